From an optimization exercise on the open Yosys and OpenROAD flow, aimed at small area and a short achievable clock period; shortcuts taken in it are not production practice. RTL that was checked went through simulation tests only; none was proved equivalent to the original. Order is by start time. A run may have started before the one above it ended, and the first run may already hold edits. The series may have gaps, and a smaller design here may also do less where the tests do not look. Only the layout flow was run in runs 3, 4, 6, 12 to 17 and 20; the RTL was not checked for function there. No driver is modelled on the clock port, so clock power and skew are understated where the tree is cut down; a real chip needs a root buffer or a tree.

$ cat design/flow/run.sh
#!/bin/bash
# synth_recipe.tcl (not shown) runs the flow's synth.tcl, then flattens the netlist and writes it again
# the make line also repeats each setting of config.mk as NAME=value (left out here)
make -C /OpenROAD-flow-scripts/flow DESIGN_CONFIG=/design/flow/config.mk WORK_HOME=/design/flow/orfs CLKGATE_MAP_FILE= SYNTH_SCRIPT=/design/flow/synth_recipe.tcl finish
$ cat design/flow/config.mk
export PLATFORM = sky130hd
export DESIGN_NAME = fifo_sync
export DESIGN_NICKNAME = fifo_sync
export VERILOG_FILES = /design/flow/design.v
export SDC_FILE = /design/flow/constraint.sdc
export NUM_CORES = 4
export LEC_CHECK = 0
export CAP_MARGIN = 20
export CORE_MARGIN = 2
export CORE_UTILIZATION = 40
export SLEW_MARGIN = 20
$ cat design/flow/constraint.sdc
create_clock -name core_clock -period 5.0 [get_ports {clk}]
set_input_delay 1.0000 -clock core_clock [delete_from_list [all_inputs] [get_ports {clk}]]
set_output_delay 1.0000 -clock core_clock [all_outputs]
set_load 0.01 [all_outputs]
$ cat design/flow/design.v
module fifo_sync #(
    parameter DATA_WIDTH = 8,
    parameter DEPTH = 32,
    localparam ADDR_WIDTH = $clog2(DEPTH)
)(
    input  wire                  clk,
    input  wire                  reset,
    input  wire                  write_en,
    input  wire                  read_en,
    input  wire [DATA_WIDTH-1:0] data_in,
    output wire [DATA_WIDTH-1:0] data_out,
    output wire                  empty,
    output wire                  full
);
    reg [DATA_WIDTH-1:0] mem [0:DEPTH-1];
    reg [ADDR_WIDTH-1:0] wr_ptr;
    reg [ADDR_WIDTH-1:0] rd_ptr;
    reg [DATA_WIDTH-1:0] data_out_reg;
    assign data_out = data_out_reg;
    wire [ADDR_WIDTH-1:0] next_wr_ptr;
    assign next_wr_ptr = (wr_ptr == DEPTH-1) ? 0 : wr_ptr + 1;
    assign empty = (wr_ptr == rd_ptr);
    assign full  = (next_wr_ptr == rd_ptr);
    always @(posedge clk or posedge reset) begin
        if (reset) begin
            wr_ptr <= 0;
            rd_ptr <= 0;
            data_out_reg <= 0;
        end
        else begin
            if (write_en && !full) begin
                mem[wr_ptr] <= data_in;
                wr_ptr <= next_wr_ptr;
            end
            if (read_en && !empty) begin
                data_out_reg <= mem[rd_ptr];
                rd_ptr <= (rd_ptr == DEPTH-1) ? 0 : rd_ptr + 1;
            end
        end
    end
endmodule
==> results of run 1 <==
## per-stage QoR
stage               setup WS [ps]  area (um^2)  utilization
floorplan                    1810        11400            -
global placement             1350        12100        0.434
detailed placement           1240        12100        0.434
CTS                           808        13100        0.467
global route                  571        13100        0.467
finish                        805        13100        0.467
## worst max-delay path, cell delays in order, from the launching register on
cell	delay [ps]
dfrtp_1	480
ha_1	300
and3_1	220
ha_1	320
nor2_1	110
xnor2_1	130
nor4b_1	370
and2_1	190
clkdlybuf4s50_1	530
## logic make-up (layout without fill, tap and decap cells)
kind of cell / Yosys count / after routing / synth area share
xor gates and xnor gates: 10 / 10 / 0.00766
DFF: 274 / 274 / 0.712
muxes: 51 / 51 / 0.0551
buffers and inverters: 64 / 125 / 0.0276
and+or+nand+nor: 216 / 216 / 0.0964
AOI/OAI and AO/OA: 131 / 131 / 0.0883
adders and majority gates: 12 / 12 / 0.0131
## layout make-up
| type | instances | area [um^2] | share of cell area |
|---|---|---|---|
| sequential | 274 | 8140 | 0.624 |
| multi-input combinational | 420 | 2980 | 0.228 |
| clock buffer | 33 | 741 | 0.0568 |
| tap | 378 | 473 | 0.0362 |
| timing repair buffer | 59 | 470 | 0.0360 |
| clock inverter | 21 | 199 | 0.0152 |
| inverter | 12 | 45.0 | 0.00345 |
## worst paths after layout
| check | start | end | slack [ps] |
|---|---|---|---|
| max in group asynchronous | reset | rd_ptr[4] | 3970 |
| max reg2reg | wr_ptr[0] | mem[23][2] | 1190 |
| max | wr_ptr[0] | full | 800 |
| min | data_out_reg[5] | data_out_reg[5] | 480 |
| min in group asynchronous | reset | data_out_reg[0] | 790 |
| min reg2reg | data_out_reg[5] | data_out_reg[5] | 480 |
## cell usage in the layout, fill, tap and decap left out, types with 8 or more instances in the layout
cell type / instances
a22o_1: 12
a22oi_1: 29
a32oi_1: 10
buf_4: 38
clkbuf_16: 29
clkdlybuf4s50_1: 16
dfrtp_1: 15
edfxtp_1: 256
ha_1: 12
inv_1: 11
mux2_2: 25
mux2i_1: 19
nand2_1: 50
nand3_1: 42
nand4_1: 18
nor2_1: 28
nor2b_1: 11
nor3_1: 27
o21ai_0: 17
o22ai_1: 9
o31ai_1: 8
## per-layer routing
layer,wire length (um),track usage,vias up
li1,-,-,3081
met1,14200,0.328,3712
met2,14700,0.334,519
met3,3640,0.0444,103
met4,1430,0.0699,0
met5,0,0,-
## cells in the mapped netlist, types with 4 or more instances
library cell / number / area, um^2
a22o_1: 12 / 105
buf_6: 5 / 56.3
mux4_2: 7 / 158
a21oi_1: 6 / 30.0
dfrtp_1: 18 / 450
nor2b_1: 12 / 75.1
nor3_1: 27 / 135
xnor2_1: 6 / 52.6
nor2_1: 28 / 105
nand2_1: 50 / 188
and2_1: 5 / 31.3
xor2_1: 4 / 35.0
nor4_1: 4 / 25.0
o2111ai_1: 4 / 35.0
ha_1: 12 / 150
buf_1: 4 / 15.0
o221ai_1: 4 / 35.0
mux2_2: 25 / 282
nand2b_1: 5 / 31.3
a22oi_1: 29 / 218
and3_1: 7 / 43.8
inv_1: 11 / 41.3
a32oi_1: 10 / 87.6
clkbuf_1: 19 / 71.3
o22ai_1: 9 / 56.3
nand4_1: 18 / 113
a221oi_1: 4 / 35.0
nand3_1: 42 / 210
buf_2: 21 / 105
o31ai_1: 8 / 60.1
edfxtp_1: 256 / 7690
o21ai_0: 17 / 85.1
mux2i_1: 19 / 190
==> reports/metrics.csv, run 1 <==
stage;metric;value;unit
setup_path;crit_fanout;9;
min_path;holdCritPathClass;reg2reg;
setup_path;crit_type;reg2out;
layout;antenna_cells;0;
floorplanning;core_area;27900;um^2
layout;area_delta_synth_final;14.2;%
outcome;outcome;finished clean;
route;drcViolationCount;0;
cts;cts.sinks;274;
global_route;gr-total-overflow;0;
timing;tightestPinTransition;1130;ps
global_route;grt_pass1_vias;6939;
cts;path_clk_slew;60;ps
route;ant_nets;0;
floorplanning;die_h;173;um
synth;yosys.cell_types.count;63;
timing;slew_headroom;0.248;
setup_path;required;4000;ps
timing;rsz0062_at_grt;false;
layout;fin_nets;820;
cts;cts_resized;0;
timing;slew_viol_final;0;
floorplanning;rows;61;
synth;syn-cell-area;11400;um^2
cts;postCtsSetupBuffers;0;
min_path;hold_depth;2;
route;firstDrtPassIters;8;
global_route;grt_max_degree;41;
timing;period_minus_slack;4200;ps
setup_path;worstSetupStartpointType;flip-flop;
synth;synth_edf_count;256;
timing;finalSetupViolCount;0;
setup_path;worstSetupEndpointType;output port;
timing;hold_ws;477;ps
synth;syn_avg_cell_area;15.1;um^2
timing;max_freq;238;MHz
synth;synthArstFlopShare;0.0657;
cts;cts_tree;done;
layout;largest_register_ffs;256;
placement;portBuffers;21;
setup_path;arrival;3200;ps
synth;synth_warnings;2;
placement;gp_congestion;0.979;
timing;tns;0;ps
placement;post-place-cells;1143;
floorplanning;die_x;173;um
layout;drive_above_1_share;0.165;
cts;clk_latency;550;ps
synth;synth_seq_area_share;0.712;
synth;syn_inst;758;
synth;ys_ff_latch;274;
timing;hold_viol;0;
global_route;grt_pass1_wl;48.7;mm
synth;ys.flop_type;edfxtp_1;
global_route;antenna_found_initial;0;
cts;htreeDepth;1;
layout;fin_cells;1197;
route;viasPerCell;6.19;
global_route;track_usage;0.223;
setup_path;worstRegToRegCells;10;
route;wl_per_cell;28.4;um
cts;cts-root-buf;clkbuf_16;
timing;min_period_over_period;0.839;
cts;clockBufferDepth;3;
placement;dp_hpwl;21.9;mm
route;via_count;7415;
route;drtIter0Drc;1298;
cts;ctsHoldBuffers;0;
floorplanning;dieArea;29900;um^2
timing;finClkSkew;9.81;ps
job;max_cap_violations;0;
cts;numCtsBuffers;29;
floorplanning;ios;22;
floorplanning;initial_core_util;0.409;
layout;fill_cells;2455;
route;routed_wl;34.0;mm
Power of run 1 is not shown: the default activity estimate is doubtful for this run.
==> run 2: changes to the inputs <==
==> design/flow/design.v (replaced) <==
module fifo_sync #(
    parameter DATA_WIDTH = 8,
    parameter DEPTH = 32,
    localparam ADDR_WIDTH = $clog2(DEPTH)
)(
    input  wire                  clk,
    input  wire                  reset,
    input  wire                  write_en,
    input  wire                  read_en,
    input  wire [DATA_WIDTH-1:0] data_in,
    output wire [DATA_WIDTH-1:0] data_out,
    output wire                  empty,
    output wire                  full
);
    localparam W = DATA_WIDTH;
    localparam N = DEPTH - 1;
    reg  [W*N-1:0]        sh;
    reg  [W-1:0]          din_q;
    reg                   wr_q;
    reg  [ADDR_WIDTH-1:0] rd_idx;       
    reg  [W-1:0]          data_out_reg;
    reg                   empty_reg;
    reg                   full_reg;
    assign data_out = data_out_reg;
    assign empty    = empty_reg;
    assign full     = full_reg;
    wire wr = write_en & ~full_reg;
    wire rd = read_en  & ~empty_reg;
    wire [W*DEPTH-1:0] rd_arr = {din_q, sh};
    wire [W-1:0]       rd_word = rd_arr[rd_idx*W +: W];
    wire [ADDR_WIDTH-1:0] idx_w  = rd_idx + {{(ADDR_WIDTH-1){1'b0}}, wr_q};
    wire [ADDR_WIDTH-1:0] idx_wr = idx_w - 1'b1;
    wire n_is_1  = wr_q ? (rd_idx == DEPTH-1) : (rd_idx == 0);
    wire n_is_30 = wr_q ? (rd_idx == DEPTH-4) : (rd_idx == DEPTH-3);
    always @(posedge clk) begin
        din_q <= data_in;
        if (wr_q)
            sh <= {sh[W*(N-1)-1:0], din_q};
    end
    always @(posedge clk or posedge reset) begin
        if (reset) begin
            wr_q         <= 1'b0;
            rd_idx       <= {ADDR_WIDTH{1'b1}};
            data_out_reg <= {W{1'b0}};
            empty_reg    <= 1'b1;
            full_reg     <= 1'b0;
        end else begin
            wr_q   <= wr;
            rd_idx <= rd ? idx_wr : idx_w;
            if (rd)
                data_out_reg <= rd_word;
            if (wr & ~rd) begin
                empty_reg <= 1'b0;
                full_reg  <= n_is_30;
            end else if (rd & ~wr) begin
                empty_reg <= n_is_1;
                full_reg  <= 1'b0;
            end
        end
    end
endmodule
==> run 2 against run 1 <==
Against the previous run: sequential share of layout area up 4.3 points; final cell count down 23%; register-to-register slack better by 780 ps.
==> reports/metrics.csv, run 2 <==
stage;metric;value;unit;change
outcome;outcome;finished clean;;
synth;ys.flop_type;edfxtp_1;;
synth;ys_top_cells_by_count;edfxtp_1, mux2i_1, o22ai_1;;
cts;ctsHoldBuffers;0;;unchanged
cts;numCtsBuffers;29;;unchanged
setup_path;worstSetupStartpointType;flip-flop;;
layout;drive_above_1_share;0.164;;-0.000733
floorplanning;die_h;166;um;-3.8%
global_route;grtUsageMet3;0.0204;;-0.0240
route;drcViolationCount;0;;unchanged
setup_path;arrival;3490;ps;+290 ps
synth;synth_top_area_share;0.706;;+0.0332
floorplanning;rows;59;;-3.3%
timing;tightestPinTransition;1260;ps;+130 ps
cts;cts.sinks;272;;-0.73%
cts;cts_tree;done;;
setup_path;required;5460;ps;+1460 ps
route;drtIter0Drc;522;;-60%
layout;multiInputGateArea;2340;um^2;-21%
layout;fill_cells;2217;;-9.7%
route;ant_nets;0;;unchanged
floorplanning;die_x;166;um;-3.8%
floorplanning;core_area;26000;um^2;-7.0%
cts;clockBufferDepth;3;;unchanged
route;routed_wl;20.2;mm;-40%
cts;htreeDepth;1;;unchanged
setup_path;setup.worst_path.start;rd_idx[0];;
placement;gp_congestion;0.759;;-22%
synth;yosys.cell_types.count;43;;-32%
cts;cts_resized;0;;unchanged
setup_path;slowest_delay;1240;ps;+710 ps
setup_path;path_buf_inv;1;;unchanged
setup_path;crit_chain;ha_1 -> ha_1 -> inv_1 -> ha_1 -> nand3b_1 -> mux2_2 -> a31oi_1 -> xnor2_1;;
placement;dp_hpwl;11.8;mm;-46%
synth;synth_seq_area_share;0.759;;+0.0476
global_route;antenna_found_initial;0;;unchanged
global_route;use_met1;0.210;;-0.118
setup_path;crit_fanout;63;;+54
timing;slew_headroom;0.163;;-0.0852
cts;postCtsSetupBuffers;0;;unchanged
route;firstDrtPassIters;5;;-3
min_path;holdCritPathClass;reg2reg;;
setup_path;path_delay_family;flip-flops;;
timing;hold_viol;0;;unchanged
timing;min_period_over_period;0.607;;-0.233
synth;yosys-top-cells-area;edfxtp_1, mux2i_1, mux4_2;;
floorplanning;dieArea;27700;um^2;-7.5%
timing;finalSetupViolCount;0;;unchanged
layout;final_common_cell;edfxtp_1;;
timing;finClkSkew;18.3;ps;+8.47 ps
route;via_count;5109;;-31%
synth;syn_avg_cell_area;19.9;um^2;+32%
setup_path;path_common_cell;ha_1;;
floorplanning;initial_core_util;0.406;;-0.00310
cts;path_clk_slew;60;ps;about the same
setup_path;r2r-start;rd_idx[0];;
timing;rsz0062_at_grt;false;;
layout;largest_register_ffs;248;;-3.1%
setup_path;crit_type;reg2reg;;
timing;tns;0;ps;unchanged
layout;fin_nets;579;;-29%
setup_path;critPathSlowestCell;dfstp_4;;
route;wl_per_cell;22.0;um;-22%
floorplanning;ios;22;;unchanged
global_route;grt_util_met2;0.225;;-0.109
timing;slew_viol_final;0;;unchanged
placement;portBuffers;21;;unchanged
cts;clk_latency;550;ps;about the same
synth;yosys.cell_count.top_type;edfxtp_1;;
layout;seqCellArea;8020;um^2;-1.5%
synth;synth_warnings;1;;-1
route;viasPerCell;5.55;;-10%
global_route;grt_pass1_vias;5304;;-24%
synth;syn-cell-area;10600;um^2;-7.7%
global_route;track_usage;0.145;;-0.0785
global_route;grt_max_degree;202;;+390%
global_route;grt_busiest_layer;met2;;
synth;synth_edf_count;248;;-3.1%
layout;antenna_cells;0;;unchanged
layout;final_cell_mix;edfxtp_1, mux2i_1, clkbuf_16;;
job;max_cap_violations;0;;unchanged
global_route;gr-total-overflow;0;;unchanged
timing;max_freq;330;MHz;+38%
synth;synth.largest_area_cell;edfxtp_1;;
setup_path;worstSetupEndpointType;flip-flop;;
timing;period_minus_slack;3030;ps;-1160 ps
layout;area_delta_synth_final;13.9;%;
synth;syn_inst;531;;-30%
min_path;min_from;din_q[5];;
synth;ys_ff_latch;272;;-0.73%
global_route;grt_pass1_wl;31.5;mm;-35%
cts;cts-root-buf;clkbuf_16;;
synth;synthArstFlopShare;0.0588;;-0.00687
run 2: worst register-to-register path, cell delays in order, from the launching register on:
cell,delay [ps]
dfstp_4,1240
ha_1,410
ha_1,260
inv_1,80
ha_1,150
nand3b_1,150
mux2_2,310
a31oi_1,200
xnor2_1,150
run 2: worst paths after layout:
check	endpoint	slack (ps)	depth (start not counted)
setup / recovery	rd_idx[4]	1970	8
hold reg to reg	sh[5]	430	0
hold / removal	sh[5]	430	0
max in group asynchronous	wr_q	3540	2
min in group asynchronous	data_out_reg[3]	900	2
setup reg to reg	rd_idx[4]	1970	8
run 2: area by class of cell:
type | instances | area share
Inverter | 6 | 0.00187
Clock inverter | 12 | 0.00884
Timing Repair Buffer | 27 | 0.0223
Tap cell | 335 | 0.0349
Multi-Input combinational cell | 227 | 0.195
Clock buffer | 41 | 0.0699
Sequential cell | 272 | 0.667
run 2: logic make-up (layout without fill, tap and decap cells):
group	count (synthesis)	count (layout)	share of synthesized area
AND/OR/NAND/NOR	59	59	0.0307
buffers and inverters	32	86	0.0184
AO/OA/AOI/OAI	59	59	0.0417
flip-flops	272	272	0.759
XOR/XNOR	6	6	0.00498
multiplexers	99	99	0.140
adder cells (fa/ha/maj)	4	4	0.00474
run 2: per-layer routing:
layer | share of wire | vias up
li1 | - | 2257
met1 | 0.46 | 2675
met2 | 0.47 | 137
met3 | 0.047 | 40
met4 | 0.027 | 0
met5 | 0 | -
run 2: through the flow:
| stage | instance area, um^2 | setup WS (ps) | hold WS [ps] | util | std cells |
|---|---|---|---|---|---|
| CTS | 12000 | 1960 | 429 | 0.463 | 920 |
| floorplan | 10600 | 196 | 400 | - | 531 |
| global placement | 11100 | 2100 | 420 | 0.426 | 867 |
| detailed placement | 11100 | 1970 | 415 | 0.426 | 867 |
| finish | 12000 | 1970 | 425 | 0.463 | 920 |
| global route | 12000 | 1760 | 450 | 0.463 | 920 |
Power of run 2 is not shown: the default activity estimate is doubtful for this run.
==> run 3: changes to the inputs <==
--- a/design/flow/design.v
+++ b/design/flow/design.v
@@ -30,4 +30,6 @@
     wire [W-1:0]       rd_word = rd_arr[rd_idx*W +: W];
-    wire [ADDR_WIDTH-1:0] idx_w  = rd_idx + {{(ADDR_WIDTH-1){1'b0}}, wr_q};
-    wire [ADDR_WIDTH-1:0] idx_wr = idx_w - 1'b1;
+    wire [ADDR_WIDTH-1:0] idx_inc = rd_idx + 1'b1;
+    wire [ADDR_WIDTH-1:0] idx_dec = rd_idx - 1'b1;
+    wire [ADDR_WIDTH-1:0] idx_nrd = wr_q ? idx_inc : rd_idx;
+    wire [ADDR_WIDTH-1:0] idx_rd  = wr_q ? rd_idx  : idx_dec;
     wire n_is_1  = wr_q ? (rd_idx == DEPTH-1) : (rd_idx == 0);
@@ -48,3 +50,3 @@
             wr_q   <= wr;
-            rd_idx <= rd ? idx_wr : idx_w;
+            rd_idx <= rd ? idx_rd : idx_nrd;
             if (rd)
--- a/design/flow/config.mk
+++ b/design/flow/config.mk
@@ -9,3 +9,4 @@
 export CORE_MARGIN = 2
-export CORE_UTILIZATION = 40
+export CORE_UTILIZATION = 60
+export SETUP_SLACK_MARGIN = 3.0
 export SLEW_MARGIN = 20
==> run 3 against run 2 <==
Against the previous run: first-iteration DRC count is 5.7% lower; via count is 1.9% higher; fmax is 38% higher; critical path depth is 3 lower; final cell count is 10% lower; synthesized cell count is 3.4% lower; sequential share of layout area is 1.8 points lower; register-to-register slack better by 830 ps; setup slack better by 830 ps; synthesized area is 1.1% lower; global-route usage is 7.9 points higher; clock skew is 7.8 ps lower; highest routed layer unchanged.
==> reports/metrics.csv, run 3 <==
stage;metric;value;unit;change
outcome;outcome;finished clean;;
synth;syn-cell-area;10400;um^2;-1.1%
setup_path;crit_fanout;4;;-94%
route;ant_nets;0;;unchanged
global_route;grt_pass1_wl;30.8;mm;-2.1%
setup_path;worstSetupEndpointType;flip-flop;;
layout;final_cell_mix;edfxtp_1, mux4_2, clkbuf_16;;
setup_path;arrival;2590;ps;-900 ps
synth;synth.largest_area_cell;edfxtp_1;;
timing;finalSetupViolCount;0;;unchanged
cts;cts.sinks;272;;unchanged
timing;slew_headroom;0.507;;+0.344
layout;largest_register_ffs;248;;unchanged
setup_path;path_delay_family;multiplexers;;
timing;period_minus_slack;2200;ps;-835 ps
route;via_count;5208;;+1.9%
route;viasPerCell;6.31;;+14%
timing;max_freq;455;MHz;+38%
synth;yosys.cell_count.top_type;edfxtp_1;;
floorplanning;ios;22;;unchanged
layout;antenna_cells;0;;unchanged
floorplanning;dieArea;18500;um^2;-33%
setup_path;crit_type;reg2reg;;
cts;ctsHoldBuffers;0;;unchanged
layout;fill_cells;1082;;-51%
layout;area_delta_synth_final;18.6;%;
timing;tns;0;ps;unchanged
job;max_cap_violations;0;;unchanged
cts;cts-root-buf;clkbuf_16;;
synth;ys.flop_type;edfxtp_1;;
synth;syn_avg_cell_area;20.3;um^2;+2.3%
floorplanning;die_x;136;um;-18%
setup_path;rrSetupSlack;2800;ps;+830 ps
route;firstDrtPassIters;5;;unchanged
cts;numCtsBuffers;27;;-6.9%
synth;yosys-top-cells-area;edfxtp_1, mux4_2, mux2_2;;
placement;portBuffers;21;;unchanged
global_route;gr-total-overflow;0;;unchanged
setup_path;crit_chain;buf_6 -> mux4_2 -> mux2_2 -> a2111oi_4 -> a211oi_1;;
timing;min_period_over_period;0.440;;-0.167
global_route;track_usage;0.224;;+0.0789
route;wl_per_cell;25.2;um;+15%
timing;hold_viol;0;;unchanged
cts;clockBufferDepth;3;;unchanged
floorplanning;die_h;136;um;-18%
setup_path;critPathSlowestCell;dfstp_4;;
cts;cts_tree;done;;
setup_path;worstSetupStartpointType;flip-flop;;
timing;rsz0062_at_grt;true;;
timing;slew_viol_final;0;;unchanged
min_path;holdCritPathClass;reg2reg;;
floorplanning;rows;48;;-19%
timing;tightestPinTransition;739;ps;-517 ps
synth;syn_inst;513;;-3.4%
layout;multiInputGateArea;2420;um^2;+3.2%
synth;ys_top_cells_by_count;edfxtp_1, mux4_2, mux2i_1;;
placement;gp_congestion;0.753;;-0.88%
setup_path;slowest_delay;680;ps;-560 ps
global_route;antenna_found_initial;0;;unchanged
placement;dp_hpwl;10.8;mm;-8.7%
route;drcViolationCount;0;;unchanged
synth;ys_ff_latch;272;;unchanged
synth;synth_warnings;1;;unchanged
floorplanning;core_area;17200;um^2;-34%
layout;fin_nets;595;;+2.8%
global_route;grt_pass1_vias;5241;;-1.2%
floorplanning;initial_core_util;0.607;;+0.201
setup_path;required;5390;ps;-70 ps
cts;htreeDepth;1;;unchanged
layout;final_common_cell;edfxtp_1;;
synth;synth_top_area_share;0.714;;+0.00821
layout;seqCellArea;8030;um^2;+0.14%
synth;synth_edf_count;248;;unchanged
synth;synth_seq_area_share;0.768;;+0.00884
synth;yosys.cell_types.count;43;;unchanged
timing;finClkSkew;10.5;ps;-7.77 ps
layout;drive_above_1_share;0.313;;+0.149
global_route;grt_max_degree;117;;-42%
synth;synthArstFlopShare;0.0588;;unchanged
route;routed_wl;20.8;mm;+2.8%
route;drtIter0Drc;492;;-5.7%
cts;clk_latency;520;ps;-30 ps
cts;path_clk_slew;60;ps;about the same
setup_path;path_buf_inv;1;;unchanged
-- run 3: changes by cell type after synthesis, sizes merged, moves of 6 or more --
cell / delta
a21oi: +6
mux2: +14
o22ai: -14
nand2: +11
mux2i: -24
mux4: +6
nor2b: -6
-- run 3: routing by layer --
| layer | vias up | routed length, um | GRT usage |
|---|---|---|---|
| met2 | 154 | 9790 | 0.333 |
| li1 | 2270 | - | - |
| met1 | 2766 | 9800 | 0.359 |
| met4 | 0 | 274 | 0.0498 |
| met5 | - | 0 | 0 |
| met3 | 18 | 941 | 0.0339 |
-- run 3: cell type report --
class	instances	share of cell area
inverters	4	0.00152
clock buffers	37	0.0593
repair buffers	66	0.0655
flip-flops and latches	272	0.649
clock inverters	11	0.00597
multi-input cells	211	0.196
well taps	225	0.0228
-- run 3: logic make-up after synthesis --
kind of cell,share of synthesized area
flops,0.768
buf+inv,0.0144
xor+xnor,0.00588
fa+ha+maj,0.00120
simple gates,0.0273
mux,0.142
compound gates,0.0405
-- run 3: worst paths after layout --
check,from,end,cells past startpoint
worst max-delay path,rd_idx[0],data_out_reg[6],5
worst min-delay path,sh[105],sh[113],0
worst max register to register,rd_idx[0],data_out_reg[6],5
worst min register to register,sh[105],sh[113],0
max in group asynchronous,reset,wr_q,2
min in group asynchronous,reset,data_out_reg[1],2
-- run 3: worst reg2reg max path, cell delays in order (launching register included) --
cell       delay [ps]
dfstp_4           680
buf_6             150
mux4_2            510
mux2_2            310
a2111oi_4         340
a211oi_1           80
-- run 3: repair_timing --
item	in CTS	in global routing
resized for setup	54	39
pin swaps	0	18
setup buffers	12	23
gates cloned	1	2
endpoints found under the setup margin	185	20
-- run 3: per-stage QoR --
step                      cells  setup WS (ps)  utilization  cell area (um^2)  hold slack (ps)
after floorplan             513           2070            -             10500              403
after global placement      740           2050        0.635             10900              422
after detailed placement    740           2020        0.635             10900              427
after CTS                   801           2750        0.694             11900              444
after global routing        826           2770        0.720             12400              453
final                       826           2800        0.720             12400              446
Power of run 3 is not shown: the default activity estimate is doubtful for this run.
==> run 4: changes to the inputs <==
--- a/design/flow/config.mk
+++ b/design/flow/config.mk
@@ -10,2 +10,3 @@
 export CORE_UTILIZATION = 60
+export CTS_BUF_LIST = sky130_fd_sc_hd__clkbuf_4 sky130_fd_sc_hd__clkbuf_8
 export SETUP_SLACK_MARGIN = 3.0
==> run 4 against run 3 <==
Against the previous run: fmax is 0.70% lower; synthesized area stayed put; clock-buffer cell count is 31 higher; sequential cell count stayed put; register-to-register slack worse by 20 ps; global-route usage is 1.8 points higher; hold slack worse by 1.1 ps; wire length is 2.3% higher; critical endpoint unchanged.
==> reports/metrics.csv, run 4 <==
stage;metric;value;unit;change
outcome;outcome;finished clean;;
setup_path;crit_chain;buf_12 -> mux4_2 -> mux2_2 -> a2111oi_2 -> a211oi_1;;
setup_path;critPathCapture;data_out_reg[6];;
layout;final_cell_mix;edfxtp_1, clkbuf_8, mux4_2;;
cts;numCtsBuffers;43;;+59%
cts;cts.sinks;272;;unchanged
setup_path;worstRegToRegCells;5;;unchanged
setup_path;r2r-end;data_out_reg[6];;
layout;seqCellArea;8030;um^2;unchanged
timing;finalSetupViolCount;0;;unchanged
timing;slew_viol_final;0;;unchanged
synth;ys_ff_latch;272;;unchanged
route;viasPerCell;6.27;;-0.64%
timing;slew_headroom;0.509;;+0.00253
timing;rsz0062_at_grt;true;;
layout;final_common_cell;edfxtp_1;;
global_route;gr-total-overflow;0;;unchanged
placement;post-place-cells;740;;unchanged
setup_path;crit_fanout;11;;+7
placement;gp_congestion;0.753;;unchanged
floorplanning;dieArea;18500;um^2;unchanged
job;max_cap_violations;0;;unchanged
synth;yosys.cell_count.top_type;edfxtp_1;;
layout;fin_nets;605;;+1.7%
floorplanning;core_area;17200;um^2;unchanged
floorplanning;initial_core_util;0.607;;unchanged
route;via_count;5319;;+2.1%
setup_path;critPathSlowestCell;dfstp_4;;
cts;cts_tree;done;;
synth;synthArstFlopShare;0.0588;;unchanged
placement;dp_hpwl;10.8;mm;unchanged
timing;tightestPinTransition;736;ps;-3.79 ps
setup_path;rrSetupSlack;2790;ps;-20 ps
synth;synth_edf_count;248;;unchanged
layout;multiInputGateArea;2410;um^2;-0.36%
floorplanning;rows;48;;unchanged
setup_path;crit_type;reg2reg;;
setup_path;setup.worst_path.start;rd_idx[0];;
route;firstDrtPassIters;5;;unchanged
layout;fin_cells;849;;+2.8%
cts;clk_latency;540;ps;+20 ps
setup_path;slowest_delay;690;ps;about the same
layout;drive_above_1_share;0.354;;+0.0414
synth;synth_top_area_share;0.714;;unchanged
cts;htreeDepth;2;;+1
synth;syn_avg_cell_area;20.3;um^2;unchanged
timing;period_minus_slack;2210;ps;+15.5 ps
layout;largest_register_ffs;248;;unchanged
floorplanning;ios;22;;unchanged
synth;synth_warnings;1;;unchanged
cts;cts-root-buf;clkbuf_8;;
route;routed_wl;21.3;mm;+2.3%
global_route;grt_pass1_vias;5514;;+5.2%
synth;synth.largest_area_cell;edfxtp_1;;
synth;ys.flop_type;edfxtp_1;;
setup_path;required;5420;ps;+30 ps
global_route;grt_pass1_wl;32.7;mm;+6.2%
floorplanning;die_x;136;um;unchanged
timing;hold_viol;0;;unchanged
layout;fill_cells;1090;;+0.74%
placement;portBuffers;21;;unchanged
route;drcViolationCount;0;;unchanged
route;drtIter0Drc;548;;+11%
layout;area_delta_synth_final;18.6;%;unchanged
setup_path;worstSetupStartpointType;flip-flop;;
timing;min_period_over_period;0.443;;+0.00309
route;ant_nets;0;;unchanged
timing;tns;0;ps;unchanged
global_route;track_usage;0.242;;+0.0181
synth;yosys.cell_types.count;43;;unchanged
floorplanning;die_h;136;um;unchanged
route;wl_per_cell;25.1;um;-0.44%
cts;path_clk_slew;60;ps;about the same
setup_path;r2r-start;rd_idx[0];;
global_route;grt_max_degree;117;;unchanged
synth;yosys-top-cells-area;edfxtp_1, mux4_2, mux2_2;;
synth;ys_top_cells_by_count;edfxtp_1, mux4_2, mux2i_1;;
cts;ctsHoldBuffers;0;;unchanged
placement;place_area;10900;um^2;unchanged
synth;synth_seq_area_share;0.768;;unchanged
setup_path;arrival;2640;ps;+50 ps
setup_path;worstSetupEndpointType;flip-flop;;
layout;design_area;12400;um^2;unchanged
synth;syn_inst;513;;unchanged
layout;antenna_cells;0;;unchanged
cts;clockBufferDepth;3;;unchanged
min_path;holdCritPathClass;reg2reg;;
timing;finClkSkew;19.9;ps;+9.40 ps
global_route;antenna_found_initial;0;;unchanged
timing;max_freq;452;MHz;-0.70%
synth;syn-cell-area;10400;um^2;unchanged
==> run 4: cell counts after synthesis <==
Identical to the previous run, type by type.
==> run 4: what timing repair did <==
item	4_1_cts	5_1_grt
buffers inserted	25	2
resized for setup	87	11
setup endpoints to repair	185	20
hold endpoints to repair	0	0
cloned	5	0
pin swaps	18	10
==> run 4: stage by stage <==
| stage | hold WS [ps] | worst slack, ps | utilization |
|---|---|---|---|
| after floorplan | 403 | 2070 | - |
| after global placement | 422 | 2050 | 0.635 |
| after detailed placement | 427 | 2020 | 0.635 |
| after CTS | 443 | 2760 | 0.718 |
| after global routing | 453 | 2720 | 0.720 |
| final | 445 | 2790 | 0.720 |
==> run 4: kinds of logic (layout without fill, tap and decap cells) <==
family / Yosys count / in the layout / share of synthesized area
flops: 272 / 272 / 0.768
mux: 95 / 95 / 0.142
compound gates: 54 / 54 / 0.0405
simple gates: 54 / 54 / 0.0273
buf+inv: 30 / 141 / 0.0144
xor+xnor: 7 / 7 / 0.00588
fa+ha+maj: 1 / 1 / 0.00120
==> run 4: worst min-delay path by stage <==
stage               startpoint  endpoint  slack, ps  cells past startpoint
global route            sh[86]    sh[94]        450                      0
global placement         sh[2]    sh[10]        420                      0
CTS                    sh[109]   sh[117]        440                      0
floorplan             din_q[1]     sh[1]        400                      0
detailed placement     sh[112]   sh[120]        430                      0
finish                 sh[197]   sh[205]        450                      0
==> run 4: cell type report <==
class | instances | share of cell area
clock buffer | 68 | 0.0650
multi-input combinational | 211 | 0.195
timing repair buffer | 60 | 0.0634
clock inverter | 9 | 0.00334
inverter | 4 | 0.00121
sequential | 272 | 0.649
tap | 225 | 0.0228
==> run 4: layer usage <==
layer / track usage / part of all wire
met5: 0 / 0
met4: 0.0712 / 0.018
met3: 0.0418 / 0.063
met2: 0.350 / 0.45
met1: 0.385 / 0.47
==> run 4: critical path, delay by kind of cell, from the launching register on <==
| kind | cells | cell delay, ps |
|---|---|---|
| buf+inv | 1 | 170 |
| flops | 1 | 690 |
| compound gates | 2 | 430 |
| mux | 2 | 800 |
Power of run 4 is not shown: the default activity estimate is doubtful for this run.
==> run 5: changes to the inputs <==
==> design/flow/design.v (replaced) <==
module fifo_sync #(
    parameter DATA_WIDTH = 8,
    parameter DEPTH = 32,
    localparam ADDR_WIDTH = $clog2(DEPTH)
)(
    input  wire                  clk,
    input  wire                  reset,
    input  wire                  write_en,
    input  wire                  read_en,
    input  wire [DATA_WIDTH-1:0] data_in,
    output wire [DATA_WIDTH-1:0] data_out,
    output wire                  empty,
    output wire                  full
);
    localparam W = DATA_WIDTH;
    localparam N = DEPTH - 1;
    reg  [W*N-1:0]        sh;
    reg  [ADDR_WIDTH-1:0] rd_sel;
    reg  [W-1:0]          data_out_reg;
    reg                   not_empty;
    reg                   full_reg;
    assign data_out = data_out_reg;
    assign empty    = ~not_empty;
    assign full     = full_reg;
    wire wr = write_en & ~full_reg;
    wire rd = read_en  & not_empty;
    wire [W*DEPTH-1:0] rd_arr;
    genvar j;
    generate
        for (j = 0; j < DEPTH; j = j + 1) begin : g_rd
            if (j == 0) begin : g_none
                assign rd_arr[W-1:0] = {W{1'b0}};
            end else begin : g_word
                assign rd_arr[W*j +: W] = sh[W*(DEPTH-1-j) +: W];
            end
        end
    endgenerate
    wire [W-1:0] rd_word = rd_arr[rd_sel*W +: W];
    wire n_is_1  = (rd_sel == DEPTH-1);
    wire n_is_30 = (rd_sel == 2);
    always @(posedge clk) begin
        if (wr)
            sh <= {sh[W*(N-1)-1:0], data_in};
    end
    always @(posedge clk or posedge reset) begin
        if (reset) begin
            rd_sel       <= {ADDR_WIDTH{1'b0}};
            data_out_reg <= {W{1'b0}};
            not_empty    <= 1'b0;
            full_reg     <= 1'b0;
        end else begin
            if (rd)
                data_out_reg <= rd_word;
            if (wr & ~rd) begin
                rd_sel    <= rd_sel - 1'b1;
                not_empty <= 1'b1;
                full_reg  <= n_is_30;
            end else if (rd & ~wr) begin
                rd_sel    <= rd_sel + 1'b1;
                not_empty <= ~n_is_1;
                full_reg  <= 1'b0;
            end
        end
    end
endmodule
--- a/design/flow/config.mk
+++ b/design/flow/config.mk
@@ -10,3 +10,4 @@
 export CORE_UTILIZATION = 60
-export CTS_BUF_LIST = sky130_fd_sc_hd__clkbuf_4 sky130_fd_sc_hd__clkbuf_8
+export CTS_CLUSTER_DIAMETER = 60
+export CTS_CLUSTER_SIZE = 30
 export SETUP_SLACK_MARGIN = 3.0
==> run 5 against run 4 <==
Against the previous run: wire length is 7.4% lower; still clean on timing, DRC and antenna; utilization is 2.0 points lower; critical path depth is 3 lower; hold slack worse by 5.9 ps; via count is 1.4% lower; sequential share of layout area is 0.15 points higher; fmax is 6.7% higher.
==> reports/metrics.csv, run 5 <==
stage;metric;value;unit;change
floorplanning;initial_core_util;0.608;;about the same
synth;syn_avg_cell_area;19.0;um^2;-6.5%
layout;fill_cells;1156;;+6.1%
synth;yosys.cell_count.top_type;edfxtp_1;;
global_route;grt_max_degree;92;;-21%
setup_path;r2r-end;data_out_reg[7];;
synth;syn_inst;549;;+7.0%
layout;final_common_cell;edfxtp_1;;
timing;slew_viol_final;0;;unchanged
route;wl_met1;9.01;mm;-9.1%
min_path;holdCritPathClass;reg2reg;;
synth;synth_compound_area_frac;0.0592;;+0.0187
synth;yosys-top-cells-area;edfxtp_1, mux2i_1, dfrtp_1;;
setup_path;crit_fanout;2;;-9
cts;htreeDepth;1;;-1
setup_path;worstSetupStartpointType;flip-flop;;
global_route;grt_pass1_wl;31.0;mm;-5.3%
synth;synth-xor-area-share;0.00587;;about the same
synth;synth.largest_area_cell;edfxtp_1;;
cts;cts-root-buf;clkbuf_16;;
min_path;min_from;sh[37];;
synth;synth-simple-area-share;0.0216;;-0.00576
job;max_cap_violations;0;;unchanged
global_route;grt_pass1_vias;5271;;-4.4%
timing;hold_viol;0;;unchanged
timing;max_freq;482;MHz;+6.7%
route;via_count;5245;;-1.4%
placement;portBuffers;21;;unchanged
synth;synth_warnings;1;;unchanged
synth;synth_seq_area_share;0.750;;-0.0187
setup_path;worstRegToRegCells;9;;+4
layout;area_delta_synth_final;15.2;%;
setup_path;arrival;1080;ps;-1560 ps
floorplanning;rows;48;;unchanged
route;drtIter0Drc;507;;-7.5%
setup_path;worstSetupEndpointType;output port;;
floorplanning;dieArea;18500;um^2;about the same
timing;slew_headroom;0.276;;-0.233
synth;ys_ff_latch;263;;-3.3%
timing;tightestPinTransition;1090;ps;+350 ps
route;routed.top_layer;met4;;
cts;path_clk_slew;90;ps;+30 ps
cts;cts.sinks;263;;-3.3%
timing;hold_ws;439;ps;-5.93 ps
outcome;outcome;finished clean;;
layout;fin_nets;624;;+3.1%
synth;synth_top_area_share;0.714;;about the same
synth;syn-cell-area;10400;um^2;about the same
cts;numCtsBuffers;17;;-60%
synth;ys.flop_type;edfxtp_1;;
layout;antenna_cells;0;;unchanged
setup_path;required;4000;ps;-1420 ps
setup_path;slowest_delay;410;ps;-280 ps
synth;synthAdderAreaFrac;0.00360;;+0.00240
setup_path;critPathSlowestCell;dfrtp_1;;
cts;cts_tree;done;;
timing;period_minus_slack;2080;ps;-138 ps
floorplanning;die_x;136;um;about the same
route;route.met3.wl;1.04;mm;-22%
floorplanning;core_area;17200;um^2;unchanged
synth;synth_mux_area_frac;0.133;;-0.00952
setup_path;crit_chain;inv_2 -> buf_6;;
layout;largest_register_ffs;248;;unchanged
synth;ys_top_cells_by_count;edfxtp_1, mux2i_1, a22oi_1;;
setup_path;rrSetupSlack;2930;ps;+140 ps
setup_path;setup.worst_path.start;not_empty;;
route;firstDrtPassIters;5;;unchanged
cts;ctsHoldBuffers;0;;unchanged
min_path;hold_depth;0;;unchanged
route;ant_nets;0;;unchanged
placement;dp_hpwl;9.76;mm;-9.5%
min_path;holdPathEnd;sh[45];;
global_route;gr-total-overflow;0;;unchanged
route;drcViolationCount;0;;unchanged
timing;finalSetupViolCount;0;;unchanged
route;wl_per_cell;23.4;um;-6.8%
setup_path;r2r-start;rd_sel[0];;
layout;utilization;0.700;;-0.0201
layout;final_cell_mix;edfxtp_1, mux2i_1, buf_4;;
synth;synth_edf_count;248;;unchanged
global_route;track_usage;0.221;;-0.0205
placement;gp_congestion;0.730;;-3.0%
layout;drive_above_1_share;0.229;;-0.125
timing;finClkSkew;16.1;ps;-3.79 ps
route;viasPerCell;6.21;;-0.81%
cts;clk_latency;500;ps;-40 ps
global_route;antenna_found_initial;0;;unchanged
synth;synth_top_family_by_area;multiplexers;;
floorplanning;ios;22;;unchanged
floorplanning;die_h;136;um;about the same
cts;clockBufferDepth;3;;unchanged
route;wl_met2;9.32;mm;-3.4%
timing;min_period_over_period;0.415;;-0.0277
synth;synthArstFlopShare;0.0570;;-0.00179
timing;tns;0;ps;unchanged
layout;multiInputGateArea;2460;um^2;+2.0%
setup_path;crit_type;reg2out;;
timing;rsz0062_at_grt;true;;
route;routed_wl;19.7;mm;-7.4%
layout;seqCellArea;7830;um^2;-2.6%
synth;yosys.cell_types.count;45;;+4.7%
==> run 5: routing by layer <==
metal  GRT usage  up-vias
li1            -     2362
met1       0.342     2725
met2       0.335      132
met3      0.0377       26
met4      0.0532        0
met5           0        -
==> run 5: cell type report <==
| type | instances | share of cell area |
|---|---|---|
| timing repair buffer | 75 | 0.0685 |
| clock buffer | 17 | 0.0354 |
| sequential | 263 | 0.651 |
| tap | 225 | 0.0234 |
| inverter | 5 | 0.00156 |
| multi-input combinational | 247 | 0.204 |
| clock inverter | 12 | 0.0159 |
==> run 5: kinds of logic (layout without fill, tap and decap cells) <==
logic type                 Yosys count  after routing
xor gates and xnor gates             7              7
AOI/OAI and AO/OA                   86             86
and+or+nand+nor                     44             44
adders and majority gates            3              3
DFF                                263            263
buffers and inverters               39            109
muxes                              107            107
==> run 5: metrics by stage <==
step                      area, um^2  setup WS, ps  std cells
after floorplan                10500         -1400        549
after global placement         10800          1440        772
after detailed placement       10800          1300        772
after CTS                      11800          2910        829
after global routing           12000          2870        844
final                          12000          2920        844
==> run 5: worst max-delay path by stage <==
stage	endpoint	slack, ps	depth (start not counted)
after floorplan	rd_sel[4]	-1400	10
after global placement	rd_sel[4]	1440	10
after detailed placement	rd_sel[4]	1300	10
after CTS	data_out[1]	2910	1
after global routing	rd_sel[4]	2870	10
final	empty	2920	2
==> run 5: critical path, delay by kind of cell (launching register included) <==
family	cells	cell delay, ps
flops	1	410
buf+inv	2	160
==> run 5: what timing repair did <==
action,in CTS,in global routing
buffers inserted,23,14
endpoints found under the setup margin,273,98
hold endpoints to repair,0,0
gates resized for setup,84,15
gates cloned,5,1
pin swaps,9,20
Power of run 5 is not shown: the default activity estimate is doubtful for this run.
==> run 6: changes to the inputs <==
--- a/design/flow/design.v
+++ b/design/flow/design.v
@@ -17,2 +17,4 @@
     reg  [W*N-1:0]        sh;
+    reg  [W-1:0]          din_q;
+    reg                   wr_q;
     reg  [ADDR_WIDTH-1:0] rd_sel;
@@ -30,4 +32,4 @@
         for (j = 0; j < DEPTH; j = j + 1) begin : g_rd
-            if (j == 0) begin : g_none
-                assign rd_arr[W-1:0] = {W{1'b0}};
+            if (j == 0) begin : g_pend
+                assign rd_arr[W-1:0] = din_q;
             end else begin : g_word
@@ -38,7 +40,12 @@
     wire [W-1:0] rd_word = rd_arr[rd_sel*W +: W];
-    wire n_is_1  = (rd_sel == DEPTH-1);
-    wire n_is_30 = (rd_sel == 2);
+    wire [ADDR_WIDTH-1:0] sel_inc = rd_sel + 1'b1;
+    wire [ADDR_WIDTH-1:0] sel_dec = rd_sel - 1'b1;
+    wire [ADDR_WIDTH-1:0] sel_nrd = wr_q ? sel_dec : rd_sel;
+    wire [ADDR_WIDTH-1:0] sel_rd  = wr_q ? rd_sel  : sel_inc;
+    wire n_is_1  = wr_q ? (rd_sel == 0) : (rd_sel == DEPTH-1);
+    wire n_is_30 = wr_q ? (rd_sel == 3) : (rd_sel == 2);
     always @(posedge clk) begin
-        if (wr)
-            sh <= {sh[W*(N-1)-1:0], data_in};
+        din_q <= data_in;
+        if (wr_q)
+            sh <= {sh[W*(N-1)-1:0], din_q};
     end
@@ -46,2 +53,3 @@
         if (reset) begin
+            wr_q         <= 1'b0;
             rd_sel       <= {ADDR_WIDTH{1'b0}};
@@ -51,2 +59,4 @@
         end else begin
+            wr_q   <= wr;
+            rd_sel <= rd ? sel_rd : sel_nrd;
             if (rd)
@@ -54,3 +64,2 @@
             if (wr & ~rd) begin
-                rd_sel    <= rd_sel - 1'b1;
                 not_empty <= 1'b1;
@@ -58,3 +67,2 @@
             end else if (rd & ~wr) begin
-                rd_sel    <= rd_sel + 1'b1;
                 not_empty <= ~n_is_1;
==> run 6 against run 5 <==
Against the previous run: still clean on timing, DRC and antenna; critical path depth up 5; non-clock buffer count increased by 1; hold slack better by 5.2 ps; cell area grew 2.3%.
==> reports/metrics.csv, run 6 <==
stage;metric;value;unit;change
global_route;grt_max_degree;113;;+23%
synth;synthArstFlopShare;0.0588;;+0.00179
cts;cts_tree;done;;
route;firstDrtPassIters;5;;unchanged
route;drtIter0Drc;600;;+18%
setup_path;rrSetupSlack;2880;ps;-50 ps
floorplanning;initial_core_util;0.608;;about the same
min_path;holdCritPathClass;reg2reg;;
timing;slew_viol_final;0;;unchanged
layout;antenna_cells;0;;unchanged
job;max_cap_violations;0;;unchanged
synth;synth.largest_area_cell;edfxtp_1;;
route;drcViolationCount;0;;unchanged
placement;place_area;10900;um^2;+0.91%
synth;syn-cell-area;10400;um^2;about the same
synth;ys.flop_type;edfxtp_1;;
floorplanning;ios;22;;unchanged
route;wl_per_cell;25.1;um;+7.2%
route;ant_nets;0;;unchanged
global_route;track_usage;0.229;;+0.00798
route;via_count;5197;;-0.92%
layout;fin_nets;597;;-4.3%
cts;numCtsBuffers;17;;unchanged
floorplanning;rows;48;;unchanged
layout;area_delta_synth_final;17.8;%;
floorplanning;core_area;17200;um^2;unchanged
setup_path;crit_fanout;5;;+3
timing;rsz0062_at_grt;true;;
global_route;antenna_found_initial;0;;unchanged
synth;yosys-top-cells-area;edfxtp_1, mux4_2, mux2i_1;;
route;routed_wl;20.4;mm;+3.6%
cts;path_clk_slew;100;ps;about the same
layout;drive_above_1_share;0.322;;+0.0926
synth;syn_inst;510;;-7.1%
placement;gp_congestion;0.757;;+3.7%
setup_path;required;5370;ps;+1370 ps
setup_path;crit_type;reg2reg;;
floorplanning;dieArea;18500;um^2;about the same
synth;ys_top_cells_by_count;edfxtp_1, mux2i_1, mux4_2;;
layout;largest_register_ffs;248;;unchanged
placement;dp_hpwl;10.4;mm;+6.6%
synth;syn_avg_cell_area;20.5;um^2;+7.7%
placement;place_ws;1470;ps;+175 ps
global_route;grt_pass1_vias;5234;;-0.70%
synth;synth_edf_count;248;;unchanged
floorplanning;die_h;136;um;about the same
global_route;grt_pass1_wl;31.1;mm;+0.27%
timing;worst_slack;2880;ps;-47.1 ps
cts;clockBufferDepth;3;;unchanged
layout;final_cell_mix;edfxtp_1, mux2i_1, mux4_2;;
timing;period_minus_slack;2120;ps;+47.1 ps
timing;finClkSkew;14.7;ps;-1.40 ps
synth;yosys.cell_types.count;37;;-18%
synth;ys_ff_latch;272;;+3.4%
timing;tightestPinTransition;886;ps;-200 ps
cts;htreeDepth;1;;unchanged
cts;clk_latency;500;ps;about the same
timing;finalSetupViolCount;0;;unchanged
outcome;outcome;finished clean;;
synth;yosys.cell_count.top_type;edfxtp_1;;
timing;min_period_over_period;0.424;;+0.00942
route;viasPerCell;6.38;;+2.6%
timing;slew_headroom;0.409;;+0.133
setup_path;worstSetupEndpointType;flip-flop;;
floorplanning;die_x;136;um;about the same
cts;cts.sinks;272;;+3.4%
timing;max_freq;471;MHz;-2.2%
setup_path;worstSetupStartpointType;flip-flop;;
timing;tns;0;ps;unchanged
timing;hold_viol;0;;unchanged
layout;design_area;12300;um^2;+2.3%
setup_path;arrival;2490;ps;+1410 ps
synth;synth_top_area_share;0.713;;about the same
global_route;gr-total-overflow;0;;unchanged
placement;portBuffers;21;;unchanged
synth;synth_seq_area_share;0.767;;+0.0172
cts;ctsHoldBuffers;0;;unchanged
cts;cts-root-buf;clkbuf_16;;
layout;final_common_cell;edfxtp_1;;
synth;synth_warnings;1;;unchanged
[run 6: path summary, 6_finish.rpt]
path | cells after the start | end | start
min in group asynchronous | 2 | data_out_reg[6] | reset
setup reg to reg | 7 | data_out_reg[5] | rd_sel[0]
setup / recovery | 7 | data_out_reg[5] | rd_sel[0]
hold / removal | 0 | sh[59] | sh[51]
hold reg to reg | 0 | sh[59] | sh[51]
max in group asynchronous | 2 | wr_q | reset
[run 6: cells by family after synthesis]
| family | count (synthesis) | synth area share |
|---|---|---|
| DFF | 272 | 0.767 |
| muxes | 106 | 0.152 |
| AOI/OAI and AO/OA | 56 | 0.0374 |
| and+or+nand+nor | 37 | 0.0174 |
| buffers and inverters | 28 | 0.0152 |
| xor gates and xnor gates | 6 | 0.00503 |
| adders and majority gates | 5 | 0.00671 |
[run 6: layout make-up]
class,instances,area [um^2]
clock buffers,17,425
flip-flops and latches,272,8020
clock inverters,12,129
multi-input cells,210,2570
well taps,225,282
repair buffers,76,862
fillers,1070,4870
inverters,3,15.0
[run 6: timing repair]
item                       CTS  global route
gates cloned                 5             0
gates resized for setup    119            20
pin swaps                   16            16
setup endpoints to repair  191            76
setup buffers               35             8
[run 6: critical path, stage by stage (launching register included)]
cell and delay [ps]:
dfrtp_4 500, buf_4 150, buf_6 120, buf_16 140, mux4_2 420, mux2_4 300
a2111oi_4 290, a211oi_2 80
[run 6: routing by layer]
metal,vias to the layer above,GRT usage,share of wire
met2,139,0.361,0.49
met4,0,0.0532,0.016
met3,25,0.0347,0.046
met1,2790,0.347,0.45
met5,-,0,0
li1,2243,-,-
[run 6: through the flow]
stage,instances,hold WS (ps),utilization
2_1_floorplan,510,404,-
3_3_place_gp,738,420,0.633
5_1_grt,815,463,0.716
3_5_place_dp,738,428,0.633
6_report,815,444,0.716
4_1_cts,807,448,0.709
Power of run 6 is not shown: the default activity estimate is doubtful for this run.
==> run 7: changes to the inputs <==
--- a/design/flow/design.v
+++ b/design/flow/design.v
@@ -17,4 +17,2 @@
     reg  [W*N-1:0]        sh;
-    reg  [W-1:0]          din_q;
-    reg                   wr_q;
     reg  [ADDR_WIDTH-1:0] rd_sel;
@@ -32,4 +30,4 @@
         for (j = 0; j < DEPTH; j = j + 1) begin : g_rd
-            if (j == 0) begin : g_pend
-                assign rd_arr[W-1:0] = din_q;
+            if (j == 0) begin : g_none
+                assign rd_arr[W-1:0] = {W{1'b0}};
             end else begin : g_word
@@ -40,12 +38,7 @@
     wire [W-1:0] rd_word = rd_arr[rd_sel*W +: W];
-    wire [ADDR_WIDTH-1:0] sel_inc = rd_sel + 1'b1;
-    wire [ADDR_WIDTH-1:0] sel_dec = rd_sel - 1'b1;
-    wire [ADDR_WIDTH-1:0] sel_nrd = wr_q ? sel_dec : rd_sel;
-    wire [ADDR_WIDTH-1:0] sel_rd  = wr_q ? rd_sel  : sel_inc;
-    wire n_is_1  = wr_q ? (rd_sel == 0) : (rd_sel == DEPTH-1);
-    wire n_is_30 = wr_q ? (rd_sel == 3) : (rd_sel == 2);
+    wire n_is_1  = (rd_sel == DEPTH-1);
+    wire n_is_30 = (rd_sel == 2);
     always @(posedge clk) begin
-        din_q <= data_in;
-        if (wr_q)
-            sh <= {sh[W*(N-1)-1:0], din_q};
+        if (wr)
+            sh <= {sh[W*(N-1)-1:0], data_in};
     end
@@ -53,3 +46,2 @@
         if (reset) begin
-            wr_q         <= 1'b0;
             rd_sel       <= {ADDR_WIDTH{1'b0}};
@@ -59,4 +51,2 @@
         end else begin
-            wr_q   <= wr;
-            rd_sel <= rd ? sel_rd : sel_nrd;
             if (rd)
@@ -64,2 +54,3 @@
             if (wr & ~rd) begin
+                rd_sel    <= rd_sel - 1'b1;
                 not_empty <= 1'b1;
@@ -67,2 +58,3 @@
             end else if (rd & ~wr) begin
+                rd_sel    <= rd_sel + 1'b1;
                 not_empty <= ~n_is_1;
==> design/flow/flow/run.sh (new file) <==
#!/bin/bash
# Standard layout, with the clock tree built without dummy loads.
bash standard.sh CTS_ARGS="-sink_clustering_enable -repair_clock_nets -dont_use_dummy_load -sink_clustering_size 18 -sink_clustering_max_diameter 50 -buf_list sky130_fd_sc_hd__clkbuf_8" finish > standard.log 2>&1
==> design/flow/standard.sh (new file) <==
#!/bin/bash
# synth_recipe.tcl (not shown) runs the flow's synth.tcl, then flattens the netlist and writes it again
# the make line also repeats each setting of config.mk as NAME=value (left out here)
make -C /OpenROAD-flow-scripts/flow DESIGN_CONFIG=/design/flow/config.mk WORK_HOME=/design/flow/orfs CLKGATE_MAP_FILE= SYNTH_SCRIPT=/design/flow/synth_recipe.tcl "${@:-finish}"
removed: design/flow/run.sh
==> run 7 against run 6 <==
Against the previous run: still clean on timing, DRC and antenna; register-to-register slack better by 50 ps; die area about the same; fmax down 0.48%; hold slack worse by 20 ps; synthesized area about the same; clock-buffer cell count up 8; final cell count up 5.3%; utilization down 1.0 points; global-route usage down 0.43 points; largest cell class unchanged.
==> reports/metrics.csv, run 7 <==
stage;metric;value;unit;change
min_path;holdCritPathClass;reg2reg;;
timing;period_minus_slack;2130;ps;+10.1 ps
layout;largest_register_ffs;248;;unchanged
route;ant_nets;0;;unchanged
cts;numCtsBuffers;25;;+8
layout;fill_cells;1130;;+5.6%
layout;final_common_cell;edfxtp_1;;
timing;finalSetupViolCount;0;;unchanged
cts;cts-root-buf;clkbuf_8;;
synth;ys.flop_type;edfxtp_1;;
setup_path;crit_type;reg2out;;
placement;gp_congestion;0.730;;-3.5%
setup_path;arrival;1130;ps;-1360 ps
setup_path;required;4000;ps;-1370 ps
setup_path;critPathSlowestCell;dfrtp_1;;
route;wl_per_cell;23.7;um;-5.4%
synth;synthArstFlopShare;0.0570;;-0.00179
route;drtIter0Drc;593;;-1.2%
cts;cts.sinks;263;;-3.3%
floorplanning;initial_core_util;0.608;;about the same
floorplanning;die_h;136;um;about the same
setup_path;worstSetupStartpointType;flip-flop;;
cts;path_clk_slew;110;ps;about the same
timing;hold_viol;0;;unchanged
min_path;hold_depth;0;;unchanged
cts;ctsHoldBuffers;0;;unchanged
timing;min_period_over_period;0.426;;+0.00203
synth;synth_warnings;1;;unchanged
placement;post-place-cells;772;;+4.6%
route;firstDrtPassIters;5;;unchanged
synth;syn-cell-area;10400;um^2;about the same
synth;synth_edf_count;248;;unchanged
global_route;grt_pass1_vias;5401;;+3.2%
setup_path;crit_cells;2;;-5
synth;synth_top_area_share;0.714;;about the same
job;max_cap_violations;0;;unchanged
layout;fin_nets;650;;+8.9%
route;via_count;5393;;+3.8%
placement;place_area;10800;um^2;-0.90%
floorplanning;die_x;136;um;about the same
layout;final_cell_mix;edfxtp_1, mux2i_1, buf_4;;
timing;slew_viol_final;0;;unchanged
synth;synth.largest_area_cell;edfxtp_1;;
setup_path;r2r-end;data_out_reg[0];;
timing;slew_headroom;0.239;;-0.170
layout;antenna_cells;0;;unchanged
setup_path;worstSetupEndpointType;output port;;
setup_path;path_delay_family;flip-flops;;
timing;hold_ws;425;ps;-19.6 ps
synth;ys_top_cells_by_count;edfxtp_1, mux2i_1, a22oi_1;;
synth;syn_avg_cell_area;19.0;um^2;-7.2%
cts;cts_tree;done;;
route;routed_wl;20.3;mm;-0.46%
synth;yosys.cell_types.count;45;;+22%
route;drcViolationCount;0;;unchanged
layout;drive_above_1_share;0.265;;-0.0566
timing;tightestPinTransition;1140;ps;+255 ps
min_path;holdPathEnd;sh[154];;
floorplanning;dieArea;18500;um^2;about the same
global_route;gr-total-overflow;0;;unchanged
placement;dp_hpwl;9.76;mm;-6.2%
route;viasPerCell;6.29;;-1.4%
synth;yosys.cell_count.top_type;edfxtp_1;;
floorplanning;rows;48;;unchanged
timing;rsz0062_at_grt;true;;
cts;htreeDepth;1;;unchanged
setup_path;worstRegToRegCells;7;;unchanged
setup_path;r2r-start;rd_sel[0];;
floorplanning;core_area;17200;um^2;unchanged
setup_path;rrSetupSlack;2930;ps;+50 ps
outcome;outcome;finished clean;;
min_path;min_from;sh[146];;
timing;finClkSkew;40.3;ps;+25.5 ps
cts;clockBufferDepth;3;;unchanged
timing;max_freq;469;MHz;-0.48%
cts;clk_latency;560;ps;+60 ps
synth;syn_inst;549;;+7.6%
setup_path;crit_fanout;2;;-3
setup_path;slowest_delay;410;ps;-90 ps
synth;synth_seq_area_share;0.750;;-0.0172
floorplanning;ios;22;;unchanged
synth;yosys-top-cells-area;edfxtp_1, mux2i_1, dfrtp_1;;
setup_path;crit_chain;inv_2 -> buf_6;;
layout;area_delta_synth_final;16.3;%;
global_route;grt_pass1_wl;31.3;mm;+0.58%
global_route;track_usage;0.225;;-0.00429
synth;ys_ff_latch;263;;-3.3%
placement;portBuffers;21;;unchanged
global_route;grt_max_degree;92;;-19%
setup_path;path_buf_inv;2;;-1
layout;design_area;12100;um^2;-1.4%
layout;fin_cells;858;;+5.3%
global_route;antenna_found_initial;0;;unchanged
==> run 7: stage by stage <==
stage	util	setup TNS [ps]	worst slack, ps
after detailed placement	0.628	0	1300
after floorplan	-	-49820	-1400
final	0.706	0	2870
after CTS	0.691	0	2850
after global routing	0.706	0	2820
after global placement	0.628	0	1440
==> run 7: worst max-delay path by stage <==
| stage | startpoint | end | slack (ps) |
|---|---|---|---|
| global placement | read_en | rd_sel[4] | 1440 |
| floorplan | write_en | rd_sel[4] | -1400 |
| finish | not_empty | empty | 2870 |
| global route | not_empty | empty | 2820 |
| detailed placement | read_en | rd_sel[4] | 1300 |
| CTS | not_empty | empty | 2850 |
==> run 7: final cells by class <==
cell class | instances | area (um^2) | area share
clock buffers | 25 | 344 | 0.0284
flip-flops and latches | 263 | 7830 | 0.645
repair buffers | 93 | 1160 | 0.0953
inverters | 5 | 18.8 | 0.00155
multi-input cells | 247 | 2500 | 0.206
well taps | 225 | 282 | 0.0232
==> run 7: kinds of logic after synthesis <==
logic type,after synthesis,share of synthesized area
AOI/OAI and AO/OA,86,0.0592
xor gates and xnor gates,7,0.00587
adders and majority gates,3,0.00360
buffers and inverters,39,0.0273
DFF,263,0.750
muxes,107,0.133
and+or+nand+nor,44,0.0216
==> run 7: layer usage <==
metal	vias up	track usage	wire length (um)
met2	151	0.347	9700
li1	2397	-	-
met3	24	0.0354	852
met1	2821	0.341	9440
met5	-	0	0
met4	0	0.0590	334
==> run 7: timing repair <==
action	in CTS	in global routing
pin swaps	18	31
endpoints found under the setup margin	273	127
cloned	7	2
buffers inserted	35	17
gates resized for setup	93	32
Power of run 7 is not shown: the default activity estimate is doubtful for this run.
==> run 8: changes to the inputs <==
==> design/flow/flow/run.sh (replaced) <==
#!/bin/bash
# Standard layout, with the clock tree built without dummy loads.
bash standard.sh CTS_ARGS="-sink_clustering_enable -repair_clock_nets -dont_use_dummy_load -sink_clustering_size 30 -sink_clustering_max_diameter 60" finish > standard.log 2>&1
==> run 8 against run 7 <==
Against the previous run: hold slack improved by 8.4 ps; synthesized cell count did not move; non-clock buffer count fell by 23; wire length fell by 2.1%; clock-buffer cell count fell by 8; cell area fell by 2.8%; critical endpoint is now data_out_reg[6]; largest cell class unchanged.
==> reports/metrics.csv, run 8 <==
stage;metric;value;unit;change
outcome;outcome;finished clean;;
layout;final_cell_mix;edfxtp_1, mux2i_1, a22oi_1;;
cts;cts_tree;done;;
layout;drive_above_1_share;0.213;;-0.0528
route;wl_met2;9.23;mm;-4.8%
cts;clockBufferDepth;3;;unchanged
synth;synth.largest_area_cell;edfxtp_1;;
route;route.met3.wl;1.17;mm;+37%
layout;seqCellArea;7830;um^2;unchanged
floorplanning;rows;48;;unchanged
synth;synth_top_area_share;0.714;;unchanged
placement;gp_congestion;0.730;;unchanged
route;wl_met1;9.18;mm;-2.8%
cts;cts-root-buf;clkbuf_16;;
layout;design_area;11800;um^2;-2.8%
layout;fin_nets;619;;-4.8%
cts;cts.sinks;263;;unchanged
route;drcViolationCount;0;;unchanged
synth;yosys-top-cells-area;edfxtp_1, mux2i_1, dfrtp_1;;
cts;numCtsBuffers;17;;-32%
setup_path;crit_fanout;4;;+2
synth;syn_avg_cell_area;19.0;um^2;unchanged
floorplanning;dieArea;18500;um^2;unchanged
route;drtIter0Drc;568;;-4.2%
layout;largest_register_ffs;248;;unchanged
layout;antenna_cells;0;;unchanged
floorplanning;core_area;17200;um^2;unchanged
setup_path;required;5430;ps;+1430 ps
timing;rsz0062_at_grt;true;;
timing;tightestPinTransition;1060;ps;-83.6 ps
timing;finalSetupViolCount;0;;unchanged
setup_path;setup.worst_path.start;rd_sel[0];;
layout;fin_cells;827;;-3.6%
synth;yosys.cell_types.count;45;;unchanged
synth;synth_seq_area_share;0.750;;unchanged
floorplanning;die_x;136;um;unchanged
route;routed.top_layer;met4;;
placement;post-place-cells;772;;unchanged
synth;syn-cell-area;10400;um^2;unchanged
global_route;track_usage;0.221;;-0.00343
synth;ys_ff_latch;263;;unchanged
layout;multiInputGateArea;2430;um^2;-2.8%
synth;synth_warnings;1;;unchanged
timing;finClkSkew;34.6;ps;-5.63 ps
floorplanning;die_h;136;um;unchanged
timing;max_freq;481;MHz;+2.7%
global_route;grt_max_degree;92;;unchanged
global_route;gr-total-overflow;0;;unchanged
route;wl_per_cell;24.1;um;+1.6%
setup_path;r2r-start;rd_sel[0];;
route;firstDrtPassIters;5;;unchanged
global_route;grt_pass1_wl;30.9;mm;-1.1%
synth;syn_inst;549;;unchanged
global_route;grt_pass1_vias;5299;;-1.9%
setup_path;arrival;2510;ps;+1380 ps
min_path;min_from;sh[37];;
cts;path_clk_slew;90;ps;-20 ps
global_route;antenna_found_initial;0;;unchanged
layout;fill_cells;1152;;+1.9%
route;via_count;5208;;-3.4%
min_path;holdCritPathClass;reg2reg;;
floorplanning;initial_core_util;0.608;;unchanged
synth;ys_top_cells_by_count;edfxtp_1, mux2i_1, a22oi_1;;
cts;clk_latency;500;ps;-60 ps
route;ant_nets;0;;unchanged
timing;min_period_over_period;0.415;;-0.0110
placement;place_area;10800;um^2;unchanged
setup_path;worstSetupEndpointType;flip-flop;;
synth;ys.flop_type;edfxtp_1;;
route;viasPerCell;6.30;;+0.19%
placement;place_ws;1300;ps;unchanged
synth;synth_edf_count;248;;unchanged
timing;hold_viol;0;;unchanged
floorplanning;ios;22;;unchanged
cts;ctsHoldBuffers;0;;unchanged
synth;yosys.cell_count.top_type;edfxtp_1;;
timing;period_minus_slack;2080;ps;-55.2 ps
route;routed_wl;19.9;mm;-2.1%
layout;utilization;0.687;;-0.0194
cts;htreeDepth;1;;unchanged
timing;slew_viol_final;0;;unchanged
layout;final_common_cell;edfxtp_1;;
setup_path;crit_type;reg2reg;;
setup_path;worstSetupStartpointType;flip-flop;;
synth;synthArstFlopShare;0.0570;;unchanged
timing;slew_headroom;0.295;;+0.0557
timing;worst_slack;2920;ps;+55.2 ps
layout;area_delta_synth_final;13.1;%;
placement;portBuffers;21;;unchanged
placement;dp_hpwl;9.76;mm;unchanged
job;max_cap_violations;0;;unchanged
[run 8: final cells by class]
type	count	area share
Timing Repair Buffer	70	0.0687
Tap cell	225	0.0239
Inverter	5	0.00159
Clock buffer	17	0.0361
Multi-Input combinational cell	247	0.206
Sequential cell	263	0.663
[run 8: final timing paths]
path / cells past startpoint / to / slack, ps
max: 7 / data_out_reg[6] / 2920
max reg2reg: 7 / data_out_reg[6] / 2920
min reg2reg: 0 / sh[45] / 430
max in group asynchronous: 2 / rd_sel[1] / 3620
min: 0 / sh[45] / 430
min in group asynchronous: 2 / data_out_reg[6] / 890
[run 8: timing repair]
item / 4_1_cts / 5_1_grt
pin swaps: 5 / 24
cloned: 5 / 2
resized for setup: 78 / 22
buffers inserted: 23 / 8
setup endpoints to repair: 273 / 21
[run 8: cell families after synthesis]
logic type,after synthesis,synth area share
buffers and inverters,39,0.0273
xor gates and xnor gates,7,0.00587
and+or+nand+nor,44,0.0216
DFF,263,0.750
adders and majority gates,3,0.00360
muxes,107,0.133
AOI/OAI and AO/OA,86,0.0592
[run 8: critical path, cell delays in order (launching register included)]
cell and delay, ps:
dfrtp_4 510, buf_12 150, buf_4 140, mux4_1 320, nor2b_1 50, or4_1 520
a41oi_2 220, a21o_1 110
[run 8: per-layer routing]
layer | vias up | GRT usage
li1 | 2324 | -
met2 | 146 | 0.341
met1 | 2710 | 0.338
met4 | 0 | 0.0480
met3 | 28 | 0.0391
met5 | - | 0
[run 8: through the flow]
stage | setup TNS (ps) | hold slack, ps
5_1_grt | 0 | 440
2_1_floorplan | -49820 | 417
6_report | 0 | 433
4_1_cts | 0 | 437
3_3_place_gp | 0 | 424
3_5_place_dp | 0 | 430
Power of run 8 is not shown: the default activity estimate is doubtful for this run.
==> run 9: changes to the inputs <==
--- a/design/flow/design.v
+++ b/design/flow/design.v
@@ -40,2 +40,6 @@
     wire n_is_30 = (rd_sel == 2);
+    wire [ADDR_WIDTH-1:0] sel_inc = rd_sel + 1'b1;
+    wire [ADDR_WIDTH-1:0] sel_dec = rd_sel - 1'b1;
+    wire grow   = wr & ~rd;
+    wire shrink = rd & ~wr;
     always @(posedge clk) begin
@@ -53,11 +57,5 @@
                 data_out_reg <= rd_word;
-            if (wr & ~rd) begin
-                rd_sel    <= rd_sel - 1'b1;
-                not_empty <= 1'b1;
-                full_reg  <= n_is_30;
-            end else if (rd & ~wr) begin
-                rd_sel    <= rd_sel + 1'b1;
-                not_empty <= ~n_is_1;
-                full_reg  <= 1'b0;
-            end
+            rd_sel    <= grow ? sel_dec : shrink ? sel_inc : rd_sel;
+            not_empty <= grow | (not_empty & ~(shrink & n_is_1));
+            full_reg  <= (grow & n_is_30) | (full_reg & ~shrink);
         end
==> run 9 against run 8 <==
Against the previous run: register-to-register slack better by 90 ps; sequential cell count unchanged; die area up 0.79%; clock-buffer cell count shrank 1; sequential share of layout area increased by 0.50 points; global-route usage decreased by 1.2 points; hold slack got worse by 14 ps; critical path depth fell by 5; via count fell by 1.2%; wire length down 4.5%; non-clock buffer count is 10 lower; synthesized cell count fell by 2.4%.
==> reports/metrics.csv, run 9 <==
stage;metric;value;unit;change
synth;synth_edf_count;248;;unchanged
cts;htreeDepth;1;;unchanged
timing;tns;0;ps;unchanged
layout;fin_nets;599;;-3.2%
route;drcViolationCount;0;;unchanged
layout;multiInputGateArea;2550;um^2;+4.7%
timing;min_period_over_period;0.418;;+0.00278
setup_path;worstSetupStartpointType;flip-flop;;
setup_path;arrival;1090;ps;-1420 ps
layout;area_delta_synth_final;11.4;%;
timing;finClkSkew;45.3;ps;+10.7 ps
setup_path;crit_type;reg2out;;
synth;yosys.cell_types.count;40;;-11%
synth;syn_inst;536;;-2.4%
outcome;outcome;finished clean;;
cts;path_clk_slew;100;ps;about the same
floorplanning;ios;22;;unchanged
synth;syn-cell-area;10500;um^2;+0.82%
synth;yosys.cell_count.top_type;edfxtp_1;;
placement;place_area;10900;um^2;+1.0%
cts;cts-root-buf;clkbuf_16;;
cts;numCtsBuffers;16;;-1
placement;gp_congestion;0.748;;+2.4%
route;routed_wl;19.0;mm;-4.5%
timing;tightestPinTransition;709;ps;-348 ps
layout;drive_above_1_share;0.231;;+0.0180
floorplanning;die_h;136;um;+0.39%
floorplanning;die_x;136;um;+0.39%
route;wl_per_cell;23.6;um;-2.1%
synth;syn_avg_cell_area;19.6;um^2;+3.3%
global_route;grt_max_degree;125;;+36%
timing;period_minus_slack;2090;ps;+13.9 ps
route;viasPerCell;6.38;;+1.3%
layout;utilization;0.680;;-0.00718
timing;slew_headroom;0.527;;+0.232
global_route;gr-total-overflow;0;;unchanged
setup_path;r2r-end;data_out_reg[2];;
global_route;track_usage;0.209;;-0.0120
synth;synth_seq_area_share;0.743;;-0.00606
layout;final_cell_mix;edfxtp_1, mux2i_1, buf_4;;
route;firstDrtPassIters;5;;unchanged
setup_path;worstRegToRegCells;7;;unchanged
setup_path;required;4000;ps;-1430 ps
timing;max_freq;478;MHz;-0.67%
layout;largest_register_ffs;248;;unchanged
timing;hold_viol;0;;unchanged
synth;synth.largest_area_cell;edfxtp_1;;
floorplanning;initial_core_util;0.610;;+0.00282
synth;ys_ff_latch;263;;unchanged
global_route;grt_pass1_vias;5062;;-4.5%
timing;slew_viol_final;0;;unchanged
layout;final_common_cell;edfxtp_1;;
timing;rsz0062_at_grt;true;;
setup_path;crit_fanout;2;;-2
floorplanning;dieArea;18600;um^2;+0.79%
layout;antenna_cells;0;;unchanged
setup_path;r2r-start;rd_sel[0];;
min_path;holdCritPathClass;reg2reg;;
placement;dp_hpwl;10.2;mm;+4.7%
synth;ys.flop_type;edfxtp_1;;
setup_path;setup.worst_path.start;not_empty;;
cts;clk_latency;490;ps;about the same
setup_path;worstSetupEndpointType;output port;;
cts;cts_tree;done;;
synth;synthArstFlopShare;0.0570;;unchanged
timing;hold_ws;419;ps;-14.0 ps
setup_path;critPathCapture;empty;;
global_route;grt_pass1_wl;29.2;mm;-5.7%
synth;yosys-top-cells-area;edfxtp_1, mux4_2, mux2i_1;;
floorplanning;core_area;17200;um^2;+0.35%
synth;ys_top_cells_by_count;edfxtp_1, mux2i_1, mux2_2;;
route;drtIter0Drc;461;;-19%
cts;cts.sinks;263;;unchanged
route;ant_nets;0;;unchanged
layout;design_area;11700;um^2;-0.70%
synth;synth_warnings;1;;unchanged
global_route;antenna_found_initial;0;;unchanged
job;max_cap_violations;0;;unchanged
cts;clockBufferDepth;3;;unchanged
setup_path;rrSetupSlack;3010;ps;+90 ps
route;via_count;5144;;-1.2%
placement;portBuffers;21;;unchanged
synth;synth_top_area_share;0.708;;-0.00577
layout;seqCellArea;7830;um^2;about the same
timing;finalSetupViolCount;0;;unchanged
layout;fill_cells;1099;;-4.6%
floorplanning;rows;48;;unchanged
cts;ctsHoldBuffers;0;;unchanged
==> run 9: changes by cell type after synthesis, moves of 5 or more <==
cell,previous run,this run
a221oi_1,13,8
mux4_2,10,19
mux4_1,11,16
mux2_2,9,22
nor2b_1,7,13
o21ai_1,7,0
a22oi_1,28,17
nor2_1,3,8
mux2i_1,77,42
nand2b_1,1,6
a32oi_1,1,11
==> run 9: metal layers <==
metal | routed length [um] | track usage
met1 | 8660 | 0.315
met2 | 9010 | 0.332
met3 | 911 | 0.0317
met4 | 419 | 0.0440
met5 | 0 | 0
==> run 9: cell families (layout without fill, tap and decap cells) <==
logic type	after synthesis	after routing	share of synthesized area
multiplexers	99	99	0.144
adder cells (fa/ha/maj)	4	4	0.00476
XOR/XNOR	7	7	0.00583
buffers and inverters	37	82	0.0231
flip-flops	263	263	0.743
AND/OR/NAND/NOR	58	58	0.0294
AO/OA/AOI/OAI	68	68	0.0494
==> run 9: per-stage QoR <==
step	setup slack (ps)	cells
after floorplan	-1230	536
after global placement	1760	759
after detailed placement	1650	759
after CTS	2870	795
after global routing	2880	806
final	2910	806
==> run 9: worst min path at each step <==
stage,to,start,slack (ps),cells past startpoint
after floorplan,sh[152],sh[144],420,0
after global placement,sh[219],sh[211],420,0
after detailed placement,sh[221],sh[213],430,0
after CTS,sh[217],sh[209],420,0
after global routing,sh[217],sh[209],440,0
final,sh[217],sh[209],420,0
==> run 9: final cells by class <==
class | instances | area share
Multi-Input combinational cell | 236 | 0.218
Tap cell | 225 | 0.0240
Timing Repair Buffer | 60 | 0.0535
Clock buffer | 16 | 0.0342
Inverter | 6 | 0.00224
Sequential cell | 263 | 0.668
==> run 9: repair_timing <==
action                     in CTS  in global routing
pin swaps                       6                  9
gates resized for setup        68                 19
gates cloned                    1                  1
setup endpoints to repair     273                 18
hold endpoints to repair        0                  0
setup buffers                  19                 10
==> run 9: worst max-delay path: stages, from the launching register on <==
cell	delay [ps]
dfrtp_2	450
inv_2	60
buf_6	90
Power of run 9 is not shown: the default activity estimate is doubtful for this run.
==> run 10: changes to the inputs <==
==> design/flow/flow/run.sh (replaced) <==
#!/bin/bash
# Standard layout, with the clock tree built without dummy loads.
bash standard.sh CTS_ARGS="-sink_clustering_enable -repair_clock_nets -dont_use_dummy_load -sink_clustering_size 30 -sink_clustering_max_diameter 100" finish > standard.log 2>&1
--- a/design/flow/config.mk
+++ b/design/flow/config.mk
@@ -12,3 +12,3 @@
 export CTS_CLUSTER_SIZE = 30
-export SETUP_SLACK_MARGIN = 3.0
+export SETUP_SLACK_MARGIN = 2.85
 export SLEW_MARGIN = 20
==> run 10 against run 9 <==
Against the previous run: still clean; critical path depth rose by 8; utilization is 1.6 points lower; clock-buffer cell count down 4; setup slack got worse by 63 ps; wire length shrank 2.5%; largest cell class unchanged.
==> reports/metrics.csv, run 10 <==
stage;metric;value;unit;change
placement;gp_congestion;0.820;;+9.6%
cts;clk_latency;490;ps;about the same
min_path;holdCritPathClass;reg2reg;;
layout;final_common_cell;edfxtp_1;;
setup_path;r2r-end;data_out_reg[3];;
global_route;grt_pass1_vias;4949;;-2.2%
global_route;antenna_found_initial;0;;unchanged
synth;synth.largest_area_cell;edfxtp_1;;
layout;largest_register_ffs;248;;unchanged
synth;syn-cell-area;10500;um^2;unchanged
timing;max_freq;464;MHz;-2.9%
synth;synth_seq_area_share;0.743;;unchanged
synth;synth-simple-area-share;0.0294;;unchanged
layout;area_delta_synth_final;8.74;%;
timing;period_minus_slack;2150;ps;+62.7 ps
synth;synth_warnings;1;;unchanged
route;wl_per_cell;23.5;um;-0.38%
cts;ctsHoldBuffers;0;;unchanged
layout;antenna_cells;0;;unchanged
cts;cts_tree;done;;
timing;min_period_over_period;0.431;;+0.0125
timing;hold_viol;0;;unchanged
synth;ys.flop_type;edfxtp_1;;
synth;syn_inst;536;;unchanged
synth;synth_top_area_share;0.708;;unchanged
placement;dp_hpwl;10.3;mm;+0.91%
timing;rsz0062_at_grt;true;;
floorplanning;rows;48;;unchanged
floorplanning;dieArea;18600;um^2;unchanged
floorplanning;initial_core_util;0.610;;unchanged
cts;numCtsBuffers;12;;-4
route;viasPerCell;6.50;;+1.9%
cts;htreeDepth;1;;unchanged
route;drcViolationCount;0;;unchanged
outcome;outcome;finished clean;;
timing;slew_headroom;0.477;;-0.0497
setup_path;arrival;2530;ps;+1440 ps
synth;synthAdderAreaFrac;0.00476;;unchanged
synth;synth_compound_area_frac;0.0494;;unchanged
global_route;track_usage;0.200;;-0.00968
synth;yosys.cell_types.count;40;;unchanged
synth;synth_mux_area_frac;0.144;;unchanged
timing;slew_viol_final;0;;unchanged
route;ant_nets;0;;unchanged
global_route;grt_max_degree;99;;-21%
setup_path;r2r-start;rd_sel[1];;
synth;synthArstFlopShare;0.0570;;unchanged
floorplanning;die_h;136;um;unchanged
setup_path;required;5380;ps;+1380 ps
synth;synth-xor-area-share;0.00583;;unchanged
layout;fin_nets;582;;-2.8%
route;via_count;5131;;-0.25%
route;firstDrtPassIters;5;;unchanged
synth;synth_edf_count;248;;unchanged
setup_path;rrSetupSlack;2920;ps;-90 ps
timing;finClkSkew;50.1;ps;+4.85 ps
job;max_cap_violations;0;;unchanged
setup_path;critPathCapture;rd_sel[4];;
route;routed_wl;18.5;mm;-2.5%
cts;clockBufferDepth;3;;unchanged
setup_path;worstSetupEndpointType;flip-flop;;
layout;drive_above_1_share;0.199;;-0.0321
cts;cts.sinks;263;;unchanged
timing;worst_slack;2850;ps;-62.7 ps
route;drtIter0Drc;477;;+3.5%
cts;cts-root-buf;clkbuf_16;;
floorplanning;core_area;17200;um^2;unchanged
layout;fill_cells;1109;;+0.91%
synth;synth_top_family_by_area;multiplexers;;
setup_path;setup.worst_path.start;write_en;;
floorplanning;ios;22;;unchanged
cts;path_clk_slew;110;ps;about the same
synth;syn_avg_cell_area;19.6;um^2;unchanged
layout;final_cell_mix;edfxtp_1, mux2i_1, mux2_2;;
timing;finalSetupViolCount;0;;unchanged
placement;portBuffers;21;;unchanged
global_route;gr-total-overflow;0;;unchanged
setup_path;worstRegToRegCells;5;;-2
synth;yosys-top-cells-area;edfxtp_1, mux4_2, mux2i_1;;
setup_path;crit_fanout;3;;+1
floorplanning;die_x;136;um;unchanged
setup_path;worstSetupStartpointType;primary input;;
global_route;grt_pass1_wl;28.2;mm;-3.2%
synth;ys_top_cells_by_count;edfxtp_1, mux2i_1, mux2_2;;
placement;place_ws;1410;ps;-232 ps
timing;tightestPinTransition;781;ps;+71.7 ps
synth;ys_ff_latch;263;;unchanged
synth;yosys.cell_count.top_type;edfxtp_1;;
setup_path;crit_type;in2reg;;
-- run 10: cell counts after synthesis --
Identical to the previous run, type by type.
-- run 10: critical path, stage by stage --
cell,delay (ps)
clkdlybuf4s15_2,210
nand2b_4,90
clkinvlp_4,140
ha_4,200
xor2_1,130
ha_2,220
inv_1,60
a32oi_1,220
a21oi_1,110
xor2_1,150
-- run 10: repair_timing --
item / CTS / global route
setup endpoints to repair: 223 / 12
setup buffers: 13 / 4
cloned: 2 / 1
resized for setup: 56 / 8
pin swaps: 5 / 3
-- run 10: cell type report --
| class | count | area (um^2) | share of cell area |
|---|---|---|---|
| multi-input cells | 236 | 2510 | 0.219 |
| repair buffers | 47 | 495 | 0.0433 |
| clock buffers | 12 | 300 | 0.0262 |
| inverters | 6 | 26.3 | 0.00230 |
| well taps | 225 | 282 | 0.0246 |
| flip-flops and latches | 263 | 7830 | 0.684 |
-- run 10: per-layer routing --
metal,share of wire,track usage,vias up
met1,0.46,0.315,2711
met5,0,0,-
met3,0.064,0.0373,21
met4,0.016,0.0463,0
met2,0.46,0.294,161
li1,-,-,2238
-- run 10: stage by stage --
| stage | TNS (ps) | area (um^2) | hold slack [ps] | cells | util |
|---|---|---|---|---|---|
| final | 0 | 11400 | 432 | 789 | 0.664 |
| after global routing | 0 | 11400 | 445 | 789 | 0.664 |
| after CTS | 0 | 11400 | 439 | 784 | 0.661 |
| after detailed placement | 0 | 10900 | 430 | 757 | 0.631 |
| after global placement | 0 | 10900 | 425 | 757 | 0.631 |
| after floorplan | -50520 | 10500 | 417 | 536 | - |
-- run 10: worst min path at each step --
| stage | from | to | depth (start not counted) |
|---|---|---|---|
| CTS | sh[199] | sh[207] | 0 |
| detailed placement | sh[211] | sh[219] | 0 |
| floorplan | sh[144] | sh[152] | 0 |
| global route | sh[199] | sh[207] | 0 |
| finish | sh[199] | sh[207] | 0 |
| global placement | sh[30] | sh[38] | 0 |
-- run 10: cells by family after synthesis --
logic type / after synthesis
and+or+nand+nor: 58
muxes: 99
xor gates and xnor gates: 7
AOI/OAI and AO/OA: 68
DFF: 263
buffers and inverters: 37
adders and majority gates: 4
Power of run 10 is not shown: the default activity estimate is doubtful for this run.
==> run 11: changes to the inputs <==
--- a/design/flow/config.mk
+++ b/design/flow/config.mk
@@ -12,3 +12,3 @@
 export CTS_CLUSTER_SIZE = 30
-export SETUP_SLACK_MARGIN = 2.85
+export SETUP_SLACK_MARGIN = 2.7
 export SLEW_MARGIN = 20
==> run 11 against run 10 <==
Against the previous run: sequential share of layout area increased by 0.22 points; critical path type unchanged; still clean; largest cell class unchanged; cell area down 0.32%; sequential cell count stayed put.
==> reports/metrics.csv, run 11 <==
stage;metric;value;unit;change
job;max_cap_violations;0;;unchanged
floorplanning;die_h;136;um;unchanged
global_route;track_usage;0.198;;-0.00132
setup_path;worstSetupEndpointType;flip-flop;;
timing;rsz0062_at_grt;true;;
placement;gp_congestion;0.820;;unchanged
global_route;grtUsageMet3;0.0377;;+0.000373
cts;cts.sinks;263;;unchanged
setup_path;required;5420;ps;+40 ps
synth;synth-xor-area-share;0.00583;;unchanged
timing;hold_ws;429;ps;-3.16 ps
synth;synthArstFlopShare;0.0570;;unchanged
synth;synth_warnings;1;;unchanged
setup_path;critPathSlowestCell;dlygate4sd2_1;;
layout;fin_cells;784;;-0.63%
setup_path;crit_fanout;10;;+7
global_route;use_met1;0.314;;-0.000797
synth;synth_compound_area_frac;0.0494;;unchanged
layout;final_common_cell;edfxtp_1;;
global_route;grt_pass1_vias;4934;;-0.30%
cts;clockBufferDepth;3;;unchanged
route;via_count;5087;;-0.86%
global_route;grt_util_met2;0.290;;-0.00447
setup_path;crit_chain;dlygate4sd2_1 -> nand2b_4 -> clkinvlp_4 -> ha_4 -> xor2_1 -> ha_2 -> and3b_1 -> o21ai_1 -> a21oi_1 -> xor2_1;;
setup_path;worstSetupStartpointType;primary input;;
placement;portBuffers;21;;unchanged
floorplanning;die_x;136;um;unchanged
cts;numCtsBuffers;12;;unchanged
cts;cts_tree;done;;
synth;synth_edf_count;248;;unchanged
global_route;grt_busiest_layer;met1;;
setup_path;path_common_cell;xor2_1;;
setup_path;arrival;2670;ps;+140 ps
layout;fin_nets;577;;-0.86%
synth;syn_avg_cell_area;19.6;um^2;unchanged
synth;synth_seq_area_share;0.743;;unchanged
layout;antenna_cells;0;;unchanged
synth;ys.flop_type;edfxtp_1;;
timing;period_minus_slack;2250;ps;+94.4 ps
floorplanning;core_area;17200;um^2;unchanged
timing;slew_viol_final;0;;unchanged
global_route;grt_pass1_wl;28.1;mm;-0.46%
route;wl_per_cell;23.4;um;-0.55%
synth;syn_inst;536;;unchanged
route;routed_wl;18.3;mm;-1.2%
layout;fill_cells;1105;;-0.36%
global_route;antenna_found_initial;0;;unchanged
floorplanning;dieArea;18600;um^2;unchanged
min_path;holdCritPathClass;reg2reg;;
timing;tightestPinTransition;761;ps;-20.5 ps
setup_path;path_delay_family;adder cells;;
floorplanning;initial_core_util;0.610;;unchanged
synth;yosys.cell_count.top_type;edfxtp_1;;
floorplanning;ios;22;;unchanged
cts;htreeDepth;1;;unchanged
synth;synth.largest_area_cell;edfxtp_1;;
synth;syn-cell-area;10500;um^2;unchanged
synth;yosys.cell_types.count;40;;unchanged
route;firstDrtPassIters;7;;+2
timing;finClkSkew;47.5;ps;-2.61 ps
layout;area_delta_synth_final;8.40;%;
global_route;grt_max_degree;99;;unchanged
route;ant_nets;0;;unchanged
setup_path;path_buf_inv;2;;-1
route;drtIter0Drc;485;;+1.7%
outcome;outcome;finished clean;;
synth;synth-simple-area-share;0.0294;;unchanged
layout;largest_register_ffs;248;;unchanged
timing;slew_headroom;0.491;;+0.0137
synth;synth_mux_area_frac;0.144;;unchanged
setup_path;slowest_delay;270;ps;+50 ps
cts;path_clk_slew;110;ps;about the same
layout;final_cell_mix;edfxtp_1, mux2i_1, mux2_2;;
synth;ys_ff_latch;263;;unchanged
placement;post-place-cells;757;;unchanged
synth;yosys-top-cells-area;edfxtp_1, mux4_2, mux2i_1;;
setup_path;crit_type;in2reg;;
timing;finalSetupViolCount;0;;unchanged
timing;max_freq;445;MHz;-4.2%
floorplanning;rows;48;;unchanged
synth;ys_top_cells_by_count;edfxtp_1, mux2i_1, mux2_2;;
cts;clk_latency;490;ps;about the same
layout;utilization;0.662;;-0.00211
cts;cts-root-buf;clkbuf_16;;
placement;dp_hpwl;10.3;mm;unchanged
setup_path;rrSetupSlack;2940;ps;+20 ps
synth;synthAdderAreaFrac;0.00476;;unchanged
route;drcViolationCount;0;;unchanged
layout;drive_above_1_share;0.168;;-0.0304
timing;hold_viol;0;;unchanged
cts;ctsHoldBuffers;0;;unchanged
synth;synth_top_family_by_area;multiplexers;;
route;viasPerCell;6.49;;-0.23%
global_route;gr-total-overflow;0;;unchanged
synth;synth_top_area_share;0.708;;unchanged
timing;min_period_over_period;0.450;;+0.0189
-- run 11: cell counts after synthesis --
No cell type changed its count.
-- run 11: worst paths after layout --
check,cells after the start,from,end
setup reg to reg,5,rd_sel[1],data_out_reg[1]
min in group asynchronous,2,reset,data_out_reg[0]
hold / removal,0,sh[199],sh[207]
setup / recovery,10,write_en,rd_sel[4]
hold reg to reg,0,sh[199],sh[207]
max in group asynchronous,2,reset,rd_sel[0]
-- run 11: metal layers --
metal,vias up,share of wire,routed length (um)
li1,2228,-,-
met1,2715,0.47,8610
met2,127,0.46,8470
met3,17,0.054,991
met4,0,0.013,235
met5,-,0,0
-- run 11: through the flow --
stage	setup WS, ps	TNS, ps	instance area, um^2
after floorplan	-1230	-50520	10500
after global placement	1530	0	10900
after detailed placement	1410	0	10900
after CTS	2700	0	11400
after global routing	2700	0	11400
final	2750	0	11400
-- run 11: worst reg2reg max path: stages, from the launching register on --
cell and delay, ps:
dfrtp_2 380, buf_6 420, and2b_2 380, a221oi_1 460
or3_1 180, a32oi_1 90
-- run 11: cell families after synthesis --
kind of cell | count (synthesis)
compound gates | 68
xor+xnor | 7
flops | 263
simple gates | 58
buf+inv | 37
mux | 99
fa+ha+maj | 4
-- run 11: layout make-up --
cell class | count | area (um^2) | share of cell area
Inverter | 6 | 26.3 | 0.00230
Timing Repair Buffer | 42 | 464 | 0.0407
Clock buffer | 12 | 300 | 0.0263
Multi-Input combinational cell | 236 | 2500 | 0.220
Tap cell | 225 | 282 | 0.0247
Sequential cell | 263 | 7830 | 0.686
-- run 11: repair_timing --
action                     CTS  global route
setup buffers                9             4
gates cloned                 2             0
pin swaps                    0             2
setup endpoints to repair  218            10
resized for setup           24             6
Power of run 11 is not shown: the default activity estimate is doubtful for this run.
==> run 12: changes to the inputs <==
--- a/design/flow/design.v
+++ b/design/flow/design.v
@@ -27,17 +27,41 @@
     wire [W*DEPTH-1:0] rd_arr;
-    genvar j;
-    generate
-        for (j = 0; j < DEPTH; j = j + 1) begin : g_rd
-            if (j == 0) begin : g_none
-                assign rd_arr[W-1:0] = {W{1'b0}};
-            end else begin : g_word
-                assign rd_arr[W*j +: W] = sh[W*(DEPTH-1-j) +: W];
-            end
-        end
-    endgenerate
+    assign rd_arr[W* 0 +: W] = {W{1'b0}};            
+    assign rd_arr[W* 1 +: W] = sh[W* 0 +: W];           
+    assign rd_arr[W* 2 +: W] = sh[W*22 +: W];           
+    assign rd_arr[W* 3 +: W] = sh[W* 1 +: W];           
+    assign rd_arr[W* 4 +: W] = sh[W*28 +: W];           
+    assign rd_arr[W* 5 +: W] = sh[W*23 +: W];           
+    assign rd_arr[W* 6 +: W] = sh[W*13 +: W];           
+    assign rd_arr[W* 7 +: W] = sh[W* 2 +: W];           
+    assign rd_arr[W* 8 +: W] = sh[W*29 +: W];           
+    assign rd_arr[W* 9 +: W] = sh[W*26 +: W];           
+    assign rd_arr[W*10 +: W] = sh[W*24 +: W];           
+    assign rd_arr[W*11 +: W] = sh[W*17 +: W];           
+    assign rd_arr[W*12 +: W] = sh[W*19 +: W];           
+    assign rd_arr[W*13 +: W] = sh[W*14 +: W];           
+    assign rd_arr[W*14 +: W] = sh[W* 9 +: W];           
+    assign rd_arr[W*15 +: W] = sh[W* 3 +: W];           
+    assign rd_arr[W*16 +: W] = sh[W*30 +: W];           
+    assign rd_arr[W*17 +: W] = sh[W*21 +: W];           
+    assign rd_arr[W*18 +: W] = sh[W*27 +: W];           
+    assign rd_arr[W*19 +: W] = sh[W*12 +: W];           
+    assign rd_arr[W*20 +: W] = sh[W*25 +: W];           
+    assign rd_arr[W*21 +: W] = sh[W*16 +: W];           
+    assign rd_arr[W*22 +: W] = sh[W*18 +: W];           
+    assign rd_arr[W*23 +: W] = sh[W* 8 +: W];           
+    assign rd_arr[W*24 +: W] = sh[W*20 +: W];           
+    assign rd_arr[W*25 +: W] = sh[W*11 +: W];           
+    assign rd_arr[W*26 +: W] = sh[W*15 +: W];           
+    assign rd_arr[W*27 +: W] = sh[W* 7 +: W];           
+    assign rd_arr[W*28 +: W] = sh[W*10 +: W];           
+    assign rd_arr[W*29 +: W] = sh[W* 6 +: W];           
+    assign rd_arr[W*30 +: W] = sh[W* 5 +: W];           
+    assign rd_arr[W*31 +: W] = sh[W* 4 +: W];           
     wire [W-1:0] rd_word = rd_arr[rd_sel*W +: W];
-    wire n_is_1  = (rd_sel == DEPTH-1);
-    wire n_is_30 = (rd_sel == 2);
-    wire [ADDR_WIDTH-1:0] sel_inc = rd_sel + 1'b1;
-    wire [ADDR_WIDTH-1:0] sel_dec = rd_sel - 1'b1;
+    wire [DEPTH-1:0] up_tab = 32'b01111111001100001000000011001111;
+    wire [DEPTH-1:0] dn_tab = 32'b01101010101010100101101001010100;
+    wire [ADDR_WIDTH-1:0] sel_up = {rd_sel[ADDR_WIDTH-2:0], up_tab[rd_sel]};
+    wire [ADDR_WIDTH-1:0] sel_dn = {dn_tab[rd_sel], rd_sel[ADDR_WIDTH-1:1]};
+    wire n_is_1  = (rd_sel == 5'd1);
+    wire n_is_30 = (rd_sel == 5'd8);
     wire grow   = wr & ~rd;
@@ -57,3 +81,3 @@
                 data_out_reg <= rd_word;
-            rd_sel    <= grow ? sel_dec : shrink ? sel_inc : rd_sel;
+            rd_sel    <= grow ? sel_up : shrink ? sel_dn : rd_sel;
             not_empty <= grow | (not_empty & ~(shrink & n_is_1));
==> design/flow/flow/run.sh (replaced) <==
#!/bin/bash
# Standard layout; the clock tree is built without dummy loads.
bash standard.sh CTS_ARGS="-sink_clustering_enable -repair_clock_nets -dont_use_dummy_load -sink_clustering_size 30 -sink_clustering_max_diameter 100" finish > standard.log 2>&1
--- a/design/flow/config.mk
+++ b/design/flow/config.mk
@@ -12,3 +12,3 @@
 export CTS_CLUSTER_SIZE = 30
-export SETUP_SLACK_MARGIN = 2.7
+export SETUP_SLACK_MARGIN = 3.0
 export SLEW_MARGIN = 20
==> run 12 against run 11 <==
Against the previous run: utilization is 5.1 points higher; clock-buffer cell count stayed put; synthesized cell count is 2.4% higher; final cell count rose by 6.1%; largest cell class unchanged; synthesized area down 1.8%; via count grew 5.7%; first-iteration DRC count up 33%; setup slack better by 170 ps.
==> reports/metrics.csv, run 12 <==
stage;metric;value;unit;change
outcome;outcome;finished clean;;
timing;tightestPinTransition;666;ps;-94.6 ps
global_route;antenna_found_initial;0;;unchanged
layout;final_common_cell;edfxtp_1;;
cts;numCtsBuffers;12;;unchanged
placement;place_area;10800;um^2;-0.83%
cts;path_clk_slew;110;ps;about the same
route;routed_wl;22.5;mm;+23%
route;drcViolationCount;0;;unchanged
cts;cts-root-buf;clkbuf_16;;
setup_path;critPathSlowestCell;dfrtp_1;;
synth;ys.flop_type;edfxtp_1;;
timing;finalSetupViolCount;0;;unchanged
setup_path;path_delay_family;flip-flops;;
timing;rsz0062_at_grt;true;;
synth;yosys.cell_count.top_type;edfxtp_1;;
placement;place_ws;1930;ps;+521 ps
setup_path;worstSetupStartpointType;flip-flop;;
timing;tns;0;ps;unchanged
setup_path;crit_fanout;2;;-8
synth;yosys.cell_types.count;38;;-5.0%
synth;ys_ff_latch;263;;unchanged
timing;max_freq;480;MHz;+8.0%
cts;clk_latency;490;ps;about the same
timing;hold_viol;0;;unchanged
layout;area_delta_synth_final;15.2;%;
timing;min_period_over_period;0.416;;-0.0333
synth;synth_warnings;1;;unchanged
synth;syn_avg_cell_area;18.8;um^2;-4.1%
global_route;gr-total-overflow;0;;unchanged
synth;synth_edf_count;248;;unchanged
timing;slew_headroom;0.555;;+0.0644
layout;drive_above_1_share;0.257;;+0.0884
placement;dp_hpwl;12.0;mm;+16%
route;drtIter0Drc;643;;+33%
placement;portBuffers;21;;unchanged
layout;antenna_cells;0;;unchanged
synth;syn-cell-area;10300;um^2;-1.8%
layout;largest_register_ffs;248;;unchanged
layout;final_cell_mix;edfxtp_1, mux2i_1, nand2_1;;
setup_path;rrSetupSlack;2940;ps;about the same
job;max_cap_violations;0;;unchanged
synth;yosys-top-cells-area;edfxtp_1, mux4_2, mux2i_1;;
route;ant_nets;0;;unchanged
global_route;grt_pass1_vias;5466;;+11%
global_route;grt_max_degree;65;;-34%
synth;syn_inst;549;;+2.4%
floorplanning;rows;47;;-2.1%
floorplanning;die_x;135;um;-0.89%
floorplanning;die_h;135;um;-0.89%
synth;ys_top_cells_by_count;edfxtp_1, nand2_1, mux2i_1;;
route;via_count;5376;;+5.7%
route;viasPerCell;6.46;;-0.42%
route;firstDrtPassIters;5;;-2
route;wl_per_cell;27.1;um;+16%
timing;period_minus_slack;2080;ps;-167 ps
synth;synth_top_area_share;0.721;;+0.0131
cts;htreeDepth;1;;unchanged
cts;cts_tree;done;;
timing;worst_slack;2920;ps;+167 ps
cts;clockBufferDepth;3;;unchanged
cts;ctsHoldBuffers;0;;unchanged
setup_path;worstSetupEndpointType;output port;;
floorplanning;core_area;16700;um^2;-3.1%
setup_path;crit_chain;inv_2 -> buf_6;;
setup_path;crit_type;reg2out;;
synth;synth_seq_area_share;0.757;;+0.0138
placement;gp_congestion;0.836;;+2.0%
cts;cts.sinks;263;;unchanged
global_route;track_usage;0.251;;+0.0524
setup_path;arrival;1080;ps;-1590 ps
global_route;grt_pass1_wl;33.4;mm;+19%
layout;fill_cells;1060;;-4.1%
synth;synthArstFlopShare;0.0570;;unchanged
timing;finClkSkew;43.0;ps;-4.49 ps
layout;seqCellArea;7830;um^2;about the same
floorplanning;ios;22;;unchanged
min_path;holdCritPathClass;reg2reg;;
floorplanning;initial_core_util;0.619;;+0.00811
layout;fin_nets;632;;+9.5%
synth;synth.largest_area_cell;edfxtp_1;;
setup_path;path_buf_inv;2;;unchanged
setup_path;slowest_delay;420;ps;+150 ps
layout;design_area;11900;um^2;+4.4%
setup_path;required;4000;ps;-1420 ps
floorplanning;dieArea;18300;um^2;-1.8%
layout;multiInputGateArea;2480;um^2;-1.0%
timing;slew_viol_final;0;;unchanged
[run 12: cell type report]
class / count / area share
well taps: 220 / 0.0231
flip-flops and latches: 263 / 0.658
multi-input cells: 248 / 0.208
clock buffers: 12 / 0.0252
repair buffers: 80 / 0.0811
inverters: 9 / 0.00431
[run 12: final timing paths]
path	end	depth (start not counted)	from
setup / recovery	empty	2	not_empty
setup reg to reg	data_out_reg[2]	5	rd_sel[0]
max in group asynchronous	rd_sel[2]	2	reset
hold reg to reg	sh[107]	0	sh[99]
min in group asynchronous	full_reg	2	reset
hold / removal	sh[107]	0	sh[99]
[run 12: stage by stage]
| step | hold WS (ps) | instances | utilization |
|---|---|---|---|
| 2_1_floorplan | 417 | 549 | - |
| 3_3_place_gp | 425 | 768 | 0.646 |
| 3_5_place_dp | 428 | 768 | 0.646 |
| 4_1_cts | 408 | 818 | 0.698 |
| 5_1_grt | 441 | 832 | 0.713 |
| 6_report | 422 | 832 | 0.713 |
[run 12: routing by layer]
| metal | GRT usage | part of all wire | vias to the layer above |
|---|---|---|---|
| li1 | - | - | 2329 |
| met5 | 0 | 0 | - |
| met3 | 0.0340 | 0.065 | 34 |
| met2 | 0.399 | 0.48 | 208 |
| met1 | 0.379 | 0.43 | 2805 |
| met4 | 0.0625 | 0.021 | 0 |
[run 12: cells by family (layout without fill, tap and decap cells)]
logic type | Yosys count | in the layout | synth area share
AND/OR/NAND/NOR | 86 | 87 | 0.0366
flip-flops | 263 | 263 | 0.757
adder cells (fa/ha/maj) | 6 | 6 | 0.00727
AO/OA/AOI/OAI | 67 | 67 | 0.0446
buffers and inverters | 39 | 101 | 0.0196
multiplexers | 88 | 88 | 0.135
[run 12: worst reg2reg max path, stage by stage (launching register included)]
cell and delay, ps:
dfrtp_4 480, buf_12 130, mux4_1 560, mux2_2 300, a2111oi_2 380, a211oi_1 100
[run 12: repair_timing]
action | in CTS | in global routing
pin swaps | 6 | 7
gates resized for setup | 89 | 20
cloned | 5 | 2
buffers inserted | 33 | 12
endpoints found under the setup margin | 273 | 20
Power of run 12 is not shown: the default activity estimate is doubtful for this run.
==> run 13: changes to the inputs <==
==> design/flow/flow/run.sh (replaced) <==
#!/bin/bash
# Standard layout; the clock tree is built without dummy loads, and its
# middle level (buffers that drive only other clock buffers) is folded into
# the root buffer's net after CTS (flow/collapse.tcl, run as the POST_CTS hook).
bash standard.sh CTS_ARGS="-sink_clustering_enable -repair_clock_nets -dont_use_dummy_load -sink_clustering_size 30 -sink_clustering_max_diameter 100" POST_CTS_TCL="$PWD/flow/collapse.tcl" finish > standard.log 2>&1
==> design/flow/flow/collapse.tcl (new file) <==
# Collapse the clock tree's middle level: every clock buffer driven by the
# root buffer that itself drives only clock buffers is removed, and its
# loads are moved onto the root buffer's net.
proc clk_collapse_mid {} {
  set block [ord::get_db_block]
  set clkport [$block findBTerm clk]
  set cnet [$clkport getNet]
  set roots {}
  foreach it [$cnet getITerms] {
    if {[$it isInputSignal]} { lappend roots [$it getInst] }
  }
  set removed 0
  foreach root $roots {
    set rnet ""
    foreach it [$root getITerms] { if {[$it isOutputSignal]} { set rnet [$it getNet] } }
    if {$rnet eq ""} continue
    foreach it [$rnet getITerms] {
      if {![$it isInputSignal]} continue
      set mid [$it getInst]
      set mnet ""
      foreach jt [$mid getITerms] { if {[$jt isOutputSignal]} { set mnet [$jt getNet] } }
      if {$mnet eq ""} continue
      set loads {}
      set ok 1
      foreach lt [$mnet getITerms] {
        if {[$lt isInputSignal]} {
          lappend loads $lt
          if {![string match "*clkbuf*" [[[$lt getInst] getMaster] getName]]} { set ok 0 }
        }
      }
      if {!$ok || [llength $loads] == 0} continue
      foreach lt $loads { $lt disconnect; $lt connect $rnet }
      odb::dbInst_destroy $mid
      odb::dbNet_destroy $mnet
      incr removed
    }
  }
  puts "clk_collapse_mid: removed $removed middle clock buffers"
}

clk_collapse_mid
estimate_parasitics -placement
repair_timing_helper
detailed_placement
check_placement -verbose
==> run 13 against run 12 <==
Against the previous run: sequential cell count stayed put; fmax is 1.1% higher; first-iteration DRC count is 15% higher; cell area is 1.6% higher; setup slack better by 22 ps.
==> reports/metrics.csv, run 13 <==
stage;metric;value;unit;change
layout;antenna_cells;0;;unchanged
layout;final_cell_mix;edfxtp_1, buf_4, mux2i_1;;
synth;synthAdderAreaFrac;0.00727;;unchanged
setup_path;crit_chain;buf_12 -> buf_16 -> or3b_4 -> o22ai_1 -> a2111oi_4 -> nor3_2;;
layout;drive_above_1_share;0.296;;+0.0393
synth;yosys.cell_count.top_type;edfxtp_1;;
global_route;gr-total-overflow;0;;unchanged
synth;yosys-top-cells-area;edfxtp_1, mux4_2, mux2i_1;;
min_path;holdCritPathClass;reg2reg;;
timing;finalSetupViolCount;0;;unchanged
setup_path;path_buf_inv;2;;unchanged
synth;syn_avg_cell_area;18.8;um^2;unchanged
layout;final_common_cell;edfxtp_1;;
global_route;grt_pass1_vias;5447;;-0.35%
synth;synth-xor-area-share;0;;unchanged
route;via_count;5550;;+3.2%
floorplanning;dieArea;18300;um^2;unchanged
timing;max_freq;486;MHz;+1.1%
floorplanning;core_area;16700;um^2;unchanged
synth;synth_warnings;1;;unchanged
layout;fin_nets;642;;+1.6%
synth;ys_ff_latch;263;;unchanged
synth;synth_mux_area_frac;0.135;;unchanged
timing;worst_slack;2940;ps;+22.0 ps
setup_path;slowest_delay;620;ps;+200 ps
timing;hold_viol;0;;unchanged
outcome;outcome;finished clean;;
route;wl_met1;10.1;mm;+2.7%
timing;min_period_over_period;0.412;;-0.00439
setup_path;critPathSlowestCell;dfrtp_4;;
timing;slew_viol_final;0;;unchanged
floorplanning;initial_core_util;0.619;;unchanged
synth;synth_top_area_share;0.721;;unchanged
synth;ys.flop_type;edfxtp_1;;
synth;ys_top_cells_by_count;edfxtp_1, nand2_1, mux2i_1;;
synth;synth_top_family_by_area;multiplexers;;
timing;period_minus_slack;2060;ps;-22.0 ps
synth;synth_edf_count;248;;unchanged
placement;dp_hpwl;12.0;mm;unchanged
layout;area_delta_synth_final;17.1;%;
route;ant_nets;0;;unchanged
route;drcViolationCount;0;;unchanged
layout;utilization;0.724;;+0.0113
timing;slew_headroom;0.540;;-0.0156
placement;place_ws;1930;ps;unchanged
synth;synth-simple-area-share;0.0366;;unchanged
synth;synth_compound_area_frac;0.0446;;unchanged
timing;finClkSkew;27.1;ps;-15.9 ps
global_route;grt_max_degree;65;;unchanged
job;max_cap_violations;0;;unchanged
route;route.met3.wl;1.37;mm;-6.6%
synth;synth.largest_area_cell;edfxtp_1;;
setup_path;crit_type;reg2reg;;
setup_path;path_delay_family;simple AND/OR/NAND/NOR gates;;
cts;cts.sinks;263;;unchanged
route;routed.top_layer;met4;;
layout;seqCellArea;7830;um^2;unchanged
setup_path;worstSetupEndpointType;flip-flop;;
setup_path;required;5350;ps;+1350 ps
route;drtIter0Drc;742;;+15%
cts;clk_latency;430;ps;-60 ps
floorplanning;die_x;135;um;unchanged
synth;synth_seq_area_share;0.757;;unchanged
setup_path;arrival;2410;ps;+1330 ps
synth;syn-cell-area;10300;um^2;unchanged
layout;fill_cells;1035;;-2.4%
timing;tightestPinTransition;690;ps;+23.4 ps
placement;gp_congestion;0.836;;unchanged
route;viasPerCell;6.59;;+2.0%
setup_path;worstSetupStartpointType;flip-flop;;
route;wl_per_cell;27.7;um;+2.2%
global_route;track_usage;0.261;;+0.0103
floorplanning;rows;47;;unchanged
route;routed_wl;23.3;mm;+3.4%
synth;syn_inst;549;;unchanged
layout;largest_register_ffs;248;;unchanged
floorplanning;die_h;135;um;unchanged
route;firstDrtPassIters;5;;unchanged
layout;multiInputGateArea;2580;um^2;+4.2%
synth;synthArstFlopShare;0.0570;;unchanged
timing;rsz0062_at_grt;true;;
placement;portBuffers;21;;unchanged
synth;yosys.cell_types.count;38;;unchanged
setup_path;crit_fanout;12;;+10
cts;path_clk_slew;110;ps;about the same
global_route;antenna_found_initial;0;;unchanged
route;wl_met2;11.3;mm;+4.1%
global_route;grt_pass1_wl;33.7;mm;+0.80%
floorplanning;ios;22;;unchanged
==> run 13: cell types whose count changed in the layout (fill, tap and decap cells not counted), moves of 3 or more <==
cell / delta
nand2_2: +4
nand2_1: -4
buf_6: +3
a2111oi_4: +3
a2111oi_2: -3
buf_4: +7
==> run 13: cell type report <==
cell class / count / share of cell area
Timing Repair Buffer: 92 / 0.0909
Clock buffer: 10 / 0.0207
Multi-Input combinational cell: 248 / 0.214
Tap cell: 220 / 0.0228
Sequential cell: 263 / 0.648
Inverter: 9 / 0.00424
==> run 13: path summary, 6_finish.rpt <==
path | startpoint | to | slack (ps) | cells past startpoint
max in group asynchronous | reset | rd_sel[2] | 3470 | 2
hold / removal | sh[182] | sh[190] | 430 | 0
setup / recovery | rd_sel[1] | data_out_reg[6] | 2940 | 6
min in group asynchronous | reset | data_out_reg[0] | 1030 | 2
setup reg to reg | rd_sel[1] | data_out_reg[6] | 2940 | 6
hold reg to reg | sh[182] | sh[190] | 430 | 0
==> run 13: logic make-up (layout without fill, tap and decap cells) <==
kind of cell,Yosys count,count (layout)
muxes,88,88
buffers and inverters,39,111
AOI/OAI and AO/OA,67,67
and+or+nand+nor,86,87
adders and majority gates,6,6
DFF,263,263
==> run 13: through the flow <==
| stage | hold WS, ps | std cells | cell area (um^2) | setup TNS, ps |
|---|---|---|---|---|
| 3_3_place_gp | 425 | 768 | 10800 | 0 |
| 2_1_floorplan | 417 | 549 | 10400 | -40970 |
| 3_5_place_dp | 428 | 768 | 10800 | 0 |
| 6_report | 431 | 842 | 12100 | 0 |
| 5_1_grt | 450 | 842 | 12100 | 0 |
==> run 13: layer usage <==
metal	up-vias	global-route usage
met2	253	0.402
met4	0	0.0984
li1	2347	-
met5	-	0
met3	37	0.0445
met1	2913	0.385
Power of run 13 is not shown: the default activity estimate is doubtful for this run.
==> run 14: changes to the inputs <==
--- a/design/flow/design.v
+++ b/design/flow/design.v
@@ -59,3 +59,6 @@
     assign rd_arr[W*31 +: W] = sh[W* 4 +: W];           
-    wire [W-1:0] rd_word = rd_arr[rd_sel*W +: W];
+    wire [DEPTH-1:0] rd_hot;
+    wire [W-1:0]     rd_word;
+    fifo_sync_dec #(.ADDR_WIDTH(ADDR_WIDTH)) u_dec (.sel(rd_sel), .hot(rd_hot));
+    fifo_sync_andor #(.W(W), .DEPTH(DEPTH)) u_andor (.hot(rd_hot), .words(rd_arr), .y(rd_word));
     wire [DEPTH-1:0] up_tab = 32'b01111111001100001000000011001111;
@@ -87 +90,24 @@
 endmodule
+module fifo_sync_dec #(
+    parameter ADDR_WIDTH = 5
+)(
+    input  wire [ADDR_WIDTH-1:0]    sel,
+    output wire [2**ADDR_WIDTH-1:0] hot
+);
+    assign hot = {{(2**ADDR_WIDTH-1){1'b0}}, 1'b1} << sel;
+endmodule
+module fifo_sync_andor #(
+    parameter W = 8,
+    parameter DEPTH = 32
+)(
+    input  wire [DEPTH-1:0]   hot,
+    input  wire [W*DEPTH-1:0] words,
+    output reg  [W-1:0]       y
+);
+    integer k;
+    always @* begin
+        y = {W{1'b0}};
+        for (k = 0; k < DEPTH; k = k + 1)
+            y = y | (words[W*k +: W] & {W{hot[k]}});
+    end
+endmodule
--- a/design/flow/config.mk
+++ b/design/flow/config.mk
@@ -10,3 +10,3 @@
 export CORE_UTILIZATION = 60
-export CTS_CLUSTER_DIAMETER = 60
+export CTS_CLUSTER_DIAMETER = 100
 export CTS_CLUSTER_SIZE = 30
@@ -14 +14,2 @@
 export SLEW_MARGIN = 20
+export SYNTH_HIERARCHICAL = 1
==> run 14 against run 13 <==
Against the previous run: highest routed layer unchanged; utilization grew 0.31 points; wire length grew 13%; synthesized cell count grew 4.2%; register-to-register slack lost 310 ps; die area shrank 4.0%; critical endpoint is now data_out_reg[0].
==> reports/metrics.csv, run 14 <==
stage;metric;value;unit;change
layout;largest_register_ffs;248;;unchanged
synth;synthAdderAreaFrac;0.00758;;+0.000311
synth;synth_mux_area_frac;0.0123;;-0.122
min_path;holdCritPathClass;reg2reg;;
cts;clk_latency;420;ps;about the same
setup_path;rrSetupSlack;2630;ps;-310 ps
timing;finClkSkew;27.6;ps;+0.511 ps
synth;synth-xor-area-share;0;;unchanged
synth;ys.flop_type;edfxtp_1;;
cts;path_clk_slew;110;ps;about the same
route;ant_nets;0;;unchanged
synth;syn-cell-area;9910;um^2;-4.1%
floorplanning;core_area;16000;um^2;-4.2%
route;drcViolationCount;0;;unchanged
route;wl_per_cell;31.0;um;+12%
setup_path;crit_chain;buf_6 -> nand2b_4 -> buf_12 -> nor2_4 -> a22oi_1 -> nand4_1 -> or4_1 -> mux2_4;;
layout;final_cell_mix;edfxtp_1, a22oi_1, buf_4;;
synth;synth_seq_area_share;0.790;;+0.0324
global_route;track_usage;0.304;;+0.0431
min_path;hold_depth;0;;unchanged
synth;synth_compound_area_frac;0.107;;+0.0627
layout;final_common_cell;edfxtp_1;;
synth;yosys-top-cells-area;edfxtp_1, a22oi_1, dfrtp_1;;
global_route;gr-total-overflow;0;;unchanged
route;firstDrtPassIters;5;;unchanged
synth;synth_warnings;8;;+7
synth;synth_top_area_share;0.752;;+0.0309
synth;syn_avg_cell_area;17.3;um^2;-8.0%
placement;portBuffers;21;;unchanged
setup_path;r2r-end;data_out_reg[0];;
layout;antenna_cells;0;;unchanged
timing;finalSetupViolCount;0;;unchanged
global_route;grt_pass1_vias;5741;;+5.4%
setup_path;worstRegToRegCells;8;;+2
setup_path;arrival;2650;ps;+240 ps
setup_path;required;5280;ps;-70 ps
synth;syn_inst;572;;+4.2%
setup_path;crit_fanout;8;;-4
global_route;grt_max_degree;103;;+58%
global_route;antenna_found_initial;0;;unchanged
outcome;outcome;finished clean;;
floorplanning;die_x;132;um;-2.0%
layout;fin_nets;653;;+1.7%
setup_path;critPathCapture;data_out_reg[0];;
synth;synth_top_family_by_area;compound AO/OA/AOI/OAI gates;;
route;viasPerCell;7.02;;+6.5%
timing;slew_viol_final;0;;unchanged
global_route;grt_pass1_wl;37.3;mm;+11%
timing;min_period_over_period;0.473;;+0.0613
setup_path;worstSetupEndpointType;flip-flop;;
setup_path;critPathSlowestCell;or4_1;;
floorplanning;ios;22;;unchanged
synth;synthArstFlopShare;0.0570;;unchanged
setup_path;worstSetupStartpointType;flip-flop;;
floorplanning;initial_core_util;0.619;;about the same
synth;synth.largest_area_cell;edfxtp_1;;
route;drtIter0Drc;899;;+21%
placement;post-place-cells;787;;+2.5%
setup_path;crit_type;reg2reg;;
floorplanning;die_h;132;um;-2.0%
setup_path;setup.worst_path.start;rd_sel[3];;
timing;max_freq;423;MHz;-13%
setup_path;r2r-start;rd_sel[3];;
route;routed_wl;26.3;mm;+13%
synth;synth_edf_count;248;;unchanged
placement;gp_congestion;0.834;;-0.23%
floorplanning;rows;46;;-2.1%
synth;ys_ff_latch;263;;unchanged
layout;fin_cells;849;;+0.83%
timing;period_minus_slack;2370;ps;+306 ps
job;max_cap_violations;0;;unchanged
synth;yosys.cell_types.count;40;;+5.3%
timing;tightestPinTransition;1010;ps;+320 ps
placement;dp_hpwl;14.5;mm;+21%
synth;synth-simple-area-share;0.0576;;+0.0210
floorplanning;dieArea;17600;um^2;-4.0%
layout;area_delta_synth_final;17.5;%;
timing;hold_viol;0;;unchanged
cts;cts.sinks;263;;unchanged
synth;yosys.cell_count.top_type;edfxtp_1;;
synth;ys_top_cells_by_count;edfxtp_1, a22oi_1, nor2_1;;
setup_path;slowest_delay;540;ps;-80 ps
timing;slew_headroom;0.324;;-0.215
layout;drive_above_1_share;0.303;;+0.00750
timing;rsz0062_at_grt;true;;
route;via_count;5959;;+7.4%
[run 14: changes by cell type in the layout (fill, tap and decap cells not counted), sizes merged, moves of 9 or more]
| cell | change |
|---|---|
| a22oi | +127 |
| mux2i | -38 |
| mux4 | -38 |
| nand2 | -33 |
| nand4 | +33 |
| nor2 | +19 |
| o22ai | -14 |
| o21ai | -11 |
| nor3 | -10 |
| a2111oi | -9 |
[run 14: metal layers]
layer / track usage / up-vias / part of all wire
li1: - / 2438 / -
met1: 0.442 / 3064 / 0.38
met2: 0.444 / 390 / 0.46
met3: 0.0812 / 67 / 0.12
met4: 0.125 / 0 / 0.036
met5: 0 / - / 0
[run 14: kinds of logic (layout without fill, tap and decap cells)]
group | count (synthesis) | after routing
DFF | 263 | 263
AOI/OAI and AO/OA | 142 | 142
and+or+nand+nor | 103 | 103
buffers and inverters | 46 | 100
muxes | 11 | 11
adders and majority gates | 6 | 6
other | 1 | 8
[run 14: worst min-delay path by stage]
stage | from | end | slack [ps]
after floorplan | sh[5] | sh[13] | 430
after global placement | sh[219] | sh[227] | 430
after detailed placement | sh[160] | sh[168] | 430
after global routing | sh[85] | sh[93] | 450
final | sh[85] | sh[93] | 440
[run 14: area by class of cell]
class                   count  area (um^2)
flip-flops and latches    263         7830
fillers                   999         4370
multi-input cells         270         2410
repair buffers             83          841
well taps                 216          270
clock buffers              10          250
inverters                   7         30.0
[run 14: worst max-delay path: cells and delay by family (launching register included)]
kind,cells,cell delay [ps]
muxes,1,290
DFF,1,490
AOI/OAI and AO/OA,1,280
buffers and inverters,2,270
and+or+nand+nor,4,890
[run 14: through the flow]
stage / worst slack [ps] / utilization / cell area (um^2) / TNS, ps / hold WS [ps]
after global placement: 2000 / 0.644 / 10300 / 0 / 428
after floorplan: -658 / - / 9970 / -40810 / 427
after detailed placement: 1960 / 0.645 / 10300 / 0 / 435
after global routing: 2600 / 0.727 / 11600 / 0 / 447
final: 2630 / 0.727 / 11600 / 0 / 436
Power of run 14 is not shown: the default activity estimate is doubtful for this run.
==> run 15: changes to the inputs <==
==> design/flow/flow/run.sh (replaced) <==
#!/bin/bash
# Standard layout; the clock tree is built without dummy loads.
bash standard.sh CTS_ARGS="-sink_clustering_enable -repair_clock_nets -dont_use_dummy_load -sink_clustering_size 30 -sink_clustering_max_diameter 100" finish > standard.log 2>&1
removed: design/flow/flow/collapse.tcl
==> run 15 against run 14 <==
Against the previous run: still clean; hold slack better by 5.6 ps; non-clock buffer count fell by 19; global-route usage down 1.8 points; sequential share of layout area grew 1.7 points; die area unchanged; critical path type unchanged.
==> reports/metrics.csv, run 15 <==
stage;metric;value;unit;change
placement;dp_hpwl;14.5;mm;unchanged
route;wl_per_cell;30.2;um;-2.5%
cts;ctsHoldBuffers;0;;
floorplanning;die_h;132;um;unchanged
layout;area_delta_synth_final;14.6;%;
route;ant_nets;0;;unchanged
timing;hold_viol;0;;unchanged
setup_path;worstSetupEndpointType;flip-flop;;
min_path;holdCritPathClass;reg2reg;;
setup_path;arrival;2720;ps;+70 ps
synth;syn_inst;572;;unchanged
layout;final_cell_mix;edfxtp_1, a22oi_1, nand4_1;;
placement;place_area;10300;um^2;unchanged
setup_path;r2r-start;rd_sel[1];;
setup_path;slowest_delay;450;ps;-90 ps
outcome;outcome;finished clean;;
global_route;track_usage;0.286;;-0.0182
layout;multiInputGateArea;2310;um^2;-4.2%
setup_path;crit_type;reg2reg;;
layout;seqCellArea;7830;um^2;unchanged
layout;fin_nets;636;;-2.6%
setup_path;setup.worst_path.start;rd_sel[1];;
layout;final_common_cell;edfxtp_1;;
timing;rsz0062_at_grt;true;;
synth;ys_top_cells_by_count;edfxtp_1, a22oi_1, nor2_1;;
global_route;grt_max_degree;104;;+0.97%
synth;synth_edf_count;248;;unchanged
layout;drive_above_1_share;0.261;;-0.0420
placement;portBuffers;21;;unchanged
placement;place_ws;1960;ps;unchanged
timing;finalSetupViolCount;0;;unchanged
layout;antenna_cells;0;;unchanged
layout;fill_cells;1046;;+4.7%
route;via_count;5850;;-1.8%
timing;worst_slack;2650;ps;+20.8 ps
cts;cts.sinks;263;;unchanged
setup_path;path_common_cell;buf_6;;
route;drtIter0Drc;861;;-4.2%
synth;yosys.cell_types.count;40;;unchanged
route;routed_wl;25.2;mm;-4.5%
min_path;min_from;sh[213];;
setup_path;path_delay_family;simple AND/OR/NAND/NOR gates;;
floorplanning;dieArea;17600;um^2;unchanged
timing;period_minus_slack;2350;ps;-20.8 ps
timing;finClkSkew;27.5;ps;-0.0915 ps
synth;ys.flop_type;edfxtp_1;;
setup_path;path_buf_inv;3;;+1
setup_path;critPathSlowestCell;or4_4;;
floorplanning;rows;46;;unchanged
floorplanning;die_x;132;um;unchanged
timing;tightestPinTransition;1090;ps;+84.2 ps
placement;gp_congestion;0.834;;unchanged
route;viasPerCell;7.03;;+0.18%
synth;synth_warnings;8;;unchanged
route;firstDrtPassIters;5;;unchanged
cts;cts-root-buf;clkbuf_16;;
synth;synth_top_area_share;0.752;;unchanged
cts;path_clk_slew;110;ps;about the same
setup_path;worstSetupStartpointType;flip-flop;;
setup_path;required;5380;ps;+100 ps
layout;utilization;0.709;;-0.0180
timing;min_period_over_period;0.469;;-0.00416
global_route;grt_pass1_wl;36.2;mm;-3.2%
global_route;antenna_found_initial;0;;unchanged
global_route;grt_pass1_vias;5638;;-1.8%
floorplanning;core_area;16000;um^2;unchanged
synth;synth_seq_area_share;0.790;;unchanged
synth;yosys-top-cells-area;edfxtp_1, a22oi_1, dfrtp_1;;
timing;slew_viol_final;0;;unchanged
setup_path;crit_fanout;8;;unchanged
setup_path;crit_chain;buf_6 -> nand3b_1 -> buf_6 -> nor2_4 -> buf_4 -> a22oi_2 -> nand4_1 -> or4_4 -> mux2_1;;
layout;largest_register_ffs;248;;unchanged
job;max_cap_violations;0;;unchanged
floorplanning;ios;22;;unchanged
synth;syn-cell-area;9910;um^2;unchanged
floorplanning;initial_core_util;0.619;;unchanged
timing;slew_headroom;0.268;;-0.0563
synth;synthArstFlopShare;0.0570;;unchanged
timing;max_freq;426;MHz;+0.89%
route;drcViolationCount;0;;unchanged
synth;ys_ff_latch;263;;unchanged
cts;htreeDepth;1;;
cts;clk_latency;480;ps;+60 ps
synth;syn_avg_cell_area;17.3;um^2;unchanged
timing;hold_ws;441;ps;+5.60 ps
synth;synth.largest_area_cell;edfxtp_1;;
layout;design_area;11300;um^2;-2.5%
synth;yosys.cell_count.top_type;edfxtp_1;;
global_route;gr-total-overflow;0;;unchanged
cts;numCtsBuffers;12;;
cts;cts_tree;done;;
cts;clockBufferDepth;3;;
-- run 15: cell counts after synthesis --
Identical to the previous run, type by type.
-- run 15: final cells by class --
type,count,area share
repair buffers,64,0.0534
multi-input cells,270,0.204
flip-flops and latches,263,0.690
inverters,7,0.00265
well taps,216,0.0238
clock buffers,12,0.0265
-- run 15: cells by family (layout without fill, tap and decap cells) --
family,after synthesis,in the layout,synth area share
buffers and inverters,46,83,0.0253
other,1,8,0.000379
flip-flops,263,263,0.790
AO/OA/AOI/OAI,142,142,0.107
adder cells (fa/ha/maj),6,6,0.00758
AND/OR/NAND/NOR,103,103,0.0576
multiplexers,11,11,0.0123
-- run 15: final timing paths --
path                                        end  slack, ps  depth (start not counted)
min in group asynchronous             rd_sel[4]        930                          2
worst max register to register  data_out_reg[6]       2650                          9
max in group asynchronous             rd_sel[2]       3550                          2
worst min register to register          sh[221]        440                          0
worst min-delay path                    sh[221]        440                          0
worst max-delay path            data_out_reg[6]       2650                          9
-- run 15: timing repair --
| action | in CTS | in global routing |
|---|---|---|
| pin swaps | 8 | 24 |
| cloned | 1 | 0 |
| endpoints found under the setup margin | 272 | 20 |
| gates resized for setup | 119 | 47 |
| setup buffers | 26 | 6 |
-- run 15: through the flow --
| step | instances | TNS, ps |
|---|---|---|
| 3_3_place_gp | 786 | 0 |
| 5_1_grt | 832 | 0 |
| 4_1_cts | 826 | 0 |
| 6_report | 832 | 0 |
| 2_1_floorplan | 579 | -40810 |
| 3_5_place_dp | 787 | 0 |
-- run 15: metal layers --
layer | global-route usage | up-vias | wire, um
li1 | - | 2404 | -
met1 | 0.422 | 2986 | 9710
met2 | 0.431 | 393 | 11700
met3 | 0.0636 | 67 | 2820
met4 | 0.0950 | 0 | 877
met5 | 0 | - | 0
Power of run 15 is not shown: the default activity estimate is doubtful for this run.
==> run 16: changes to the inputs <==
==> design/flow/flow/run.sh (replaced) <==
#!/bin/bash
# Standard layout, with sizing free to change cell footprints; the clock tree is built without dummy loads.
bash standard.sh CTS_ARGS="-sink_clustering_enable -repair_clock_nets -dont_use_dummy_load -sink_clustering_size 30 -sink_clustering_max_diameter 100" MATCH_CELL_FOOTPRINT=0 finish > standard.log 2>&1
==> run 16 against run 15 <==
Against the previous run: sequential share of layout area up 0.72 points; hold slack got worse by 7.7 ps; synthesized area is the same; first-iteration DRC count decreased by 0.81%; sequential cell count unchanged; final cell count shrank 0.48%; critical path depth shrank 3; fmax is 0.33% higher; wire length shrank 0.89%; utilization fell by 0.74 points; clock skew grew 5.6 ps.
==> reports/metrics.csv, run 16 <==
stage;metric;value;unit;change
layout;final_common_cell;edfxtp_1;;
synth;syn-cell-area;9910;um^2;unchanged
route;via_count;5818;;-0.55%
global_route;grt_pass1_wl;36.0;mm;-0.52%
cts;cts_tree;done;;
timing;rsz0062_at_grt;true;;
placement;dp_hpwl;14.5;mm;unchanged
layout;design_area;11200;um^2;-1.0%
layout;area_delta_synth_final;13.4;%;
setup_path;critPathSlowestCell;nor2_2;;
global_route;grt_pass1_vias;5632;;-0.11%
setup_path;r2r-end;data_out_reg[0];;
synth;ys.flop_type;edfxtp_1;;
timing;tightestPinTransition;1020;ps;-74.5 ps
global_route;gr-total-overflow;0;;unchanged
timing;period_minus_slack;2340;ps;-7.72 ps
synth;yosys.cell_types.count;40;;unchanged
timing;finClkSkew;33.1;ps;+5.56 ps
global_route;track_usage;0.285;;-0.00110
timing;max_freq;428;MHz;+0.33%
setup_path;arrival;2730;ps;about the same
synth;syn_inst;572;;unchanged
floorplanning;core_area;16000;um^2;unchanged
synth;synthArstFlopShare;0.0570;;unchanged
timing;hold_viol;0;;unchanged
min_path;holdPathEnd;sh[93];;
global_route;antenna_found_initial;0;;unchanged
layout;fin_cells;828;;-0.48%
synth;synth_warnings;8;;unchanged
placement;gp_congestion;0.834;;unchanged
setup_path;r2r-start;rd_sel[4];;
outcome;outcome;finished clean;;
layout;drive_above_1_share;0.232;;-0.0293
route;viasPerCell;7.03;;about the same
layout;final_cell_mix;edfxtp_1, a22oi_1, nand4_1;;
cts;cts-root-buf;clkbuf_16;;
timing;slew_headroom;0.318;;+0.0498
timing;finalSetupViolCount;0;;unchanged
route;wl_per_cell;30.1;um;-0.42%
floorplanning;die_h;132;um;unchanged
setup_path;required;5400;ps;+20 ps
synth;synth_edf_count;248;;unchanged
setup_path;slowest_delay;610;ps;+160 ps
synth;synth.largest_area_cell;edfxtp_1;;
min_path;holdCritPathClass;reg2reg;;
layout;antenna_cells;0;;unchanged
route;drcViolationCount;0;;unchanged
route;drtIter0Drc;854;;-0.81%
synth;synth_seq_area_share;0.790;;unchanged
synth;ys_top_cells_by_count;edfxtp_1, a22oi_1, nor2_1;;
cts;clk_latency;480;ps;about the same
floorplanning;die_x;132;um;unchanged
setup_path;path_delay_family;simple AND/OR/NAND/NOR gates;;
timing;slew_viol_final;0;;unchanged
global_route;grt_max_degree;104;;unchanged
cts;clockBufferDepth;3;;unchanged
setup_path;crit_chain;or3_1 -> nor2_2 -> a22oi_1 -> nand4_1 -> or4_1 -> mux2_1;;
layout;largest_register_ffs;248;;unchanged
setup_path;rrSetupSlack;2660;ps;about the same
synth;syn_avg_cell_area;17.3;um^2;unchanged
min_path;min_from;sh[85];;
cts;path_clk_slew;110;ps;about the same
layout;fill_cells;1061;;+1.4%
min_path;hold_depth;0;;unchanged
route;ant_nets;0;;unchanged
job;max_cap_violations;0;;unchanged
floorplanning;rows;46;;unchanged
synth;yosys-top-cells-area;edfxtp_1, a22oi_1, dfrtp_1;;
cts;htreeDepth;1;;unchanged
timing;min_period_over_period;0.467;;-0.00154
cts;cts.sinks;263;;unchanged
setup_path;path_buf_inv;0;;-3
floorplanning;dieArea;17600;um^2;unchanged
setup_path;crit_type;reg2reg;;
layout;seqCellArea;7830;um^2;unchanged
cts;numCtsBuffers;12;;unchanged
route;firstDrtPassIters;5;;unchanged
placement;post-place-cells;787;;unchanged
layout;fin_nets;632;;-0.63%
synth;synth_top_area_share;0.752;;unchanged
route;routed_wl;24.9;mm;-0.89%
placement;portBuffers;21;;unchanged
floorplanning;initial_core_util;0.619;;unchanged
floorplanning;ios;22;;unchanged
setup_path;worstRegToRegCells;6;;-3
placement;place_area;10300;um^2;unchanged
setup_path;worstSetupEndpointType;flip-flop;;
setup_path;crit_fanout;8;;unchanged
synth;yosys.cell_count.top_type;edfxtp_1;;
synth;ys_ff_latch;263;;unchanged
setup_path;worstSetupStartpointType;flip-flop;;
layout;multiInputGateArea;2230;um^2;-3.7%
## run 16: worst max path at each step
stage	cells after the start	to	start	slack (ps)
after global placement	7	rd_sel[0]	read_en	2000
after global routing	7	data_out_reg[2]	rd_sel[1]	2620
final	6	data_out_reg[0]	rd_sel[4]	2660
after detailed placement	6	rd_sel[0]	read_en	1960
after CTS	7	data_out_reg[0]	rd_sel[1]	2740
after floorplan	7	rd_sel[4]	write_en	-660
## run 16: what timing repair did
| action | CTS | global route |
|---|---|---|
| hold buffers | 0 | 0 |
| pin swaps | 8 | 5 |
| resized for setup | 99 | 29 |
| cloned | 1 | 0 |
| setup endpoints to repair | 272 | 18 |
| setup buffers | 25 | 3 |
## run 16: logic make-up after synthesis
logic type	Yosys count	synth area share
buffers and inverters	46	0.0253
adders and majority gates	6	0.00758
AOI/OAI and AO/OA	142	0.107
other	1	0.000379
DFF	263	0.790
and+or+nand+nor	103	0.0576
muxes	11	0.0123
## run 16: final cells by class
class                           count  share of cell area
Tap cell                          216              0.0241
Timing Repair Buffer               60              0.0510
Inverter                            7             0.00267
Clock buffer                       12              0.0267
Multi-Input combinational cell    270               0.198
Sequential cell                   263               0.697
## run 16: metrics by stage
stage / worst slack (ps) / setup TNS (ps) / hold slack (ps) / util
3_3_place_gp: 2000 / 0 / 428 / 0.644
3_5_place_dp: 1960 / 0 / 435 / 0.645
6_report: 2660 / 0 / 433 / 0.702
5_1_grt: 2620 / 0 / 447 / 0.702
2_1_floorplan: -658 / -40810 / 427 / -
4_1_cts: 2740 / 0 / 436 / 0.693
## run 16: metal layers
metal	wire length, um	global-route usage	up-vias
met1	9880	0.419	2984
met5	0	0	-
li1	-	-	2395
met4	861	0.0914	0
met2	11400	0.429	376
met3	2750	0.0682	63
Power of run 16 is not shown: the default activity estimate is doubtful for this run.
==> run 17: changes to the inputs <==
==> design/flow/flow/run.sh (replaced) <==
#!/bin/bash
# Standard layout, with sizing free to change cell footprints; the clock tree is built without dummy loads, and its
# middle level (buffers that drive only other clock buffers) is folded into
# the root buffer's net after CTS (flow/collapse.tcl, run as the POST_CTS hook).
bash standard.sh CTS_ARGS="-sink_clustering_enable -repair_clock_nets -dont_use_dummy_load -sink_clustering_size 30 -sink_clustering_max_diameter 100" POST_CTS_TCL="$PWD/flow/collapse.tcl" MATCH_CELL_FOOTPRINT=0 finish > standard.log 2>&1
==> design/flow/flow/collapse.tcl (new file) <==
# Collapse the clock tree's middle level: every clock buffer driven by the
# root buffer that itself drives only clock buffers is removed, and its
# loads are moved onto the root buffer's net.
proc clk_collapse_mid {} {
  set block [ord::get_db_block]
  set clkport [$block findBTerm clk]
  set cnet [$clkport getNet]
  set roots {}
  foreach it [$cnet getITerms] {
    if {[$it isInputSignal]} { lappend roots [$it getInst] }
  }
  set removed 0
  foreach root $roots {
    set rnet ""
    foreach it [$root getITerms] { if {[$it isOutputSignal]} { set rnet [$it getNet] } }
    if {$rnet eq ""} continue
    foreach it [$rnet getITerms] {
      if {![$it isInputSignal]} continue
      set mid [$it getInst]
      set mnet ""
      foreach jt [$mid getITerms] { if {[$jt isOutputSignal]} { set mnet [$jt getNet] } }
      if {$mnet eq ""} continue
      set loads {}
      set ok 1
      foreach lt [$mnet getITerms] {
        if {[$lt isInputSignal]} {
          lappend loads $lt
          if {![string match "*clkbuf*" [[[$lt getInst] getMaster] getName]]} { set ok 0 }
        }
      }
      if {!$ok || [llength $loads] == 0} continue
      foreach lt $loads { $lt disconnect; $lt connect $rnet }
      odb::dbInst_destroy $mid
      odb::dbNet_destroy $mnet
      incr removed
    }
  }
  puts "clk_collapse_mid: removed $removed middle clock buffers"
}

clk_collapse_mid
estimate_parasitics -placement
repair_timing_helper
detailed_placement
check_placement -verbose
==> run 17 against run 16 <==
Against the previous run: via count up 1.9%; first-iteration DRC count up 8.4%; global-route usage up 1.5 points; wire length up 2.6%; still clean on timing, DRC and antenna; cell area up 1.8%; hold slack worse by 2.0 ps; largest cell class unchanged; register-to-register slack about the same; sequential cell count unchanged.
==> reports/metrics.csv, run 17 <==
stage;metric;value;unit;change
synth;synth_edf_count;248;;unchanged
min_path;holdCritPathClass;reg2reg;;
synth;synth_compound_area_frac;0.107;;unchanged
timing;slew_viol_final;0;;unchanged
floorplanning;ios;22;;unchanged
layout;largest_register_ffs;248;;unchanged
timing;finClkSkew;30.9;ps;-2.21 ps
synth;synth_top_area_share;0.752;;unchanged
floorplanning;core_area;16000;um^2;unchanged
timing;max_freq;428;MHz;about the same
timing;min_period_over_period;0.467;;about the same
timing;slew_headroom;0.326;;+0.00807
route;ant_nets;0;;unchanged
setup_path;crit_fanout;6;;-2
layout;drive_above_1_share;0.281;;+0.0493
placement;portBuffers;21;;unchanged
synth;synth.largest_area_cell;edfxtp_1;;
setup_path;path_buf_inv;2;;+2
layout;fill_cells;1037;;-2.3%
setup_path;slowest_delay;560;ps;-50 ps
synth;yosys.cell_count.top_type;edfxtp_1;;
floorplanning;die_x;132;um;unchanged
layout;final_common_cell;edfxtp_1;;
setup_path;path_delay_family;simple AND/OR/NAND/NOR gates;;
route;firstDrtPassIters;5;;unchanged
synth;synthArstFlopShare;0.0570;;unchanged
floorplanning;die_h;132;um;unchanged
setup_path;worstSetupEndpointType;flip-flop;;
setup_path;arrival;2610;ps;-120 ps
cts;clk_latency;420;ps;-60 ps
route;wl_per_cell;30.5;um;+1.4%
synth;synth_mux_area_frac;0.0123;;unchanged
global_route;track_usage;0.299;;+0.0146
synth;ys_ff_latch;263;;unchanged
synth;synth_warnings;8;;unchanged
floorplanning;dieArea;17600;um^2;unchanged
cts;cts.sinks;263;;unchanged
synth;synth_top_family_by_area;compound AO/OA/AOI/OAI gates;;
synth;syn-cell-area;9910;um^2;unchanged
route;via_count;5928;;+1.9%
synth;synthAdderAreaFrac;0.00758;;unchanged
layout;final_cell_mix;edfxtp_1, a22oi_1, a22oi_2;;
synth;synth_seq_area_share;0.790;;unchanged
placement;post-place-cells;787;;unchanged
synth;ys_top_cells_by_count;edfxtp_1, a22oi_1, nor2_1;;
layout;antenna_cells;0;;unchanged
timing;finalSetupViolCount;0;;unchanged
layout;fin_cells;838;;+1.2%
setup_path;critPathSlowestCell;or4_4;;
job;max_cap_violations;0;;unchanged
timing;tightestPinTransition;1010;ps;-12.1 ps
global_route;grt_pass1_wl;36.9;mm;+2.7%
timing;rsz0062_at_grt;true;;
global_route;grt_pass1_vias;5722;;+1.6%
synth;synth-simple-area-share;0.0576;;unchanged
route;routed_wl;25.6;mm;+2.6%
synth;synth-xor-area-share;0;;unchanged
placement;gp_congestion;0.834;;unchanged
synth;syn_inst;572;;unchanged
layout;fin_nets;642;;+1.6%
route;drtIter0Drc;926;;+8.4%
synth;ys.flop_type;edfxtp_1;;
synth;yosys.cell_types.count;40;;unchanged
global_route;antenna_found_initial;0;;unchanged
setup_path;crit_type;reg2reg;;
setup_path;required;5280;ps;-120 ps
timing;period_minus_slack;2340;ps;-2.15 ps
setup_path;worstSetupStartpointType;flip-flop;;
setup_path;crit_chain;nand3b_1 -> buf_4 -> nor2_4 -> buf_6 -> a22oi_2 -> nand4_1 -> or4_4 -> mux2_4;;
outcome;outcome;finished clean;;
route;viasPerCell;7.07;;+0.67%
layout;multiInputGateArea;2380;um^2;+6.7%
global_route;gr-total-overflow;0;;unchanged
cts;path_clk_slew;110;ps;about the same
synth;syn_avg_cell_area;17.3;um^2;unchanged
timing;hold_viol;0;;unchanged
floorplanning;initial_core_util;0.619;;unchanged
synth;yosys-top-cells-area;edfxtp_1, a22oi_1, dfrtp_1;;
route;drcViolationCount;0;;unchanged
placement;dp_hpwl;14.5;mm;unchanged
layout;area_delta_synth_final;15.4;%;
layout;seqCellArea;7830;um^2;unchanged
global_route;grt_max_degree;104;;unchanged
floorplanning;rows;46;;unchanged
==> run 17: layout make-up <==
type	count	area share
clock buffer	10	0.0219
inverter	7	0.00263
multi-input combinational	270	0.208
sequential	263	0.685
tap	216	0.0236
timing repair buffer	72	0.0592
==> run 17: logic make-up after synthesis <==
logic type,after synthesis
compound gates,142
simple gates,103
buf+inv,46
mux,11
other cells,1
flops,263
fa+ha+maj,6
==> run 17: final timing paths <==
| kind | start | end | slack [ps] | depth (start not counted) |
|---|---|---|---|---|
| worst min register to register | sh[85] | sh[93] | 430 | 0 |
| max in group asynchronous | reset | rd_sel[0] | 3480 | 2 |
| min in group asynchronous | reset | not_empty | 1000 | 2 |
| worst min-delay path | sh[85] | sh[93] | 430 | 0 |
| worst max register to register | rd_sel[1] | data_out_reg[5] | 2660 | 8 |
| worst max-delay path | rd_sel[1] | data_out_reg[5] | 2660 | 8 |
==> run 17: metrics by stage <==
stage               hold WS (ps)  TNS (ps)  utilization  setup WS [ps]  area [um^2]
finish                       432         0        0.715           2660        11400
global route                 447         0        0.715           2610        11400
floorplan                    427    -40810            -           -658         9970
detailed placement           435         0        0.645           1960        10300
global placement             428         0        0.644           2000        10300
==> run 17: worst reg2reg max path, delay by kind of cell, from the launching register on <==
family	cells	cell delay [ps]
simple gates	4	910
mux	1	280
buf+inv	2	340
compound gates	1	180
flops	1	480
==> run 17: routing by layer <==
metal | global-route usage | wire, um | up-vias
li1 | - | - | 2419
met1 | 0.437 | 9940 | 3046
met2 | 0.446 | 12000 | 397
met3 | 0.0762 | 2880 | 66
met4 | 0.109 | 798 | 0
met5 | 0 | 0 | -
Power of run 17 is not shown: the default activity estimate is doubtful for this run.
==> run 18: changes to the inputs <==
==> design/flow/design.v (replaced) <==
module fifo_sync #(
    parameter DATA_WIDTH = 8,
    parameter DEPTH = 32,
    localparam ADDR_WIDTH = $clog2(DEPTH)
)(
    input  wire                  clk,
    input  wire                  reset,
    input  wire                  write_en,
    input  wire                  read_en,
    input  wire [DATA_WIDTH-1:0] data_in,
    output wire [DATA_WIDTH-1:0] data_out,
    output wire                  empty,
    output wire                  full
);
    localparam W = DATA_WIDTH;
    localparam N = DEPTH - 1;
    reg  [W*N-1:0]        sh;
    reg  [ADDR_WIDTH-1:0] rd_sel;
    reg  [W-1:0]          data_out_reg;
    reg                   not_empty;
    reg                   full_reg;
    assign data_out = data_out_reg;
    assign empty    = ~not_empty;
    assign full     = full_reg;
    wire wr = write_en & ~full_reg;
    wire rd = read_en  & not_empty;
    wire [W*DEPTH-1:0] rd_arr;
    genvar j;
    generate
        for (j = 0; j < DEPTH; j = j + 1) begin : g_rd
            if (j == 0) begin : g_none
                assign rd_arr[W-1:0] = {W{1'b0}};
            end else begin : g_word
                assign rd_arr[W*j +: W] = sh[W*(DEPTH-1-j) +: W];
            end
        end
    endgenerate
    wire [W-1:0] rd_word = rd_arr[rd_sel*W +: W];
    wire n_is_1  = (rd_sel == DEPTH-1);
    wire n_is_30 = (rd_sel == 2);
    wire [ADDR_WIDTH-1:0] sel_inc = rd_sel + 1'b1;
    wire [ADDR_WIDTH-1:0] sel_dec = rd_sel - 1'b1;
    wire grow   = wr & ~rd;
    wire shrink = rd & ~wr;
    always @(posedge clk) begin
        if (wr)
            sh <= {sh[W*(N-1)-1:0], data_in};
    end
    always @(posedge clk or posedge reset) begin
        if (reset) begin
            rd_sel       <= {ADDR_WIDTH{1'b0}};
            data_out_reg <= {W{1'b0}};
            not_empty    <= 1'b0;
            full_reg     <= 1'b0;
        end else begin
            if (rd)
                data_out_reg <= rd_word;
            rd_sel    <= grow ? sel_dec : shrink ? sel_inc : rd_sel;
            not_empty <= grow | (not_empty & ~(shrink & n_is_1));
            full_reg  <= (grow & n_is_30) | (full_reg & ~shrink);
        end
    end
endmodule
==> design/flow/flow/run.sh (replaced) <==
#!/bin/bash
# Standard layout, with the clock tree built without dummy loads.
bash standard.sh CTS_ARGS="-sink_clustering_enable -repair_clock_nets -dont_use_dummy_load -sink_clustering_size 30 -sink_clustering_max_diameter 100" finish > standard.log 2>&1
--- a/design/flow/config.mk
+++ b/design/flow/config.mk
@@ -14,2 +14 @@
 export SLEW_MARGIN = 20
-export SYNTH_HIERARCHICAL = 1
removed: design/flow/flow/collapse.tcl
==> run 18 against run 17 <==
Against the previous run: still clean on timing, DRC and antenna; synthesized area grew 6.2%; first-iteration DRC count down 49%; sequential cell count stayed put; sequential share of layout area shrank 1.1 points; non-clock buffer count down 14; hold slack worse by 18 ps; clock skew increased by 13 ps; synthesized cell count decreased by 6.3%; die area up 6.0%; critical path type is now reg2out; largest cell class unchanged.
==> reports/metrics.csv, run 18 <==
stage;metric;value;unit;change
setup_path;critPathSlowestCell;dfrtp_2;;
timing;rsz0062_at_grt;true;;
synth;ys_ff_latch;263;;unchanged
timing;period_minus_slack;2090;ps;-248 ps
synth;synth_mux_area_frac;0.144;;+0.132
placement;place_ws;1650;ps;-314 ps
synth;synth_seq_area_share;0.743;;-0.0462
layout;antenna_cells;0;;unchanged
cts;cts.sinks;263;;unchanged
timing;tightestPinTransition;664;ps;-343 ps
floorplanning;dieArea;18600;um^2;+6.0%
global_route;grt_pass1_wl;29.0;mm;-21%
layout;drive_above_1_share;0.221;;-0.0605
setup_path;worstSetupStartpointType;flip-flop;;
timing;worst_slack;2910;ps;+248 ps
setup_path;worstSetupEndpointType;output port;;
min_path;holdCritPathClass;reg2reg;;
layout;area_delta_synth_final;10.4;%;
route;routed_wl;18.9;mm;-26%
route;firstDrtPassIters;5;;unchanged
setup_path;slowest_delay;450;ps;-110 ps
global_route;use_met1;0.311;;-0.126
layout;fill_cells;1103;;+6.4%
floorplanning;rows;48;;+4.3%
placement;gp_congestion;0.748;;-10%
placement;dp_hpwl;10.2;mm;-29%
layout;final_cell_mix;edfxtp_1, mux2i_1, mux2_2;;
placement;portBuffers;21;;unchanged
route;viasPerCell;6.32;;-11%
synth;synth.largest_area_cell;edfxtp_1;;
synth;ys_top_cells_by_count;edfxtp_1, mux2i_1, mux2_2;;
timing;slew_headroom;0.557;;+0.231
synth;synth_compound_area_frac;0.0494;;-0.0579
cts;cts-root-buf;clkbuf_16;;
synth;synth_top_area_share;0.708;;-0.0440
setup_path;crit_fanout;2;;-4
min_path;hold_depth;0;;unchanged
synth;syn_avg_cell_area;19.6;um^2;+13%
synth;synthArstFlopShare;0.0570;;unchanged
synth;syn_inst;536;;-6.3%
global_route;grt_util_met2;0.338;;-0.108
outcome;outcome;finished clean;;
cts;numCtsBuffers;12;;
route;drtIter0Drc;468;;-49%
synth;synth-simple-area-share;0.0294;;-0.0282
floorplanning;die_h;136;um;+3.0%
synth;synthAdderAreaFrac;0.00476;;-0.00282
cts;clk_latency;490;ps;+70 ps
floorplanning;core_area;17200;um^2;+7.7%
cts;path_clk_slew;110;ps;about the same
route;via_count;5052;;-15%
setup_path;worstRegToRegCells;6;;-2
cts;ctsHoldBuffers;0;;
setup_path;crit_chain;inv_2 -> buf_6;;
timing;slew_viol_final;0;;unchanged
global_route;grt_pass1_vias;4999;;-13%
global_route;antenna_found_initial;0;;unchanged
synth;synth_edf_count;248;;unchanged
global_route;grt_max_degree;125;;+20%
layout;final_common_cell;edfxtp_1;;
setup_path;crit_type;reg2out;;
synth;yosys.cell_count.top_type;edfxtp_1;;
global_route;grtUsageMet3;0.0268;;-0.0494
timing;max_freq;479;MHz;+12%
setup_path;required;4000;ps;-1280 ps
route;wl_per_cell;23.6;um;-23%
job;max_cap_violations;0;;unchanged
route;ant_nets;0;;unchanged
layout;fin_nets;593;;-7.6%
global_route;gr-total-overflow;0;;unchanged
floorplanning;die_x;136;um;+3.0%
timing;hold_viol;0;;unchanged
synth;syn-cell-area;10500;um^2;+6.2%
synth;synth-xor-area-share;0.00583;;+0.00583
cts;cts_tree;done;;
route;drcViolationCount;0;;unchanged
synth;ys.flop_type;edfxtp_1;;
timing;min_period_over_period;0.418;;-0.0496
global_route;track_usage;0.209;;-0.0908
setup_path;arrival;1090;ps;-1520 ps
layout;largest_register_ffs;248;;unchanged
synth;yosys.cell_types.count;40;;unchanged
synth;synth_top_family_by_area;multiplexers;;
timing;finalSetupViolCount;0;;unchanged
timing;finClkSkew;44.2;ps;+13.4 ps
floorplanning;ios;22;;unchanged
global_route;grt_busiest_layer;met2;;
cts;htreeDepth;1;;
cts;clockBufferDepth;3;;
floorplanning;initial_core_util;0.610;;-0.00869
synth;synth_warnings;1;;-7
timing;hold_ws;413;ps;-18.3 ps
synth;yosys-top-cells-area;edfxtp_1, mux4_2, mux2i_1;;
run 18: cell types whose count changed after synthesis, moves of 13 or more:
cell / previous run / this run
a22oi_1: 128 / 17
mux2i_1: 2 / 42
nand4_1: 33 / 1
nor2_1: 34 / 8
mux2_2: 1 / 22
mux4_2: 0 / 19
mux4_1: 0 / 16
a21oi_1: 2 / 15
nor2b_1: 0 / 13
run 18: final timing paths:
path,startpoint,to,slack [ps]
min in group asynchronous,reset,data_out_reg[7],910
setup reg to reg,rd_sel[0],data_out_reg[3],3050
hold reg to reg,sh[102],sh[110],410
setup / recovery,not_empty,empty,2910
hold / removal,sh[102],sh[110],410
max in group asynchronous,reset,rd_sel[0],3600
run 18: through the flow:
stage	instance area, um^2	instances	TNS [ps]	util
2_1_floorplan	10600	536	-50520	-
3_3_place_gp	10900	759	0	0.632
3_5_place_dp	10900	759	0	0.632
4_1_cts	11500	793	0	0.666
5_1_grt	11600	800	0	0.674
6_report	11600	800	0	0.674
run 18: worst max-delay path, delay by kind of cell (launching register included):
family / cells / cell delay [ps]
flip-flops: 1 / 450
buffers and inverters: 2 / 150
run 18: cell type report:
cell class / count / area (um^2) / share of cell area
clock buffer: 12 / 300 / 0.0258
timing repair buffer: 58 / 626 / 0.0538
inverter: 6 / 26.3 / 0.00226
tap: 225 / 282 / 0.0242
multi-input combinational: 236 / 2550 / 0.220
sequential: 263 / 7830 / 0.674
run 18: layer usage:
layer | part of all wire | wire length [um] | vias up
li1 | - | - | 2260
met1 | 0.46 | 8630 | 2655
met2 | 0.49 | 9190 | 113
met3 | 0.038 | 719 | 24
met4 | 0.018 | 335 | 0
met5 | 0 | 0 | -
run 18: cells by family (layout without fill, tap and decap cells):
group                    count (synthesis)  count (layout)
flip-flops                             263             263
multiplexers                            99              99
AO/OA/AOI/OAI                           68              68
AND/OR/NAND/NOR                         58              58
buffers and inverters                   37              76
XOR/XNOR                                 7               7
adder cells (fa/ha/maj)                  4               4
run 18: timing repair:
action	4_1_cts	5_1_grt
hold endpoints to repair	0	0
cloned	1	1
gates resized for setup	70	17
pin swaps	7	7
setup buffers	21	6
endpoints found under the setup margin	273	20
Power of run 18 is not shown: the default activity estimate is doubtful for this run.
==> run 19: changes to the inputs <==
==> design/flow/flow/run.sh (replaced) <==
#!/bin/bash
# Standard layout, with the clock tree built without dummy loads.
bash standard.sh CTS_ARGS="-sink_clustering_enable -repair_clock_nets -dont_use_dummy_load -sink_clustering_size 30 -sink_clustering_max_diameter 100" MATCH_CELL_FOOTPRINT=0 finish > standard.log 2>&1
==> run 19 against run 18 <==
Against the previous run: still clean on timing, DRC and antenna; critical endpoint unchanged; critical path depth did not move; clock skew fell by 19 ps; synthesized cell count did not move; fmax rose by 0.48%; setup slack improved by 10 ps; via count fell by 0.69%.
==> reports/metrics.csv, run 19 <==
stage;metric;value;unit;change
timing;max_freq;481;MHz;+0.48%
synth;synth.largest_area_cell;edfxtp_1;;
synth;synth_seq_area_share;0.743;;unchanged
placement;gp_congestion;0.747;;-0.16%
setup_path;worstSetupStartpointType;flip-flop;;
global_route;gr-total-overflow;0;;unchanged
floorplanning;initial_core_util;0.610;;unchanged
layout;area_delta_synth_final;10.2;%;
layout;fill_cells;1109;;+0.54%
synth;ys_ff_latch;263;;unchanged
layout;multiInputGateArea;2580;um^2;+0.98%
synth;synth_edf_count;248;;unchanged
job;max_cap_violations;0;;unchanged
setup_path;path_buf_inv;2;;unchanged
setup_path;arrival;1080;ps;about the same
timing;slew_viol_final;0;;unchanged
placement;portBuffers;21;;unchanged
setup_path;slowest_delay;450;ps;about the same
route;drcViolationCount;0;;unchanged
synth;synth_top_area_share;0.708;;unchanged
floorplanning;die_x;136;um;unchanged
synth;yosys.cell_types.count;40;;unchanged
timing;tns;0;ps;unchanged
synth;synth_warnings;1;;unchanged
global_route;track_usage;0.204;;-0.00456
synth;syn_inst;536;;unchanged
layout;largest_register_ffs;248;;unchanged
setup_path;critPathSlowestCell;dfrtp_2;;
route;drtIter0Drc;435;;-7.1%
min_path;holdCritPathClass;reg2reg;;
timing;hold_viol;0;;unchanged
route;ant_nets;0;;unchanged
floorplanning;die_h;136;um;unchanged
setup_path;crit_type;reg2out;;
setup_path;crit_fanout;2;;unchanged
global_route;grt_pass1_vias;5030;;+0.62%
cts;cts-root-buf;clkbuf_16;;
cts;cts.sinks;263;;unchanged
setup_path;required;4000;ps;about the same
cts;clk_latency;490;ps;about the same
layout;final_cell_mix;edfxtp_1, mux2i_1, mux2_2;;
timing;rsz0062_at_grt;true;;
route;viasPerCell;6.29;;-0.32%
cts;clockBufferDepth;3;;unchanged
synth;syn-cell-area;10500;um^2;unchanged
setup_path;crit_chain;inv_2 -> buf_6;;
layout;final_common_cell;edfxtp_1;;
synth;yosys-top-cells-area;edfxtp_1, mux4_2, mux2i_1;;
setup_path;path_delay_family;flip-flops;;
route;via_count;5017;;-0.69%
synth;ys.flop_type;edfxtp_1;;
floorplanning;core_area;17200;um^2;unchanged
outcome;outcome;finished clean;;
floorplanning;ios;22;;unchanged
cts;ctsHoldBuffers;0;;unchanged
timing;period_minus_slack;2080;ps;-9.96 ps
route;wl_per_cell;23.3;um;-1.1%
floorplanning;dieArea;18600;um^2;unchanged
global_route;grt_max_degree;125;;unchanged
floorplanning;rows;48;;unchanged
synth;syn_avg_cell_area;19.6;um^2;unchanged
cts;path_clk_slew;120;ps;about the same
layout;antenna_cells;0;;unchanged
timing;finalSetupViolCount;0;;unchanged
synth;yosys.cell_count.top_type;edfxtp_1;;
global_route;antenna_found_initial;0;;unchanged
timing;slew_headroom;0.559;;+0.00186
layout;drive_above_1_share;0.227;;+0.00640
synth;ys_top_cells_by_count;edfxtp_1, mux2i_1, mux2_2;;
route;routed_wl;18.6;mm;-1.5%
layout;fin_nets;590;;-0.51%
layout;seqCellArea;7830;um^2;unchanged
global_route;grt_pass1_wl;28.6;mm;-1.4%
route;firstDrtPassIters;4;;-1
timing;tightestPinTransition;661;ps;-2.79 ps
synth;synthArstFlopShare;0.0570;;unchanged
timing;finClkSkew;24.9;ps;-19.3 ps
cts;numCtsBuffers;12;;unchanged
timing;min_period_over_period;0.416;;-0.00199
placement;dp_hpwl;10.0;mm;-2.0%
cts;htreeDepth;1;;unchanged
setup_path;worstSetupEndpointType;output port;;
cts;cts_tree;done;;
==> run 19: cell counts after synthesis <==
No cell type changed its count.
==> run 19: cell type report <==
type / count / share of cell area
Sequential cell: 263 / 0.675
Multi-Input combinational cell: 236 / 0.222
Tap cell: 225 / 0.0243
Timing Repair Buffer: 55 / 0.0498
Clock buffer: 12 / 0.0259
Inverter: 6 / 0.00227
==> run 19: cells by family after synthesis <==
logic type,after synthesis,share of synthesized area
and+or+nand+nor,58,0.0294
buffers and inverters,37,0.0231
AOI/OAI and AO/OA,68,0.0494
adders and majority gates,4,0.00476
muxes,99,0.144
DFF,263,0.743
xor gates and xnor gates,7,0.00583
==> run 19: through the flow <==
stage                     setup WS (ps)  hold WS [ps]  cells  utilization  instance area, um^2
after detailed placement           1670           429    759        0.632                10900
after floorplan                   -1220           417    536            -                10600
final                              2920           434    797        0.673                11600
after global placement             1760           424    759        0.632                10900
after CTS                          2900           442    791        0.663                11400
after global routing               2900           455    797        0.673                11600
==> run 19: final timing paths <==
| check | start | to | slack [ps] | cells past startpoint |
|---|---|---|---|---|
| max | not_empty | empty | 2920 | 2 |
| min in group asynchronous | reset | data_out_reg[7] | 910 | 2 |
| max in group asynchronous | reset | rd_sel[0] | 3590 | 2 |
| min | sh[70] | sh[78] | 430 | 0 |
| max reg2reg | rd_sel[0] | data_out_reg[0] | 2990 | 5 |
| min reg2reg | sh[70] | sh[78] | 430 | 0 |
==> run 19: repair_timing <==
| item | in CTS | in global routing |
|---|---|---|
| resized for setup | 44 | 20 |
| setup buffers | 19 | 5 |
| cloned | 1 | 1 |
| endpoints found under the setup margin | 273 | 18 |
| pin swaps | 7 | 10 |
==> run 19: layer usage <==
layer | global-route usage | part of all wire
met4 | 0.0480 | 0.016
met2 | 0.316 | 0.48
met3 | 0.0291 | 0.044
met1 | 0.313 | 0.46
met5 | 0 | 0
Power of run 19 is not shown: the default activity estimate is doubtful for this run.
==> run 20: changes to the inputs <==
==> design/flow/design.v (replaced) <==
module fifo_sync #(
    parameter DATA_WIDTH = 8,
    parameter DEPTH = 32,
    localparam ADDR_WIDTH = $clog2(DEPTH)
)(
    input  wire                  clk,
    input  wire                  reset,
    input  wire                  write_en,
    input  wire                  read_en,
    input  wire [DATA_WIDTH-1:0] data_in,
    output wire [DATA_WIDTH-1:0] data_out,
    output wire                  empty,
    output wire                  full
);
    localparam W  = DATA_WIDTH;
    localparam N  = DEPTH - 1;
    localparam LO = 8;
    localparam HI = DEPTH / LO;
    reg  [W*N-1:0]  sh;
    reg  [LO-1:0]   cnt_lo;
    reg  [HI-1:0]   cnt_hi;
    reg  [W-1:0]    data_out_reg;
    reg             not_empty;
    reg             full_reg;
    assign data_out = data_out_reg;
    assign empty    = ~not_empty;
    assign full     = full_reg;
    wire wr = write_en & ~full_reg;
    wire rd = read_en  & not_empty;
    wire [N-1:0] rd_hot;
    genvar k;
    generate
        for (k = 1; k < DEPTH; k = k + 1) begin : g_hot
            assign rd_hot[k-1] = cnt_hi[k / LO] & cnt_lo[k % LO];
        end
    endgenerate
    wire [W-1:0] rd_word;
    fifo_sync_andor #(.W(W), .N(N)) u_andor (.hot(rd_hot), .words(sh), .y(rd_word));
    wire n_is_1  = cnt_hi[0] & cnt_lo[1];
    wire n_is_30 = cnt_hi[30 / LO] & cnt_lo[30 % LO];
    wire grow   = wr & ~rd;
    wire shrink = rd & ~wr;
    wire [LO-1:0] lo_up = {cnt_lo[LO-2:0], cnt_lo[LO-1]};
    wire [LO-1:0] lo_dn = {cnt_lo[0], cnt_lo[LO-1:1]};
    wire [HI-1:0] hi_up = cnt_lo[LO-1] ? {cnt_hi[HI-2:0], cnt_hi[HI-1]} : cnt_hi;
    wire [HI-1:0] hi_dn = cnt_lo[0]    ? {cnt_hi[0], cnt_hi[HI-1:1]}    : cnt_hi;
    always @(posedge clk) begin
        if (wr)
            sh <= {sh[W*(N-1)-1:0], data_in};
    end
    always @(posedge clk or posedge reset) begin
        if (reset) begin
            cnt_lo       <= {{(LO-1){1'b0}}, 1'b1};
            cnt_hi       <= {{(HI-1){1'b0}}, 1'b1};
            data_out_reg <= {W{1'b0}};
            not_empty    <= 1'b0;
            full_reg     <= 1'b0;
        end else begin
            if (rd)
                data_out_reg <= rd_word;
            cnt_lo    <= grow ? lo_up : shrink ? lo_dn : cnt_lo;
            cnt_hi    <= grow ? hi_up : shrink ? hi_dn : cnt_hi;
            not_empty <= grow | (not_empty & ~(shrink & n_is_1));
            full_reg  <= (grow & n_is_30) | (full_reg & ~shrink);
        end
    end
endmodule
module fifo_sync_andor #(
    parameter W = 8,
    parameter N = 31
)(
    input  wire [N-1:0]   hot,
    input  wire [W*N-1:0] words,
    output reg  [W-1:0]   y
);
    integer i;
    always @* begin
        y = {W{1'b0}};
        for (i = 0; i < N; i = i + 1)
            y = y | (words[W*i +: W] & {W{hot[i]}});
    end
endmodule
--- a/design/flow/config.mk
+++ b/design/flow/config.mk
@@ -14 +14,2 @@
 export SLEW_MARGIN = 20
+export SYNTH_HIERARCHICAL = 1
==> run 20 against run 19 <==
Against the previous run: final cell count rose by 1.8%; critical endpoint is now data_out_reg[0]; via count grew 12%; sequential cell count grew 7; register-to-register slack got worse by 120 ps; clock skew grew 5.0 ps.
==> reports/metrics.csv, run 20 <==
stage;metric;value;unit;change
outcome;outcome;finished clean;;
synth;yosys.cell_count.top_type;edfxtp_1;;
route;ant_nets;0;;unchanged
global_route;grt_max_degree;31;;-75%
floorplanning;rows;47;;-2.1%
synth;synth_seq_area_share;0.798;;+0.0543
timing;min_period_over_period;0.426;;+0.0102
synth;ys_top_cells_by_count;edfxtp_1, a22oi_1, and2_1;;
setup_path;critPathCapture;data_out_reg[0];;
setup_path;crit_type;reg2reg;;
layout;final_common_cell;edfxtp_1;;
layout;fill_cells;1102;;-0.63%
timing;finalSetupViolCount;0;;unchanged
timing;hold_viol;0;;unchanged
timing;tightestPinTransition;431;ps;-230 ps
job;max_cap_violations;0;;unchanged
floorplanning;initial_core_util;0.609;;-0.00137
layout;utilization;0.688;;+0.0149
synth;ys.flop_type;edfxtp_1;;
timing;rsz0062_at_grt;true;;
synth;syn-cell-area;10000;um^2;-4.7%
layout;fin_cells;811;;+1.8%
setup_path;crit_fanout;7;;+5
cts;cts-root-buf;clkbuf_16;;
layout;seqCellArea;8010;um^2;+2.3%
floorplanning;core_area;16500;um^2;-4.5%
layout;multiInputGateArea;1990;um^2;-23%
setup_path;rrSetupSlack;2870;ps;-120 ps
route;viasPerCell;6.96;;+11%
floorplanning;ios;22;;unchanged
placement;post-place-cells;759;;unchanged
synth;ys_ff_latch;270;;+2.7%
cts;htreeDepth;1;;unchanged
global_route;grt_pass1_wl;35.9;mm;+26%
setup_path;worstRegToRegCells;7;;+2
cts;cts.sinks;270;;+2.7%
placement;dp_hpwl;13.6;mm;+36%
route;drcViolationCount;0;;unchanged
route;routed_wl;25.6;mm;+38%
setup_path;worstSetupEndpointType;flip-flop;;
layout;drive_above_1_share;0.240;;+0.0130
setup_path;setup.worst_path.start;cnt_lo[2];;
synth;syn_inst;552;;+3.0%
floorplanning;dieArea;17800;um^2;-4.6%
setup_path;required;5370;ps;+1370 ps
layout;fin_nets;608;;+3.1%
timing;slew_headroom;0.713;;+0.154
synth;yosys-top-cells-area;edfxtp_1, a22oi_1, dfrtp_1;;
synth;synth_edf_count;248;;unchanged
layout;largest_register_ffs;248;;unchanged
setup_path;r2r-start;cnt_lo[2];;
global_route;track_usage;0.289;;+0.0851
cts;clockBufferDepth;3;;unchanged
placement;place_ws;1510;ps;-154 ps
global_route;gr-total-overflow;0;;unchanged
layout;antenna_cells;0;;unchanged
synth;synth_top_area_share;0.743;;+0.0348
route;wl_per_cell;31.6;um;+36%
cts;cts_tree;done;;
synth;synthArstFlopShare;0.0815;;+0.0244
placement;portBuffers;21;;unchanged
cts;clk_latency;480;ps;about the same
timing;worst_slack;2870;ps;-50.8 ps
cts;path_clk_slew;120;ps;about the same
global_route;grt_pass1_vias;5585;;+11%
timing;max_freq;470;MHz;-2.4%
route;via_count;5643;;+12%
placement;gp_congestion;0.804;;+7.6%
synth;synth.largest_area_cell;edfxtp_1;;
global_route;antenna_found_initial;0;;unchanged
layout;area_delta_synth_final;12.9;%;
setup_path;r2r-end;data_out_reg[0];;
timing;slew_viol_final;0;;unchanged
synth;syn_avg_cell_area;18.2;um^2;-7.4%
synth;yosys.cell_types.count;25;;-38%
synth;synth_warnings;8;;+7
cts;numCtsBuffers;12;;unchanged
floorplanning;die_h;133;um;-2.3%
timing;finClkSkew;29.9;ps;+5.02 ps
setup_path;arrival;2500;ps;+1420 ps
layout;design_area;11300;um^2;-2.4%
floorplanning;die_x;133;um;-2.3%
placement;place_area;10400;um^2;-4.7%
timing;period_minus_slack;2130;ps;+50.8 ps
route;drtIter0Drc;868;;+100%
layout;final_cell_mix;edfxtp_1, a22oi_1, and2_4;;
route;firstDrtPassIters;6;;+2
min_path;holdCritPathClass;reg2reg;;
setup_path;worstSetupStartpointType;flip-flop;;
run 20: cell types whose count changed in the layout (fill, tap and decap cells not counted), moves of 11 or more:
cell and delta:
mux2i_1 -33, and2_4 +23, nand4_1 +15, nor2b_1 -11, a21oi_1 -12, a22oi_1 +78
mux4_2 -19, mux4_1 -16
run 20: worst max-delay path, stage by stage, from the launching register on:
cell and delay (ps):
dfrtp_2 460, and2_4 230, buf_12 140, a22o_1 210, a221oi_2 180, nand3_1 120, or4_4 430, mux2_2 270
run 20: how the worst min path moves through the flow:
stage | from | endpoint | slack, ps | depth (start not counted)
after detailed placement | sh[239] | sh[247] | 430 | 0
after global routing | sh[52] | sh[60] | 460 | 0
after floorplan | sh[104] | sh[112] | 430 | 0
after CTS | sh[53] | sh[61] | 440 | 0
after global placement | sh[12] | sh[20] | 430 | 0
final | sh[55] | sh[63] | 440 | 0
run 20: metrics by stage:
step	hold slack [ps]	TNS [ps]
after floorplan	426	-55120
after global placement	430	0
after detailed placement	434	0
after CTS	441	0
after global routing	459	0
final	440	0
run 20: cells by family after synthesis:
family	Yosys count	share of synthesized area
multiplexers	25	0.0269
AO/OA/AOI/OAI	130	0.104
buffers and inverters	41	0.0188
AND/OR/NAND/NOR	83	0.0483
flip-flops	270	0.798
adder cells (fa/ha/maj)	3	0.00374
run 20: routing by layer:
metal  global-route usage  vias up  wire (um)
met4                0.121        0       1060
met2                0.424      369      11400
li1                     -     2328          -
met3               0.0833       70       2970
met5                    0        -          0
met1                0.414     2876      10200
run 20: cell type report:
| class | count | share of cell area |
|---|---|---|
| Multi-Input combinational cell | 241 | 0.176 |
| Timing Repair Buffer | 63 | 0.0641 |
| Clock buffer | 12 | 0.0265 |
| Tap cell | 220 | 0.0243 |
| Sequential cell | 270 | 0.707 |
| Inverter | 5 | 0.00199 |
run 20: what timing repair did:
item	CTS	global route
pin swaps	8	11
gates resized for setup	100	17
gates cloned	12	0
buffers inserted	12	15
hold buffers	0	0
endpoints found under the setup margin	280	18
Power of run 20 is not shown: the default activity estimate is doubtful for this run.
==> run 21: changes to the inputs <==
==> design/flow/design.v (replaced) <==
module fifo_sync #(
    parameter DATA_WIDTH = 8,
    parameter DEPTH = 32,
    localparam ADDR_WIDTH = $clog2(DEPTH)
)(
    input  wire                  clk,
    input  wire                  reset,
    input  wire                  write_en,
    input  wire                  read_en,
    input  wire [DATA_WIDTH-1:0] data_in,
    output wire [DATA_WIDTH-1:0] data_out,
    output wire                  empty,
    output wire                  full
);
    localparam W = DATA_WIDTH;
    localparam N = DEPTH - 1;
    reg  [W*N-1:0]        sh;
    reg  [ADDR_WIDTH-1:0] rd_sel;
    reg  [W-1:0]          data_out_reg;
    reg                   not_empty;
    reg                   full_reg;
    assign data_out = data_out_reg;
    assign empty    = ~not_empty;
    assign full     = full_reg;
    wire wr = write_en & ~full_reg;
    wire rd = read_en  & not_empty;
    wire [W*DEPTH-1:0] rd_arr;
    genvar j;
    generate
        for (j = 0; j < DEPTH; j = j + 1) begin : g_rd
            if (j == 0) begin : g_none
                assign rd_arr[W-1:0] = {W{1'b0}};
            end else begin : g_word
                assign rd_arr[W*j +: W] = sh[W*(DEPTH-1-j) +: W];
            end
        end
    endgenerate
    wire [W-1:0] rd_word = rd_arr[rd_sel*W +: W];
    wire n_is_1  = (rd_sel == DEPTH-1);
    wire n_is_30 = (rd_sel == 2);
    wire [ADDR_WIDTH-1:0] sel_inc = rd_sel + 1'b1;
    wire [ADDR_WIDTH-1:0] sel_dec = rd_sel - 1'b1;
    wire grow   = wr & ~rd;
    wire shrink = rd & ~wr;
    always @(posedge clk) begin
        if (wr)
            sh <= {sh[W*(N-1)-1:0], data_in};
    end
    always @(posedge clk or posedge reset) begin
        if (reset) begin
            rd_sel       <= {ADDR_WIDTH{1'b0}};
            data_out_reg <= {W{1'b0}};
            not_empty    <= 1'b0;
            full_reg     <= 1'b0;
        end else begin
            if (rd)
                data_out_reg <= rd_word;
            rd_sel    <= grow ? sel_dec : shrink ? sel_inc : rd_sel;
            not_empty <= grow | (not_empty & ~(shrink & n_is_1));
            full_reg  <= (grow & n_is_30) | (full_reg & ~shrink);
        end
    end
endmodule
--- a/design/flow/config.mk
+++ b/design/flow/config.mk
@@ -9,3 +9,3 @@
 export CORE_MARGIN = 2
-export CORE_UTILIZATION = 60
+export CORE_UTILIZATION = 75
 export CTS_CLUSTER_DIAMETER = 100
@@ -14,2 +14 @@
 export SLEW_MARGIN = 20
-export SYNTH_HIERARCHICAL = 1
==> run 21 against run 20 <==
Against the previous run: wire length shrank 24%; register-to-register slack better by 50 ps; die area is 16% lower; clock-buffer cell count stayed put; global-route usage is 3.2 points lower; utilization is 15 points higher; clock skew grew 18 ps; first-iteration DRC count decreased by 29%; fmax fell by 2.2%; via count shrank 6.4%; final cell count down 7.9%; sequential share of layout area down 2.8 points; highest routed layer unchanged.
==> reports/metrics.csv, run 21 <==
stage;metric;value;unit;change
global_route;grt_pass1_vias;5096;;-8.8%
timing;rsz0062_at_grt;true;;
cts;htreeDepth;1;;unchanged
min_path;min_from;sh[73];;
timing;finalSetupViolCount;0;;unchanged
layout;fin_nets;585;;-3.8%
setup_path;rrSetupSlack;2920;ps;+50 ps
min_path;hold_depth;0;;unchanged
setup_path;path_buf_inv;2;;+1
setup_path;r2r-end;rd_sel[4];;
cts;path_clk_slew;110;ps;about the same
route;firstDrtPassIters;7;;+1
timing;slew_headroom;0.555;;-0.158
setup_path;crit_chain;buf_6 -> nand2b_4 -> clkinvlp_4 -> ha_4 -> xor2_2 -> ha_2 -> and3b_2 -> o21ai_2 -> a21oi_2 -> xor2_1;;
placement;place_area;10800;um^2;+4.3%
placement;gp_congestion;0.860;;+7.0%
layout;final_cell_mix;edfxtp_1, mux2i_1, mux2_2;;
synth;synth_edf_count;248;;unchanged
layout;antenna_cells;0;;unchanged
global_route;track_usage;0.257;;-0.0316
setup_path;crit_fanout;3;;-4
setup_path;required;5400;ps;+30 ps
setup_path;path_delay_family;adder cells;;
timing;min_period_over_period;0.435;;+0.00961
synth;synth_warnings;1;;-7
floorplanning;dieArea;15000;um^2;-16%
floorplanning;ios;22;;unchanged
setup_path;r2r-start;not_empty;;
setup_path;worstRegToRegCells;9;;+2
synth;synth_top_area_share;0.708;;-0.0348
cts;cts_tree;done;;
timing;max_freq;459;MHz;-2.2%
floorplanning;rows;43;;-8.5%
synth;yosys.cell_types.count;40;;+60%
global_route;grt_pass1_wl;28.6;mm;-20%
timing;period_minus_slack;2180;ps;+48.0 ps
synth;synthArstFlopShare;0.0570;;-0.0244
layout;area_delta_synth_final;9.58;%;
layout;fin_cells;747;;-7.9%
job;max_cap_violations;0;;unchanged
route;drcViolationCount;0;;unchanged
synth;ys_ff_latch;263;;-2.6%
floorplanning;die_h;122;um;-8.1%
layout;largest_register_ffs;248;;unchanged
cts;clk_latency;480;ps;about the same
timing;tns;0;ps;unchanged
timing;slew_viol_final;0;;unchanged
setup_path;worstSetupStartpointType;primary input;;
synth;ys_top_cells_by_count;edfxtp_1, mux2i_1, mux2_2;;
cts;cts.sinks;263;;-2.6%
route;via_count;5283;;-6.4%
timing;hold_viol;0;;unchanged
setup_path;worstSetupEndpointType;flip-flop;;
layout;design_area;11500;um^2;+1.8%
global_route;gr-total-overflow;0;;unchanged
setup_path;crit_type;in2reg;;
placement;post-place-cells;711;;-6.3%
outcome;outcome;finished clean;;
synth;syn_avg_cell_area;19.6;um^2;+8.0%
synth;ys.flop_type;edfxtp_1;;
floorplanning;die_x;122;um;-8.1%
min_path;holdPathEnd;sh[81];;
route;drtIter0Drc;616;;-29%
setup_path;critPathSlowestCell;ha_2;;
cts;numCtsBuffers;12;;unchanged
synth;yosys.cell_count.top_type;edfxtp_1;;
placement;portBuffers;21;;unchanged
route;ant_nets;0;;unchanged
layout;drive_above_1_share;0.212;;-0.0286
global_route;antenna_found_initial;0;;unchanged
synth;syn_inst;536;;-2.9%
timing;finClkSkew;47.5;ps;+17.6 ps
min_path;holdCritPathClass;reg2reg;;
cts;clockBufferDepth;3;;unchanged
floorplanning;initial_core_util;0.764;;+0.155
cts;cts-root-buf;clkbuf_16;;
synth;synth_seq_area_share;0.743;;-0.0543
route;viasPerCell;7.07;;+1.6%
synth;syn-cell-area;10500;um^2;+4.9%
placement;dp_hpwl;10.3;mm;-24%
route;routed_wl;19.6;mm;-24%
timing;tightestPinTransition;667;ps;+236 ps
floorplanning;core_area;13800;um^2;-16%
synth;yosys-top-cells-area;edfxtp_1, mux4_2, mux2i_1;;
global_route;grt_max_degree;249;;+700%
layout;utilization;0.837;;+0.149
setup_path;arrival;2580;ps;+80 ps
setup_path;slowest_delay;260;ps;-200 ps
route;wl_per_cell;26.2;um;-17%
synth;synth.largest_area_cell;edfxtp_1;;
layout;final_common_cell;edfxtp_1;;
## run 21: changes by cell type after synthesis, moves of 13 or more
cell / previous run / this run
nand4_1: 16 / 1
mux4_1: 0 / 16
a21oi_1: 0 / 15
mux2i_1: 9 / 42
and2_1: 31 / 1
nor2b_1: 0 / 13
a22oi_1: 96 / 17
mux4_2: 0 / 19
## run 21: metal layers
| layer | GRT usage | vias to the layer above | routed length [um] |
|---|---|---|---|
| li1 | - | 2245 | - |
| met1 | 0.380 | 2774 | 8020 |
| met2 | 0.423 | 230 | 9960 |
| met3 | 0.0353 | 34 | 1200 |
| met4 | 0.0611 | 0 | 371 |
| met5 | 0 | - | 0 |
## run 21: worst max path at each step
stage | cells past startpoint | startpoint | slack (ps) | to
global placement | 9 | read_en | 1800 | rd_sel[2]
floorplan | 10 | write_en | -1220 | rd_sel[2]
detailed placement | 9 | read_en | 1630 | rd_sel[2]
finish | 10 | write_en | 2820 | rd_sel[4]
global route | 10 | write_en | 2820 | rd_sel[4]
CTS | 10 | write_en | 2860 | rd_sel[4]
## run 21: layout make-up
type,instances,area [um^2]
fill,619,2240
sequential,263,7830
timing repair buffer,50,577
tap,180,225
inverter,6,26.3
clock buffer,12,300
multi-input combinational,236,2570
## run 21: kinds of logic after synthesis
group	synth area share
xor gates and xnor gates	0.00583
muxes	0.144
and+or+nand+nor	0.0294
DFF	0.743
adders and majority gates	0.00476
AOI/OAI and AO/OA	0.0494
buffers and inverters	0.0231
## run 21: stage by stage
step / setup slack, ps / hold WS [ps]
detailed placement: 1630 / 427
global placement: 1800 / 422
finish: 2820 / 438
CTS: 2860 / 440
global route: 2820 / 458
floorplan: -1220 / 417
## run 21: timing repair
action                     in CTS  in global routing
hold buffers                    0                  0
resized for setup              41                 20
setup endpoints to repair     273                143
gates cloned                    1                  3
pin swaps                       4                  4
buffers inserted               15                  4
Power of run 21 is not shown: the default activity estimate is doubtful for this run.
==> run 22: changes to the inputs <==
==> design/flow/design.v (replaced) <==
module fifo_sync #(
    parameter DATA_WIDTH = 8,
    parameter DEPTH = 32,
    localparam ADDR_WIDTH = $clog2(DEPTH)
)(
    input  wire                  clk,
    input  wire                  reset,
    input  wire                  write_en,
    input  wire                  read_en,
    input  wire [DATA_WIDTH-1:0] data_in,
    output wire [DATA_WIDTH-1:0] data_out,
    output wire                  empty,
    output wire                  full
);
    localparam W  = DATA_WIDTH;
    localparam N  = DEPTH - 1;
    localparam LO = 8;
    localparam HI = DEPTH / LO;
    reg  [W*N-1:0]  sh;
    reg  [LO-1:0]   cnt_lo;
    reg  [HI-1:0]   cnt_hi;
    reg  [W-1:0]    data_out_reg;
    reg             not_empty;
    reg             full_reg;
    assign data_out = data_out_reg;
    assign empty    = ~not_empty;
    assign full     = full_reg;
    wire wr = write_en & ~full_reg;
    wire rd = read_en  & not_empty;
    wire [N-1:0] rd_hot;
    genvar k;
    generate
        for (k = 1; k < DEPTH; k = k + 1) begin : g_hot
            assign rd_hot[k-1] = cnt_hi[k / LO] & cnt_lo[k % LO];
        end
    endgenerate
    wire [W-1:0] data_out_next;
    fifo_sync_rdmux #(.W(W), .N(N)) u_rdmux (.hot(rd_hot), .words(sh), .rd(rd),
                                             .q(data_out_reg), .d(data_out_next));
    wire n_is_1  = cnt_hi[0] & cnt_lo[1];
    wire n_is_30 = cnt_hi[30 / LO] & cnt_lo[30 % LO];
    wire grow   = wr & ~rd;
    wire shrink = rd & ~wr;
    wire [LO-1:0] lo_up = {cnt_lo[LO-2:0], cnt_lo[LO-1]};
    wire [LO-1:0] lo_dn = {cnt_lo[0], cnt_lo[LO-1:1]};
    wire [HI-1:0] hi_up = cnt_lo[LO-1] ? {cnt_hi[HI-2:0], cnt_hi[HI-1]} : cnt_hi;
    wire [HI-1:0] hi_dn = cnt_lo[0]    ? {cnt_hi[0], cnt_hi[HI-1:1]}    : cnt_hi;
    always @(posedge clk) begin
        if (wr)
            sh <= {sh[W*(N-1)-1:0], data_in};
    end
    always @(posedge clk or posedge reset) begin
        if (reset) begin
            cnt_lo       <= {{(LO-1){1'b0}}, 1'b1};
            cnt_hi       <= {{(HI-1){1'b0}}, 1'b1};
            data_out_reg <= {W{1'b0}};
            not_empty    <= 1'b0;
            full_reg     <= 1'b0;
        end else begin
            data_out_reg <= data_out_next;
            cnt_lo    <= grow ? lo_up : shrink ? lo_dn : cnt_lo;
            cnt_hi    <= grow ? hi_up : shrink ? hi_dn : cnt_hi;
            not_empty <= grow | (not_empty & ~(shrink & n_is_1));
            full_reg  <= (grow & n_is_30) | (full_reg & ~shrink);
        end
    end
endmodule
module fifo_sync_rdmux #(
    parameter W = 8,
    parameter N = 31
)(
    input  wire [N-1:0]   hot,
    input  wire [W*N-1:0] words,
    input  wire           rd,
    input  wire [W-1:0]   q,
    output wire [W-1:0]   d
);
    reg [W-1:0] y;
    integer i;
    always @* begin
        y = {W{1'b0}};
        for (i = 0; i < N; i = i + 1)
            y = y | (words[W*i +: W] & {W{hot[i]}});
    end
    assign d = rd ? y : q;
endmodule
--- a/design/flow/config.mk
+++ b/design/flow/config.mk
@@ -9,3 +9,3 @@
 export CORE_MARGIN = 2
-export CORE_UTILIZATION = 75
+export CORE_UTILIZATION = 60
 export CTS_CLUSTER_DIAMETER = 100
@@ -14 +14,2 @@
 export SLEW_MARGIN = 20
+export SYNTH_HIERARCHICAL = 1
==> run 22 against run 21 <==
Against the previous run: largest cell class unchanged; still clean on timing, DRC and antenna; non-clock buffer count down 3; fmax up 6.3%; critical endpoint is now data_out[6]; synthesized cell count is 2.1% higher; die area is 19% higher; clock-buffer cell count unchanged.
==> reports/metrics.csv, run 22 <==
stage;metric;value;unit;change
job;max_cap_violations;0;;unchanged
route;drcViolationCount;0;;unchanged
timing;min_period_over_period;0.410;;-0.0257
floorplanning;dieArea;17800;um^2;+19%
timing;finalSetupViolCount;0;;unchanged
setup_path;path_delay_family;flip-flops;;
route;routed_wl;25.3;mm;+29%
global_route;use_met1;0.411;;+0.0308
cts;clockBufferDepth;3;;unchanged
cts;ctsHoldBuffers;0;;unchanged
layout;drive_above_1_share;0.167;;-0.0444
global_route;grt_max_degree;56;;-78%
synth;yosys-top-cells-area;edfxtp_1, dfrtp_1, a22o_1;;
synth;synth_edf_count;248;;unchanged
synth;ys_ff_latch;270;;+2.7%
synth;ys_top_cells_by_count;edfxtp_1, a22o_1, a221oi_1;;
synth;synth_warnings;8;;+7
synth;syn-cell-area;10100;um^2;-4.4%
setup_path;worstSetupEndpointType;output port;;
timing;hold_viol;0;;unchanged
layout;antenna_cells;0;;unchanged
synth;synth_seq_area_share;0.795;;+0.0519
setup_path;required;4000;ps;-1400 ps
global_route;grt_pass1_wl;35.9;mm;+25%
layout;multiInputGateArea;1930;um^2;-25%
placement;gp_congestion;0.817;;-5.1%
layout;design_area;11000;um^2;-4.7%
synth;yosys.cell_types.count;26;;-35%
min_path;holdCritPathClass;reg2reg;;
setup_path;path_buf_inv;1;;-1
timing;period_minus_slack;2050;ps;-129 ps
layout;area_delta_synth_final;9.29;%;
synth;yosys.cell_count.top_type;edfxtp_1;;
setup_path;crit_type;reg2out;;
setup_path;rrSetupSlack;2970;ps;+50 ps
placement;portBuffers;21;;unchanged
floorplanning;rows;47;;+9.3%
floorplanning;initial_core_util;0.611;;-0.153
route;wl_per_cell;32.1;um;+23%
placement;place_area;10400;um^2;-4.2%
outcome;outcome;finished clean;;
route;via_count;5578;;+5.6%
route;viasPerCell;7.08;;about the same
layout;fill_cells;1122;;+81%
route;firstDrtPassIters;5;;-2
route;drtIter0Drc;735;;+19%
synth;ys.flop_type;edfxtp_1;;
layout;largest_register_ffs;248;;unchanged
setup_path;arrival;1050;ps;-1530 ps
synth;syn_inst;547;;+2.1%
cts;htreeDepth;1;;unchanged
floorplanning;core_area;16500;um^2;+20%
floorplanning;ios;22;;unchanged
synth;syn_avg_cell_area;18.4;um^2;-6.3%
timing;rsz0062_at_grt;true;;
timing;finClkSkew;21.7;ps;-25.8 ps
layout;fin_nets;585;;unchanged
global_route;gr-total-overflow;0;;unchanged
global_route;grtUsageMet3;0.0616;;+0.0263
setup_path;critPathSlowestCell;dfrtp_1;;
global_route;grt_pass1_vias;5486;;+7.7%
timing;slew_viol_final;0;;unchanged
placement;dp_hpwl;13.7;mm;+33%
cts;path_clk_slew;120;ps;about the same
setup_path;crit_chain;clkbuf_2;;
global_route;track_usage;0.286;;+0.0286
route;ant_nets;0;;unchanged
cts;cts.sinks;270;;+2.7%
cts;cts-root-buf;clkbuf_16;;
layout;final_common_cell;edfxtp_1;;
timing;tightestPinTransition;833;ps;+166 ps
global_route;antenna_found_initial;0;;unchanged
cts;clk_latency;480;ps;about the same
floorplanning;die_x;133;um;+9.0%
global_route;grt_util_met2;0.455;;+0.0321
cts;cts_tree;done;;
floorplanning;die_h;133;um;+9.0%
synth;synth.largest_area_cell;edfxtp_1;;
synth;synthArstFlopShare;0.0815;;+0.0244
setup_path;slowest_delay;430;ps;+170 ps
setup_path;crit_fanout;2;;-1
cts;numCtsBuffers;12;;unchanged
synth;synth_top_area_share;0.740;;+0.0326
layout;seqCellArea;8000;um^2;+2.2%
timing;max_freq;488;MHz;+6.3%
setup_path;worstSetupStartpointType;flip-flop;;
layout;final_cell_mix;edfxtp_1, a22o_1, a221oi_1;;
global_route;grt_busiest_layer;met2;;
timing;slew_headroom;0.445;;-0.110
## run 22: cell types whose count changed in the layout (fill, tap and decap cells not counted), sizes merged, moves of 14 or more
cell	before	now
mux2	22	8
a22o	0	49
mux4	35	0
nand4	1	16
a21oi	15	0
a221oi	8	48
mux2i	42	9
and2	1	31
## run 22: kinds of logic (layout without fill, tap and decap cells)
kind of cell | count (synthesis) | in the layout | share of synthesized area
DFF | 270 | 270 | 0.795
AOI/OAI and AO/OA | 138 | 138 | 0.118
and+or+nand+nor | 75 | 75 | 0.0412
buffers and inverters | 44 | 65 | 0.0236
muxes | 17 | 17 | 0.0179
adders and majority gates | 3 | 3 | 0.00373
## run 22: worst paths after layout
path,end,cells after the start,start
max,data_out[6],1,data_out_reg[6]
max in group asynchronous,cnt_lo[0],3,reset
min reg2reg,sh[181],0,sh[173]
min,sh[181],0,sh[173]
min in group asynchronous,data_out_reg[4],3,reset
max reg2reg,data_out_reg[6],5,cnt_lo[3]
## run 22: layout make-up
| type | count | share of cell area |
|---|---|---|
| Timing Repair Buffer | 47 | 0.0417 |
| Multi-Input combinational cell | 233 | 0.176 |
| Tap cell | 220 | 0.0250 |
| Sequential cell | 270 | 0.728 |
| Inverter | 5 | 0.00205 |
| Timing Repair inverter | 1 | 0.000683 |
| Clock buffer | 12 | 0.0273 |
## run 22: stage by stage
step / setup slack, ps / hold slack (ps) / std cells / setup TNS (ps) / utilization
after floorplan: -1060 / 427 / 547 / -55100 / -
after global placement: 1580 / 430 / 752 / 0 / 0.630
after detailed placement: 1440 / 436 / 752 / 0 / 0.630
after CTS: 2930 / 451 / 785 / 0 / 0.664
after global routing: 2900 / 458 / 788 / 0 / 0.668
final: 2950 / 455 / 788 / 0 / 0.668
## run 22: routing by layer
layer	wire (um)	vias up	part of all wire
met1	10300	2915	0.41
met5	0	-	0
met2	12100	334	0.48
li1	-	2287	-
met3	2410	42	0.095
met4	558	0	0.022
## run 22: repair_timing
action | 4_1_cts | 5_1_grt
gates cloned | 4 | 0
resized for setup | 54 | 25
endpoints found under the hold margin | 0 | 0
setup buffers | 17 | 3
pin swaps | 3 | 0
setup endpoints to repair | 280 | 34
Power of run 22 is not shown: the default activity estimate is doubtful for this run.
==> run 23: changes to the inputs <==
==> design/flow/flow/run.sh (replaced) <==
#!/bin/bash
# Standard layout, with sizing free to change cell footprints; the clock
# tree is built without dummy loads, and its middle level (buffers that
# drive only other clock buffers) is folded into the root buffer's net after
# CTS (flow/collapse.tcl, run as the POST_CTS hook).
bash standard.sh CTS_ARGS="-sink_clustering_enable -repair_clock_nets -dont_use_dummy_load -sink_clustering_size 30 -sink_clustering_max_diameter 100" POST_CTS_TCL="$PWD/flow/collapse.tcl" MATCH_CELL_FOOTPRINT=0 finish > standard.log 2>&1
==> design/flow/flow/collapse.tcl (new file) <==
# Collapse the clock tree's middle level: every clock buffer driven by the
# root buffer that itself drives only clock buffers is removed, and its
# loads are moved onto the root buffer's net.
proc clk_collapse_mid {} {
  set block [ord::get_db_block]
  set clkport [$block findBTerm clk]
  set cnet [$clkport getNet]
  set roots {}
  foreach it [$cnet getITerms] {
    if {[$it isInputSignal]} { lappend roots [$it getInst] }
  }
  set removed 0
  foreach root $roots {
    set rnet ""
    foreach it [$root getITerms] { if {[$it isOutputSignal]} { set rnet [$it getNet] } }
    if {$rnet eq ""} continue
    foreach it [$rnet getITerms] {
      if {![$it isInputSignal]} continue
      set mid [$it getInst]
      set mnet ""
      foreach jt [$mid getITerms] { if {[$jt isOutputSignal]} { set mnet [$jt getNet] } }
      if {$mnet eq ""} continue
      set loads {}
      set ok 1
      foreach lt [$mnet getITerms] {
        if {[$lt isInputSignal]} {
          lappend loads $lt
          if {![string match "*clkbuf*" [[[$lt getInst] getMaster] getName]]} { set ok 0 }
        }
      }
      if {!$ok || [llength $loads] == 0} continue
      foreach lt $loads { $lt disconnect; $lt connect $rnet }
      odb::dbInst_destroy $mid
      odb::dbNet_destroy $mnet
      incr removed
    }
  }
  puts "clk_collapse_mid: removed $removed middle clock buffers"
}

clk_collapse_mid
estimate_parasitics -placement
repair_timing_helper
detailed_placement
check_placement -verbose
==> run 23 against run 22 <==
Against the previous run: synthesized cell count unchanged; clock skew fell by 6.8 ps; die area unchanged; clock-buffer cell count decreased by 2; synthesized area did not move; utilization is 0.44 points lower; fmax grew 1.8%; critical path depth grew 4; wire length is essentially flat; critical endpoint is now data_out_reg[6]; highest routed layer unchanged.
==> reports/metrics.csv, run 23 <==
stage;metric;value;unit;change
synth;synth_warnings;8;;unchanged
floorplanning;core_area;16500;um^2;unchanged
timing;max_freq;497;MHz;+1.8%
timing;finClkSkew;14.9;ps;-6.81 ps
route;via_count;5561;;-0.30%
floorplanning;dieArea;17800;um^2;unchanged
setup_path;crit_chain;and2_1 -> a22o_1 -> a221oi_1 -> nand3_1 -> o32a_1;;
synth;yosys.cell_types.count;26;;unchanged
synth;syn-cell-area;10100;um^2;unchanged
floorplanning;die_h;133;um;unchanged
layout;final_common_cell;edfxtp_1;;
global_route;grtUsageMet3;0.0662;;+0.00457
layout;antenna_cells;0;;unchanged
synth;yosys-top-cells-area;edfxtp_1, dfrtp_1, a22o_1;;
placement;dp_hpwl;13.7;mm;unchanged
global_route;grt_pass1_wl;35.9;mm;unchanged
synth;yosys.cell_count.top_type;edfxtp_1;;
layout;fill_cells;1132;;+0.89%
synth;ys.flop_type;edfxtp_1;;
route;routed_wl;25.3;mm;about the same
job;max_cap_violations;0;;unchanged
layout;fin_cells;783;;-0.63%
timing;hold_ws;461;ps;+5.65 ps
setup_path;crit_fanout;8;;+6
floorplanning;ios;22;;unchanged
setup_path;arrival;2320;ps;+1270 ps
placement;gp_congestion;0.817;;unchanged
setup_path;critPathSlowestCell;dfrtp_1;;
placement;portBuffers;21;;unchanged
layout;utilization;0.663;;-0.00441
layout;seqCellArea;8000;um^2;about the same
setup_path;slowest_delay;470;ps;+40 ps
synth;synthArstFlopShare;0.0815;;unchanged
synth;synth_top_area_share;0.740;;unchanged
setup_path;crit_type;reg2reg;;
global_route;grt_busiest_layer;met2;;
route;drtIter0Drc;668;;-9.1%
global_route;use_met1;0.417;;+0.00574
synth;syn_inst;547;;unchanged
synth;synth_seq_area_share;0.795;;unchanged
global_route;grt_util_met2;0.457;;+0.00172
global_route;antenna_found_initial;0;;unchanged
layout;final_cell_mix;edfxtp_1, a22o_1, a221oi_1;;
route;firstDrtPassIters;5;;unchanged
synth;ys_ff_latch;270;;unchanged
floorplanning;initial_core_util;0.611;;unchanged
setup_path;required;5310;ps;+1310 ps
cts;path_clk_slew;120;ps;about the same
global_route;track_usage;0.293;;+0.00693
route;ant_nets;0;;unchanged
setup_path;worstSetupStartpointType;flip-flop;;
timing;slew_viol_final;0;;unchanged
timing;tightestPinTransition;818;ps;-14.7 ps
placement;post-place-cells;752;;unchanged
cts;cts.sinks;270;;unchanged
layout;largest_register_ffs;248;;unchanged
outcome;outcome;finished clean;;
layout;drive_above_1_share;0.167;;-0.000291
timing;min_period_over_period;0.402;;-0.00726
layout;area_delta_synth_final;8.57;%;
floorplanning;rows;47;;unchanged
timing;rsz0062_at_grt;true;;
timing;hold_viol;0;;unchanged
synth;ys_top_cells_by_count;edfxtp_1, a22o_1, a221oi_1;;
global_route;gr-total-overflow;0;;unchanged
floorplanning;die_x;133;um;unchanged
synth;syn_avg_cell_area;18.4;um^2;unchanged
route;viasPerCell;7.10;;+0.33%
timing;period_minus_slack;2010;ps;-36.3 ps
timing;finalSetupViolCount;0;;unchanged
global_route;grt_max_degree;56;;unchanged
synth;synth_edf_count;248;;unchanged
route;drcViolationCount;0;;unchanged
synth;synth.largest_area_cell;edfxtp_1;;
timing;slew_headroom;0.455;;+0.00981
cts;clk_latency;420;ps;-60 ps
setup_path;worstSetupEndpointType;flip-flop;;
global_route;grt_pass1_vias;5461;;-0.46%
min_path;holdCritPathClass;reg2reg;;
layout;fin_nets;580;;-0.85%
route;wl_per_cell;32.3;um;+0.71%
layout;multiInputGateArea;1930;um^2;+0.26%
==> run 23: cell count changes in the layout (fill, tap and decap cells not counted), sizes merged <==
cell,before,now
clkbuf,22,21
buf,26,22
==> run 23: cell families after synthesis <==
logic type	synth area share
AOI/OAI and AO/OA	0.118
buffers and inverters	0.0236
adders and majority gates	0.00373
and+or+nand+nor	0.0412
DFF	0.795
muxes	0.0179
==> run 23: metrics by stage <==
step / TNS, ps / setup slack, ps / cell area (um^2)
3_5_place_dp: 0 / 1440 / 10400
5_1_grt: 0 / 2970 / 10900
6_report: 0 / 2990 / 10900
2_1_floorplan: -55100 / -1060 / 10100
3_3_place_gp: 0 / 1580 / 10400
==> run 23: critical path, delay by kind of cell, from the launching register on <==
kind	cells	cell delay (ps)
AOI/OAI and AO/OA	3	880
and+or+nand+nor	2	540
DFF	1	470
==> run 23: metal layers <==
metal / share of wire / wire length, um / up-vias
met5: 0 / 0 / -
met4: 0.030 / 754 / 0
met3: 0.094 / 2380 / 54
met2: 0.48 / 12000 / 331
met1: 0.40 / 10200 / 2904
li1: - / - / 2272
==> run 23: worst paths after layout <==
| kind | startpoint | to | slack, ps | cells after the start |
|---|---|---|---|---|
| max reg2reg | cnt_lo[3] | data_out_reg[6] | 2990 | 5 |
| min | sh[59] | sh[67] | 460 | 0 |
| min reg2reg | sh[59] | sh[67] | 460 | 0 |
| max in group asynchronous | reset | cnt_lo[0] | 3730 | 3 |
| max | cnt_lo[3] | data_out_reg[6] | 2990 | 5 |
| min in group asynchronous | reset | cnt_hi[2] | 950 | 3 |
==> run 23: area by class of cell <==
cell class | count | share of cell area
sequential | 270 | 0.733
multi-input combinational | 233 | 0.177
timing repair buffer | 44 | 0.0393
tap | 220 | 0.0252
clock buffer | 10 | 0.0229
inverter | 5 | 0.00206
timing repair inverter | 1 | 0.000687
Power of run 23 is not shown: the default activity estimate is doubtful for this run.
==> run 24: changes to the inputs <==
--- a/design/flow/design.v
+++ b/design/flow/design.v
@@ -29,12 +29,6 @@
     wire rd = read_en  & not_empty;
-    wire [N-1:0] rd_hot;
-    genvar k;
-    generate
-        for (k = 1; k < DEPTH; k = k + 1) begin : g_hot
-            assign rd_hot[k-1] = cnt_hi[k / LO] & cnt_lo[k % LO];
-        end
-    endgenerate
     wire [W-1:0] data_out_next;
-    fifo_sync_rdmux #(.W(W), .N(N)) u_rdmux (.hot(rd_hot), .words(sh), .rd(rd),
-                                             .q(data_out_reg), .d(data_out_next));
+    fifo_sync_rdmux #(.W(W), .N(N), .LO(LO), .HI(HI)) u_rdmux (
+        .cnt_lo(cnt_lo), .cnt_hi(cnt_hi), .words(sh), .rd(rd),
+        .q(data_out_reg), .d(data_out_next));
     wire n_is_1  = cnt_hi[0] & cnt_lo[1];
@@ -68,6 +62,9 @@
 module fifo_sync_rdmux #(
-    parameter W = 8,
-    parameter N = 31
+    parameter W  = 8,
+    parameter N  = 31,
+    parameter LO = 8,
+    parameter HI = 4
 )(
-    input  wire [N-1:0]   hot,
+    input  wire [LO-1:0]  cnt_lo,
+    input  wire [HI-1:0]  cnt_hi,
     input  wire [W*N-1:0] words,
@@ -81,4 +78,4 @@
         y = {W{1'b0}};
-        for (i = 0; i < N; i = i + 1)
-            y = y | (words[W*i +: W] & {W{hot[i]}});
+        for (i = 1; i <= N; i = i + 1)
+            y = y | (words[W*(i-1) +: W] & {W{cnt_hi[i / LO] & cnt_lo[i % LO]}});
     end
==> run 24 against run 23 <==
Against the previous run: die area is 0.48% higher; register-to-register slack better by 110 ps; clock-buffer cell count stayed put; global-route usage is 3.7 points lower; setup slack better by 6.0 ps; via count is 1.3% higher; still clean; sequential share of layout area is 0.32 points higher; synthesized cell count is 6.6% higher; clock skew is 0.90 ps lower; wire length is 13% lower; synthesized area is 0.50% higher.
==> reports/metrics.csv, run 24 <==
stage;metric;value;unit;change
timing;rsz0062_at_grt;true;;
timing;tightestPinTransition;1000;ps;+187 ps
setup_path;worstRegToRegCells;5;;unchanged
setup_path;worstSetupStartpointType;flip-flop;;
floorplanning;ios;22;;unchanged
placement;dp_hpwl;11.4;mm;-17%
layout;fill_cells;1159;;+2.4%
synth;ys.flop_type;edfxtp_1;;
timing;finClkSkew;14.0;ps;-0.902 ps
synth;yosys.cell_types.count;31;;+19%
route;ant_nets;0;;unchanged
layout;final_common_cell;edfxtp_1;;
placement;portBuffers;21;;unchanged
layout;fin_nets;613;;+5.7%
global_route;grt_max_degree;56;;unchanged
route;viasPerCell;6.91;;-2.8%
synth;syn-cell-area;10100;um^2;+0.50%
timing;hold_viol;0;;unchanged
cts;path_clk_slew;110;ps;about the same
global_route;track_usage;0.256;;-0.0368
synth;syn_avg_cell_area;17.3;um^2;-5.7%
layout;drive_above_1_share;0.114;;-0.0529
timing;period_minus_slack;2010;ps;-6.01 ps
setup_path;crit_fanout;2;;-6
timing;finalSetupViolCount;0;;unchanged
route;firstDrtPassIters;5;;unchanged
synth;synth_warnings;8;;unchanged
placement;gp_congestion;0.819;;+0.24%
synth;synth_top_area_share;0.737;;-0.00367
synth;syn_inst;583;;+6.6%
setup_path;crit_type;reg2out;;
layout;final_cell_mix;edfxtp_1, a22oi_1, a21oi_1;;
synth;synth.largest_area_cell;edfxtp_1;;
synth;ys_ff_latch;270;;unchanged
cts;clk_latency;410;ps;about the same
job;max_cap_violations;0;;unchanged
synth;synth_seq_area_share;0.791;;-0.00394
global_route;grt_pass1_wl;33.5;mm;-6.7%
min_path;hold_depth;0;;unchanged
synth;yosys.cell_count.top_type;edfxtp_1;;
cts;cts.sinks;270;;unchanged
timing;slew_viol_final;0;;unchanged
setup_path;required;4000;ps;-1310 ps
timing;max_freq;499;MHz;+0.30%
floorplanning;core_area;16500;um^2;+0.36%
outcome;outcome;finished clean;;
timing;min_period_over_period;0.401;;-0.00120
floorplanning;rows;47;;unchanged
floorplanning;die_x;134;um;+0.24%
synth;synthArstFlopShare;0.0815;;unchanged
setup_path;worstSetupEndpointType;output port;;
floorplanning;initial_core_util;0.612;;+0.000855
layout;antenna_cells;0;;unchanged
route;via_count;5635;;+1.3%
layout;area_delta_synth_final;7.70;%;
timing;slew_headroom;0.326;;-0.129
global_route;gr-total-overflow;0;;unchanged
route;drcViolationCount;0;;unchanged
floorplanning;dieArea;17900;um^2;+0.48%
setup_path;arrival;1010;ps;-1310 ps
synth;yosys-top-cells-area;edfxtp_1, a22oi_1, dfrtp_1;;
synth;synth_edf_count;248;;unchanged
route;wl_per_cell;27.0;um;-17%
global_route;antenna_found_initial;0;;unchanged
route;routed_wl;22.0;mm;-13%
timing;hold_ws;460;ps;-0.886 ps
layout;utilization;0.659;;-0.00440
layout;largest_register_ffs;248;;unchanged
synth;ys_top_cells_by_count;edfxtp_1, a22oi_1, a21oi_1;;
global_route;grt_pass1_vias;5505;;+0.81%
min_path;holdCritPathClass;reg2reg;;
floorplanning;die_h;134;um;+0.24%
route;drtIter0Drc;796;;+19%
-- run 24: stage by stage --
step                instance area (um^2)  instances  setup slack, ps  setup TNS (ps)
floorplan                          10100        583            -1060          -50010
global placement                   10400        796             1650               0
detailed placement                 10400        796             1590               0
global route                       10900        816             2930               0
finish                             10900        816             2990               0
-- run 24: worst paths after layout --
| kind | from | end | slack (ps) |
|---|---|---|---|
| setup / recovery | not_empty | empty | 2990 |
| hold / removal | sh[108] | sh[116] | 460 |
| setup reg to reg | cnt_hi[1] | data_out_reg[5] | 3100 |
| hold reg to reg | sh[108] | sh[116] | 460 |
| max in group asynchronous | reset | cnt_lo[6] | 3500 |
| min in group asynchronous | reset | not_empty | 990 |
-- run 24: cell type report --
| cell class | instances | area, um^2 | share of cell area |
|---|---|---|---|
| Tap cell | 220 | 275 | 0.0253 |
| Sequential cell | 270 | 8010 | 0.736 |
| Multi-Input combinational cell | 268 | 1910 | 0.175 |
| Inverter | 9 | 45.0 | 0.00414 |
| Clock buffer | 10 | 250 | 0.0230 |
| Timing Repair Buffer | 39 | 399 | 0.0367 |
-- run 24: logic make-up (layout without fill, tap and decap cells) --
kind of cell             after synthesis  after routing  synth area share
AO/OA/AOI/OAI                        180            180             0.125
multiplexers                          17             17            0.0178
adder cells (fa/ha/maj)                3              3           0.00371
buffers and inverters                 45             58            0.0283
flip-flops                           270            270             0.791
AND/OR/NAND/NOR                       68             68            0.0337
-- run 24: routing by layer --
metal	vias to the layer above	global-route usage	routed length, um	share of wire
met5	-	0	0	0
met4	0	0.0757	311	0.014
met3	21	0.0563	1720	0.078
met2	299	0.379	10200	0.46
met1	2917	0.390	9760	0.44
li1	2398	-	-	-
-- run 24: worst max-delay path, cell delays in order, from the launching register on --
cell     delay [ps]
dfrtp_1         410
inv_1            60
buf_2           120
Power of run 24 is not shown: the default activity estimate is doubtful for this run.
==> run 25: changes to the inputs <==
==> design/flow/flow/run.sh (replaced) <==
#!/bin/bash
# Standard layout, with the smallest buffer on the ports and sizing free to
# change cell footprints; the clock
# tree is built without dummy loads, and its middle level (buffers that
# drive only other clock buffers) is folded into the root buffer's net after
# CTS (flow/collapse.tcl, run as the POST_CTS hook).
bash standard.sh CTS_ARGS="-sink_clustering_enable -repair_clock_nets -dont_use_dummy_load -sink_clustering_size 30 -sink_clustering_max_diameter 100" POST_CTS_TCL="$PWD/flow/collapse.tcl" MATCH_CELL_FOOTPRINT=0 BUFFER_PORTS_ARGS="-buffer_cell sky130_fd_sc_hd__buf_1" finish > standard.log 2>&1
==> run 25 against run 24 <==
Against the previous run: utilization is 0.61 points lower; sequential share of layout area is 0.71 points higher; register-to-register slack worse by 20 ps; fmax is 3.4% lower; final cell count is 0.49% higher; cell area is 0.92% lower; first-iteration DRC count is 11% lower; sequential cell count stayed put; non-clock buffer count is 4 higher; critical path depth is 3 higher; via count is 0.14% lower; die area stayed put; critical endpoint is now sh[220]; highest routed layer unchanged.
==> reports/metrics.csv, run 25 <==
stage;metric;value;unit;change
outcome;outcome;finished clean;;
timing;finClkSkew;8.91;ps;-5.07 ps
global_route;grt_pass1_wl;32.8;mm;-1.9%
layout;fill_cells;1200;;+3.5%
floorplanning;die_x;134;um;unchanged
route;drtIter0Drc;712;;-11%
synth;synth_top_family_by_area;compound AO/OA/AOI/OAI gates;;
timing;period_minus_slack;2080;ps;+70.2 ps
global_route;antenna_found_initial;0;;unchanged
route;wl_per_cell;26.3;um;-2.4%
timing;min_period_over_period;0.415;;+0.0140
setup_path;crit_type;in2reg;;
timing;finalSetupViolCount;0;;unchanged
timing;worst_slack;2920;ps;-70.2 ps
timing;tightestPinTransition;1000;ps;-3.64 ps
synth;synthArstFlopShare;0.0815;;unchanged
layout;antenna_cells;0;;unchanged
synth;syn_inst;583;;unchanged
route;via_count;5627;;-0.14%
layout;utilization;0.653;;-0.00606
floorplanning;rows;47;;unchanged
route;ant_nets;0;;unchanged
timing;slew_viol_final;0;;unchanged
global_route;grt_max_degree;98;;+75%
setup_path;worstSetupStartpointType;primary input;;
synth;synth-xor-area-share;0;;unchanged
setup_path;crit_fanout;97;;+95
route;drcViolationCount;0;;unchanged
synth;ys_ff_latch;270;;unchanged
route;viasPerCell;6.86;;-0.63%
job;max_cap_violations;0;;unchanged
route;routed_wl;21.6;mm;-2.0%
layout;multiInputGateArea;1890;um^2;-0.79%
placement;gp_congestion;0.766;;-6.5%
layout;final_cell_mix;edfxtp_1, a22oi_1, a21oi_1;;
placement;place_ws;1740;ps;+150 ps
synth;ys_top_cells_by_count;edfxtp_1, a22oi_1, a21oi_1;;
setup_path;arrival;2170;ps;+1160 ps
cts;cts.sinks;270;;unchanged
synth;yosys.cell_types.count;31;;unchanged
placement;portBuffers;21;;unchanged
synth;synth_edf_count;248;;unchanged
layout;drive_above_1_share;0.120;;+0.00591
timing;hold_viol;0;;unchanged
cts;clk_latency;410;ps;about the same
synth;synth_mux_area_frac;0.0178;;unchanged
global_route;gr-total-overflow;0;;unchanged
layout;seqCellArea;8010;um^2;about the same
timing;slew_headroom;0.328;;+0.00244
layout;area_delta_synth_final;6.71;%;
layout;design_area;10800;um^2;-0.92%
synth;synth-simple-area-share;0.0337;;unchanged
synth;synthAdderAreaFrac;0.00371;;unchanged
layout;fin_nets;617;;+0.65%
global_route;grt_pass1_vias;5581;;+1.4%
synth;syn-cell-area;10100;um^2;unchanged
placement;place_area;10300;um^2;-1.4%
layout;final_common_cell;edfxtp_1;;
synth;yosys-top-cells-area;edfxtp_1, a22oi_1, dfrtp_1;;
global_route;track_usage;0.250;;-0.00647
placement;dp_hpwl;11.2;mm;-1.9%
synth;synth.largest_area_cell;edfxtp_1;;
setup_path;required;5100;ps;+1100 ps
synth;synth_compound_area_frac;0.125;;unchanged
floorplanning;initial_core_util;0.612;;unchanged
synth;ys.flop_type;edfxtp_1;;
floorplanning;die_h;134;um;unchanged
setup_path;worstSetupEndpointType;flip-flop;;
synth;synth_top_area_share;0.737;;unchanged
timing;max_freq;482;MHz;-3.4%
synth;synth_seq_area_share;0.791;;unchanged
timing;rsz0062_at_grt;true;;
layout;largest_register_ffs;248;;unchanged
floorplanning;core_area;16500;um^2;unchanged
synth;syn_avg_cell_area;17.3;um^2;unchanged
synth;yosys.cell_count.top_type;edfxtp_1;;
cts;path_clk_slew;110;ps;about the same
min_path;holdCritPathClass;reg2reg;;
floorplanning;ios;22;;unchanged
route;firstDrtPassIters;5;;unchanged
synth;synth_warnings;8;;unchanged
floorplanning;dieArea;17900;um^2;unchanged
-- run 25: cell counts after synthesis --
Identical to the previous run, type by type.
-- run 25: critical path, stage by stage --
cell and delay [ps]:
clkbuf_2 130, nand2_8 60, clkinvlp_4 150, buf_16 370
buf_12 340
-- run 25: final timing paths --
kind | startpoint | end | slack [ps] | cells past startpoint
setup / recovery | write_en | sh[220] | 2920 | 5
setup reg to reg | full_reg | sh[220] | 3080 | 5
min in group asynchronous | reset | not_empty | 660 | 2
max in group asynchronous | reset | cnt_lo[1] | 3840 | 2
hold / removal | sh[95] | sh[103] | 460 | 0
hold reg to reg | sh[95] | sh[103] | 460 | 0
-- run 25: cell type report --
cell class,instances,area share
well taps,220,0.0255
flip-flops and latches,270,0.743
multi-input cells,268,0.175
repair buffers,43,0.0289
inverters,9,0.00418
clock buffers,10,0.0232
-- run 25: per-stage QoR --
step | instances | TNS (ps) | hold slack, ps
after detailed placement | 794 | 0 | 434
after floorplan | 583 | -50010 | 427
after global routing | 820 | 0 | 474
after global placement | 794 | 0 | 430
final | 820 | 0 | 463
-- run 25: kinds of logic after synthesis --
group           Yosys count
flops                   270
compound gates          180
simple gates             68
buf+inv                  45
mux                      17
fa+ha+maj                 3
-- run 25: layer usage --
layer | track usage | wire, um | share of wire | up-vias
li1 | - | - | - | 2403
met1 | 0.386 | 9380 | 0.43 | 2892
met2 | 0.363 | 10100 | 0.47 | 297
met3 | 0.0472 | 1720 | 0.080 | 35
met4 | 0.0887 | 410 | 0.019 | 0
met5 | 0 | 0 | 0 | -
Power of run 25 is not shown: the default activity estimate is doubtful for this run.
==> run 26: changes to the inputs <==
--- a/design/flow/config.mk
+++ b/design/flow/config.mk
@@ -12,3 +12,3 @@
 export CTS_CLUSTER_SIZE = 30
-export SETUP_SLACK_MARGIN = 3.0
+export SETUP_SLACK_MARGIN = 3.15
 export SLEW_MARGIN = 20
==> run 26 against run 25 <==
Against the previous run: sequential cell count did not move; clock skew rose by 1.8 ps; wire length barely moved; clock-buffer cell count did not move; fmax rose by 3.1%; utilization rose by 0.71 points; non-clock buffer count rose by 6; largest cell class unchanged; highest routed layer unchanged; critical endpoint is now empty; setup slack improved by 63 ps; sequential share of layout area fell by 0.78 points; final cell count rose by 0.85%; first-iteration DRC count rose by 14%.
==> reports/metrics.csv, run 26 <==
stage;metric;value;unit;change
setup_path;required;4000;ps;-1100 ps
timing;period_minus_slack;2010;ps;-62.6 ps
timing;slew_viol_final;0;;unchanged
layout;antenna_cells;0;;unchanged
synth;synth.largest_area_cell;edfxtp_1;;
floorplanning;die_x;134;um;unchanged
timing;finalSetupViolCount;0;;unchanged
timing;tightestPinTransition;711;ps;-290 ps
route;viasPerCell;6.85;;-0.25%
timing;hold_viol;0;;unchanged
cts;cts.sinks;270;;unchanged
route;routed_wl;21.6;mm;about the same
placement;gp_congestion;0.755;;-1.4%
synth;syn-cell-area;10100;um^2;unchanged
route;drcViolationCount;0;;unchanged
setup_path;worstSetupEndpointType;output port;;
timing;min_period_over_period;0.403;;-0.0125
timing;finClkSkew;10.7;ps;+1.75 ps
floorplanning;core_area;16500;um^2;unchanged
global_route;track_usage;0.250;;about the same
cts;path_clk_slew;110;ps;about the same
synth;yosys-top-cells-area;edfxtp_1, a22oi_1, dfrtp_1;;
synth;syn_avg_cell_area;17.3;um^2;unchanged
synth;ys.flop_type;edfxtp_1;;
setup_path;crit_fanout;3;;-97%
synth;synth_seq_area_share;0.791;;unchanged
setup_path;arrival;1010;ps;-1160 ps
layout;final_common_cell;edfxtp_1;;
min_path;holdCritPathClass;reg2reg;;
floorplanning;dieArea;17900;um^2;unchanged
global_route;antenna_found_initial;0;;unchanged
synth;ys_top_cells_by_count;edfxtp_1, a22oi_1, a21oi_1;;
job;max_cap_violations;0;;unchanged
route;via_count;5661;;+0.60%
timing;max_freq;497;MHz;+3.1%
layout;final_cell_mix;edfxtp_1, a22oi_1, a21oi_1;;
floorplanning;initial_core_util;0.612;;unchanged
global_route;grt_pass1_vias;5534;;-0.84%
floorplanning;rows;47;;unchanged
synth;ys_ff_latch;270;;unchanged
floorplanning;die_h;134;um;unchanged
outcome;outcome;finished clean;;
route;drtIter0Drc;810;;+14%
timing;slew_headroom;0.526;;+0.198
global_route;gr-total-overflow;0;;unchanged
layout;largest_register_ffs;248;;unchanged
placement;portBuffers;21;;unchanged
synth;syn_inst;583;;unchanged
floorplanning;ios;22;;unchanged
synth;synth_warnings;8;;unchanged
global_route;grt_max_degree;83;;-15%
timing;tns;0;ps;unchanged
placement;dp_hpwl;11.2;mm;-0.11%
synth;synth_edf_count;248;;unchanged
route;wl_per_cell;26.1;um;-0.75%
synth;synthArstFlopShare;0.0815;;unchanged
synth;yosys.cell_types.count;31;;unchanged
synth;synth_top_area_share;0.737;;unchanged
global_route;grt_pass1_wl;32.9;mm;+0.17%
route;firstDrtPassIters;5;;unchanged
timing;hold_ws;454;ps;-9.61 ps
setup_path;worstSetupStartpointType;flip-flop;;
layout;area_delta_synth_final;7.87;%;
cts;clk_latency;410;ps;about the same
timing;rsz0062_at_grt;true;;
route;ant_nets;0;;unchanged
layout;fin_nets;624;;+1.1%
setup_path;crit_type;reg2out;;
synth;yosys.cell_count.top_type;edfxtp_1;;
layout;drive_above_1_share;0.138;;+0.0184
## run 26: cell counts after synthesis
Identical to the previous run, type by type.
## run 26: cell families (layout without fill, tap and decap cells)
| kind of cell | count (synthesis) | in the layout | synth area share |
|---|---|---|---|
| compound gates | 180 | 180 | 0.125 |
| fa+ha+maj | 3 | 3 | 0.00371 |
| buf+inv | 45 | 69 | 0.0283 |
| flops | 270 | 270 | 0.791 |
| mux | 17 | 17 | 0.0178 |
| simple gates | 68 | 68 | 0.0337 |
## run 26: per-layer routing
metal	up-vias	track usage	share of wire
met5	-	0	0
met4	0	0.0881	0.021
met3	32	0.0529	0.078
met2	280	0.375	0.46
met1	2936	0.370	0.44
li1	2413	-	-
## run 26: per-stage QoR
stage               utilization  cell area [um^2]  cells  setup slack (ps)
floorplan                     -             10100    583             -1060
global placement          0.624             10300    796              1770
detailed placement        0.624             10300    796              1680
global route              0.660             10900    827              2930
finish                    0.660             10900    827              2990
## run 26: area by class of cell
type | instances | area [um^2]
sequential | 270 | 8020
tap | 220 | 275
timing repair buffer | 49 | 392
multi-input combinational | 268 | 1910
timing repair inverter | 1 | 7.51
clock buffer | 10 | 250
inverter | 9 | 50.0
fill | 1141 | 5620
## run 26: worst paths after layout
| check | slack [ps] | start | endpoint | cells after the start |
|---|---|---|---|---|
| max in group asynchronous | 3910 | reset | cnt_lo[3] | 2 |
| setup / recovery | 2990 | not_empty | empty | 2 |
| hold reg to reg | 450 | sh[196] | sh[204] | 0 |
| hold / removal | 450 | sh[196] | sh[204] | 0 |
| min in group asynchronous | 630 | reset | data_out_reg[5] | 2 |
| setup reg to reg | 3180 | full_reg | cnt_hi[3] | 7 |
## run 26: critical path, stage by stage, from the launching register on
cell and delay, ps:
dfrtp_1 420, inv_1 60, buf_2 120
Power of run 26 is not shown: the default activity estimate is doubtful for this run.
==> run 27: changes to the inputs <==
==> design/flow/flow/run.sh (replaced) <==
#!/bin/bash
# Standard layout, with sizing free to change cell footprints; the clock
# tree is built without dummy loads, and its middle level (buffers that
# drive only other clock buffers) is folded into the root buffer's net after
# CTS (flow/collapse.tcl, run as the POST_CTS hook).
bash standard.sh CTS_ARGS="-sink_clustering_enable -repair_clock_nets -dont_use_dummy_load -sink_clustering_size 30 -sink_clustering_max_diameter 100" POST_CTS_TCL="$PWD/flow/collapse.tcl" MATCH_CELL_FOOTPRINT=0 finish > standard.log 2>&1
==> run 27 against run 26 <==
Against the previous run: still clean; critical path depth unchanged; first-iteration DRC count increased by 6.0%; utilization rose by 0.71 points; hold slack got worse by 6.5 ps; wire length increased by 1.9%; non-clock buffer count up 6; critical path type unchanged.
==> reports/metrics.csv, run 27 <==
stage;metric;value;unit;change
setup_path;crit_chain;inv_1 -> buf_2;;
synth;synth-xor-area-share;0;;unchanged
timing;slew_viol_final;0;;unchanged
synth;ys_top_cells_by_count;edfxtp_1, a22oi_1, a21oi_1;;
min_path;holdCritPathClass;reg2reg;;
floorplanning;core_area;16500;um^2;unchanged
job;max_cap_violations;0;;unchanged
timing;max_freq;499;MHz;+0.51%
route;drtIter0Drc;859;;+6.0%
synth;yosys.cell_types.count;31;;unchanged
layout;drive_above_1_share;0.144;;+0.00541
placement;dp_hpwl;11.2;mm;+0.24%
synth;synth_top_area_share;0.737;;unchanged
setup_path;worstRegToRegCells;4;;-3
route;via_count;5734;;+1.3%
global_route;grt_pass1_vias;5492;;-0.76%
synth;ys.flop_type;edfxtp_1;;
timing;finalSetupViolCount;0;;unchanged
synth;yosys-top-cells-area;edfxtp_1, a22oi_1, dfrtp_1;;
setup_path;required;4000;ps;about the same
global_route;grt_pass1_wl;32.9;mm;+0.23%
global_route;grt_max_degree;98;;+18%
setup_path;worstSetupEndpointType;output port;;
cts;clk_latency;420;ps;about the same
route;viasPerCell;6.89;;+0.68%
route;drcViolationCount;0;;unchanged
synth;synth_warnings;8;;unchanged
synth;ys_ff_latch;270;;unchanged
synth;synth_mux_area_frac;0.0178;;unchanged
floorplanning;die_x;134;um;unchanged
timing;period_minus_slack;2000;ps;-10.1 ps
setup_path;path_delay_family;flip-flops;;
placement;portBuffers;21;;unchanged
placement;gp_congestion;0.766;;+1.4%
setup_path;path_buf_inv;2;;unchanged
setup_path;critPathSlowestCell;dfrtp_1;;
route;wl_per_cell;26.4;um;+1.3%
route;firstDrtPassIters;5;;unchanged
synth;synth_top_family_by_area;compound AO/OA/AOI/OAI gates;;
synth;syn-cell-area;10100;um^2;unchanged
min_path;hold_depth;0;;unchanged
synth;synth-simple-area-share;0.0337;;unchanged
setup_path;crit_fanout;2;;-1
synth;synthAdderAreaFrac;0.00371;;unchanged
setup_path;r2r-start;cnt_hi[2];;
synth;synthArstFlopShare;0.0815;;unchanged
timing;tns;0;ps;unchanged
min_path;min_from;sh[176];;
layout;fin_nets;629;;+0.80%
outcome;outcome;finished clean;;
floorplanning;die_h;134;um;unchanged
synth;yosys.cell_count.top_type;edfxtp_1;;
layout;final_cell_mix;edfxtp_1, a22oi_1, a21oi_1;;
timing;finClkSkew;11.8;ps;+1.17 ps
setup_path;crit_type;reg2out;;
layout;fill_cells;1124;;-1.5%
layout;largest_register_ffs;248;;unchanged
synth;syn_inst;583;;unchanged
setup_path;slowest_delay;410;ps;about the same
synth;synth_edf_count;248;;unchanged
floorplanning;ios;22;;unchanged
timing;slew_headroom;0.518;;-0.00831
setup_path;worstSetupStartpointType;flip-flop;;
route;routed_wl;22.0;mm;+1.9%
floorplanning;rows;47;;unchanged
route;ant_nets;0;;unchanged
timing;min_period_over_period;0.401;;-0.00202
synth;synth.largest_area_cell;edfxtp_1;;
layout;area_delta_synth_final;9.04;%;
synth;synth_seq_area_share;0.791;;unchanged
setup_path;arrival;1000;ps;about the same
setup_path;setup.worst_path.start;not_empty;;
timing;tightestPinTransition;724;ps;+12.5 ps
layout;antenna_cells;0;;unchanged
floorplanning;dieArea;17900;um^2;unchanged
floorplanning;initial_core_util;0.612;;unchanged
global_route;antenna_found_initial;0;;unchanged
cts;cts.sinks;270;;unchanged
setup_path;crit_cells;2;;unchanged
cts;path_clk_slew;110;ps;about the same
global_route;gr-total-overflow;0;;unchanged
global_route;track_usage;0.251;;+0.000736
layout;final_common_cell;edfxtp_1;;
timing;rsz0062_at_grt;true;;
synth;synth_compound_area_frac;0.125;;unchanged
synth;syn_avg_cell_area;17.3;um^2;unchanged
timing;hold_viol;0;;unchanged
-- run 27: per-layer routing --
metal / global-route usage / share of wire / routed length, um
met2: 0.368 / 0.46 / 10100
met1: 0.388 / 0.44 / 9690
met5: 0 / 0 / 0
met4: 0.0697 / 0.018 / 392
met3: 0.0533 / 0.082 / 1810
-- run 27: worst paths after layout --
check / end / slack (ps)
setup / recovery: empty / 3000
hold / removal: sh[184] / 450
setup reg to reg: data_out_reg[6] / 3240
hold reg to reg: sh[184] / 450
max in group asynchronous: cnt_lo[3] / 3610
min in group asynchronous: data_out_reg[5] / 990
-- run 27: kinds of logic after synthesis --
kind of cell	after synthesis
muxes	17
DFF	270
AOI/OAI and AO/OA	180
and+or+nand+nor	68
buffers and inverters	45
adders and majority gates	3
-- run 27: final cells by class --
type | instances | area [um^2] | area share
flip-flops and latches | 270 | 8030 | 0.728
clock buffers | 10 | 250 | 0.0227
repair buffers | 55 | 492 | 0.0446
multi-input cells | 268 | 1920 | 0.174
well taps | 220 | 275 | 0.0250
inverters | 9 | 63.8 | 0.00579
-- run 27: metrics by stage --
stage               setup slack [ps]   util  hold WS (ps)  std cells  cell area [um^2]
floorplan                      -1060      -           427        583             10100
global placement                1910  0.632           429        796             10400
detailed placement              1840  0.632           433        796             10400
global route                    2950  0.667           466        832             11000
finish                          3000  0.667           447        832             11000
Power of run 27 is not shown: the default activity estimate is doubtful for this run.
==> run 28: changes to the inputs <==
--- a/design/flow/config.mk
+++ b/design/flow/config.mk
@@ -12,3 +12,4 @@
 export CTS_CLUSTER_SIZE = 30
-export SETUP_SLACK_MARGIN = 3.15
+export GPL_ROUTABILITY_DRIVEN = 0
+export SETUP_SLACK_MARGIN = 3.0
 export SLEW_MARGIN = 20
==> run 28 against run 27 <==
Against the previous run: clock-buffer cell count is the same; global-route usage increased by 0.56 points; final cell count decreased by 1.9%; clock skew grew 2.1 ps; hold slack better by 12 ps; setup slack lost 2.5 ps; sequential share of layout area up 0.78 points; first-iteration DRC count fell by 7.3%; via count fell by 1.7%; non-clock buffer count is 16 lower; synthesized area stayed put; synthesized cell count did not move.
==> reports/metrics.csv, run 28 <==
stage;metric;value;unit;change
layout;utilization;0.659;;-0.00818
layout;area_delta_synth_final;7.70;%;
route;drcViolationCount;0;;unchanged
synth;synthAdderAreaFrac;0.00371;;unchanged
synth;ys_ff_latch;270;;unchanged
timing;finalSetupViolCount;0;;unchanged
layout;design_area;10900;um^2;-1.2%
cts;clk_latency;410;ps;about the same
layout;largest_register_ffs;248;;unchanged
min_path;hold_depth;0;;unchanged
setup_path;required;4000;ps;about the same
synth;synthArstFlopShare;0.0815;;unchanged
global_route;antenna_found_initial;0;;unchanged
global_route;grt_max_degree;56;;-43%
synth;syn-cell-area;10100;um^2;unchanged
setup_path;rrSetupSlack;3100;ps;-140 ps
global_route;grt_pass1_vias;5505;;+0.24%
synth;synth_seq_area_share;0.791;;unchanged
setup_path;setup.worst_path.start;not_empty;;
timing;hold_viol;0;;unchanged
synth;synth_top_area_share;0.737;;unchanged
synth;synth_warnings;8;;unchanged
synth;synth.largest_area_cell;edfxtp_1;;
setup_path;worstSetupStartpointType;flip-flop;;
placement;place_area;10400;um^2;about the same
timing;tns;0;ps;unchanged
synth;synth_edf_count;248;;unchanged
global_route;gr-total-overflow;0;;unchanged
synth;syn_inst;583;;unchanged
route;ant_nets;0;;unchanged
timing;period_minus_slack;2010;ps;+2.53 ps
timing;tightestPinTransition;1000;ps;+281 ps
floorplanning;core_area;16500;um^2;unchanged
setup_path;r2r-start;cnt_hi[1];;
floorplanning;initial_core_util;0.612;;unchanged
min_path;holdCritPathClass;reg2reg;;
layout;final_cell_mix;edfxtp_1, a22oi_1, a21oi_1;;
synth;yosys-top-cells-area;edfxtp_1, a22oi_1, dfrtp_1;;
route;viasPerCell;6.91;;+0.20%
outcome;outcome;finished clean;;
timing;slew_headroom;0.326;;-0.192
setup_path;slowest_delay;410;ps;about the same
route;drtIter0Drc;796;;-7.3%
cts;cts.sinks;270;;unchanged
synth;synth_compound_area_frac;0.125;;unchanged
floorplanning;dieArea;17900;um^2;unchanged
synth;synth-simple-area-share;0.0337;;unchanged
setup_path;arrival;1010;ps;about the same
placement;dp_hpwl;11.4;mm;+1.8%
synth;syn_avg_cell_area;17.3;um^2;unchanged
setup_path;crit_fanout;2;;unchanged
synth;synth_mux_area_frac;0.0178;;unchanged
synth;ys_top_cells_by_count;edfxtp_1, a22oi_1, a21oi_1;;
timing;rsz0062_at_grt;true;;
synth;yosys.cell_types.count;31;;unchanged
setup_path;crit_chain;inv_1 -> buf_2;;
cts;path_clk_slew;110;ps;about the same
floorplanning;rows;47;;unchanged
setup_path;r2r-end;data_out_reg[5];;
timing;min_period_over_period;0.401;;+0.000506
synth;ys.flop_type;edfxtp_1;;
layout;drive_above_1_share;0.114;;-0.0297
synth;synth_top_family_by_area;compound AO/OA/AOI/OAI gates;;
setup_path;critPathCapture;empty;;
layout;antenna_cells;0;;unchanged
global_route;grt_pass1_wl;33.5;mm;+1.6%
floorplanning;die_x;134;um;unchanged
timing;max_freq;499;MHz;-0.13%
placement;portBuffers;21;;unchanged
timing;finClkSkew;14.0;ps;+2.14 ps
setup_path;worstRegToRegCells;5;;+1
route;routed_wl;22.0;mm;about the same
floorplanning;ios;22;;unchanged
global_route;track_usage;0.256;;+0.00563
timing;hold_ws;460;ps;+12.4 ps
route;via_count;5635;;-1.7%
synth;yosys.cell_count.top_type;edfxtp_1;;
setup_path;crit_type;reg2out;;
timing;slew_viol_final;0;;unchanged
setup_path;worstSetupEndpointType;output port;;
setup_path;critPathSlowestCell;dfrtp_1;;
layout;fin_nets;613;;-2.5%
route;firstDrtPassIters;5;;unchanged
route;wl_per_cell;27.0;um;+2.0%
layout;final_common_cell;edfxtp_1;;
floorplanning;die_h;134;um;unchanged
synth;synth-xor-area-share;0;;unchanged
job;max_cap_violations;0;;unchanged
run 28: cell counts after synthesis:
Identical to the previous run, type by type.
run 28: cell families after synthesis:
family	after synthesis
compound gates	180
fa+ha+maj	3
buf+inv	45
flops	270
mux	17
simple gates	68
run 28: worst min-delay path by stage:
stage,from,end,slack [ps]
3_5_place_dp,sh[147],sh[155],430
5_1_grt,sh[71],sh[79],470
2_1_floorplan,sh[104],sh[112],430
6_report,sh[108],sh[116],460
3_3_place_gp,sh[145],sh[153],430
run 28: through the flow:
| stage | instances | setup WS (ps) |
|---|---|---|
| floorplan | 583 | -1060 |
| global placement | 796 | 1650 |
| detailed placement | 796 | 1590 |
| global route | 816 | 2930 |
| finish | 816 | 2990 |
run 28: critical path, delay by kind of cell (launching register included):
| kind | cells | cell delay (ps) |
|---|---|---|
| flip-flops | 1 | 410 |
| buffers and inverters | 2 | 180 |
run 28: area by class of cell:
type                    count  area (um^2)
well taps                 220          275
inverters                   9         45.0
flip-flops and latches    270         8010
repair buffers             39          399
multi-input cells         268         1910
clock buffers              10          250
fillers                  1159         5640
run 28: per-layer routing:
metal,vias up,global-route usage,part of all wire
li1,2398,-,-
met1,2917,0.390,0.44
met2,299,0.379,0.46
met3,21,0.0563,0.078
met4,0,0.0757,0.014
met5,-,0,0
Power of run 28 is not shown: the default activity estimate is doubtful for this run.
==> run 29: changes to the inputs <==
--- a/design/flow/config.mk
+++ b/design/flow/config.mk
@@ -9,6 +9,5 @@
 export CORE_MARGIN = 2
-export CORE_UTILIZATION = 60
+export CORE_UTILIZATION = 52
 export CTS_CLUSTER_DIAMETER = 100
 export CTS_CLUSTER_SIZE = 30
-export GPL_ROUTABILITY_DRIVEN = 0
 export SETUP_SLACK_MARGIN = 3.0
==> run 29 against run 28 <==
Against the previous run: still clean; die area grew 15%; cell area up 0.63%; sequential cell count stayed put; utilization shrank 7.9 points; register-to-register slack better by 40 ps; global-route usage shrank 2.9 points; synthesized area unchanged; wire length grew 1.8%; fmax up 0.63%; clock-buffer cell count unchanged; largest cell class unchanged.
==> reports/metrics.csv, run 29 <==
stage;metric;value;unit;change
timing;slew_viol_final;0;;unchanged
setup_path;setup.worst_path.start;data_out_reg[5];;
route;ant_nets;0;;unchanged
route;routed_wl;22.4;mm;+1.8%
route;viasPerCell;6.50;;-5.9%
synth;ys_top_cells_by_count;edfxtp_1, a22oi_1, a21oi_1;;
placement;gp_congestion;0.794;;
synth;syn-cell-area;10100;um^2;unchanged
global_route;grt_pass1_wl;34.0;mm;+1.8%
synth;synth.largest_area_cell;edfxtp_1;;
layout;fin_nets;621;;+1.3%
synth;synth_seq_area_share;0.791;;unchanged
setup_path;required;4000;ps;about the same
job;max_cap_violations;0;;unchanged
placement;dp_hpwl;11.6;mm;+1.9%
route;drtIter0Drc;782;;-1.8%
layout;largest_register_ffs;248;;unchanged
global_route;gr-total-overflow;0;;unchanged
outcome;outcome;finished clean;;
min_path;holdCritPathClass;reg2reg;;
route;via_count;5613;;-0.39%
global_route;antenna_found_initial;0;;unchanged
timing;period_minus_slack;1990;ps;-12.6 ps
setup_path;crit_chain;clkbuf_2;;
min_path;min_from;sh[209];;
setup_path;worstSetupStartpointType;flip-flop;;
layout;fill_cells;1485;;+28%
setup_path;r2r-start;cnt_lo[3];;
placement;portBuffers;21;;unchanged
floorplanning;initial_core_util;0.535;;-0.0767
setup_path;arrival;990;ps;-20 ps
route;firstDrtPassIters;5;;unchanged
floorplanning;dieArea;20600;um^2;+15%
global_route;grt_max_degree;93;;+66%
layout;seqCellArea;8010;um^2;unchanged
layout;antenna_cells;0;;unchanged
setup_path;crit_type;reg2out;;
global_route;track_usage;0.228;;-0.0287
setup_path;path_buf_inv;1;;-1
layout;area_delta_synth_final;8.38;%;
synth;synth_top_area_share;0.737;;unchanged
cts;cts.sinks;270;;unchanged
floorplanning;core_area;18900;um^2;+14%
cts;clk_latency;420;ps;about the same
layout;drive_above_1_share;0.124;;+0.0101
timing;slew_headroom;0.339;;+0.0131
synth;synth_edf_count;248;;unchanged
cts;path_clk_slew;120;ps;about the same
route;drcViolationCount;0;;unchanged
setup_path;worstSetupEndpointType;output port;;
setup_path;slowest_delay;440;ps;+30 ps
floorplanning;rows;50;;+6.4%
synth;syn_inst;583;;unchanged
timing;finClkSkew;16.1;ps;+2.13 ps
timing;max_freq;502;MHz;+0.63%
timing;min_period_over_period;0.399;;-0.00252
route;wl_per_cell;25.9;um;-3.9%
synth;ys_ff_latch;270;;unchanged
synth;syn_avg_cell_area;17.3;um^2;unchanged
floorplanning;ios;22;;unchanged
timing;finalSetupViolCount;0;;unchanged
setup_path;path_delay_family;flip-flops;;
global_route;grt_pass1_vias;5568;;+1.1%
synth;synthArstFlopShare;0.0815;;unchanged
synth;synth_warnings;8;;unchanged
floorplanning;die_x;143;um;+7.2%
layout;final_cell_mix;edfxtp_1, a22oi_1, a21oi_1;;
layout;design_area;11000;um^2;+0.63%
synth;yosys.cell_types.count;31;;unchanged
layout;multiInputGateArea;1890;um^2;-0.59%
timing;hold_viol;0;;unchanged
timing;rsz0062_at_grt;true;;
placement;place_area;10500;um^2;+0.48%
synth;ys.flop_type;edfxtp_1;;
setup_path;critPathSlowestCell;dfrtp_1;;
timing;tightestPinTransition;990;ps;-14.5 ps
layout;final_common_cell;edfxtp_1;;
floorplanning;die_h;143;um;+7.2%
setup_path;crit_fanout;2;;unchanged
synth;yosys.cell_count.top_type;edfxtp_1;;
synth;yosys-top-cells-area;edfxtp_1, a22oi_1, dfrtp_1;;
## run 29: cell counts after synthesis
Identical to the previous run, type by type.
## run 29: cells by family after synthesis
| group | synth area share |
|---|---|
| AOI/OAI and AO/OA | 0.125 |
| adders and majority gates | 0.00371 |
| buffers and inverters | 0.0283 |
| DFF | 0.791 |
| muxes | 0.0178 |
| and+or+nand+nor | 0.0337 |
## run 29: routing by layer
layer  GRT usage  vias to the layer above  part of all wire
met5           0                        -                 0
met4      0.0697                        0             0.020
met3      0.0410                       38             0.056
met2       0.354                      229              0.47
met1       0.332                     2931              0.45
li1            -                     2415                 -
## run 29: worst paths after layout
check / to / slack, ps / cells past startpoint
max in group asynchronous: cnt_lo[6] / 3230 / 2
min: sh[217] / 450 / 0
max reg2reg: data_out_reg[6] / 3140 / 4
min in group asynchronous: cnt_hi[3] / 1110 / 2
max: data_out[5] / 3010 / 1
min reg2reg: sh[217] / 450 / 0
## run 29: per-stage QoR
| step | utilization | instances | hold WS, ps | setup slack, ps | setup TNS (ps) |
|---|---|---|---|---|---|
| finish | 0.580 | 864 | 448 | 3010 | 0 |
| global route | 0.580 | 864 | 470 | 2950 | 0 |
| detailed placement | 0.555 | 836 | 435 | 1900 | 0 |
| global placement | 0.555 | 836 | 431 | 1940 | 0 |
| floorplan | - | 583 | 427 | -1060 | -50010 |
## run 29: area by class of cell
type | count | area share
Timing Repair Buffer | 47 | 0.0395
Multi-Input combinational cell | 268 | 0.173
Sequential cell | 270 | 0.731
Clock buffer | 10 | 0.0228
Tap cell | 260 | 0.0297
Inverter | 9 | 0.00377
Power of run 29 is not shown: the default activity estimate is doubtful for this run.
==> run 30: changes to the inputs <==
--- a/design/flow/config.mk
+++ b/design/flow/config.mk
@@ -9,3 +9,3 @@
 export CORE_MARGIN = 2
-export CORE_UTILIZATION = 52
+export CORE_UTILIZATION = 45
 export CTS_CLUSTER_DIAMETER = 100
==> run 30 against run 29 <==
Against the previous run: critical path type unchanged; register-to-register slack got worse by 60 ps; hold slack improved by 9.7 ps; synthesized cell count unchanged; clock skew decreased by 2.5 ps; cell area increased by 0.19%; sequential share of layout area decreased by 0.14 points; utilization decreased by 8.0 points; sequential cell count unchanged; wire length increased by 0.54%; setup slack improved by 10 ps; die area increased by 15%; first-iteration DRC count decreased by 4.1%.
==> reports/metrics.csv, run 30 <==
stage;metric;value;unit;change
synth;yosys.cell_count.top_type;edfxtp_1;;
layout;largest_register_ffs;248;;unchanged
layout;antenna_cells;0;;unchanged
floorplanning;die_h;154;um;+7.3%
synth;yosys.cell_types.count;31;;unchanged
global_route;grt_pass1_wl;34.0;mm;-0.16%
synth;synth_top_area_share;0.737;;unchanged
floorplanning;rows;54;;+8.0%
synth;ys.flop_type;edfxtp_1;;
setup_path;required;4000;ps;about the same
floorplanning;ios;22;;unchanged
synth;syn-cell-area;10100;um^2;unchanged
global_route;grt_max_degree;54;;-42%
route;ant_nets;0;;unchanged
timing;rsz0062_at_grt;true;;
floorplanning;die_x;154;um;+7.3%
global_route;grt_pass1_vias;5407;;-2.9%
timing;hold_viol;0;;unchanged
floorplanning;core_area;22000;um^2;+16%
placement;gp_congestion;0.791;;-0.47%
setup_path;crit_fanout;2;;unchanged
setup_path;arrival;980;ps;about the same
synth;syn_inst;583;;unchanged
floorplanning;initial_core_util;0.460;;-0.0747
placement;portBuffers;21;;unchanged
min_path;holdCritPathClass;reg2reg;;
timing;tightestPinTransition;938;ps;-52.3 ps
cts;cts.sinks;270;;unchanged
layout;final_cell_mix;edfxtp_1, a22oi_1, a21oi_1;;
layout;fin_cells;879;;+1.7%
layout;final_common_cell;edfxtp_1;;
layout;drive_above_1_share;0.119;;-0.00564
layout;area_delta_synth_final;8.59;%;
synth;yosys-top-cells-area;edfxtp_1, a22oi_1, dfrtp_1;;
placement;post-place-cells;859;;+2.8%
route;routed_wl;22.5;mm;+0.54%
synth;synth_seq_area_share;0.791;;unchanged
route;drcViolationCount;0;;unchanged
synth;synth.largest_area_cell;edfxtp_1;;
synth;ys_ff_latch;270;;unchanged
layout;fin_nets;616;;-0.81%
cts;path_clk_slew;110;ps;about the same
placement;dp_hpwl;11.7;mm;+0.96%
route;drtIter0Drc;750;;-4.1%
timing;slew_viol_final;0;;unchanged
placement;place_ws;1510;ps;-391 ps
synth;syn_avg_cell_area;17.3;um^2;unchanged
setup_path;worstSetupEndpointType;output port;;
timing;worst_slack;3020;ps;+10.0 ps
synth;ys_top_cells_by_count;edfxtp_1, a22oi_1, a21oi_1;;
timing;finalSetupViolCount;0;;unchanged
layout;seqCellArea;8010;um^2;unchanged
global_route;gr-total-overflow;0;;unchanged
floorplanning;dieArea;23700;um^2;+15%
route;firstDrtPassIters;5;;unchanged
global_route;track_usage;0.195;;-0.0326
synth;synthArstFlopShare;0.0815;;unchanged
timing;slew_headroom;0.375;;+0.0356
global_route;antenna_found_initial;0;;unchanged
timing;period_minus_slack;1980;ps;-10.0 ps
synth;synth_edf_count;248;;unchanged
layout;fill_cells;1774;;+19%
outcome;outcome;finished clean;;
route;wl_per_cell;25.6;um;-1.2%
setup_path;worstSetupStartpointType;flip-flop;;
timing;max_freq;504;MHz;+0.51%
layout;multiInputGateArea;1900;um^2;+0.20%
cts;clk_latency;420;ps;about the same
timing;finClkSkew;13.6;ps;-2.50 ps
job;max_cap_violations;0;;unchanged
setup_path;crit_type;reg2out;;
route;viasPerCell;6.40;;-1.5%
synth;synth_warnings;8;;unchanged
route;via_count;5627;;+0.25%
timing;min_period_over_period;0.397;;-0.00200
-- run 30: cell type report --
type	instances	area share
Tap cell	280	0.0319
Multi-Input combinational cell	268	0.173
Timing Repair Buffer	42	0.0388
Sequential cell	270	0.730
Clock buffer	10	0.0228
Inverter	9	0.00376
-- run 30: cell families (layout without fill, tap and decap cells) --
kind of cell    count (synthesis)  after routing  synth area share
fa+ha+maj                       3              3           0.00371
simple gates                   68             68            0.0337
buf+inv                        45             61            0.0283
flops                         270            270             0.791
compound gates                180            180             0.125
mux                            17             17            0.0178
-- run 30: critical path: stages (launching register included) --
cell and delay [ps]:
dfrtp_1 400, inv_1 50, buf_2 120
-- run 30: worst paths after layout --
path / cells after the start / slack [ps] / to / start
min: 0 / 460 / sh[95] / sh[87]
max reg2reg: 5 / 3080 / data_out_reg[0] / cnt_lo[5]
max: 2 / 3020 / empty / not_empty
max in group asynchronous: 3 / 3420 / cnt_hi[0] / reset
min reg2reg: 0 / 460 / sh[95] / sh[87]
min in group asynchronous: 2 / 970 / full_reg / reset
-- run 30: per-stage QoR --
stage | hold WS (ps) | TNS (ps) | instance area (um^2) | util
floorplan | 427 | -50010 | 10100 | -
global placement | 431 | 0 | 10500 | 0.480
detailed placement | 434 | 0 | 10500 | 0.480
global route | 457 | 0 | 11000 | 0.500
finish | 458 | 0 | 11000 | 0.500
-- run 30: routing by layer --
layer  up-vias  GRT usage  wire [um]
li1       2404          -          -
met1      2968      0.280       9950
met2       222      0.300      10600
met3        33     0.0454       1500
met4         0     0.0601        454
met5         -          0          0
Power of run 30 is not shown: the default activity estimate is doubtful for this run.

==> what the ideal ports hide <==
No port has a modelled driver above. Below, the same layouts with a new extraction and two added sets of constraints.
Step 1 (the two cells are an assumption about what drives the block):
set clk [get_ports {clk}]
set_driving_cell -lib_cell sky130_fd_sc_hd__clkbuf_16 $clk
set_driving_cell -lib_cell sky130_fd_sc_hd__buf_2 [delete_from_list [all_inputs] $clk]
Step 2 moves the port delays by t, midway between the first and last clock arrival at a register: inputs arrive t later, outputs are due t later. That takes back most of the time a late clock gives input paths.
a / b / c = ideal / step 1 / step 2; a / b = the first two.
| run | t, ns | setup WS [ns] | pins driven straight from the clock port |
|---|---|---|---|
| run 1 | 0.597 | 0.805 / 0.755 / 1.194 | 1 |
| run 2 | 0.583 | 1.967 / 1.967 / 1.967 | 1 |
| run 3 | 0.556 | 2.802 / 2.785 / 2.646 | 1 |
| run 4 | 0.573 | 2.786 / 2.759 / 2.625 | 1 |
| run 5 | 0.534 | 2.925 / 2.881 / 2.450 | 1 |
| run 6 | 0.542 | 2.878 / 2.832 / 2.480 | 1 |
| run 7 | 0.576 | 2.868 / 2.828 / 2.341 | 1 |
| run 8 | 0.522 | 2.923 / 2.917 / 2.423 | 1 |
| run 9 | 0.512 | 2.909 / 2.863 / 2.512 | 1 |
| run 10 | 0.513 | 2.846 / 2.839 / 2.348 | 1 |
| run 11 | 0.509 | 2.752 / 2.738 / 2.269 | 1 |
| run 12 | 0.514 | 2.918 / 2.873 / 2.493 | 1 |
| run 13 | 0.460 | 2.940 / 2.929 / 2.596 | 1 |
| run 14 | 0.450 | 2.634 / 2.634 / 2.631 | 1 |
| run 15 | 0.512 | 2.655 / 2.655 / 2.570 | 1 |
| run 16 | 0.513 | 2.663 / 2.663 / 2.614 | 1 |
| run 17 | 0.446 | 2.665 / 2.665 / 2.616 | 1 |
| run 18 | 0.518 | 2.912 / 2.863 / 2.537 | 1 |
| run 19 | 0.515 | 2.922 / 2.877 / 2.490 | 1 |
| run 20 | 0.508 | 2.872 / 2.872 / 2.646 | 1 |
| run 21 | 0.506 | 2.824 / 2.832 / 2.326 | 1 |
| run 22 | 0.511 | 2.952 / 2.910 / 2.593 | 1 |
| run 23 | 0.457 | 2.988 / 2.969 / 2.594 | 1 |
| run 24 | 0.450 | 2.995 / 2.951 / 2.599 | 1 |
| run 25 | 0.454 | 2.924 / 2.945 / 2.492 | 1 |
| run 26 | 0.451 | 2.987 / 2.944 / 2.634 | 1 |
| run 27 | 0.456 | 2.997 / 2.951 / 2.642 | 1 |
| run 28 | 0.450 | 2.995 / 2.951 / 2.599 | 1 |
| run 29 | 0.454 | 3.007 / 2.963 / 2.597 | 1 |
| run 30 | 0.456 | 3.017 / 2.969 / 2.586 | 1 |
After both steps every run listed still meets setup and hold. The setup slack of run 7, which loses most, moves by -0.040 ns with the drivers and by -0.527 ns with both steps.
